Source: an optimization exercise on an open RTL-to-GDS flow (aim: small area). Production flows keep margins and buffers that such runs may drop.
Where RTL was checked, it was by simulation tests only, not by an equivalence proof against the original.
The runs stand in the order in which they began. Some may have run side by side, so a run need not build on the results above it, and the first need not be the original design.
The series may have gaps, and a smaller design here may also do less where the tests do not look.
Function not checked in run 2: the RTL went through the layout flow alone.

`design/flow/run.sh`:
```
#!/bin/bash
# synth_recipe.tcl (not shown) runs the flow's synth.tcl, then flattens the netlist and writes it again
# the make line also repeats each setting of config.mk as NAME=value (left out here)
make -C /OpenROAD-flow-scripts/flow DESIGN_CONFIG=/design/flow/config.mk WORK_HOME=/design/flow/orfs CLKGATE_MAP_FILE= SYNTH_SCRIPT=/design/flow/synth_recipe.tcl finish
```
`design/flow/config.mk`:
```
export PLATFORM = sky130hd
export DESIGN_NAME = ALU
export DESIGN_NICKNAME = ALU
export VERILOG_FILES = /design/flow/design.v
export SDC_FILE = /design/flow/constraint.sdc
export NUM_CORES = 4
export LEC_CHECK = 0
export CAP_MARGIN = 20
export CORE_MARGIN = 2
export CORE_UTILIZATION = 40
export SLEW_MARGIN = 20
```
`design/flow/constraint.sdc`:
```
create_clock -name core_clock -period 20.0 [get_ports {CLK}]
set_input_delay 4.0000 -clock core_clock [delete_from_list [all_inputs] [get_ports {CLK}]]
set_output_delay 4.0000 -clock core_clock [all_outputs]
set_load 0.01 [all_outputs]
```
`design/flow/design.v`:
```
`timescale 1ns / 1ps
module ACT16bits(A,OP,R);
	input [15:0] A;
	input OP;
	output reg [15:0] R;
	always @(A or OP)
		case (OP)
			1'b0: R=16'b0;
			1'b1: R=A;
		endcase
endmodule
`timescale 1ns / 1ps
module ALU1module(opA,opB,Cin,op,R,CFA,AFA,OFA);
	input [15:0] opA,opB;
	input Cin;
	input [2:0] op;
	output wire [15:0] R;
	output wire CFA,AFA,OFA;
	wire [15:0] RAND,ROR,RXOR,RSUM;
	wire CinAdder,AF,CF,OF;
	assign CinAdder=(Cin&op[1]&~op[2]);
	ANDmodule AND(opA,opB,RAND);
	ORmodule OR(opA,opB,ROR);
	XORmodule XOR(opA,opB,RXOR);
	Adder16bits Adder(opA,opB,op[0],CinAdder,RSUM,AF,CF,OF);
	wire [1:0] opMux;
	wire FA,FS;
	DecoALU1module DecSal(op,opMux,FA,FS);
	Mux4a1de16bits MuxRDatos(RAND,ROR,RXOR,RSUM,opMux,R);
	assign CFA=(CF&FA)|(~CF&FS);
	assign AFA=(AF&FA)|(~AF&FS);
	assign OFA=OF&(FA|FS);
endmodule
`timescale 1ns / 1ps
module ALU2module(opA,opB,V,Cin,op,R,CF,OF);
	input [15:0] opA;
	input [3:0] opB;
	input V,Cin;
	input [2:0] op;
	output wire [15:0] R;
	output wire CF,OF;
	wire [15:0] RS,RR;
	wire CFS,CFR,OFS,OFR;
	ShiftBasicModule SHI(opA,opB,V,op[1:0],RS,CFS,OFS);
	RotateBasicModule ROT(opA,opB,Cin,V,op[1:0],RR,CFR,OFR);
	Mux2a1de16bits MuxRDatos(RR,RS,op[2],R);
	assign CF=(CFS&op[2])|(CFR&~op[2]);
	assign OF=(OFS&op[2])|(OFR&~op[2]);	
endmodule
`timescale 1ns / 1ps
module ANDmodule(A,B,R);
	input [15:0] A,B;
	output [15:0] R;
	assign R=A&B;
endmodule
`timescale 1ns / 1ps
module Adder16bits(A,B,OP,Cin,R,AF,CF,OF);
	input [15:0] A,B;
	input OP,Cin;
	output [15:0] R;
	output wire AF,CF,OF;
	wire C0,C1,C2,C4,C5,C6,C7,C8,C9,C10,C11,C12,C13,C14,C15,C16;
	wire [15:0] opB;
	assign AF=C4,
			 CF=C16,
			 OF=(C15^C16);
	assign opB[0]=B[0]^OP,opB[1]=B[1]^OP,
			 opB[2]=B[2]^OP,opB[3]=B[3]^OP, 
			 opB[4]=B[4]^OP,opB[5]=B[5]^OP,
			 opB[6]=B[6]^OP,opB[7]=B[7]^OP,
			 opB[8]=B[8]^OP,opB[9]=B[9]^OP, 
			 opB[10]=B[10]^OP,opB[11]=B[11]^OP, 
			 opB[12]=B[12]^OP,opB[13]=B[13]^OP,
			 opB[14]=B[14]^OP,opB[15]=B[15]^OP; 
	assign C0=(Cin^OP);
	FullAdder	AD0 (A[0],opB[0],C0,R[0],C1);
	FullAdder	AD1 (A[1],opB[1],C1,R[1],C2);
	FullAdder	AD2 (A[2],opB[2],C2,R[2],C3);
	FullAdder	AD3 (A[3],opB[3],C3,R[3],C4);
	FullAdder	AD4 (A[4],opB[4],C4,R[4],C5);
	FullAdder	AD5 (A[5],opB[5],C5,R[5],C6); 
	FullAdder	AD6 (A[6],opB[6],C6,R[6],C7);
	FullAdder	AD7 (A[7],opB[7],C7,R[7],C8);
	FullAdder	AD8 (A[8],opB[8],C8,R[8],C9);
	FullAdder	AD9 (A[9],opB[9],C9,R[9],C10);
	FullAdder	AD10 (A[10],opB[10],C10,R[10],C11);
	FullAdder	AD11 (A[11],opB[11],C11,R[11],C12);
	FullAdder	AD12 (A[12],opB[12],C12,R[12],C13);
	FullAdder	AD13 (A[13],opB[13],C13,R[13],C14);
	FullAdder	AD14 (A[14],opB[14],C14,R[14],C15);
	FullAdder	AD15 (A[15],opB[15],C15,R[15],C16);				
endmodule 
`timescale 1ns / 1ps
module AjustBasicModule(Ain,Bin,op,CFin,AFin,A,B,CF,AF);
	input [15:0] Ain,Bin;
	input [1:0] op;
	input AFin,CFin;
	output wire [15:0] A,B;
	output wire CF,AF;
	wire MA,MD;
	assign MA=(AFin|(Ain[3]&(Ain[2]|Ain[1])));
	assign MD=(CFin|(Ain[7]&(Ain[6]|Ain[5])));	
	wire [2:0] Dir;
	assign Dir={op[0],MD,MA};
   wire [15:0] Sal;
	RomDatosAjustBasic Rom(Dir,Sal);
	Mux2a1de16bits MuxB(Bin,Sal,op[1],B);
	assign A=Ain;
	assign AF=op[1]&MA;
	assign CF=op[1]&((~op[0]&AF)|(op[0]&MD));
endmodule
`timescale 1ns / 1ps
module Comple2d16bits(A,cmp,R);
	input [15:0] A;
	input cmp;
	output [15:0] R;
	wire C0,C1,C2,C3,C4,C5,C6,C7,C8,C9,C10,C11,C12,C13,C14;
	FullComple2 FC0(A[0],cmp,cmp,R[0],C0);
	FullComple2 FC1(A[1],C0,cmp,R[1],C1);
	FullComple2 FC2(A[2],C1,cmp,R[2],C2);
	FullComple2 FC3(A[3],C2,cmp,R[3],C3);
	FullComple2 FC4(A[4],C3,cmp,R[4],C4);
	FullComple2 FC5(A[5],C4,cmp,R[5],C5);
	FullComple2 FC6(A[6],C5,cmp,R[6],C6);
	FullComple2 FC7(A[7],C6,cmp,R[7],C7);
	FullComple2 FC8(A[8],C7,cmp,R[8],C8);
	FullComple2 FC9(A[9],C8,cmp,R[9],C9);
	FullComple2 FC10(A[10],C9,cmp,R[10],C10);
	FullComple2 FC11(A[11],C10,cmp,R[11],C11);
	FullComple2 FC12(A[12],C11,cmp,R[12],C12);
	FullComple2 FC13(A[13],C12,cmp,R[13],C13);
	FullComple2 FC14(A[14],C13,cmp,R[14],C14);
	FullComple2inc FC15(A[15],C14,cmp,R[15]);
endmodule
`timescale 1ns / 1ps
module Comple2d16bitsB(A,Cin,cmp,R,Co);
	input [15:0] A;
	input Cin,cmp;
	output wire [15:0] R;
	output wire Co;
	wire C0,C1,C2,C3,C4,C5,C6,C7,C8,C9,C10,C11,C12,C13,C14;
	FullComple2 FC0(A[0],Cin,cmp,R[0],C0);
	FullComple2 FC1(A[1],C0,cmp,R[1],C1);
	FullComple2 FC2(A[2],C1,cmp,R[2],C2);
	FullComple2 FC3(A[3],C2,cmp,R[3],C3);
	FullComple2 FC4(A[4],C3,cmp,R[4],C4);
	FullComple2 FC5(A[5],C4,cmp,R[5],C5);
	FullComple2 FC6(A[6],C5,cmp,R[6],C6);
	FullComple2 FC7(A[7],C6,cmp,R[7],C7);
	FullComple2 FC8(A[8],C7,cmp,R[8],C8);
	FullComple2 FC9(A[9],C8,cmp,R[9],C9);
	FullComple2 FC10(A[10],C9,cmp,R[10],C10);
	FullComple2 FC11(A[11],C10,cmp,R[11],C11);
	FullComple2 FC12(A[12],C11,cmp,R[12],C12);
	FullComple2 FC13(A[13],C12,cmp,R[13],C13);
	FullComple2 FC14(A[14],C13,cmp,R[14],C14);
	FullComple2 FC15(A[15],C14,cmp,R[15],Co);
endmodule
`timescale 1ns / 1ps
module Comple2d16bitsCin(A,Cin,cmp,R);
	input [15:0] A;
	input Cin,cmp;
	output [15:0] R;
	wire C0,C1,C2,C3,C4,C5,C6,C7,C8,C9,C10,C11,C12,C13,C14;
	FullComple2 FC0(A[0],Cin,cmp,R[0],C0);
	FullComple2 FC1(A[1],C0,cmp,R[1],C1);
	FullComple2 FC2(A[2],C1,cmp,R[2],C2);
	FullComple2 FC3(A[3],C2,cmp,R[3],C3);
	FullComple2 FC4(A[4],C3,cmp,R[4],C4);
	FullComple2 FC5(A[5],C4,cmp,R[5],C5);
	FullComple2 FC6(A[6],C5,cmp,R[6],C6);
	FullComple2 FC7(A[7],C6,cmp,R[7],C7);
	FullComple2 FC8(A[8],C7,cmp,R[8],C8);
	FullComple2 FC9(A[9],C8,cmp,R[9],C9);
	FullComple2 FC10(A[10],C9,cmp,R[10],C10);
	FullComple2 FC11(A[11],C10,cmp,R[11],C11);
	FullComple2 FC12(A[12],C11,cmp,R[12],C12);
	FullComple2 FC13(A[13],C12,cmp,R[13],C13);
	FullComple2 FC14(A[14],C13,cmp,R[14],C14);
	FullComple2inc FC15(A[15],C14,cmp,R[15]);
endmodule
`timescale 1ns / 1ps
module Comple2d32bits(A,Cin,cmp,R);
	input [31:0] A;
	input Cin,cmp;
	output [31:0] R;
	wire C0,C1,C2,C3,C4,C5,C6,C7,C8,C9,C10,C11,C12,C13,C14,C15,
		  C16,C17,C18,C19,C20,C21,C22,C23,C24,C25,C26,C27,C28,C29,C30;
	FullComple2 FC0(A[0],Cin,cmp,R[0],C0);
	FullComple2 FC1(A[1],C0,cmp,R[1],C1);
	FullComple2 FC2(A[2],C1,cmp,R[2],C2);
	FullComple2 FC3(A[3],C2,cmp,R[3],C3);
	FullComple2 FC4(A[4],C3,cmp,R[4],C4);
	FullComple2 FC5(A[5],C4,cmp,R[5],C5);
	FullComple2 FC6(A[6],C5,cmp,R[6],C6);
	FullComple2 FC7(A[7],C6,cmp,R[7],C7);
	FullComple2 FC8(A[8],C7,cmp,R[8],C8);
	FullComple2 FC9(A[9],C8,cmp,R[9],C9);
	FullComple2 FC10(A[10],C9,cmp,R[10],C10);
	FullComple2 FC11(A[11],C10,cmp,R[11],C11);
	FullComple2 FC12(A[12],C11,cmp,R[12],C12);
	FullComple2 FC13(A[13],C12,cmp,R[13],C13);
	FullComple2 FC14(A[14],C13,cmp,R[14],C14);
	FullComple2 FC15(A[15],C14,cmp,R[15],C15);
	FullComple2 FC16(A[16],C15,cmp,R[16],C16);
	FullComple2 FC17(A[17],C16,cmp,R[17],C17);
	FullComple2 FC18(A[18],C17,cmp,R[18],C18);
	FullComple2 FC19(A[19],C18,cmp,R[19],C19);
	FullComple2 FC20(A[20],C19,cmp,R[20],C20);
	FullComple2 FC21(A[21],C20,cmp,R[21],C21);
	FullComple2 FC22(A[22],C21,cmp,R[22],C22);
	FullComple2 FC23(A[23],C22,cmp,R[23],C23);
	FullComple2 FC24(A[24],C23,cmp,R[24],C24);
	FullComple2 FC25(A[25],C24,cmp,R[25],C25);
	FullComple2 FC26(A[26],C25,cmp,R[26],C26);
	FullComple2 FC27(A[27],C26,cmp,R[27],C27);
	FullComple2 FC28(A[28],C27,cmp,R[28],C28);
	FullComple2 FC29(A[29],C28,cmp,R[29],C29);
	FullComple2 FC30(A[30],C29,cmp,R[30],C30);
	FullComple2inc FC31(A[31],C30,cmp,R[31]);
endmodule
`timescale 1ns / 1ps
module DecoALU1module(op,opMux,FA,FS);
	input [2:0] op;
	output reg [1:0] opMux;
	output wire FA,FS;
	assign FA=(opMux[1]&opMux[0]&~op[0]);
	assign FS=(opMux[1]&opMux[0]&op[0]);
	always @(op)
		case (op)
			3'b000: opMux=2'b11;
			3'b001: opMux=2'b01;
			3'b010: opMux=2'b11;
			3'b011: opMux=2'b11;
			3'b100: opMux=2'b00;
			3'b101: opMux=2'b11;
			3'b110: opMux=2'b10;
			3'b111: opMux=2'b11;
		endcase
endmodule
`timescale 1ns / 1ps
module DetectorParidad(A,P);
	input [15:0] A;
	output wire P;
	assign P=~(^A[15:0]);
endmodule
`timescale 1ns / 1ps
module DetectorZero(A,Z);
	input [15:0] A;
	output wire Z;
	assign Z=~|A;
endmodule
`timescale 1ns / 1ps
module Divi16bits(A,B,Comp,R,Cout);
	input [16:0] A;
	input [15:0] B;
	input Comp;
	output wire [15:0] R;
	output wire Cout;
	wire C0,C1,C2,C3,C4,C5,C6,C7,C8,C9,C10,C11,C12,C13,C14,C15;
	FullDivi FD0(A[0],B[0],Comp,Comp,R[0],C0);
	FullDivi FD1(A[1],B[1],Comp,C0,R[1],C1);
	FullDivi FD2(A[2],B[2],Comp,C1,R[2],C2);
	FullDivi FD3(A[3],B[3],Comp,C2,R[3],C3);
	FullDivi FD4(A[4],B[4],Comp,C3,R[4],C4);
	FullDivi FD5(A[5],B[5],Comp,C4,R[5],C5);
	FullDivi FD6(A[6],B[6],Comp,C5,R[6],C6);
	FullDivi FD7(A[7],B[7],Comp,C6,R[7],C7);
	FullDivi FD8(A[8],B[8],Comp,C7,R[8],C8);
	FullDivi FD9(A[9],B[9],Comp,C8,R[9],C9);
	FullDivi FD10(A[10],B[10],Comp,C9,R[10],C10);
	FullDivi FD11(A[11],B[11],Comp,C10,R[11],C11);
	FullDivi FD12(A[12],B[12],Comp,C11,R[12],C12);
	FullDivi FD13(A[13],B[13],Comp,C12,R[13],C13);
	FullDivi FD14(A[14],B[14],Comp,C13,R[14],C14);
	FullDivi FD15(A[15],B[15],Comp,C14,R[15],C15);
	assign Cout=((~Comp&A[16]&C15)|(Comp&(A[16]|C15)));
endmodule 
`timescale 1ns / 1ps
module Divi16x16bits(CLK,RST,ENA,D,A,B,R,R2,FIN);
	input CLK,RST,ENA;
	input [15:0] D,A,B;
	output wire [15:0] R,R2;
	output wire FIN;
	wire [3:0] PRE;
	FSMDivi MaqEstDivi(CLK,RST,ENA,FIN,PRE);
	wire [15:0] R3,Ro,RE,opD;
	wire C,Co,A0,P0;
	assign P0=|PRE;
	Mux16a1de1bit MuxdeA0(A[15],A[14],A[13],A[12],A[11],A[10],A[9],A[8],
								 A[7],A[6],A[5],A[4],A[3],A[2],A[1],A[0],PRE,A0);
	Mux16a1de1bit MuxdeC(1'b1,R[15],R[14],R[13],R[12],R[11],R[10],R[9],
								R[8],R[7],R[6],R[5],R[4],R[3],R[2],R[1],PRE,C);
	Mux2a1de16bits MuxdeA(D,RE,P0,opD);
	Divi16bits D15({opD[15:0],A0},B,C,Ro,Co);
	Reg16bitsEnaDown RegDeRE(CLK,RST,ENA|P0,Ro,RE);
	RegRotate16bitsEnaDown RegDeC(CLK,RST,ENA|P0,PRE,Co,R);
	SemiAdder16bits Sum(RE,B,R3);
	Mux2a1de16bits MuxResiduo(R3,RE,R[0],R2);
endmodule
`timescale 1ns / 1ps
module FSMDivi(CLK,RST,ENA,FIN,PRE);
	input CLK,RST,ENA;
	output [3:0] PRE;
	output wire FIN;
	reg [3:0] PRE,FUT;
	parameter T0=4'b0000,T1=4'b0001,T2=4'b0010,T3=4'b0011,
				 T4=4'b0100,T5=4'b0101,T6=4'b0110,T7=4'b0111,
				 T8=4'b1000,T9=4'b1001,T10=4'b1010,T11=4'b1011,
				 T12=4'b1100,T13=4'b1101,T14=4'b1110,T15=4'b1111;
	always @(posedge CLK or posedge RST)
		if (RST)
			PRE<=T0;
		else 
			PRE<=FUT;
	always @(PRE or ENA)
		case (PRE)
			T0: if (ENA)
					FUT=T1;
				 else
					FUT=T0;
			T1: FUT=T2;
			T2: FUT=T3;
			T3: FUT=T4;
			T4: FUT=T5;
			T5: FUT=T6;
			T6: FUT=T7;
			T7: FUT=T8;
			T8: FUT=T9;
			T9: FUT=T10;
			T10: FUT=T11;
			T11: FUT=T12;
			T12: FUT=T13;
			T13: FUT=T14;
			T14: FUT=T15;
			T15: FUT=T0;
		endcase
	assign FIN=(~PRE[3]&~PRE[2]&~PRE[1]&~PRE[0]);
endmodule
`timescale 1ns / 1ps
module FullAdder(A,B,Cin,R,Cout);
	input A,B,Cin;
	output wire R,Cout;
	wire R1,O1,O2;
	assign R1=A^B;
	assign O1=A&B;
	assign R=R1^Cin;
	assign O2=R1&Cin;
	assign Cout=O1|O2;
endmodule 
`timescale 1ns / 1ps
module FullComple2(A,Cin,cmp,R,Cout);
	input A,Cin,cmp;
	output wire R,Cout;
	wire opA;
	assign opA=A^cmp;
	assign R=opA^Cin;
	assign Cout=opA&Cin;
endmodule
`timescale 1ns / 1ps
module FullComple2inc(A,Cin,cmp,R);
	input A,Cin,cmp;
	output wire R;
	wire opA;
	assign opA=A^cmp;
	assign R=opA^Cin;
endmodule
`timescale 1ns / 1ps
module FullDivi(A,B,Comp,Cin,R,Cout);
	input A,B,Comp,Cin;
	output wire R,Cout;
	wire opB;
	assign opB=B^Comp;
	FullAdder FA(A,opB,Cin,R,Cout);
endmodule
`timescale 1ns / 1ps
module Multi(A,B,R);
	input [15:0] A,B;
	output wire [31:0] R;
	assign R=A*B;
endmodule
`timescale 1ns / 1ps
module Mux16a1de1bit(A0,A1,A2,A3,A4,A5,A6,A7,A8,A9,A10,A11,A12,A13,A14,A15,op,R);
	input A0,A1,A2,A3,A4,A5,A6,A7,A8,A9,A10,A11,A12,A13,A14,A15;
	input [3:0] op;
	output reg R;
	always @ (A0 or A1 or A2 or A3 or A4 or A5 or A6 or A7 or A8
			or A9 or A10 or A11 or A12 or A13 or A14 or A15 or op)
		case (op)
			4'b0000: R=A0;
			4'b0001: R=A1;
			4'b0010: R=A2;
			4'b0011: R=A3;
			4'b0100: R=A4;
			4'b0101: R=A5;
			4'b0110: R=A6;
			4'b0111: R=A7;
			4'b1000: R=A8;
			4'b1001: R=A9;
			4'b1010: R=A10;
			4'b1011: R=A11;
			4'b1100: R=A12;
			4'b1101: R=A13;
			4'b1110: R=A14;
			4'b1111: R=A15;
		endcase
endmodule 
`timescale 1ns / 1ps
module Mux2a1de16bits(A0,A1,OP,R);
	input [15:0] A0,A1;
	input OP;
	output reg [15:0] R;
	always @(A0 or A1 or OP)
		case (OP)
			1'b0: R=A0;
			1'b1: R=A1;
		endcase
endmodule
`timescale 1ns / 1ps
module Mux2a1de8bits(A0,A1,OP,R);
	input [7:0] A0,A1;
	input OP;
	output reg [7:0] R;
	always @(A0 or A1 or OP)
		case (OP)
			1'b0: R=A0;
			1'b1: R=A1;
		endcase
endmodule
`timescale 1ns / 1ps
module Mux4a1de16bits(A0,A1,A2,A3,OP,R);
	input [15:0] A0,A1,A2,A3;
	input [1:0] OP;
	output reg [15:0] R;
	always @(A0 or A1 or A2 or A3 or OP)
		case (OP)
			2'b00: R=A0;
			2'b01: R=A1;
			2'b10: R=A2;
			2'b11: R=A3;
		endcase
endmodule
`timescale 1ns / 1ps
module Mux4a1de1bit(A0,A1,A2,A3,OP,R);
	input A0,A1,A2,A3;
	input [1:0] OP;
	output reg R;
	always @(A0 or A1 or A2 or A3 or OP)
		case (OP)
			2'b00: R=A0;
			2'b01: R=A1;
			2'b10: R=A2;
			2'b11: R=A3;
		endcase
endmodule
`timescale 1ns / 1ps
module Mux8a1de1bit(A0,A1,A2,A3,A4,A5,A6,A7,OP,R);
	input A0,A1,A2,A3,A4,A5,A6,A7;
	input [2:0] OP;
	output reg R;
	always @(A0 or A1 or A2 or A3 or A4 or A5 or A6 or A7 or OP)
		case (OP)
			3'b000: R=A0;
			3'b001: R=A1;
			3'b010: R=A2;
			3'b011: R=A3;
			3'b100: R=A4;
			3'b101: R=A5;
			3'b110: R=A6;
			3'b111: R=A7;
		endcase
endmodule
`timescale 1ns / 1ps
module MuxShiftLeftRota(A,OP,R);
	input [15:0] A;
	input [3:0] OP;
	output reg [15:0] R;
	always @ (A or OP)
		case (OP)
			4'b0000: R=A[15:0];
			4'b0001: R={A[14:0],A[15]};
			4'b0010: R={A[13:0],A[15:14]};
			4'b0011: R={A[12:0],A[15:13]};
			4'b0100: R={A[11:0],A[15:12]};
			4'b0101: R={A[10:0],A[15:11]};
			4'b0110: R={A[9:0],A[15:10]};
			4'b0111: R={A[8:0],A[15:9]};
			4'b1000: R={A[7:0],A[15:8]};
			4'b1001: R={A[6:0],A[15:7]};
			4'b1010: R={A[5:0],A[15:6]};
			4'b1011: R={A[4:0],A[15:5]};
			4'b1100: R={A[3:0],A[15:4]};
			4'b1101: R={A[2:0],A[15:3]};
			4'b1110: R={A[1:0],A[15:2]};
			4'b1111: R={A[0],A[15:1]};
		endcase
endmodule 
`timescale 1ns / 1ps
module MuxShiftLeftRotaWC(A,Cin,OP,R);
	input Cin;
	input [15:0] A;
	input [3:0] OP;
	output reg [16:0] R;
	always @ (A or Cin or OP)
		case (OP)
			4'b0000: R={Cin,A[15:0]};
			4'b0001: R={A[15:0],Cin};
			4'b0010: R={A[14:0],Cin,A[15]};
			4'b0011: R={A[13:0],Cin,A[15:14]};
			4'b0100: R={A[12:0],Cin,A[15:13]};
			4'b0101: R={A[11:0],Cin,A[15:12]};
			4'b0110: R={A[10:0],Cin,A[15:11]}; 
			4'b0111: R={A[9:0],Cin,A[15:10]};
			4'b1000: R={A[8:0],Cin,A[15:9]};
			4'b1001: R={A[7:0],Cin,A[15:8]};
			4'b1010: R={A[6:0],Cin,A[15:7]};
			4'b1011: R={A[5:0],Cin,A[15:6]};
			4'b1100: R={A[4:0],Cin,A[15:5]};
			4'b1101: R={A[3:0],Cin,A[15:4]};
			4'b1110: R={A[2:0],Cin,A[15:3]};
			4'b1111: R={A[1:0],Cin,A[15:2]};
		endcase
endmodule 
`timescale 1ns / 1ps
module MuxShiftLeftSimple(A,OP,R);
	input [15:0] A;
	input [3:0] OP;
	output reg [15:0] R;
	always @ (A or OP)
		case (OP)
			4'b0000: R=A[15:0];
			4'b0001: R={A[14:0],1'b0};
			4'b0010: R={A[13:0],2'b0};
			4'b0011: R={A[12:0],3'b0};
			4'b0100: R={A[11:0],4'b0};
			4'b0101: R={A[10:0],5'b0};
			4'b0110: R={A[9:0],6'b0};
			4'b0111: R={A[8:0],7'b0};
			4'b1000: R={A[7:0],8'b0};
			4'b1001: R={A[6:0],9'b0};
			4'b1010: R={A[5:0],10'b0};
			4'b1011: R={A[4:0],11'b0};
			4'b1100: R={A[3:0],12'b0};
			4'b1101: R={A[2:0],13'b0};
			4'b1110: R={A[1:0],14'b0};
			4'b1111: R={A[0],15'b0};
		endcase
endmodule 
`timescale 1ns / 1ps
module MuxShiftRightRota(A,OP,R);
	input [15:0] A;
	input [3:0] OP;
	output reg [15:0] R;
	always @ (A or OP)
		case (OP)
			4'b0000: R=A[15:0];
			4'b0001: R={A[0],A[15:1]};
			4'b0010: R={A[1:0],A[15:2]};
			4'b0011: R={A[2:0],A[15:3]};
			4'b0100: R={A[3:0],A[15:4]};
			4'b0101: R={A[4:0],A[15:5]};
			4'b0110: R={A[5:0],A[15:6]};
			4'b0111: R={A[6:0],A[15:7]};
			4'b1000: R={A[7:0],A[15:8]};
			4'b1001: R={A[8:0],A[15:9]};
			4'b1010: R={A[9:0],A[15:10]};
			4'b1011: R={A[10:0],A[15:11]};
			4'b1100: R={A[11:0],A[15:12]};
			4'b1101: R={A[12:0],A[15:13]};
			4'b1110: R={A[13:0],A[15:14]};
			4'b1111: R={A[14:0],A[15]};
		endcase
endmodule 
`timescale 1ns / 1ps
module MuxShiftRightRotaWC(A,Cin,OP,R);
	input Cin;
	input [15:0] A;
	input [3:0] OP;
	output reg [16:0] R;
	always @ (A or Cin or OP)
		case (OP)
			4'b0000: R={A[15:0],Cin};
			4'b0001: R={Cin,A[15:0]};
			4'b0010: R={A[0],Cin,A[15:1]};
			4'b0011: R={A[1:0],Cin,A[15:2]};
			4'b0100: R={A[2:0],Cin,A[15:3]};
			4'b0101: R={A[3:0],Cin,A[15:4]};
			4'b0110: R={A[4:0],Cin,A[15:5]};
			4'b0111: R={A[5:0],Cin,A[15:6]};
			4'b1000: R={A[6:0],Cin,A[15:7]};
			4'b1001: R={A[7:0],Cin,A[15:8]};
			4'b1010: R={A[8:0],Cin,A[15:9]};
			4'b1011: R={A[9:0],Cin,A[15:10]};
			4'b1100: R={A[10:0],Cin,A[15:11]};
			4'b1101: R={A[11:0],Cin,A[15:12]};
			4'b1110: R={A[12:0],Cin,A[15:13]};
			4'b1111: R={A[13:0],Cin,A[15:14]};
		endcase
endmodule 
`timescale 1ns / 1ps
module MuxShiftRightSimple(A,OP,R);
	input [15:0] A;
	input [3:0] OP;
	output reg [15:0] R;
	always @ (A or OP)
		case (OP)
			4'b0000: R=A[15:0];
			4'b0001: R={1'b0,A[15:1]};
			4'b0010: R={2'b0,A[15:2]};
			4'b0011: R={3'b0,A[15:3]};
			4'b0100: R={4'b0,A[15:4]};
			4'b0101: R={5'b0,A[15:5]};
			4'b0110: R={6'b0,A[15:6]};
			4'b0111: R={7'b0,A[15:7]};
			4'b1000: R={8'b0,A[15:8]};
			4'b1001: R={9'b0,A[15:9]};
			4'b1010: R={10'b0,A[15:10]};
			4'b1011: R={11'b0,A[15:11]};
			4'b1100: R={12'b0,A[15:12]};
			4'b1101: R={13'b0,A[15:13]};
			4'b1110: R={14'b0,A[15:14]};
			4'b1111: R={15'b0,A[15]};
		endcase
endmodule 
`timescale 1ns / 1ps
module MuxShiftRightSimpleArit(A,OP,R);
	input [15:0] A;
	input [3:0] OP;
	output reg [15:0] R;
	always @ (A or OP)
		case (OP)
			4'b0000: R=A[15:0];
			4'b0001: R={A[15],A[15:1]};
			4'b0010: R={A[15],A[15],A[15:2]};
			4'b0011: R={A[15],A[15],A[15],A[15:3]};
			4'b0100: R={A[15],A[15],A[15],A[15],A[15:4]};
			4'b0101: R={A[15],A[15],A[15],A[15],A[15],A[15:5]};
			4'b0110: R={A[15],A[15],A[15],A[15],A[15],A[15],A[15:6]};
			4'b0111: R={A[15],A[15],A[15],A[15],A[15],A[15],A[15],A[15:7]};
			4'b1000: R={A[15],A[15],A[15],A[15],A[15],A[15],A[15],A[15],A[15:8]};
			4'b1001: R={A[15],A[15],A[15],A[15],A[15],A[15],A[15],A[15],A[15],A[15:9]};
			4'b1010: R={A[15],A[15],A[15],A[15],A[15],A[15],A[15],A[15],A[15],A[15],A[15:10]};
			4'b1011: R={A[15],A[15],A[15],A[15],A[15],A[15],A[15],A[15],A[15],A[15],A[15],A[15:11]};
			4'b1100: R={A[15],A[15],A[15],A[15],A[15],A[15],A[15],A[15],A[15],A[15],A[15],A[15],A[15:12]};
			4'b1101: R={A[15],A[15],A[15],A[15],A[15],A[15],A[15],A[15],A[15],A[15],A[15],A[15],A[15],A[15:13]};
			4'b1110: R={A[15],A[15],A[15],A[15],A[15],A[15],A[15],A[15],A[15],A[15],A[15],A[15],A[15],A[15],A[15:14]};
			4'b1111: R={A[15],A[15],A[15],A[15],A[15],A[15],A[15],A[15],A[15],A[15],A[15],A[15],A[15],A[15],A[15],A[15]};
		endcase
endmodule 
`timescale 1ns / 1ps
module ORmodule(A,B,R);
	input [15:0] A,B;
	output [15:0] R;
	assign R=A|B;
endmodule
`timescale 1ns / 1ps
module Reg16bitsEnaDown(CLK,RST,ENA,D,Q);
	input CLK,RST,ENA;
	input [15:0] D;
	output reg [15:0] Q;
	always @(posedge CLK or posedge RST)
		if (RST)
			Q<=16'h0000;
		else if (ENA)
			Q<=D;
		else
			Q<=Q;
endmodule
`timescale 1ns / 1ps
module Reg1bitEnaDown(CLK,RST,ENA,D,Q);
	input CLK,RST,ENA;
	input D;
	output reg Q;
	always @(posedge CLK or posedge RST)
		if (RST)
			Q<=1'b0;
		else if (ENA)
			Q<=D;
		else
			Q<=Q;
endmodule
`timescale 1ns / 1ps
module Reg1bitEnaSetDown(CLK,RST,ENA,SET,D,Q);
	input CLK,RST,ENA,SET;
	input D;
	output reg Q;
	always @(posedge CLK or posedge RST)
		if (RST)
			Q<=1'b0;
		else if (SET)
			Q<=1'b1;
		else if (ENA)
			Q<=D;
		else
			Q<=Q;
endmodule
`timescale 1ns / 1ps
module Reg1bitEnaSetTogDown(CLK,RST,ENA,SET,TOG,D,Q);
	input CLK,RST,ENA,TOG,SET;
	input D;
	output reg Q;
	always @(posedge CLK or posedge RST)
		if (RST)
			Q<=1'b0;
		else if (SET)
			Q<=1'b1;
		else if (TOG)
			Q<=~Q;
		else if (ENA)
			Q<=D;
		else
			Q<=Q;
endmodule
`timescale 1ns / 1ps
module RegIfEnaSetDown(CLK,RST,RSET,ENA,SET,D,Q);
	input CLK,RST,RSET,ENA,SET;
	input D;
	output reg Q;
	always @(posedge CLK or posedge RST)
		if (RST)
			Q<=1'b1;
		else if (RSET)
			Q<=1'b0;
		else if (SET)
			Q<=1'b1;
		else if (ENA)
			Q<=D;
		else
			Q<=Q;
endmodule
`timescale 1ns / 1ps
module RegRotate16bitsEnaDown(CLK,RST,ENA,SEL,D,Q);
	input CLK,RST,ENA;
	input D;
	input [3:0] SEL;
	output wire [15:0] Q;
	wire [15:0] WR;
	RomRegRotate16bits RomSel(SEL,WR);
	Reg1bitEnaDown Q0(CLK,RST,ENA&WR[0],D,Q[15]);
	Reg1bitEnaDown Q1(CLK,RST,ENA&WR[1],D,Q[14]);
	Reg1bitEnaDown Q2(CLK,RST,ENA&WR[2],D,Q[13]);
	Reg1bitEnaDown Q3(CLK,RST,ENA&WR[3],D,Q[12]);
	Reg1bitEnaDown Q4(CLK,RST,ENA&WR[4],D,Q[11]);
	Reg1bitEnaDown Q5(CLK,RST,ENA&WR[5],D,Q[10]);
	Reg1bitEnaDown Q6(CLK,RST,ENA&WR[6],D,Q[9]);
	Reg1bitEnaDown Q7(CLK,RST,ENA&WR[7],D,Q[8]);
	Reg1bitEnaDown Q8(CLK,RST,ENA&WR[8],D,Q[7]);
	Reg1bitEnaDown Q9(CLK,RST,ENA&WR[9],D,Q[6]);
	Reg1bitEnaDown Q10(CLK,RST,ENA&WR[10],D,Q[5]);
	Reg1bitEnaDown Q11(CLK,RST,ENA&WR[11],D,Q[4]);
	Reg1bitEnaDown Q12(CLK,RST,ENA&WR[12],D,Q[3]);
	Reg1bitEnaDown Q13(CLK,RST,ENA&WR[13],D,Q[2]);
	Reg1bitEnaDown Q14(CLK,RST,ENA&WR[14],D,Q[1]);
	Reg1bitEnaDown Q15(CLK,RST,ENA&WR[15],D,Q[0]);
endmodule
`timescale 1ns / 1ps
module RomDatosAjustBasic(Dir,Sal);
	input [2:0] Dir;
	output reg [15:0] Sal;
	always @(Dir)
		case (Dir)
			3'b000: Sal=16'b0000;
			3'b001: Sal=16'h0106;
			3'b010: Sal=16'h0000;
			3'b011: Sal=16'h0106;
			3'b100: Sal=16'b0000;
			3'b101: Sal=16'h0006;
			3'b110: Sal=16'h0060;
			3'b111: Sal=16'h0066;
		endcase
endmodule
`timescale 1ns / 1ps
module RomDecComp(op,A15,A7,B15,B7,D15,CA,c2inA,c2inB,c2out);	
	input [3:0] op;
	input A15,A7,B15,B7,D15;
	output wire CA,c2inA,c2inB,c2out;
	wire I,Mu,Di,N8,N16,MD,NI;
	assign I=op[1];
	assign Mu=~op[3]&~op[2];
	assign Di=~op[3]&op[2];
	assign N8=~op[0];
	assign N16=op[0];
	assign MD=~op[3];
	assign NI=op[3]&~op[2];
	assign c2inA=(I&((Mu&((A15&N16)|(A7&N8)))|(Di&((D15&N16)|(A15&N8)))))|NI;
	assign c2inB=I&(MD)&
						((B15&N16)|(B7&N8));
	assign CA=(MD&(I&((Mu&((A15&N16)|(A7&N8)))|(Di&((D15&N16)|(A15&N8))))))|(NI&op[0]);
	assign c2out=MD&(c2inA^c2inB);
endmodule
`timescale 1ns / 1ps
module RomRegRotate16bits(SEL,WR);
	input [3:0] SEL;
	output reg [15:0] WR;
	always @(SEL)
		case (SEL)
			4'b0000: WR={4'b0000,4'b0000,4'b0000,4'b0001};
			4'b0001: WR={4'b0000,4'b0000,4'b0000,4'b0010};
			4'b0010: WR={4'b0000,4'b0000,4'b0000,4'b0100};
			4'b0011: WR={4'b0000,4'b0000,4'b0000,4'b1000};
			4'b0100: WR={4'b0000,4'b0000,4'b0001,4'b0000};
			4'b0101: WR={4'b0000,4'b0000,4'b0010,4'b0000};
			4'b0110: WR={4'b0000,4'b0000,4'b0100,4'b0000};
			4'b0111: WR={4'b0000,4'b0000,4'b1000,4'b0000};
			4'b1000: WR={4'b0000,4'b0001,4'b0000,4'b0000};
			4'b1001: WR={4'b0000,4'b0010,4'b0000,4'b0000};
			4'b1010: WR={4'b0000,4'b0100,4'b0000,4'b0000};
			4'b1011: WR={4'b0000,4'b1000,4'b0000,4'b0000};
			4'b1100: WR={4'b0001,4'b0000,4'b0000,4'b0000};
			4'b1101: WR={4'b0010,4'b0000,4'b0000,4'b0000};
			4'b1110: WR={4'b0100,4'b0000,4'b0000,4'b0000};
			4'b1111: WR={4'b1000,4'b0000,4'b0000,4'b0000};
	endcase
endmodule
`timescale 1ns / 1ps
module RomopFL(opFL,RSTCF,RSTDF,RSTIF,SETCF,SETDF,SETIF,TOGCF);
	input [2:0] opFL;
	output wire RSTCF,RSTDF,RSTIF,SETCF,SETDF,SETIF,TOGCF;
	reg [6:0] D;
	assign {RSTCF,RSTDF,RSTIF,SETCF,SETDF,SETIF,TOGCF}=D;
	always @(opFL)
		case (opFL)
			3'b000: D=7'b0000000;
			3'b001: D=7'b1000000;
			3'b010: D=7'b0000001;
			3'b011: D=7'b0001000;
			3'b100: D=7'b0100000;
			3'b101: D=7'b0000100;
			3'b110: D=7'b0010000;
			3'b111: D=7'b0000010;
		endcase
endmodule
`timescale 1ns / 1ps
module RotateBasicModule(A,B,Cin,Simp,op,R,CF,OF);
	input [15:0] A;
	input [3:0] B;
	input [1:0] op;
	input Cin,Simp;
	output wire [15:0] R;
	output wire CF,OF;
	wire [15:0] RRCL,RRCR,RROL,RROR;
	wire CRCR,CRCL;
	reg [3:0] Des;
	always @(B or Simp)
		if (Simp)
			Des=4'b0001;
		else
			Des=B;
	MuxShiftRightRotaWC RotacionRCR(A,Cin,Des,{RRCR[15:0],CRCR});
	MuxShiftLeftRotaWC RotacionRCL(A,Cin,Des,{CRCL,RRCL[15:0]});
	MuxShiftLeftRota RotacionROL(A,Des,RROL);
	MuxShiftRightRota RotacionROR(A,Des,RROR);	
	Mux4a1de16bits Mux(RROL,RROR,RRCL,RRCR,op,R);
	Mux4a1de1bit MuxC(R[15],R[0],CRCL,CRCR,op,CF);
	assign OF=(A[15]^R[15]);
endmodule
`timescale 1ns / 1ps
module SemiAdder16bits(A,B,R);
	input [15:0] A,B;
	output [15:0] R;
	wire C0,C1,C2,C4,C5,C6,C7,C8,C9,C10,C11,C12,C13,C14;
	SemiAdderIni	AD0 (A[0],B[0],R[0],C0);
	FullAdder	AD1 (A[1],B[1],C0,R[1],C1);
	FullAdder	AD2 (A[2],B[2],C1,R[2],C2);
	FullAdder	AD3 (A[3],B[3],C2,R[3],C3);
	FullAdder	AD4 (A[4],B[4],C3,R[4],C4);
	FullAdder	AD5 (A[5],B[5],C4,R[5],C5); 
	FullAdder	AD6 (A[6],B[6],C5,R[6],C6);
	FullAdder	AD7 (A[7],B[7],C6,R[7],C7);
	FullAdder	AD8 (A[8],B[8],C7,R[8],C8);
	FullAdder	AD9 (A[9],B[9],C8,R[9],C9);
	FullAdder	AD10 (A[10],B[10],C9,R[10],C10);
	FullAdder	AD11 (A[11],B[11],C10,R[11],C11);
	FullAdder	AD12 (A[12],B[12],C11,R[12],C12);
	FullAdder	AD13 (A[13],B[13],C12,R[13],C13);
	FullAdder	AD14 (A[14],B[14],C13,R[14],C14);
	SemiAdderFin	AD15 (A[15],B[15],C14,R[15]);
endmodule 
`timescale 1ns / 1ps
module SemiAdder8bits(A,B,R);
	input [7:0] A,B;
	output [7:0] R;
	wire C0,C1,C2,C4,C5,C6;
	SemiAdderIni	AD0 (A[0],B[0],R[0],C0);
	FullAdder	AD1 (A[1],B[1],C0,R[1],C1);
	FullAdder	AD2 (A[2],B[2],C1,R[2],C2);
	FullAdder	AD3 (A[3],B[3],C2,R[3],C3);
	FullAdder	AD4 (A[4],B[4],C3,R[4],C4);
	FullAdder	AD5 (A[5],B[5],C4,R[5],C5); 
	FullAdder	AD6 (A[6],B[6],C5,R[6],C6);
	SemiAdderFin	AD7 (A[7],B[7],C6,R[7]);
endmodule 
`timescale 1ns / 1ps
module SemiAdderFin(A,B,Cin,R);
	input A,B,Cin;
	output wire R;
	wire R1;
	assign R1=A^B;
	assign R=R1^Cin;
endmodule 
`timescale 1ns / 1ps
module SemiAdderIni(A,B,R,Cout);
	input A,B;
	output wire R,Cout;
	assign R=A^B;
	assign Cout=A&B;
endmodule 
`timescale 1ns / 1ps
module ShiftBasicModule(A,B,Simp,op,R,CF,OF);
	input [15:0] A;
	input [3:0] B;
	input [1:0] op;
	input Simp;
	output wire [15:0] R;
	output wire CF,OF;
	wire [15:0] RSHL,RSHR,RSAR;
	wire CFRight,CFLeft;
	reg [3:0] Des;
	always @(B or Simp)
		if (Simp)
			Des=4'b0001;
		else
			Des=B;
	MuxShiftRightSimple CorrimientoRS(A,Des,RSHR);
	MuxShiftLeftSimple CorrimientoLS(A,Des,RSHL);
	MuxShiftRightSimpleArit CorrimientoRSA(A,Des,RSAR);
	Mux16a1de1bit CarryRight(A[14],A[13],A[12],A[11],A[10],A[9],A[8],A[7],A[6],A[5],A[4],A[3],A[2],A[1],A[0],1'b0,Des,CFRight);
	Mux16a1de1bit CarryLeft(A[1],A[2],A[3],A[4],A[5],A[6],A[7],A[8],A[9],A[10],A[11],A[12],A[13],A[14],A[15],1'b0,Des,CFLeft);
	Mux4a1de16bits Mux(RSHL,RSHR,RSHL,RSAR,op,R);
	assign CF=(CFRight&op[0])|(CFLeft&~op[0]);
	assign OF=(A[15]^R[15]);
endmodule
`timescale 1ns / 1ps
module UnidadProducto(CLK,RST,ENA,A,B,D,op,R1,R2,OF,CF,FIN);
	input CLK,RST,ENA;
	input [15:0] A,B,D;
	input [3:0] op;
	output wire [15:0] R1,R2;
	output wire OF,CF,FIN;
	wire [15:0] AAMD,AA;
	Mux2a1de8bits MuxAMAD(A[7:0],A[15:8],op[0],AAMD[7:0]);
	assign AAMD[15:8]=8'b0;
	Mux2a1de16bits MuxdeEntrada(A,AAMD,op[3]&op[2],AA);
	wire CA,Co,c2inA,c2inB,c2out;
	wire [15:0] opA,opB,opD,DR;
	Comple2d32bits CompA2A({D,AA},CA,c2inA,{DR,opA});
	Comple2d16bits CompA2B(B,c2inB,opB);
	ACT16bits ActivadorD(DR,op[0],opD);
	RomDecComp DecoComple(op,AA[15],AA[7],B[15],B[7],D[15],CA,c2inA,c2inB,c2out);	
	wire [15:0] RMUL,RDIV,RMUL2,REDIV;
	Divi16x16bits Divisor(CLK,RST,ENA,opD,opA,opB,RDIV,REDIV,FIN);
	Multi Multiplicador(opA,opB,{RMUL2,RMUL});
	wire [15:0] opR1,opR2,C2R1,C2R2,opR;
	Mux2a1de16bits MuxR1(RMUL,RDIV,op[2],opR1);
	Mux2a1de16bits MuxR2(RMUL2,REDIV,op[2],opR2);
	Comple2d16bitsB CompA2R1(opR1,c2out,c2out,C2R1,Co);
	Comple2d16bitsCin CompA2R2(opR2,((Co&~op[2])|(c2out&op[2])),c2out,C2R2);
	Mux2a1de16bits AjustedeDIV(C2R1,{C2R2[7:0],C2R1[7:0]},(op[2]&~op[0]),opR);
	wire [15:0] opAAMDC;
	wire [7:0] opRAAD;
	SemiAdder8bits AdderdeAAM(RMUL[7:0],A[7:0],opRAAD);	
	Mux4a1de16bits MuxdeopAAMDC({A[7],A[7],A[7],A[7],A[7],A[7],A[7],A[7],A[7:0]},
										{A[15],A[15],A[15],A[15],A[15],A[15],A[15],A[15],A[15],A[15],A[15],A[15],A[15],A[15],A[15],A[15]},
										{RDIV[7:0],REDIV[7:0]},
										{8'b0,opRAAD},
										op[1:0],opAAMDC);
	Mux4a1de16bits MuxdeR1(opR,opR,opA,opAAMDC,op[3:2],R1);
	assign R2=C2R2;
	assign OF=CF;
	assign CF=|RMUL2;
endmodule
`timescale 1ns / 1ps
module XORmodule(A,B,R);
	input [15:0] A,B;
	output [15:0] R;
	assign R=A^B;
endmodule
`timescale 1ns / 1ps
module ALU(CLK,RST,A,V,op,WA,WB,WD,WR,ENADi,opFL,R1,R2,FLAGS,FL,FINP,IF);
	input CLK,RST;
	input [15:0] A;
	input V;
	input [5:0] op;
	input WA,WB,WD,ENADi;
	input [1:0] WR;
	input [2:0] opFL;
	output wire [15:0] R1,R2,FLAGS;
	output wire [5:0] FL;
	output wire FINP,IF;
	wire [15:0] opA,opB,opD,R;
	Reg16bitsEnaDown REGA(CLK,RST,WA,A,opA);
	Reg16bitsEnaDown REGB(CLK,RST,WB,A,opB);
	Reg16bitsEnaDown REGD(CLK,RST,WD,A,opD);
	wire [15:0] AA,BA;
	wire CFC,AFC;
	AjustBasicModule Ajuste(opA,opB,op[4:3],FLAGS[0],FLAGS[4],AA,BA,CFC,AFC);
	wire [15:0] RA;
	wire CFA,AFA,OFA;
	ALU1module ALU1(AA,BA,FLAGS[0],op[2:0],RA,CFA,AFA,OFA);
	wire [15:0] RB;
	wire CFB,OFB;
	ALU2module ALU2(opA,opB[3:0],V,FLAGS[0],op[2:0],RB,CFB,OFB);
	wire [15:0]opR1;
	wire OFD,CFD;
	UnidadProducto UnidPro(CLK,RST,ENADi,opA,opB,opD,op[3:0],opR1,R2,OFD,CFD,FINP);
	wire CF,OF,AF;
	Mux4a1de16bits MuxSal(RA,RB,{RA[15:8],4'b0,RA[3:0]},RA,op[4:3],R);
	Mux2a1de16bits MuxSalFinal(R,opR1,op[5],R1);
	Mux8a1de1bit MuxCF(CFA,CFB,CFC,CFC,CFD,CFD,1'b0,1'b0,op[5:3],CF);
	Mux8a1de1bit MuxOF(OFA,OFB,OFA,OFA,OFD,OFD,1'b0,1'b0,op[5:3],OF);
	Mux4a1de1bit MuxAF(AFA,AFA,AFC,AFC,op[4:3],AF);
	assign FLAGS[1]=1'b0,FLAGS[3]=1'b0,FLAGS[5]=1'b0,FLAGS[8]=1'b0,
			 FLAGS[12]=1'b0,FLAGS[13]=1'b0,FLAGS[14]=1'b0,FLAGS[15]=1'b0;
	wire P,Z,S;
	DetectorParidad Parid(R1,P);
	DetectorZero Zer(R1,Z);
	assign S=R1[15];
	wire CFR,PR,AFR,ZR,SR,OFR;
	assign CFR=(CF&~WR[1])|(A[0]&WR[1]);
	assign PR=(P&~WR[1])|(A[2]&WR[1]);
	assign AFR=(AF&~WR[1])|(A[4]&WR[1]);
	assign ZR=(Z&~WR[1])|(A[6]&WR[1]);
	assign SR=(S&~WR[1])|(A[7]&WR[1]);
	assign OFR=(OF&~WR[1])|(A[11]&WR[1]);
	wire RSTCF,RSTDF,RSTIF,SETCF,SETDF,SETIF,TOGCF;
	RomopFL RomdeopFL(opFL,RSTCF,RSTDF,RSTIF,SETCF,SETDF,SETIF,TOGCF);
	Reg1bitEnaSetTogDown REGF0(CLK,RST,(WR[1]|WR[0]|RSTCF),SETCF,TOGCF,CFR&~RSTCF,FLAGS[0]);	 
	Reg1bitEnaDown REGF2(CLK,RST,(WR[1]|WR[0]),PR,FLAGS[2]);										 
	Reg1bitEnaDown REGF4(CLK,RST,(WR[1]|WR[0]),AFR,FLAGS[4]);									 
	Reg1bitEnaDown REGF6(CLK,RST,(WR[1]|WR[0]),ZR,FLAGS[6]);										 
	Reg1bitEnaDown REGF7(CLK,RST,(WR[1]|WR[0]),SR,FLAGS[7]);										 
	RegIfEnaSetDown REGF9(CLK,RST,RSTIF,(WR[1]&~WR[0]),SETIF,A[9],FLAGS[9]);				 
	Reg1bitEnaSetDown REGF10(CLK,RST,((WR[1]&~WR[0])|RSTDF),SETDF,A[10]&~RSTDF,FLAGS[10]);			 
	Reg1bitEnaDown REGF11(CLK,RST,(WR[1]^WR[0]),OFR,FLAGS[11]);									 
	assign FL={FLAGS[10],FLAGS[0],FLAGS[6],FLAGS[7],FLAGS[11],FLAGS[2]};
	assign IF=FLAGS[9];			
endmodule
```
==> impl_metrics.json, run 1 <==
{
  "outcome": "timing/DRC/antenna clean",
  "dp_hpwl_um": 87000,
  "ys_ff_latch": 92,
  "num_vias": 24064,
  "yosysTopAreaCell": "fa_1",
  "slowest_delay_ns": 0.53,
  "criticalPathCategory": "primary input to output pin",
  "dieHeight_um": 250,
  "min_path_type": "flop to flop",
  "clk_path_buf_depth": 2,
  "die_w_um": 250,
  "dr.pass1.iters": 6,
  "row_count": 90,
  "clock_latency_ns": 0.37,
  "crit_required_ns": 16.00,
  "initial_core_util": 0.403,
  "r2r_setup_slack_ns": 6.92,
  "htreeDepth": 3,
  "syn_avg_cell_area_um2": 8.13,
  "worstPathArrival_ns": 15.56,
  "synth_ff_type": "dfrtp_1",
  "nets": 3553,
  "yosys_warnings": 29,
  "cts_tree": "done",
  "fillCellCount": 5993,
  "yosys.area_share.simple": 0.192,
  "muxShareOfSynthArea": 0.0733,
  "rr_endpoint": "REGF2.Q",
  "fmax_ghz": 0.0511,
  "end_kind": "output pin",
  "synth_compound_area_frac": 0.153,
  "ys_top_cells_by_area": "fa_1 20%, ha_1 12%, dfrtp_1 9.4%, nand2_1 5.8%, inv_1 5.2%",
  "first_iter_violations": 2499,
  "postCtsHoldBufs": 0,
  "worst_pin_slew_ns": 1.18,
  "via_per_inst": 6.27,
  "worstPathMaxFanout": 5,
  "pre_cts_ws_ns": -1.05,
  "wire_per_inst_um": 29.8,
  "cts_made_buffers": 9,
  "drt_wl_total_um": 114000,
  "slew_violations": 0,
  "ioPinCount": 90,
  "synth_cell_types": 98,
  "crit_end": "R1[14]",
  "fin_crit_ns": 19.56,
  "synth_enable_flop_cells": 0,
  "overflow": 0,
  "hold_violations": 0,
  "yosys.area_share.xor_xnor": 0.0610,
  "synthCells": 2974,
  "grtUsageTotal": 0.361,
  "drc": 0,
  "setup_slack_ns": 0.445,
  "synth_top_family_by_area": "adder cells",
  "cts_root_buffer": "clkbuf_16",
  "cp_slowest_cell": "fa_1",
  "min_period_over_period": 0.978,
  "die-area_mm2": 0.0625,
  "maxCapViolCount": 0,
  "cpMostUsedCell": "ha_1",
  "netlist_area_mm2": 0.0242,
  "portBuffers": 81,
  "worst_setup_hold_path_clk_slew_ns": 0.07,
  "reg2reg_from": "REGB.Q[1]",
  "ys_seq_area_frac": 0.0952,
  "drive_gt1_frac": 0.146,
  "antenna_found_initial": 3,
  "grt_max_degree": 65,
  "crit_path_start_kind": "primary input",
  "reg2reg_depth": 57,
  "place.gp.congestion": 1.00,
  "slew-limit-headroom": 0.205,
  "cp-startpoint": "op[0]",
  "clock_skew_ns": 0.0149,
  "grt_pass1_wl_um": 167000,
  "syn2layout_area_growth_pct": 13.2,
  "drtAntennaViolNets": 0,
  "coreArea_mm2": 0.0600,
  "setup_viol_count_final": 0,
  "clkSinkCount": 92,
  "async_flop_share": 1.00,
  "first_global_vias": 24402,
  "synth-adder-area-share": 0.320,
  "synth_top_area_share": 0.203
}
-- per-layer routing --
metal | vias to the layer above | GRT usage | routed length (um)
met2 | 1426 | 0.572 | 51300
met3 | 390 | 0.0525 | 9940
met5 | - | 0 | 0
met4 | 0 | 0.198 | 7530
met1 | 12022 | 0.476 | 45700
li1 | 10226 | - | -
-- area by class of cell --
class / count / area, um2 / area share
antenna: 2 / 5.00 / 0.000183
clock buffer: 10 / 239 / 0.00872
clock inverter: 6 / 92.6 / 0.00338
inverter: 341 / 1280 / 0.0468
multi-input combinational: 2288 / 19800 / 0.722
sequential: 92 / 2300 / 0.0841
tap: 782 / 978 / 0.0357
timing repair buffer: 317 / 2710 / 0.0991
-- layout by cell type, fill, tap and decap left out, drive strengths merged, types with 92 or more instances in the layout --
master    n
fa      245
nor2    144
ha      225
nand2   374
and2    128
a21oi    92
inv     340
o21ai   137
xnor2   110
buf     240
-- how the worst min path moves through the flow --
stage	start	end	slack [ns]	cells past startpoint
floorplan	REGF4.Q	REGF4.Q	0.48	2
global placement	REGF7.Q	REGF7.Q	0.50	2
detailed placement	REGF2.Q	REGF2.Q	0.51	2
CTS	REGF2.Q	REGF2.Q	0.53	2
global route	REGD.Q[9]	REGD.Q[9]	0.55	1
finish	REGF2.Q	REGF2.Q	0.52	2
-- metrics by stage --
step	instances	hold slack [ns]	area, um2	setup TNS [ns]	util
5_1_grt	3836	0.552	27400	-0.0142	0.456
3_5_place_dp	3809	0.509	26600	-3.69	0.442
3_3_place_gp	3809	0.498	26600	-2.72	0.442
4_1_cts	3830	0.527	27000	0	0.450
6_report	3838	0.520	27400	0	0.456
2_1_floorplan	2981	0.476	24300	0	-
-- cell usage after synthesis (all sizes together) (7+ instances only) --
cell type	n
nand2	374
inv	338
fa	245
ha	225
nor2	144
clkbuf	141
o21ai	137
and2	128
buf	119
xnor2	110
a21oi	92
dfrtp	91
nand3	77
mux2	70
o22ai	57
nor3	55
xor2	50
mux2i	49
nand2b	34
nor4	32
o211ai	32
a21o	25
a211oi	22
mux4	22
a31oi	21
nor2b	21
nand4	19
o32ai	14
or4	14
a22oi	13
o221ai	13
o31ai	12
a311oi	11
o2111ai	11
or3	9
a2111oi	8
a211o	8
a32oi	8
and3	8
a221oi	7
-- worst max-delay path, delay by kind of cell --
family / cells / cell delay [ns]
AO/OA/AOI/OAI: 10 / 1.83
XOR/XNOR: 4 / 0.72
adder cells (fa/ha/maj): 25 / 6.74
buffers and inverters: 11 / 1.57
multiplexers: 3 / 0.53
AND/OR/NAND/NOR: 2 / 0.15
-- kinds of logic after synthesis --
group,Yosys count
mux,141
other cells,1
buf+inv,601
xor+xnor,163
flops,92
fa+ha+maj,471
compound gates,552
simple gates,953
-- repair_timing --
action / 4_1_cts / 5_1_grt
endpoints found under the setup margin: 8 / 9
gates resized for setup: 25 / 73
buffers inserted: 5 / 5
pin swaps: 10 / 42
-- sequential cells by signal (all words and copies together) (netlist names), 4 cells and up --
register	flops
UnidPro.Divisor.RegDeRE.Q	16
REGB.Q	16
REGA.Q	16
REGD.Q	16
UnidPro.Divisor.MaqEstDivi.PRE	4
Power of run 1 is left out: the tool's default activity adds up to more than one toggle a clock period on the data nets, which glitch-free logic cannot reach.
==> run 2, diff against run 1 <==
==> design/flow/design.v (replaced) <==
`timescale 1ns / 1ps
module ALU1module(ra,rb,op,cf,af,RA,CFA,AFA,OFA,CFC,AFC);
	input [15:0] ra,rb;
	input [4:0] op;
	input cf,af;
	output reg [15:0] RA;
	output wire CFA,AFA,OFA,CFC,AFC;
	wire MA = af | (ra[3] & (ra[2] | ra[1]));
	wire MDj = cf | (ra[7] & (ra[6] | ra[5]));
	wire [15:0] Sal = op[3] ? {9'b0, MDj, MDj, 2'b0, MA, MA, 1'b0} : {7'b0, MA, 5'b0, MA, MA, 1'b0};
	wire [15:0] BA = op[4] ? Sal : rb;
	assign AFC = op[4] & MA;
	assign CFC = op[4] & (op[3] ? MDj : MA);
	wire sub = op[0];
	wire ci = (cf & op[1] & ~op[2]) ^ sub;
	wire [15:0] Bx = BA ^ {16{sub}};
	wire [16:0] ac;
	wire [15:0] RSUM;
	assign ac[0] = ci;
	genvar gi;
	generate for (gi = 0; gi < 16; gi = gi + 1) begin: gad
		FullAdder fa(ra[gi], Bx[gi], ac[gi], RSUM[gi], ac[gi+1]);
	end endgenerate
	always @(*)
		case (op[2:0])
			3'b001: RA = ra | BA;
			3'b100: RA = ra & BA;
			3'b110: RA = ra ^ BA;
			default: RA = RSUM;
		endcase
	wire arith = ~((op[2:0] == 3'b001) | (op[2:0] == 3'b100) | (op[2:0] == 3'b110));
	assign CFA = arith & (ac[16] ^ sub);
	assign AFA = arith & (ac[4] ^ sub);
	assign OFA = arith & (ac[15] ^ ac[16]);
endmodule
`timescale 1ns / 1ps
module ALU2module(ra,rb,V,cf,op,RB,CFB,OFB);
	input [15:0] ra;
	input [3:0] rb;
	input V,cf;
	input [2:0] op;
	output wire [15:0] RB;
	output wire CFB,OFB;
	wire [3:0] k = V ? 4'd1 : rb;
	wire k0 = ~|k;
	wire left = ~op[0];
	wire [3:0] s = (k ^ {4{left}}) + {3'b0, left};
	wire useRa = ~left | ~op[1] & ~op[2] | k0;
	wire useRa1 = left & op[1] & ~op[2] & ~k0;
	wire [15:0] ra1 = {cf, ra[15:1]};
	wire [15:0] Wl = ({16{useRa}} & ra) | ({16{useRa1}} & ra1);
	wire selA = left | ~op[1] & ~op[2];
	wire selS = ~left & op[1] & op[2];
	wire selC = ~left & op[1] & ~op[2];
	wire [14:0] rc = {ra[13:0], cf};
	wire [14:0] Wh = ({15{selA}} & ra[14:0]) | ({15{selS}} & {15{ra[15]}}) | ({15{selC}} & rc);
	wire [30:0] W = {Wh, Wl};
	wire [22:0] T1 = s[3] ? W[30:8] : W[22:0];
	wire [18:0] T2 = s[2] ? T1[22:4] : T1[18:0];
	wire [16:0] T3 = s[1] ? T2[18:2] : T2[16:0];
	assign RB = s[0] ? T3[16:1] : T3[15:0];
	wire nm = (op == 3'b010) | (op[2] & op[0]);
	wire plus = (op == 3'b010) | (op[2] & ~op[0]);
	wire [3:0] idx = (k ^ {4{nm}}) + (plus ? 4'd1 : 4'd15);
	wire cfm = ra[idx];
	reg c;
	always @(*)
		casez (op)
			3'b000: c = RB[15];
			3'b001: c = RB[0];
			3'b01?: c = k0 ? cf : cfm;
			default: c = (k == 4'd15) ? 1'b0 : cfm;
		endcase
	assign CFB = c;
	assign OFB = ra[15] ^ RB[15];
endmodule
`timescale 1ns / 1ps
module Divi16bits(D,A0,B,Comp,R,Cout);
	input [15:0] D,B;
	input A0,Comp;
	output wire [15:0] R;
	output wire Cout;
	wire [16:0] c;
	wire [16:0] X = {D, A0};
	assign c[0] = Comp;
	genvar gi;
	generate for (gi = 0; gi < 16; gi = gi + 1) begin: gdv
		FullAdder fa(X[gi], B[gi] ^ Comp, c[gi], R[gi], c[gi+1]);
	end endgenerate
	assign Cout = Comp ? (X[16] | c[16]) : (X[16] & c[16]);
endmodule
`timescale 1ns / 1ps
module FullAdder(A,B,Cin,R,Cout);
	input A,B,Cin;
	output wire R,Cout;
	wire R1,O1,O2;
	assign R1=A^B;
	assign O1=A&B;
	assign R=R1^Cin;
	assign O2=R1&Cin;
	assign Cout=O1|O2;
endmodule 
module Multi(A,B,RN);
	input [15:0] A,B;
	output [31:0] RN;
	wire [255:0] pp;
	genvar i,j;
	generate for (i=0;i<16;i=i+1) begin: g
		for (j=0;j<16;j=j+1) begin: h
			assign pp[i*16+j] = ~(A[j] & B[i]);
		end
	end endgenerate
	wire t1;
	wire t2;
	wire t3;
	wire t4;
	wire t5;
	wire t6;
	wire t7;
	wire t8;
	wire t9;
	wire t10;
	wire t11;
	wire t12;
	wire t13;
	wire t14;
	wire t15;
	wire t16;
	wire t17;
	wire t18;
	wire t19;
	wire t20;
	wire t21;
	wire t22;
	wire t23;
	wire t24;
	wire t25;
	wire t26;
	wire t27;
	wire t28;
	wire t29;
	wire t30;
	wire t31;
	wire t32;
	wire t33;
	wire t34;
	wire t35;
	wire t36;
	wire t37;
	wire t38;
	wire t39;
	wire t40;
	wire t41;
	wire t42;
	wire t43;
	wire t44;
	wire t45;
	wire t46;
	wire t47;
	wire t48;
	wire t49;
	wire t50;
	wire t51;
	wire t52;
	wire t53;
	wire t54;
	wire t55;
	wire t56;
	wire t57;
	wire t58;
	wire t59;
	wire t60;
	wire t61;
	wire t62;
	wire t63;
	wire t64;
	wire t65;
	wire t66;
	wire t67;
	wire t68;
	wire t69;
	wire t70;
	wire t71;
	wire t72;
	wire t73;
	wire t74;
	wire t75;
	wire t76;
	wire t77;
	wire t78;
	wire t79;
	wire t80;
	wire t81;
	wire t82;
	wire t83;
	wire t84;
	wire t85;
	wire t86;
	wire t87;
	wire t88;
	wire t89;
	wire t90;
	wire t91;
	wire t92;
	wire t93;
	wire t94;
	wire t95;
	wire t96;
	wire t97;
	wire t98;
	wire t99;
	wire t100;
	wire t101;
	wire t102;
	wire t103;
	wire t104;
	wire t105;
	wire t106;
	wire t107;
	wire t108;
	wire t109;
	wire t110;
	wire t111;
	wire t112;
	wire t113;
	wire t114;
	wire t115;
	wire t116;
	wire t117;
	wire t118;
	wire t119;
	wire t120;
	wire t121;
	wire t122;
	wire t123;
	wire t124;
	wire t125;
	wire t126;
	wire t127;
	wire t128;
	wire t129;
	wire t130;
	wire t131;
	wire t132;
	wire t133;
	wire t134;
	wire t135;
	wire t136;
	wire t137;
	wire t138;
	wire t139;
	wire t140;
	wire t141;
	wire t142;
	wire t143;
	wire t144;
	wire t145;
	wire t146;
	wire t147;
	wire t148;
	wire t149;
	wire t150;
	wire t151;
	wire t152;
	wire t153;
	wire t154;
	wire t155;
	wire t156;
	wire t157;
	wire t158;
	wire t159;
	wire t160;
	wire t161;
	wire t162;
	wire t163;
	wire t164;
	wire t165;
	wire t166;
	wire t167;
	wire t168;
	wire t169;
	wire t170;
	wire t171;
	wire t172;
	wire t173;
	wire t174;
	wire t175;
	wire t176;
	wire t177;
	wire t178;
	wire t179;
	wire t180;
	wire t181;
	wire t182;
	wire t183;
	wire t184;
	wire t185;
	wire t186;
	wire t187;
	wire t188;
	wire t189;
	wire t190;
	wire t191;
	wire t192;
	wire t193;
	wire t194;
	wire t195;
	wire t196;
	wire t197;
	wire t198;
	wire t199;
	wire t200;
	wire t201;
	wire t202;
	wire t203;
	wire t204;
	wire t205;
	wire t206;
	wire t207;
	wire t208;
	wire t209;
	wire t210;
	wire t211;
	wire t212;
	wire t213;
	wire t214;
	wire t215;
	wire t216;
	wire t217;
	wire t218;
	wire t219;
	wire t220;
	wire t221;
	wire t222;
	wire t223;
	wire t224;
	wire t225;
	wire t226;
	wire t227;
	wire t228;
	wire t229;
	wire t230;
	wire t231;
	wire t232;
	wire t233;
	wire t234;
	wire t235;
	wire t236;
	wire t237;
	wire t238;
	wire t239;
	wire t240;
	wire t241;
	wire t242;
	wire t243;
	wire t244;
	wire t245;
	wire t246;
	wire t247;
	wire t248;
	wire t249;
	wire t250;
	wire t251;
	wire t252;
	wire t253;
	wire t254;
	wire t255;
	wire t256;
	wire t257;
	wire t258;
	wire t259;
	wire t260;
	wire t261;
	wire t262;
	wire t263;
	wire t264;
	wire t265;
	wire t266;
	wire t267;
	wire t268;
	wire t269;
	wire t270;
	wire t271;
	wire t272;
	wire t273;
	wire t274;
	wire t275;
	wire t276;
	wire t277;
	wire t278;
	wire t279;
	wire t280;
	wire t281;
	wire t282;
	wire t283;
	wire t284;
	wire t285;
	wire t286;
	wire t287;
	wire t288;
	wire t289;
	wire t290;
	wire t291;
	wire t292;
	wire t293;
	wire t294;
	wire t295;
	wire t296;
	wire t297;
	wire t298;
	wire t299;
	wire t300;
	wire t301;
	wire t302;
	wire t303;
	wire t304;
	wire t305;
	wire t306;
	wire t307;
	wire t308;
	wire t309;
	wire t310;
	wire t311;
	wire t312;
	wire t313;
	wire t314;
	wire t315;
	wire t316;
	wire t317;
	wire t318;
	wire t319;
	wire t320;
	wire t321;
	wire t322;
	wire t323;
	wire t324;
	wire t325;
	wire t326;
	wire t327;
	wire t328;
	wire t329;
	wire t330;
	wire t331;
	wire t332;
	wire t333;
	wire t334;
	wire t335;
	wire t336;
	wire t337;
	wire t338;
	wire t339;
	wire t340;
	wire t341;
	wire t342;
	wire t343;
	wire t344;
	wire t345;
	wire t346;
	wire t347;
	wire t348;
	wire t349;
	wire t350;
	wire t351;
	wire t352;
	wire t353;
	wire t354;
	wire t355;
	wire t356;
	wire t357;
	wire t358;
	wire t359;
	wire t360;
	wire t361;
	wire t362;
	wire t363;
	wire t364;
	wire t365;
	wire t366;
	wire t367;
	wire t368;
	wire t369;
	wire t370;
	wire t371;
	wire t372;
	wire t373;
	wire t374;
	wire t375;
	wire t376;
	wire t377;
	wire t378;
	wire t379;
	wire t380;
	wire t381;
	wire t382;
	wire t383;
	wire t384;
	wire t385;
	wire t386;
	wire t387;
	wire t388;
	wire t389;
	wire t390;
	wire t391;
	wire t392;
	wire t393;
	wire t394;
	wire t395;
	wire t396;
	wire t397;
	wire t398;
	wire t399;
	wire t400;
	wire t401;
	wire t402;
	wire t403;
	wire t404;
	wire t405;
	wire t406;
	wire t407;
	wire t408;
	wire t409;
	wire t410;
	wire t411;
	wire t412;
	wire t413;
	wire t414;
	wire t415;
	wire t416;
	wire t417;
	wire t418;
	wire t419;
	wire t420;
	wire t421;
	wire t422;
	wire t423;
	wire t424;
	wire t425;
	wire t426;
	wire t427;
	wire t428;
	wire t429;
	wire t430;
	wire t431;
	wire t432;
	wire t433;
	wire t434;
	wire t435;
	wire t436;
	wire t437;
	wire t438;
	wire t439;
	wire t440;
	wire t441;
	wire t442;
	wire t443;
	wire t444;
	wire t445;
	wire t446;
	wire t447;
	wire t448;
	wire t449;
	wire t450;
	wire t451;
	wire t452;
	wire t453;
	wire t454;
	wire t455;
	wire t456;
	wire t457;
	wire t458;
	wire t459;
	wire t460;
	wire t461;
	wire t462;
	wire t463;
	wire t464;
	wire t465;
	wire t466;
	wire t467;
	wire t468;
	wire t469;
	wire t470;
	wire t471;
	wire t472;
	wire t473;
	wire t474;
	wire t475;
	wire t476;
	wire t477;
	wire t478;
	wire t479;
	wire t480;
	wire t481;
	wire t482;
	wire t483;
	wire t484;
	wire t485;
	wire t486;
	wire t487;
	wire t488;
	wire t489;
	wire t490;
	wire t491;
	wire t492;
	wire t493;
	wire t494;
	wire t495;
	wire t496;
	wire t497;
	wire t498;
	wire t499;
	wire t500;
	wire t501;
	wire t502;
	wire t503;
	wire t504;
	wire t505;
	wire t506;
	wire t507;
	wire t508;
	wire t509;
	wire t510;
	wire t511;
	wire t512;
	wire t513;
	wire t514;
	wire t515;
	wire t516;
	wire t517;
	wire t518;
	wire t519;
	wire t520;
	wire t521;
	wire t522;
	wire t523;
	wire t524;
	wire t525;
	wire t526;
	wire t527;
	wire t528;
	wire t529;
	wire t530;
	wire t531;
	wire t532;
	HalfAdderN ht1(pp[13],pp[28],t1,t2);
	FullAdder ft3(pp[14],pp[29],pp[44],t3,t4);
	HalfAdderN ht5(pp[59],pp[74],t5,t6);
	FullAdder ft7(pp[15],pp[30],pp[45],t7,t8);
	FullAdder ft9(pp[60],pp[75],pp[90],t9,t10);
	HalfAdderN ht11(pp[105],pp[120],t11,t12);
	FullAdder ft13(pp[31],pp[46],pp[61],t13,t14);
	FullAdder ft15(pp[76],pp[91],pp[106],t15,t16);
	HalfAdderN ht17(pp[121],pp[136],t17,t18);
	FullAdder ft19(pp[47],pp[62],pp[77],t19,t20);
	FullAdder ft21(pp[92],pp[107],pp[122],t21,t22);
	FullAdder ft23(pp[63],pp[78],pp[93],t23,t24);
	HalfAdderN ht25(pp[9],pp[24],t25,t26);
	FullAdder ft27(pp[10],pp[25],pp[40],t27,t28);
	HalfAdderN ht29(pp[55],pp[70],t29,t30);
	FullAdder ft31(pp[11],pp[26],pp[41],t31,t32);
	FullAdder ft33(pp[56],pp[71],pp[86],t33,t34);
	HalfAdderN ht35(pp[101],pp[116],t35,t36);
	FullAdder ft37(pp[12],pp[27],pp[42],t37,t38);
	FullAdder ft39(pp[57],pp[72],pp[87],t39,t40);
	FullAdder ft41(pp[102],pp[117],pp[132],t41,t42);
	HalfAdderN ht43(pp[147],pp[162],t43,t44);
	FullAdder ft45(t1,pp[43],pp[58],t45,t46);
	FullAdder ft47(pp[73],pp[88],pp[103],t47,t48);
	FullAdder ft49(pp[118],pp[133],pp[148],t49,t50);
	FullAdder ft51(pp[163],pp[178],pp[193],t51,t52);
	FullAdder ft53(t2,t3,t5,t53,t54);
	FullAdder ft55(pp[89],pp[104],pp[119],t55,t56);
	FullAdder ft57(pp[134],pp[149],pp[164],t57,t58);
	FullAdder ft59(pp[179],pp[194],pp[209],t59,t60);
	FullAdder ft61(t4,t6,t7,t61,t62);
	FullAdder ft63(t9,t11,pp[135],t63,t64);
	FullAdder ft65(pp[150],pp[165],pp[180],t65,t66);
	FullAdder ft67(pp[195],pp[210],pp[225],t67,t68);
	FullAdder ft69(t8,t10,t12,t69,t70);
	FullAdder ft71(t13,t15,t17,t71,t72);
	FullAdder ft73(pp[151],pp[166],pp[181],t73,t74);
	FullAdder ft75(pp[196],pp[211],pp[226],t75,t76);
	FullAdder ft77(t14,t16,t18,t77,t78);
	FullAdder ft79(t19,t21,pp[137],t79,t80);
	FullAdder ft81(pp[152],pp[167],pp[182],t81,t82);
	FullAdder ft83(pp[197],pp[212],pp[227],t83,t84);
	FullAdder ft85(t20,t22,t23,t85,t86);
	FullAdder ft87(pp[108],pp[123],pp[138],t87,t88);
	FullAdder ft89(pp[153],pp[168],pp[183],t89,t90);
	FullAdder ft91(pp[198],pp[213],pp[228],t91,t92);
	FullAdder ft93(t24,pp[79],pp[94],t93,t94);
	FullAdder ft95(pp[109],pp[124],pp[139],t95,t96);
	FullAdder ft97(pp[154],pp[169],pp[184],t97,t98);
	FullAdder ft99(pp[199],pp[214],pp[229],t99,t100);
	FullAdder ft101(pp[95],pp[110],pp[125],t101,t102);
	FullAdder ft103(pp[140],pp[155],pp[170],t103,t104);
	FullAdder ft105(pp[185],pp[200],pp[215],t105,t106);
	FullAdder ft107(pp[111],pp[126],pp[141],t107,t108);
	FullAdder ft109(pp[156],pp[171],pp[186],t109,t110);
	FullAdder ft111(pp[127],pp[142],pp[157],t111,t112);
	HalfAdderN ht113(pp[6],pp[21],t113,t114);
	FullAdder ft115(pp[7],pp[22],pp[37],t115,t116);
	HalfAdderN ht117(pp[52],pp[67],t117,t118);
	FullAdder ft119(pp[8],pp[23],pp[38],t119,t120);
	FullAdder ft121(pp[53],pp[68],pp[83],t121,t122);
	HalfAdderN ht123(pp[98],pp[113],t123,t124);
	FullAdder ft125(t25,pp[39],pp[54],t125,t126);
	FullAdder ft127(pp[69],pp[84],pp[99],t127,t128);
	FullAdder ft129(pp[114],pp[129],pp[144],t129,t130);
	FullAdder ft131(t26,t27,t29,t131,t132);
	FullAdder ft133(pp[85],pp[100],pp[115],t133,t134);
	FullAdder ft135(pp[130],pp[145],pp[160],t135,t136);
	FullAdder ft137(t28,t30,t31,t137,t138);
	FullAdder ft139(t33,t35,pp[131],t139,t140);
	FullAdder ft141(pp[146],pp[161],pp[176],t141,t142);
	FullAdder ft143(t32,t34,t36,t143,t144);
	FullAdder ft145(t37,t39,t41,t145,t146);
	FullAdder ft147(t43,pp[177],pp[192],t147,t148);
	FullAdder ft149(t38,t40,t42,t149,t150);
	FullAdder ft151(t44,t45,t47,t151,t152);
	FullAdder ft153(t49,t51,pp[208],t153,t154);
	FullAdder ft155(t46,t48,t50,t155,t156);
	FullAdder ft157(t52,t53,t55,t157,t158);
	FullAdder ft159(t57,t59,pp[224],t159,t160);
	FullAdder ft161(t54,t56,t58,t161,t162);
	FullAdder ft163(t60,t61,t63,t163,t164);
	FullAdder ft165(t65,t67,pp[240],t165,t166);
	FullAdder ft167(t62,t64,t66,t167,t168);
	FullAdder ft169(t68,t69,t71,t169,t170);
	FullAdder ft171(t73,t75,pp[241],t171,t172);
	FullAdder ft173(t70,t72,t74,t173,t174);
	FullAdder ft175(t76,t77,t79,t175,t176);
	FullAdder ft177(t81,t83,pp[242],t177,t178);
	FullAdder ft179(t78,t80,t82,t179,t180);
	FullAdder ft181(t84,t85,t87,t181,t182);
	FullAdder ft183(t89,t91,pp[243],t183,t184);
	FullAdder ft185(t86,t88,t90,t185,t186);
	FullAdder ft187(t92,t93,t95,t187,t188);
	FullAdder ft189(t97,t99,pp[244],t189,t190);
	FullAdder ft191(t94,t96,t98,t191,t192);
	FullAdder ft193(t100,t101,t103,t193,t194);
	FullAdder ft195(t105,pp[230],pp[245],t195,t196);
	FullAdder ft197(t102,t104,t106,t197,t198);
	FullAdder ft199(t107,t109,pp[201],t199,t200);
	FullAdder ft201(pp[216],pp[231],pp[246],t201,t202);
	FullAdder ft203(t108,t110,t111,t203,t204);
	FullAdder ft205(pp[172],pp[187],pp[202],t205,t206);
	FullAdder ft207(pp[217],pp[232],pp[247],t207,t208);
	FullAdder ft209(t112,pp[143],pp[158],t209,t210);
	FullAdder ft211(pp[173],pp[188],pp[203],t211,t212);
	FullAdder ft213(pp[218],pp[233],pp[248],t213,t214);
	FullAdder ft215(pp[159],pp[174],pp[189],t215,t216);
	FullAdder ft217(pp[204],pp[219],pp[234],t217,t218);
	FullAdder ft219(pp[175],pp[190],pp[205],t219,t220);
	HalfAdderN ht221(pp[4],pp[19],t221,t222);
	FullAdder ft223(pp[5],pp[20],pp[35],t223,t224);
	HalfAdderN ht225(pp[50],pp[65],t225,t226);
	FullAdder ft227(t113,pp[36],pp[51],t227,t228);
	FullAdder ft229(pp[66],pp[81],pp[96],t229,t230);
	FullAdder ft231(t114,t115,t117,t231,t232);
	FullAdder ft233(pp[82],pp[97],pp[112],t233,t234);
	FullAdder ft235(t116,t118,t119,t235,t236);
	FullAdder ft237(t121,t123,pp[128],t237,t238);
	FullAdder ft239(t120,t122,t124,t239,t240);
	FullAdder ft241(t125,t127,t129,t241,t242);
	FullAdder ft243(t126,t128,t130,t243,t244);
	FullAdder ft245(t131,t133,t135,t245,t246);
	FullAdder ft247(t132,t134,t136,t247,t248);
	FullAdder ft249(t137,t139,t141,t249,t250);
	FullAdder ft251(t138,t140,t142,t251,t252);
	FullAdder ft253(t143,t145,t147,t253,t254);
	FullAdder ft255(t144,t146,t148,t255,t256);
	FullAdder ft257(t149,t151,t153,t257,t258);
	FullAdder ft259(t150,t152,t154,t259,t260);
	FullAdder ft261(t155,t157,t159,t261,t262);
	FullAdder ft263(t156,t158,t160,t263,t264);
	FullAdder ft265(t161,t163,t165,t265,t266);
	FullAdder ft267(t162,t164,t166,t267,t268);
	FullAdder ft269(t167,t169,t171,t269,t270);
	FullAdder ft271(t168,t170,t172,t271,t272);
	FullAdder ft273(t173,t175,t177,t273,t274);
	FullAdder ft275(t174,t176,t178,t275,t276);
	FullAdder ft277(t179,t181,t183,t277,t278);
	FullAdder ft279(t180,t182,t184,t279,t280);
	FullAdder ft281(t185,t187,t189,t281,t282);
	FullAdder ft283(t186,t188,t190,t283,t284);
	FullAdder ft285(t191,t193,t195,t285,t286);
	FullAdder ft287(t192,t194,t196,t287,t288);
	FullAdder ft289(t197,t199,t201,t289,t290);
	FullAdder ft291(t198,t200,t202,t291,t292);
	FullAdder ft293(t203,t205,t207,t293,t294);
	FullAdder ft295(t204,t206,t208,t295,t296);
	FullAdder ft297(t209,t211,t213,t297,t298);
	FullAdder ft299(t210,t212,t214,t299,t300);
	FullAdder ft301(t215,t217,pp[249],t301,t302);
	FullAdder ft303(t216,t218,t219,t303,t304);
	FullAdder ft305(pp[220],pp[235],pp[250],t305,t306);
	FullAdder ft307(t220,pp[191],pp[206],t307,t308);
	FullAdder ft309(pp[221],pp[236],pp[251],t309,t310);
	FullAdder ft311(pp[207],pp[222],pp[237],t311,t312);
	HalfAdderN ht313(pp[3],pp[18],t313,t314);
	FullAdder ft315(t221,pp[34],pp[49],t315,t316);
	FullAdder ft317(t222,t223,t225,t317,t318);
	FullAdder ft319(t224,t226,t227,t319,t320);
	FullAdder ft321(t228,t230,t231,t321,t322);
	FullAdder ft323(t232,t234,t235,t323,t324);
	FullAdder ft325(t236,t238,t239,t325,t326);
	FullAdder ft327(t240,t242,t243,t327,t328);
	FullAdder ft329(t244,t246,t247,t329,t330);
	FullAdder ft331(t248,t250,t251,t331,t332);
	FullAdder ft333(t252,t254,t255,t333,t334);
	FullAdder ft335(t256,t258,t259,t335,t336);
	FullAdder ft337(t260,t262,t263,t337,t338);
	FullAdder ft339(t264,t266,t267,t339,t340);
	FullAdder ft341(t268,t270,t271,t341,t342);
	FullAdder ft343(t272,t274,t275,t343,t344);
	FullAdder ft345(t276,t278,t279,t345,t346);
	FullAdder ft347(t280,t282,t283,t347,t348);
	FullAdder ft349(t284,t286,t287,t349,t350);
	FullAdder ft351(t288,t290,t291,t351,t352);
	FullAdder ft353(t292,t294,t295,t353,t354);
	FullAdder ft355(t296,t298,t299,t355,t356);
	FullAdder ft357(t300,t302,t303,t357,t358);
	FullAdder ft359(t304,t306,t307,t359,t360);
	FullAdder ft361(t308,t310,t311,t361,t362);
	FullAdder ft363(t312,pp[223],pp[238],t363,t364);
	HalfAdderN ht365(pp[2],pp[17],t365,t366);
	FullAdder ft367(t313,pp[33],pp[48],t367,t368);
	FullAdder ft369(t314,t315,pp[64],t369,t370);
	FullAdder ft371(t316,t317,pp[80],t371,t372);
	FullAdder ft373(t318,t319,t229,t373,t374);
	FullAdder ft375(t320,t321,t233,t375,t376);
	FullAdder ft377(t322,t323,t237,t377,t378);
	FullAdder ft379(t324,t325,t241,t379,t380);
	FullAdder ft381(t326,t327,t245,t381,t382);
	FullAdder ft383(t328,t329,t249,t383,t384);
	FullAdder ft385(t330,t331,t253,t385,t386);
	FullAdder ft387(t332,t333,t257,t387,t388);
	FullAdder ft389(t334,t335,t261,t389,t390);
	FullAdder ft391(t336,t337,t265,t391,t392);
	FullAdder ft393(t338,t339,t269,t393,t394);
	FullAdder ft395(t340,t341,t273,t395,t396);
	FullAdder ft397(t342,t343,t277,t397,t398);
	FullAdder ft399(t344,t345,t281,t399,t400);
	FullAdder ft401(t346,t347,t285,t401,t402);
	FullAdder ft403(t348,t349,t289,t403,t404);
	FullAdder ft405(t350,t351,t293,t405,t406);
	FullAdder ft407(t352,t353,t297,t407,t408);
	FullAdder ft409(t354,t355,t301,t409,t410);
	FullAdder ft411(t356,t357,t305,t411,t412);
	FullAdder ft413(t358,t359,t309,t413,t414);
	FullAdder ft415(t360,t361,pp[252],t415,t416);
	FullAdder ft417(t362,t363,pp[253],t417,t418);
	FullAdder ft419(t364,pp[239],pp[254],t419,t420);
	HalfAdderN ht421(pp[1],pp[16],t421,t422);
	FullAdder ft423(t365,pp[32],t422,t423,t424);
	FullAdder ft425(t366,t367,t424,t425,t426);
	FullAdder ft427(t368,t369,t426,t427,t428);
	FullAdder ft429(t370,t371,t428,t429,t430);
	FullAdder ft431(t372,t373,t430,t431,t432);
	FullAdder ft433(t374,t375,t432,t433,t434);
	FullAdder ft435(t376,t377,t434,t435,t436);
	FullAdder ft437(t378,t379,t436,t437,t438);
	FullAdder ft439(t380,t381,t438,t439,t440);
	FullAdder ft441(t382,t383,t440,t441,t442);
	FullAdder ft443(t384,t385,t442,t443,t444);
	FullAdder ft445(t386,t387,t444,t445,t446);
	FullAdder ft447(t388,t389,t446,t447,t448);
	FullAdder ft449(t390,t391,t448,t449,t450);
	HalfAdderN ht451(t392,t393,t451,t452);
	assign t453 = t392 ^ t393;
	assign t454 = t392 & t393;
	FullAdder ft455(t394,t395,t452,t455,t456);
	FullAdder ft457(t394,t395,t454,t457,t458);
	FullAdder ft459(t396,t397,t456,t459,t460);
	FullAdder ft461(t396,t397,t458,t461,t462);
	FullAdder ft463(t398,t399,t460,t463,t464);
	FullAdder ft465(t398,t399,t462,t465,t466);
	FullAdder ft467(t400,t401,t464,t467,t468);
	FullAdder ft469(t400,t401,t466,t469,t470);
	FullAdder ft471(t402,t403,t468,t471,t472);
	FullAdder ft473(t402,t403,t470,t473,t474);
	FullAdder ft475(t404,t405,t472,t475,t476);
	FullAdder ft477(t404,t405,t474,t477,t478);
	FullAdder ft479(t406,t407,t476,t479,t480);
	FullAdder ft481(t406,t407,t478,t481,t482);
	assign t483 = t450 ? t451 : t453;
	assign t484 = t450 ? t455 : t457;
	assign t485 = t450 ? t459 : t461;
	assign t486 = t450 ? t463 : t465;
	assign t487 = t450 ? t467 : t469;
	assign t488 = t450 ? t471 : t473;
	assign t489 = t450 ? t475 : t477;
	assign t490 = t450 ? t479 : t481;
	assign t491 = t450 ? t480 : t482;
	HalfAdderN ht492(t408,t409,t492,t493);
	assign t494 = t408 ^ t409;
	assign t495 = t408 & t409;
	FullAdder ft496(t410,t411,t493,t496,t497);
	FullAdder ft498(t410,t411,t495,t498,t499);
	FullAdder ft500(t412,t413,t497,t500,t501);
	FullAdder ft502(t412,t413,t499,t502,t503);
	FullAdder ft504(t414,t415,t501,t504,t505);
	FullAdder ft506(t414,t415,t503,t506,t507);
	FullAdder ft508(t416,t417,t505,t508,t509);
	FullAdder ft510(t416,t417,t507,t510,t511);
	FullAdder ft512(t418,t419,t509,t512,t513);
	FullAdder ft514(t418,t419,t511,t514,t515);
	FullAdder ft516(t420,pp[255],t513,t516,t517);
	FullAdder ft518(t420,pp[255],t515,t518,t519);
	FullAdder ft520(1'b1,1'b1,t517,t520,t521);
	FullAdder ft522(1'b1,1'b1,t519,t522,t523);
	assign t524 = t491 ? t492 : t494;
	assign t525 = t491 ? t496 : t498;
	assign t526 = t491 ? t500 : t502;
	assign t527 = t491 ? t504 : t506;
	assign t528 = t491 ? t508 : t510;
	assign t529 = t491 ? t512 : t514;
	assign t530 = t491 ? t516 : t518;
	assign t531 = t491 ? t520 : t522;
	assign t532 = t491 ? t521 : t523;
	assign RN = {t531, t530, t529, t528, t527, t526, t525, t524, t490, t489, t488, t487, t486, t485, t484, t483, t449, t447, t445, t443, t441, t439, t437, t435, t433, t431, t429, t427, t425, t423, t421, pp[0]};
endmodule
module HalfAdderN(A,B,R,Cout);
	input A,B;
	output wire R,Cout;
	XnorGate X(A,B,R);
	assign Cout=A|B;
endmodule
module XnorGate(A,B,R);
	input A,B;
	output wire R;
	assign R=~(A^B);
endmodule
`timescale 1ns / 1ps
module SemiAdderIni(A,B,R,Cout);
	input A,B;
	output wire R,Cout;
	assign R=A^B;
	assign Cout=A&B;
endmodule 
`timescale 1ns / 1ps
module UnidadProducto(ra,rb,rd,p,Q,RE,opA,opB,opD,R1,R2,CF);
	input [15:0] ra,rb,rd;
	input [3:0] p;
	input [15:0] Q,RE;
	output wire [15:0] opA,opB,opD;
	output reg [15:0] R1;
	output wire [15:0] R2;
	output wire CF;
	wire [15:0] AA = (p[3] & p[2]) ? {8'b0, p[0] ? ra[15:8] : ra[7:0]} : ra;
	wire sgnA = p[1] & ~p[3] & (p[2] ? (p[0] ? rd[15] : ra[15]) : (p[0] ? ra[15] : ra[7]));
	wire NI = p[3] & ~p[2];
	wire c2inA = sgnA | NI;
	wire CA = sgnA | (NI & p[0]);
	wire c2inB = p[1] & ~p[3] & (p[0] ? rb[15] : rb[7]);
	wire c2out = ~p[3] & (sgnA ^ c2inB);
	wire [16:0] pfA, pfB;
	wire [15:0] pfD;
	assign pfA[0] = 1'b0;
	assign pfB[0] = 1'b0;
	assign pfD[0] = pfA[16];
	genvar gi;
	generate for (gi = 0; gi < 16; gi = gi + 1) begin: gpf
		assign pfA[gi+1] = pfA[gi] | ra[gi];
		assign pfB[gi+1] = pfB[gi] | rb[gi];
		if (gi > 0) begin: gd
			assign pfD[gi] = pfD[gi-1] | rd[gi-1];
		end
	end endgenerate
	assign opA = AA ^ ({16{c2inA}} & ({16{~CA}} | pfA[15:0]));
	wire [15:0] DR = rd ^ ({16{c2inA}} & ({16{~CA}} | pfD));
	assign opB = rb ^ ({16{c2inB}} & pfB[15:0]);
	assign opD = p[0] ? DR : 16'h0000;
	wire [31:0] prodn;
	Multi Mult(opA, opB, prodn);
	wire [31:0] prod = ~prodn;
	wire [15:0] RMUL = prod[15:0];
	wire [15:0] RMUL2 = prod[31:16];
	wire [15:0] Bq = opB & {16{~Q[0]}};
	wire [15:0] rc;
	wire [15:0] REDIV;
	SemiAdderIni rc0(RE[0], Bq[0], REDIV[0], rc[1]);
	generate for (gi = 1; gi < 15; gi = gi + 1) begin: grv
		FullAdder fa(RE[gi], Bq[gi], rc[gi], REDIV[gi], rc[gi+1]);
	end endgenerate
	assign REDIV[15] = RE[15] ^ Bq[15] ^ rc[15];
	wire [15:0] opR1 = p[2] ? Q : RMUL;
	wire [15:0] opR2 = p[2] ? REDIV : RMUL2;
	wire [16:0] po1, po2;
	assign po1[0] = 1'b0;
	assign po2[0] = ~p[2] & po1[16];
	generate for (gi = 0; gi < 16; gi = gi + 1) begin: gng
		assign po1[gi+1] = po1[gi] | opR1[gi];
		assign po2[gi+1] = po2[gi] | opR2[gi];
	end endgenerate
	wire [15:0] C2R1 = opR1 ^ ({16{c2out}} & po1[15:0]);
	wire [15:0] C2R2 = opR2 ^ ({16{c2out}} & po2[15:0]);
	wire [15:0] opR = (p[2] & ~p[0]) ? {C2R2[7:0], C2R1[7:0]} : C2R1;
	wire [7:0] aad = RMUL[7:0] + ra[7:0];
	always @(*)
		casez (p)
			4'b0???: R1 = opR;
			4'b10??: R1 = opA;
			4'b1100: R1 = {{8{ra[7]}}, ra[7:0]};
			4'b1101: R1 = {16{ra[15]}};
			4'b1110: R1 = {Q[7:0], REDIV[7:0]};
			4'b1111: R1 = {8'b0, aad};
		endcase
	assign R2 = C2R2;
	assign CF = |RMUL2;
endmodule
`timescale 1ns / 1ps
module ALU(CLK,RST,A,V,op,WA,WB,WD,WR,ENADi,opFL,R1,R2,FLAGS,FL,FINP,IF);
	input CLK,RST;
	input [15:0] A;
	input V;
	input [5:0] op;
	input WA,WB,WD,ENADi;
	input [1:0] WR;
	input [2:0] opFL;
	output wire [15:0] R1,R2,FLAGS;
	output wire [5:0] FL;
	output wire FINP,IF;
	reg [15:0] ra, rb, rd;
	always @(posedge CLK or posedge RST)
		if (RST) ra <= 16'h0000; else if (WA) ra <= A;
	always @(posedge CLK or posedge RST)
		if (RST) rb <= 16'h0000; else if (WB) rb <= A;
	always @(posedge CLK or posedge RST)
		if (RST) rd <= 16'h0000; else if (WD) rd <= A;
	reg cf, pf, af, zf, sf, fi, df, of;
	wire [15:0] opA, opB, opD, PR1;
	wire CFD;
	reg [15:0] RE, Q;
	UnidadProducto UnidPro(ra, rb, rd, op[3:0], Q, RE, opA, opB, opD, PR1, R2, CFD);
	reg [3:0] PRE;
	wire P0 = |PRE;
	wire A0 = opA[~PRE];
	wire C = P0 ? Q[5'd16 - {1'b0, PRE}] : 1'b1;
	wire [15:0] Ro;
	wire Co;
	Divi16bits Step(P0 ? RE : opD, A0, opB, C, Ro, Co);
	wire dena = ENADi | P0;
	always @(posedge CLK or posedge RST)
		if (RST) PRE <= 4'd0;
		else if (dena) PRE <= PRE + 4'd1;
	always @(posedge CLK or posedge RST)
		if (RST) RE <= 16'h0000;
		else if (dena) RE <= Ro;
	integer i;
	always @(posedge CLK or posedge RST)
		if (RST) Q <= 16'h0000;
		else for (i = 0; i < 16; i = i + 1)
			if (dena && (PRE == 15 - i)) Q[i] <= Co;
	assign FINP = ~P0;
	wire [15:0] RA;
	wire CFA, AFA, OFA, CFC, AFC;
	ALU1module ALU1(ra, rb, op[4:0], cf, af, RA, CFA, AFA, OFA, CFC, AFC);
	wire [15:0] RB;
	wire CFB, OFB;
	ALU2module ALU2(ra, rb[3:0], V, cf, op[2:0], RB, CFB, OFB);
	reg [15:0] R;
	always @(*)
		case (op[4:3])
			2'b01: R = RB;
			2'b10: R = {RA[15:8], 4'b0, RA[3:0]};
			default: R = RA;
		endcase
	assign R1 = op[5] ? PR1 : R;
	reg CF, OF;
	always @(*)
		case (op[5:3])
			3'b000: begin CF = CFA; OF = OFA; end
			3'b001: begin CF = CFB; OF = OFB; end
			3'b010, 3'b011: begin CF = CFC; OF = OFA; end
			3'b100, 3'b101: begin CF = CFD; OF = CFD; end
			default: begin CF = 1'b0; OF = 1'b0; end
		endcase
	wire AF = op[4] ? AFC : AFA;
	wire P = ~^R1;
	wire Z = ~|R1;
	wire S = R1[15];
	wire we = WR[1] | WR[0];
	wire RSTCF = (opFL == 3'b001);
	wire TOGCF = (opFL == 3'b010);
	wire SETCF = (opFL == 3'b011);
	wire RSTDF = (opFL == 3'b100);
	wire SETDF = (opFL == 3'b101);
	wire RSTIF = (opFL == 3'b110);
	wire SETIF = (opFL == 3'b111);
	wire w10 = WR[1] & ~WR[0];
	always @(posedge CLK or posedge RST)
		if (RST) cf <= 1'b0;
		else if (SETCF) cf <= 1'b1;
		else if (TOGCF) cf <= ~cf;
		else if (we | RSTCF) cf <= (WR[1] ? A[0] : CF) & ~RSTCF;
	always @(posedge CLK or posedge RST)
		if (RST) begin pf <= 1'b0; af <= 1'b0; zf <= 1'b0; sf <= 1'b0; end
		else if (we) begin
			pf <= WR[1] ? A[2] : P;
			af <= WR[1] ? A[4] : AF;
			zf <= WR[1] ? A[6] : Z;
			sf <= WR[1] ? A[7] : S;
		end
	always @(posedge CLK or posedge RST)
		if (RST) fi <= 1'b1;
		else if (RSTIF) fi <= 1'b0;
		else if (SETIF) fi <= 1'b1;
		else if (w10) fi <= A[9];
	always @(posedge CLK or posedge RST)
		if (RST) df <= 1'b0;
		else if (SETDF) df <= 1'b1;
		else if (w10 | RSTDF) df <= A[10] & ~RSTDF;
	always @(posedge CLK or posedge RST)
		if (RST) of <= 1'b0;
		else if (WR[1] ^ WR[0]) of <= WR[1] ? A[11] : OF;
	assign FLAGS = {4'b0, of, df, fi, 1'b0, sf, zf, 1'b0, af, 1'b0, pf, 1'b0, cf};
	assign FL = {df, cf, zf, sf, of, pf};
	assign IF = fi;
endmodule
--- a/design/flow/config.mk
+++ b/design/flow/config.mk
@@ -9,3 +9,5 @@
 export CORE_MARGIN = 2
 export CORE_UTILIZATION = 40
 export SLEW_MARGIN = 20
+export SYNTH_HIERARCHICAL = 1
+export SYNTH_MINIMUM_KEEP_SIZE = 0
==> impl_metrics.json, run 2 <==
{
  "nets": 2591,
  "cts_made_buffers": 9,
  "crit_end": "R1[14]",
  "maxCapViolCount": 0,
  "first_iter_violations": 1815,
  "antenna_found_initial": 4,
  "worstPathMaxFanout": 24,
  "clock_skew_ns": 0.0126,
  "async_flop_share": 1.00,
  "min_path_type": "flop to flop",
  "cts_resized": 0,
  "ioPinCount": 90,
  "final_cells": 2885,
  "dieHeight_um": 229,
  "wire_per_inst_um": 24.4,
  "cp-startpoint": "op[3]",
  "ys_ff_latch": 92,
  "postCtsHoldBufs": 0,
  "yosys_warnings": 10,
  "syn2layout_area_growth_pct": 7.19,
  "grt_max_degree": 68,
  "dp_hpwl_um": 54300,
  "grt_pass1_wl_um": 108000,
  "reg2reg_depth": 39,
  "diodes": 0,
  "num_vias": 17078,
  "fmax_ghz": 0.0514,
  "worstPathArrival_ns": 15.45,
  "setup_viol_count_final": 0,
  "die-area_mm2": 0.0525,
  "drive_gt1_frac": 0.128,
  "first_global_vias": 17562,
  "synth.most_common_cell": "nand2_1",
  "multi_input_area_mm2": 0.0165,
  "ys_seq_area_frac": 0.114,
  "dr.pass1.iters": 6,
  "overflow": 0,
  "die_w_um": 229,
  "slowest_delay_ns": 0.60,
  "worst_setup_hold_path_clk_slew_ns": 0.07,
  "rr_endpoint": "pf",
  "drc": 0,
  "rsz0062_at_grt": "no",
  "end_kind": "output pin",
  "slew_violations": 0,
  "synth_cell_types": 102,
  "cts_tree": "done",
  "final_common_cell": "nand2_1",
  "regArea_mm2": 0.00230,
  "min_period_over_period": 0.973,
  "fin_crit_ns": 19.45,
  "cp_slowest_cell": "fa_1",
  "finish.utilization": 0.434,
  "place.gp.congestion": 0.995,
  "drt_wl_total_um": 70400,
  "synth_ff_type": "dfrtp_1",
  "crit_required_ns": 16.00,
  "synthCells": 2242,
  "synth_common_cells": "411 x nand2_1, 285 x fa_1, 127 x mux2_2",
  "ys_top_cells_by_area": "fa_1 28%, dfrtp_1 11%, nand2_1 7.6%, mux2_2 7.1%, xnor2_1 4.2%",
  "fillCellCount": 4980,
  "row_count": 82,
  "netlist_area_mm2": 0.0203,
  "outcome": "timing/DRC/antenna clean",
  "worst_pin_slew_ns": 1.22,
  "placed_cell_area_mm2": 0.0214,
  "cts_root_buffer": "clkbuf_16",
  "coreArea_mm2": 0.0501,
  "clk_path_buf_depth": 2,
  "cpMostUsedCell": "fa_1",
  "clock_latency_ns": 0.37,
  "syn_avg_cell_area_um2": 9.05,
  "criticalPathCategory": "primary input to output pin",
  "postCtsSetupRepairBufs": 0,
  "htreeDepth": 3,
  "portBuffers": 81,
  "clkSinkCount": 92,
  "hold_violations": 0,
  "final.setup.tns_ns": 0,
  "crit_path_start_kind": "primary input",
  "yosysTopAreaCell": "fa_1",
  "slew-limit-headroom": 0.185,
  "via_per_inst": 5.92,
  "reg2reg_from": "ra[15]",
  "layout_common_cells": "411 x nand2_1, 285 x fa_1, 127 x mux2_2",
  "place_inst": 2869,
  "initial_core_util": 0.405,
  "grtUsageTotal": 0.269,
  "synth_enable_flop_cells": 0,
  "drtAntennaViolNets": 0,
  "r2r_setup_slack_ns": 7.37,
  "synth_top_area_share": 0.281,
  "final_area_mm2": 0.0217
}
-- run 2: changes by cell type after synthesis, sizes merged, moves of 23 or more --
cell,delta
nand2,+37
and2,-106
buf,-23
o21ai,-57
nor2,-36
fa,+40
ha,-161
mux2i,+30
mux2,+58
inv,-242
o22ai,-51
nor3,-36
nand3,-54
-- run 2: logic make-up after synthesis --
family          after synthesis  share of synthesized area
simple gates                709                      0.159
buf+inv                     313                     0.0780
other cells                   2                   0.000370
mux                         220                      0.126
compound gates              389                      0.129
fa+ha+maj                   350                      0.321
xor+xnor                    167                     0.0734
flops                        92                      0.114
-- run 2: routing by layer --
| metal | vias to the layer above | track usage | share of wire |
|---|---|---|---|
| met4 | 4 | 0.0956 | 0.041 |
| met5 | - | 0 | 0.00038 |
| met1 | 8654 | 0.370 | 0.42 |
| met3 | 162 | 0.0491 | 0.085 |
| li1 | 7458 | - | - |
| met2 | 800 | 0.425 | 0.45 |
-- run 2: worst min path at each step --
| stage | endpoint | start | slack [ns] | cells past startpoint |
|---|---|---|---|---|
| global placement | zf | zf | 0.50 | 2 |
| global route | zf | zf | 0.56 | 2 |
| floorplan | zf | zf | 0.48 | 2 |
| finish | zf | zf | 0.51 | 2 |
| detailed placement | zf | zf | 0.50 | 2 |
| CTS | zf | zf | 0.52 | 2 |
-- run 2: metrics by stage --
step / setup slack (ns) / hold WS, ns
2_1_floorplan: 2.01 / 0.477
3_3_place_gp: 0.898 / 0.496
3_5_place_dp: 0.640 / 0.500
4_1_cts: 0.650 / 0.516
5_1_grt: 0.0782 / 0.556
6_report: 0.548 / 0.511
-- run 2: layout make-up --
type / instances / area share
multi-input combinational: 1847 / 0.759
sequential: 92 / 0.106
timing repair buffer: 161 / 0.0643
tap: 672 / 0.0387
inverter: 97 / 0.0169
clock buffer: 10 / 0.0110
clock inverter: 6 / 0.00397
-- run 2: worst max-delay path, delay by kind of cell --
kind                       cells  cell delay (ns)
and+or+nand+nor                7             1.69
AOI/OAI and AO/OA              4             0.91
buffers and inverters          6             1.87
adders and majority gates     13             5.47
muxes                          2             0.70
xor gates and xnor gates       2             0.80
-- run 2: per-module statistics from Yosys, one instance, submodules excluded, a selection --
| module | flip-flops and latches | area [um2] |
|---|---|---|
| ALU2module | 0 | 1900 |
| Multi | 0 | 1680 |
| ALU1module | 0 | 1590 |
| FullAdder | 0 | 20.0 |
| SemiAdderIni | 0 | 12.5 |
| HalfAdderN | 0 | 6.26 |
Power of run 2 is left out for the same reason.
==> run 3, diff against run 2 <==
--- a/design/flow/design.v
+++ b/design/flow/design.v
@@ -21,14 +21,12 @@
 	generate for (gi = 0; gi < 16; gi = gi + 1) begin: gad
 		FullAdder fa(ra[gi], Bx[gi], ac[gi], RSUM[gi], ac[gi+1]);
 	end endgenerate
-	always @(*)
-		case (op[2:0])
-			3'b001: RA = ra | BA;
-			3'b100: RA = ra & BA;
-			3'b110: RA = ra ^ BA;
-			default: RA = RSUM;
-		endcase
+	wire [3:0] tt = {~op[1], op[0] | op[1], op[0] | op[1], 1'b0};
 	wire arith = ~((op[2:0] == 3'b001) | (op[2:0] == 3'b100) | (op[2:0] == 3'b110));
+	integer j;
+	always @(*)
+		for (j = 0; j < 16; j = j + 1)
+			RA[j] = arith ? RSUM[j] : tt[{ra[j], BA[j]}];
 	assign CFA = arith & (ac[16] ^ sub);
 	assign AFA = arith & (ac[4] ^ sub);
 	assign OFA = arith & (ac[15] ^ ac[16]);
@@ -75,6 +73,18 @@
 	assign OFB = ra[15] ^ RB[15];
 endmodule
 `timescale 1ns / 1ps
+module DetectorParidad(A,P);
+	input [15:0] A;
+	output wire P;
+	assign P=~(^A[15:0]);
+endmodule
+`timescale 1ns / 1ps
+module DetectorZero(A,Z);
+	input [15:0] A;
+	output wire Z;
+	assign Z=~|A;
+endmodule
+`timescale 1ns / 1ps
 module Divi16bits(D,A0,B,Comp,R,Cout);
 	input [15:0] D,B;
 	input A0,Comp;
@@ -1078,8 +1088,9 @@
 			default: begin CF = 1'b0; OF = 1'b0; end
 		endcase
 	wire AF = op[4] ? AFC : AFA;
-	wire P = ~^R1;
-	wire Z = ~|R1;
+	wire P, Z;
+	DetectorParidad Parid(R1, P);
+	DetectorZero Zer(R1, Z);
 	wire S = R1[15];
 	wire we = WR[1] | WR[0];
 	wire RSTCF = (opFL == 3'b001);
==> impl_metrics.json, run 3 <==
{
  "initial_core_util": 0.404,
  "htreeDepth": 3,
  "synth_common_cells": "419 x nand2_1, 285 x fa_1, 123 x mux2_2",
  "reg2reg_from": "ra[15]",
  "syn2layout_area_growth_pct": 7.19,
  "crit_required_ns": 16.00,
  "slew_violations": 0,
  "cpMostUsedCell": "fa_1",
  "grt_pass1_wl_um": 104000,
  "first_iter_violations": 1738,
  "fin_crit_ns": 19.43,
  "syn_avg_cell_area_um2": 9.02,
  "crit_path_start_kind": "primary input",
  "first_global_vias": 17308,
  "drtAntennaViolNets": 0,
  "synth_enable_flop_cells": 0,
  "min_from": "pf",
  "cts_tree": "done",
  "antenna_found_initial": 0,
  "cts_root_buffer": "clkbuf_16",
  "final_area_mm2": 0.0212,
  "synthCells": 2194,
  "worst_pin_slew_ns": 1.11,
  "placed_cell_area_mm2": 0.0209,
  "num_vias": 16876,
  "worstPathMaxFanout": 14,
  "rsz0062_at_grt": "no",
  "dp_hpwl_um": 50500,
  "overflow": 0,
  "drt_wl_total_um": 66800,
  "dr.pass1.iters": 8,
  "worstPathArrival_ns": 15.43,
  "yosys_warnings": 10,
  "maxCapViolCount": 0,
  "drc": 0,
  "fmax_ghz": 0.0515,
  "cp_slowest_cell": "xnor2_1",
  "async_flop_share": 1.00,
  "criticalPathCategory": "primary input to output pin",
  "drive_gt1_frac": 0.129,
  "nets": 2496,
  "place.gp.congestion": 1.02,
  "coreArea_mm2": 0.0490,
  "via_per_inst": 5.98,
  "min_period_over_period": 0.971,
  "die_w_um": 226,
  "worst_setup_hold_path_clk_slew_ns": 0.09,
  "final.setup.tns_ns": 0,
  "yosysTopAreaCell": "fa_1",
  "clock_skew_ns": 0.0197,
  "setup_viol_count_final": 0,
  "min_path_type": "flop to flop",
  "clkSinkCount": 92,
  "postCtsHoldBufs": 0,
  "row_count": 81,
  "cts_made_buffers": 9,
  "cts_resized": 0,
  "clk_path_buf_depth": 2,
  "ys_top_cells_by_area": "fa_1 29%, dfrtp_1 12%, nand2_1 7.9%, mux2_2 7.0%, xnor2_1 4.7%",
  "portBuffers": 81,
  "outcome": "timing/DRC/antenna clean",
  "die-area_mm2": 0.0513,
  "hold_violations": 0,
  "postCtsSetupRepairBufs": 0,
  "synth_cell_types": 99,
  "wire_per_inst_um": 23.7,
  "layout_common_cells": "419 x nand2_1, 285 x fa_1, 123 x mux2_2",
  "final_common_cell": "nand2_1",
  "grt_max_degree": 84,
  "ioPinCount": 90,
  "synth_top_area_share": 0.288,
  "slew-limit-headroom": 0.254,
  "clock_latency_ns": 0.38,
  "cp-startpoint": "op[3]",
  "synth.most_common_cell": "nand2_1",
  "grtUsageTotal": 0.267,
  "ys_ff_latch": 92,
  "dieHeight_um": 226,
  "ys_seq_area_frac": 0.116,
  "synth_ff_type": "dfrtp_1",
  "netlist_area_mm2": 0.0198,
  "slowest_delay_ns": 0.72,
  "end_kind": "output pin",
  "fillCellCount": 4823
}
run 3: cell count changes after synthesis, sizes merged, moves of 12 or more:
| cell | before | now |
|---|---|---|
| xor2 | 67 | 80 |
| inv | 96 | 29 |
| o21ai | 80 | 115 |
| ha | 64 | 24 |
| a21oi | 105 | 92 |
| o32a | 1 | 13 |
| nor2b | 19 | 45 |
run 3: Yosys stat by module (local to each module, per instance), excerpt:
module | flip-flops and latches | times used
XnorGate | 0 | 18
UnidadProducto | 0 | 1
HalfAdderN | 0 | 18
ALU | 92 | 1
ALU2module | 0 | 1
Divi16bits | 0 | 1
DetectorParidad | 0 | 1
Multi | 0 | 1
ALU1module | 0 | 1
run 3: per-layer routing:
metal,routed length [um],part of all wire,track usage
met3,6140,0.092,0.0561
met2,31000,0.46,0.429
met4,1300,0.019,0.0586
met5,0,0,0
met1,28400,0.42,0.370
run 3: logic make-up after synthesis:
group | count (synthesis) | share of synthesized area
xor+xnor | 187 | 0.0831
flops | 92 | 0.116
simple gates | 747 | 0.174
compound gates | 391 | 0.130
buf+inv | 250 | 0.0655
fa+ha+maj | 310 | 0.304
other cells | 2 | 0.000379
mux | 215 | 0.127
run 3: final timing paths:
path | slack (ns) | cells after the start | end
max in group asynchronous | 14.82 | 3 | PRE[1]
worst max register to register | 7.46 | 38 | pf
worst min-delay path | 0.52 | 2 | pf
worst min register to register | 0.52 | 2 | pf
min in group asynchronous | 4.03 | 2 | rd[8]
worst max-delay path | 0.57 | 30 | R2[15]
run 3: cell type report:
type	count	area (um2)	share of cell area
Clock buffer	9	225	0.0106
Antenna cell	1	2.50	0.000118
Clock inverter	7	80.1	0.00377
Sequential cell	92	2300	0.109
Timing Repair Buffer	156	1380	0.0649
Inverter	32	123	0.00578
Tap cell	664	831	0.0391
Multi-Input combinational cell	1862	16300	0.767
run 3: through the flow:
| step | setup WS, ns | util | cells | hold WS, ns |
|---|---|---|---|---|
| after global placement | 0.945 | 0.427 | 2806 | 0.494 |
| after detailed placement | 0.812 | 0.427 | 2806 | 0.503 |
| final | 0.574 | 0.434 | 2823 | 0.519 |
| after CTS | 0.750 | 0.433 | 2822 | 0.525 |
| after global routing | 0.0745 | 0.433 | 2822 | 0.534 |
| after floorplan | 1.98 | - | 2204 | 0.477 |
run 3: critical path: cells and delay by family:
kind	cells	cell delay, ns
AOI/OAI and AO/OA	4	1.01
xor gates and xnor gates	2	0.94
adders and majority gates	13	5.80
buffers and inverters	3	1.63
muxes	2	0.58
and+or+nand+nor	6	1.45
Power of run 3 is left out for the same reason.
==> run 4, diff against run 3 <==
==> design/flow/flow/run.sh (new file) <==
#!/bin/bash
# The standard layout, with plain buf_1 cells as the port buffers
set -euo pipefail
export BUFFER_PORTS_ARGS="-buffer_cell sky130_fd_sc_hd__buf_1"
bash standard.sh > standard.log 2>&1
==> design/flow/standard.sh (new file) <==
#!/bin/bash
# synth_recipe.tcl (not shown) runs the flow's synth.tcl, then flattens the netlist and writes it again
# the make line also repeats each setting of config.mk as NAME=value (left out here)
make -C /OpenROAD-flow-scripts/flow DESIGN_CONFIG=/design/flow/config.mk WORK_HOME=/design/flow/orfs CLKGATE_MAP_FILE= SYNTH_SCRIPT=/design/flow/synth_recipe.tcl "${@:-finish}"
--- a/design/flow/config.mk
+++ b/design/flow/config.mk
@@ -7,7 +7,8 @@
 export LEC_CHECK = 0
 export CAP_MARGIN = 20
 export CORE_MARGIN = 2
-export CORE_UTILIZATION = 40
+export CORE_UTILIZATION = 65
+export CTS_BUF_LIST = sky130_fd_sc_hd__clkbuf_8
 export SLEW_MARGIN = 20
 export SYNTH_HIERARCHICAL = 1
 export SYNTH_MINIMUM_KEEP_SIZE = 0
removed: design/flow/run.sh
==> impl_metrics.json, run 4 <==
{
  "slew-limit-headroom": 0.320,
  "dp_hpwl_um": 45800,
  "yosysTopAreaCell": "fa_1",
  "rsz0062_at_grt": "no",
  "crit_required_ns": 16.00,
  "synth_ff_type": "dfrtp_1",
  "dr.pass1.iters": 6,
  "grt_max_degree": 60,
  "cp_slowest_cell": "fa_1",
  "synth.most_common_cell": "nand2_1",
  "portBuffers": 81,
  "final_common_cell": "nand2_1",
  "overflow": 0,
  "die-area_mm2": 0.0319,
  "worstPathArrival_ns": 14.75,
  "slowest_delay_ns": 0.59,
  "cts_tree": "done",
  "synth_top_area_share": 0.288,
  "worst_setup_hold_path_clk_slew_ns": 0.11,
  "hold_slack_ns": 0.523,
  "clkSinkCount": 92,
  "synthCells": 2194,
  "htreeDepth": 3,
  "ys_top_cells_by_area": "fa_1 29%, dfrtp_1 12%, nand2_1 7.9%, mux2_2 7.0%, xnor2_1 4.7%",
  "via_per_inst": 6.58,
  "slew_violations": 0,
  "num_vias": 16710,
  "worstPathMaxFanout": 43,
  "die_w_um": 179,
  "initial_core_util": 0.664,
  "maxCapViolCount": 0,
  "drive_gt1_frac": 0.125,
  "grtUsageTotal": 0.393,
  "crit_path_start_kind": "primary input",
  "pre_cts_ws_ns": 1.24,
  "synth_common_cells": "419 x nand2_1, 285 x fa_1, 123 x mux2_2",
  "fmax_ghz": 0.0533,
  "final.setup.tns_ns": 0,
  "postCtsHoldBufs": 0,
  "yosys_warnings": 10,
  "clock_latency_ns": 0.40,
  "grt_pass1_wl_um": 94600,
  "hold_violations": 0,
  "final_area_mm2": 0.0202,
  "setup_viol_count_final": 0,
  "cts_resized": 0,
  "synth_cell_types": 99,
  "syn_avg_cell_area_um2": 9.02,
  "clk_path_buf_depth": 2,
  "row_count": 63,
  "syn2layout_area_growth_pct": 2.02,
  "diodes": 0,
  "first_iter_violations": 1827,
  "place.gp.congestion": 0.944,
  "ioPinCount": 90,
  "placed_cell_area_mm2": 0.0200,
  "synth_enable_flop_cells": 0,
  "setup_slack_ns": 1.25,
  "nets": 2489,
  "cpMostUsedCell": "fa_1",
  "antenna_found_initial": 0,
  "fillCellCount": 2526,
  "cp_num_buf_inv": 5,
  "wire_per_inst_um": 23.7,
  "fin_crit_ns": 18.75,
  "end_kind": "output pin",
  "outcome": "timing/DRC/antenna clean",
  "clock_skew_ns": 0.0162,
  "layout_common_cells": "419 x nand2_1, 285 x fa_1, 123 x mux2_2",
  "ys_seq_area_frac": 0.116,
  "worst_pin_slew_ns": 1.01,
  "min_path_type": "flop to flop",
  "coreArea_mm2": 0.0298,
  "dieHeight_um": 179,
  "criticalPathCategory": "primary input to output pin",
  "drc": 0,
  "netlist_area_mm2": 0.0198,
  "drt_wl_total_um": 60300,
  "postCtsSetupRepairBufs": 0,
  "cts_root_buffer": "clkbuf_8",
  "min_period_over_period": 0.937,
  "cp_top_family": "adder cells",
  "ys_ff_latch": 92,
  "first_global_vias": 16773,
  "cts_made_buffers": 9,
  "drtAntennaViolNets": 0,
  "async_flop_share": 1.00
}
## run 4: cell counts after synthesis
No cell type changed its count.
## run 4: final cells by class
class | count | area, um2 | area share
Clock buffer | 9 | 124 | 0.00613
Clock inverter | 7 | 80.1 | 0.00396
Inverter | 32 | 123 | 0.00607
Multi-Input combinational cell | 1862 | 16300 | 0.805
Sequential cell | 92 | 2300 | 0.114
Tap cell | 390 | 488 | 0.0242
Timing Repair Buffer | 149 | 823 | 0.0408
## run 4: cells by family (layout without fill, tap and decap cells)
logic type / Yosys count / in the layout / share of synthesized area
buffers and inverters: 250 / 197 / 0.0655
AND/OR/NAND/NOR: 747 / 747 / 0.174
adder cells (fa/ha/maj): 310 / 310 / 0.304
other: 2 / 12 / 0.000379
AO/OA/AOI/OAI: 391 / 391 / 0.130
XOR/XNOR: 187 / 187 / 0.0831
flip-flops: 92 / 92 / 0.116
multiplexers: 215 / 215 / 0.127
## run 4: per-layer routing
metal	track usage	up-vias	share of wire
met2	0.597	942	0.45
met1	0.544	8280	0.41
met5	0	-	0
met3	0.0993	180	0.10
li1	-	7308	-
met4	0.146	0	0.042
## run 4: stage by stage
step / instances / util
floorplan: 2204 / -
global placement: 2525 / 0.671
detailed placement: 2525 / 0.671
CTS: 2541 / 0.678
global route: 2541 / 0.678
finish: 2541 / 0.678
## run 4: worst register-to-register path: cells and delay by family, from the launching register on
kind                     cells  cell delay [ns]
multiplexers                 3             0.78
adder cells (fa/ha/maj)     13             5.76
buffers and inverters        1             0.34
flip-flops                   1             0.95
AND/OR/NAND/NOR              7             1.37
AO/OA/AOI/OAI                6             1.52
XOR/XNOR                     6             1.32
## run 4: Yosys stat by module, one instance, submodules excluded, excerpt
module	cells inside	flops+latches	copies in the design	area [um2]
XnorGate	1	0	18	8.76
SemiAdderIni	1	0	1	12.5
ALU	424	92	1	4970
DetectorZero	5	0	1	33.8
ALU2module	266	0	1	1900
Multi	373	0	1	1680
HalfAdderN	1	0	18	6.26
ALU1module	192	0	1	1240
## run 4: worst paths after layout
check / from / endpoint / slack, ns / cells past startpoint
worst max-delay path: op[2] / R1[11] / 1.25 / 35
worst min-delay path: zf / zf / 0.52 / 2
worst max register to register: ra[7] / pf / 7.85 / 36
worst min register to register: zf / zf / 0.52 / 2
max in group asynchronous: RST / Q[6] / 15.23 / 3
min in group asynchronous: RST / of / 3.58 / 2
Power of run 4 is left out for the same reason.
==> run 5, diff against run 4 <==
--- a/design/flow/design.v
+++ b/design/flow/design.v
@@ -638,20 +638,6 @@
 	wire t516;
 	wire t517;
 	wire t518;
-	wire t519;
-	wire t520;
-	wire t521;
-	wire t522;
-	wire t523;
-	wire t524;
-	wire t525;
-	wire t526;
-	wire t527;
-	wire t528;
-	wire t529;
-	wire t530;
-	wire t531;
-	wire t532;
 	HalfAdderN ht1(pp[13],pp[28],t1,t2);
 	FullAdder ft3(pp[14],pp[29],pp[44],t3,t4);
 	HalfAdderN ht5(pp[59],pp[74],t5,t6);
@@ -878,58 +864,58 @@
 	FullAdder ft447(t388,t389,t446,t447,t448);
 	FullAdder ft449(t390,t391,t448,t449,t450);
 	HalfAdderN ht451(t392,t393,t451,t452);
-	assign t453 = t392 ^ t393;
-	assign t454 = t392 & t393;
-	FullAdder ft455(t394,t395,t452,t455,t456);
-	FullAdder ft457(t394,t395,t454,t457,t458);
-	FullAdder ft459(t396,t397,t456,t459,t460);
-	FullAdder ft461(t396,t397,t458,t461,t462);
-	FullAdder ft463(t398,t399,t460,t463,t464);
-	FullAdder ft465(t398,t399,t462,t465,t466);
-	FullAdder ft467(t400,t401,t464,t467,t468);
-	FullAdder ft469(t400,t401,t466,t469,t470);
-	FullAdder ft471(t402,t403,t468,t471,t472);
-	FullAdder ft473(t402,t403,t470,t473,t474);
-	FullAdder ft475(t404,t405,t472,t475,t476);
-	FullAdder ft477(t404,t405,t474,t477,t478);
-	FullAdder ft479(t406,t407,t476,t479,t480);
-	FullAdder ft481(t406,t407,t478,t481,t482);
-	assign t483 = t450 ? t451 : t453;
-	assign t484 = t450 ? t455 : t457;
-	assign t485 = t450 ? t459 : t461;
-	assign t486 = t450 ? t463 : t465;
-	assign t487 = t450 ? t467 : t469;
-	assign t488 = t450 ? t471 : t473;
-	assign t489 = t450 ? t475 : t477;
-	assign t490 = t450 ? t479 : t481;
-	assign t491 = t450 ? t480 : t482;
-	HalfAdderN ht492(t408,t409,t492,t493);
-	assign t494 = t408 ^ t409;
-	assign t495 = t408 & t409;
-	FullAdder ft496(t410,t411,t493,t496,t497);
-	FullAdder ft498(t410,t411,t495,t498,t499);
-	FullAdder ft500(t412,t413,t497,t500,t501);
-	FullAdder ft502(t412,t413,t499,t502,t503);
-	FullAdder ft504(t414,t415,t501,t504,t505);
-	FullAdder ft506(t414,t415,t503,t506,t507);
-	FullAdder ft508(t416,t417,t505,t508,t509);
-	FullAdder ft510(t416,t417,t507,t510,t511);
-	FullAdder ft512(t418,t419,t509,t512,t513);
-	FullAdder ft514(t418,t419,t511,t514,t515);
-	FullAdder ft516(t420,pp[255],t513,t516,t517);
-	FullAdder ft518(t420,pp[255],t515,t518,t519);
-	FullAdder ft520(1'b1,1'b1,t517,t520,t521);
-	FullAdder ft522(1'b1,1'b1,t519,t522,t523);
-	assign t524 = t491 ? t492 : t494;
-	assign t525 = t491 ? t496 : t498;
-	assign t526 = t491 ? t500 : t502;
-	assign t527 = t491 ? t504 : t506;
-	assign t528 = t491 ? t508 : t510;
-	assign t529 = t491 ? t512 : t514;
-	assign t530 = t491 ? t516 : t518;
-	assign t531 = t491 ? t520 : t522;
-	assign t532 = t491 ? t521 : t523;
-	assign RN = {t531, t530, t529, t528, t527, t526, t525, t524, t490, t489, t488, t487, t486, t485, t484, t483, t449, t447, t445, t443, t441, t439, t437, t435, t433, t431, t429, t427, t425, t423, t421, pp[0]};
+	FullAdder ft453(t394,t395,t452,t453,t454);
+	FullAdder ft455(t396,t397,t454,t455,t456);
+	FullAdder ft457(t398,t399,t456,t457,t458);
+	FullAdder ft459(t400,t401,t458,t459,t460);
+	FullAdder ft461(t402,t403,t460,t461,t462);
+	FullAdder ft463(t404,t405,t462,t463,t464);
+	FullAdder ft465(t406,t407,t464,t465,t466);
+	assign t467 = ~t450;
+	assign t468 = t451 ^ t467;
+	assign t469 = t467 & ~t451;
+	assign t470 = t453 ^ t469;
+	assign t471 = t469 & ~t453;
+	assign t472 = t455 ^ t471;
+	assign t473 = t471 & ~t455;
+	assign t474 = t457 ^ t473;
+	assign t475 = t473 & ~t457;
+	assign t476 = t459 ^ t475;
+	assign t477 = t475 & ~t459;
+	assign t478 = t461 ^ t477;
+	assign t479 = t477 & ~t461;
+	assign t480 = t463 ^ t479;
+	assign t481 = t479 & ~t463;
+	assign t482 = t465 ^ t481;
+	assign t483 = t481 & ~t465;
+	assign t484 = t466 & ~t483;
+	HalfAdderN ht485(t408,t409,t485,t486);
+	FullAdder ft487(t410,t411,t486,t487,t488);
+	FullAdder ft489(t412,t413,t488,t489,t490);
+	FullAdder ft491(t414,t415,t490,t491,t492);
+	FullAdder ft493(t416,t417,t492,t493,t494);
+	FullAdder ft495(t418,t419,t494,t495,t496);
+	FullAdder ft497(t420,pp[255],t496,t497,t498);
+	FullAdder ft499(1'b1,1'b1,t498,t499,t500);
+	assign t501 = ~t484;
+	assign t502 = t485 ^ t501;
+	assign t503 = t501 & ~t485;
+	assign t504 = t487 ^ t503;
+	assign t505 = t503 & ~t487;
+	assign t506 = t489 ^ t505;
+	assign t507 = t505 & ~t489;
+	assign t508 = t491 ^ t507;
+	assign t509 = t507 & ~t491;
+	assign t510 = t493 ^ t509;
+	assign t511 = t509 & ~t493;
+	assign t512 = t495 ^ t511;
+	assign t513 = t511 & ~t495;
+	assign t514 = t497 ^ t513;
+	assign t515 = t513 & ~t497;
+	assign t516 = t499 ^ t515;
+	assign t517 = t515 & ~t499;
+	assign t518 = t500 & ~t517;
+	assign RN = {t516, t514, t512, t510, t508, t506, t504, t502, t482, t480, t478, t476, t474, t472, t470, t468, t449, t447, t445, t443, t441, t439, t437, t435, t433, t431, t429, t427, t425, t423, t421, pp[0]};
 endmodule
 module HalfAdderN(A,B,R,Cout);
 	input A,B;
@@ -1047,7 +1033,9 @@
 	reg [3:0] PRE;
 	wire P0 = |PRE;
 	wire A0 = opA[~PRE];
-	wire C = P0 ? Q[5'd16 - {1'b0, PRE}] : 1'b1;
+	reg qlast;
+	always @(posedge CLK) qlast <= Co;
+	wire C = P0 ? qlast : 1'b1;
 	wire [15:0] Ro;
 	wire Co;
 	Divi16bits Step(P0 ? RE : opD, A0, opB, C, Ro, Co);
==> impl_metrics.json, run 5 <==
{
  "outcome": "timing/DRC/antenna clean",
  "syn2layout_area_growth_pct": -0.0565,
  "rsz0062_at_grt": "no",
  "setup_viol_count_final": 0,
  "cts_resized": 0,
  "hold_violations": 0,
  "ys_ff_latch": 93,
  "dieHeight_um": 179,
  "fillCellCount": 2547,
  "cts_root_buffer": "clkbuf_8",
  "min_period_over_period": 0.958,
  "first_iter_violations": 1654,
  "worstPathArrival_ns": 15.17,
  "cp_slowest_cell": "fa_1",
  "final.setup.tns_ns": 0,
  "layout_common_cells": "408 x nand2_1, 271 x fa_1, 107 x o21ai_0",
  "grt_use_met3": 0.0704,
  "min_path_type": "flop to flop",
  "clk_path_buf_depth": 2,
  "postCtsHoldBufs": 0,
  "portBuffers": 81,
  "initial_core_util": 0.656,
  "netlist_area_mm2": 0.0199,
  "rr_endpoint": "cf",
  "worst_pin_slew_ns": 1.09,
  "wire_per_inst_um": 24.7,
  "drive_gt1_frac": 0.124,
  "final_common_cell": "nand2_1",
  "drc": 0,
  "grtUsageTotal": 0.399,
  "criticalPathCategory": "primary input to output pin",
  "coreArea_mm2": 0.0303,
  "ioPinCount": 90,
  "cpMostUsedCell": "fa_1",
  "synth_cell_types": 98,
  "reg2reg_from": "ra[3]",
  "r2r_setup_slack_ns": 7.20,
  "grt.busiest_layer": "met2",
  "clock_skew_ns": 0.0225,
  "yosys_warnings": 10,
  "cts_tree": "done",
  "htreeDepth": 3,
  "dr.pass1.iters": 6,
  "num_vias": 16596,
  "slew_violations": 0,
  "via_per_inst": 6.54,
  "use_met1": 0.521,
  "synth.most_common_cell": "nand2_1",
  "synth_enable_flop_cells": 0,
  "clkSinkCount": 93,
  "first_global_vias": 16374,
  "grt_max_degree": 83,
  "cts_made_buffers": 9,
  "cp-startpoint": "op[2]",
  "diodes": 0,
  "die_w_um": 179,
  "fin_crit_ns": 19.17,
  "ys_top_cells_by_area": "fa_1 27%, dfrtp_1 11%, nand2_1 7.7%, mux2_2 5.1%, xnor2_1 4.6%",
  "crit_path_start_kind": "primary input",
  "grt_pass1_wl_um": 95600,
  "met2_usage": 0.641,
  "clock_latency_ns": 0.39,
  "synth_common_cells": "408 x nand2_1, 271 x fa_1, 107 x o21ai_0",
  "worstPathMaxFanout": 17,
  "dp_hpwl_um": 48000,
  "synth_ff_type": "dfrtp_1",
  "end_kind": "output pin",
  "row_count": 64,
  "crit_required_ns": 16.00,
  "place.gp.congestion": 0.996,
  "synth_top_area_share": 0.272,
  "drtAntennaViolNets": 0,
  "yosysTopAreaCell": "fa_1",
  "drt_wl_total_um": 62700,
  "nets": 2477,
  "maxCapViolCount": 0,
  "fmax_ghz": 0.0522,
  "postCtsSetupRepairBufs": 0,
  "antenna_found_initial": 0,
  "overflow": 0,
  "ys_seq_area_frac": 0.117,
  "synthCells": 2172,
  "die-area_mm2": 0.0321,
  "async_flop_share": 0.989,
  "slew-limit-headroom": 0.269,
  "worst_setup_hold_path_clk_slew_ns": 0.11,
  "slowest_delay_ns": 0.50,
  "reg2reg_depth": 38,
  "crit_end": "R2[15]",
  "syn_avg_cell_area_um2": 9.17
}
run 5: changes by cell type after synthesis, moves of 13 or more:
cell      change
clkbuf_1     -72
buf_6        +63
inv_1        +32
mux2_2       -32
mux2_4       +16
fa_1         -14
ha_1         +13
run 5: final cells by class:
type | instances | area [um2] | area share
Clock buffer | 9 | 124 | 0.00622
Tap cell | 396 | 495 | 0.0249
Clock inverter | 7 | 80.1 | 0.00402
Sequential cell | 93 | 2320 | 0.117
Multi-Input combinational cell | 1812 | 15800 | 0.792
Inverter | 64 | 243 | 0.0122
Timing Repair Buffer | 155 | 868 | 0.0436
run 5: how the worst min path moves through the flow:
stage / startpoint / endpoint / cells past startpoint
after floorplan: pf / pf / 2
after global placement: pf / pf / 2
after detailed placement: pf / pf / 2
after CTS: pf / pf / 2
after global routing: pf / pf / 2
final: pf / pf / 2
run 5: cells by family (layout without fill, tap and decap cells):
family                   Yosys count  count (layout)  synth area share
AO/OA/AOI/OAI                    385             385             0.128
other                              2              10          0.000377
adder cells (fa/ha/maj)          309             309             0.296
buffers and inverters            275             235            0.0945
AND/OR/NAND/NOR                  731             731             0.170
flip-flops                        93              93             0.117
multiplexers                     190             190             0.112
XOR/XNOR                         187             187            0.0826
run 5: through the flow:
| step | hold WS (ns) | utilization | std cells | setup slack, ns | area, um2 |
|---|---|---|---|---|---|
| finish | 0.533 | 0.656 | 2536 | 0.834 | 19900 |
| global route | 0.553 | 0.656 | 2536 | 0.204 | 19900 |
| CTS | 0.530 | 0.656 | 2536 | 0.909 | 19900 |
| detailed placement | 0.502 | 0.649 | 2520 | 0.922 | 19700 |
| global placement | 0.494 | 0.649 | 2520 | 0.958 | 19700 |
| floorplan | 0.477 | - | 2180 | 1.51 | 20000 |
run 5: Yosys stat by module, one instance, submodules excluded:
module	copies in the design	cell area (um2)	flip-flops and latches
HalfAdderN	18	6.26	0
UnidadProducto	1	3710	0
SemiAdderIni	1	12.5	0
DetectorParidad	1	131	0
FullAdder	269	20.0	0
Multi	1	2270	0
DetectorZero	1	33.8	0
ALU	1	4790	93
ALU1module	1	1240	0
ALU2module	1	1900	0
XnorGate	18	8.76	0
Divi16bits	1	183	0
run 5: per-layer routing:
| metal | up-vias | share of wire |
|---|---|---|
| met3 | 216 | 0.094 |
| met2 | 976 | 0.46 |
| met4 | 0 | 0.056 |
| met5 | - | 0 |
| li1 | 7184 | - |
| met1 | 8220 | 0.39 |
run 5: critical path, delay by kind of cell:
kind	cells	cell delay (ns)
multiplexers	1	0.35
XOR/XNOR	3	0.59
adder cells (fa/ha/maj)	24	7.18
AND/OR/NAND/NOR	7	1.52
buffers and inverters	5	0.80
AO/OA/AOI/OAI	3	0.70
Power of run 5 is left out for the same reason.
==> run 6, diff against run 5 <==
--- a/design/flow/design.v
+++ b/design/flow/design.v
@@ -53,10 +53,24 @@
 	wire [14:0] rc = {ra[13:0], cf};
 	wire [14:0] Wh = ({15{selA}} & ra[14:0]) | ({15{selS}} & {15{ra[15]}}) | ({15{selC}} & rc);
 	wire [30:0] W = {Wh, Wl};
-	wire [22:0] T1 = s[3] ? W[30:8] : W[22:0];
-	wire [18:0] T2 = s[2] ? T1[22:4] : T1[18:0];
-	wire [16:0] T3 = s[1] ? T2[18:2] : T2[16:0];
-	assign RB = s[0] ? T3[16:1] : T3[15:0];
+	wire [22:0] T1;
+	wire [18:0] T2;
+	wire [16:0] T3;
+	genvar gi;
+	generate
+		for (gi = 0; gi < 23; gi = gi + 1) begin: g1
+			MuxInv2 m(W[gi], W[gi+8], s[3], T1[gi]);
+		end
+		for (gi = 0; gi < 19; gi = gi + 1) begin: g2
+			MuxInv2 m(T1[gi], T1[gi+4], s[2], T2[gi]);
+		end
+		for (gi = 0; gi < 17; gi = gi + 1) begin: g3
+			MuxInv2 m(T2[gi], T2[gi+2], s[1], T3[gi]);
+		end
+		for (gi = 0; gi < 16; gi = gi + 1) begin: g4
+			MuxInv2 m(T3[gi], T3[gi+1], s[0], RB[gi]);
+		end
+	endgenerate
 	wire nm = (op == 3'b010) | (op[2] & op[0]);
 	wire plus = (op == 3'b010) | (op[2] & ~op[0]);
 	wire [3:0] idx = (k ^ {4{nm}}) + (plus ? 4'd1 : 4'd15);
@@ -873,22 +887,22 @@
 	FullAdder ft465(t406,t407,t464,t465,t466);
 	assign t467 = ~t450;
 	assign t468 = t451 ^ t467;
-	assign t469 = t467 & ~t451;
-	assign t470 = t453 ^ t469;
+	assign t469 = ~t451;
+	assign t470 = t453 ^ (t467 & t469);
 	assign t471 = t469 & ~t453;
-	assign t472 = t455 ^ t471;
+	assign t472 = t455 ^ (t467 & t471);
 	assign t473 = t471 & ~t455;
-	assign t474 = t457 ^ t473;
+	assign t474 = t457 ^ (t467 & t473);
 	assign t475 = t473 & ~t457;
-	assign t476 = t459 ^ t475;
+	assign t476 = t459 ^ (t467 & t475);
 	assign t477 = t475 & ~t459;
-	assign t478 = t461 ^ t477;
+	assign t478 = t461 ^ (t467 & t477);
 	assign t479 = t477 & ~t461;
-	assign t480 = t463 ^ t479;
+	assign t480 = t463 ^ (t467 & t479);
 	assign t481 = t479 & ~t463;
-	assign t482 = t465 ^ t481;
+	assign t482 = t465 ^ (t467 & t481);
 	assign t483 = t481 & ~t465;
-	assign t484 = t466 & ~t483;
+	assign t484 = t466 & ~(t467 & t483);
 	HalfAdderN ht485(t408,t409,t485,t486);
 	FullAdder ft487(t410,t411,t486,t487,t488);
 	FullAdder ft489(t412,t413,t488,t489,t490);
@@ -899,24 +913,30 @@
 	FullAdder ft499(1'b1,1'b1,t498,t499,t500);
 	assign t501 = ~t484;
 	assign t502 = t485 ^ t501;
-	assign t503 = t501 & ~t485;
-	assign t504 = t487 ^ t503;
+	assign t503 = ~t485;
+	assign t504 = t487 ^ (t501 & t503);
 	assign t505 = t503 & ~t487;
-	assign t506 = t489 ^ t505;
+	assign t506 = t489 ^ (t501 & t505);
 	assign t507 = t505 & ~t489;
-	assign t508 = t491 ^ t507;
+	assign t508 = t491 ^ (t501 & t507);
 	assign t509 = t507 & ~t491;
-	assign t510 = t493 ^ t509;
+	assign t510 = t493 ^ (t501 & t509);
 	assign t511 = t509 & ~t493;
-	assign t512 = t495 ^ t511;
+	assign t512 = t495 ^ (t501 & t511);
 	assign t513 = t511 & ~t495;
-	assign t514 = t497 ^ t513;
+	assign t514 = t497 ^ (t501 & t513);
 	assign t515 = t513 & ~t497;
-	assign t516 = t499 ^ t515;
+	assign t516 = t499 ^ (t501 & t515);
 	assign t517 = t515 & ~t499;
-	assign t518 = t500 & ~t517;
+	assign t518 = t500 & ~(t501 & t517);
 	assign RN = {t516, t514, t512, t510, t508, t506, t504, t502, t482, t480, t478, t476, t474, t472, t470, t468, t449, t447, t445, t443, t441, t439, t437, t435, t433, t431, t429, t427, t425, t423, t421, pp[0]};
 endmodule
+`timescale 1ns / 1ps
+module MuxInv2(A,B,S,R);
+	input A,B,S;
+	output wire R;
+	assign R = ~(S ? B : A);
+endmodule
 module HalfAdderN(A,B,R,Cout);
 	input A,B;
 	output wire R,Cout;
==> design/flow/flow/run.sh (replaced) <==
#!/bin/bash
# Layout flow: the standard flow with two changes.
#  1. Synthesis is the standard synthesis script, except that each ABC
#     mapping call runs Yosys's default ABC script (with a 20 ns delay target)
#     instead of ORFS's speed script. Everything else, registers included,
#     is the same as in standard.sh synth.
#  2. The port buffers that global placement inserts are buf_1 cells.
set -euo pipefail
here=$(pwd)
export BUFFER_PORTS_ARGS="-buffer_cell sky130_fd_sc_hd__buf_1"
{
  head -n 1 synth_recipe.tcl
  cat flow/abc_default.tcl
  tail -n +2 synth_recipe.tcl
} > my_synth.tcl
sed "s#SYNTH_SCRIPT=[^ ]*#SYNTH_SCRIPT=$here/my_synth.tcl#" standard.sh > my_standard.sh
bash my_standard.sh synth > synth.log 2>&1
bash standard.sh > standard.log 2>&1
==> design/flow/flow/abc_default.tcl (new file) <==
# Replaces the abc command: drops ORFS's -script and -D arguments, so that ABC
# runs Yosys's default mapping script with a 20 ns delay target.
proc abc {args} {
  set out {}
  set skip 0
  foreach a $args {
    if {$skip} { set skip 0; continue }
    if {$a eq "-script" || $a eq "-D"} { set skip 1; continue }
    lappend out $a
  }
  yosys abc {*}$out -D 20000
}
--- a/design/flow/config.mk
+++ b/design/flow/config.mk
@@ -8,7 +8,6 @@
 export CAP_MARGIN = 20
 export CORE_MARGIN = 2
 export CORE_UTILIZATION = 65
-export CTS_BUF_LIST = sky130_fd_sc_hd__clkbuf_8
 export SLEW_MARGIN = 20
 export SYNTH_HIERARCHICAL = 1
 export SYNTH_MINIMUM_KEEP_SIZE = 0
==> impl_metrics.json, run 6 <==
{
  "outcome": "timing/DRC/antenna clean",
  "synth_enable_flop_cells": 0,
  "slowest_delay_ns": 0.63,
  "wire_per_inst_um": 25.3,
  "cpMostUsedCell": "fa_1",
  "cts_tree": "done",
  "ys_seq_area_frac": 0.133,
  "drt_wl_total_um": 56900,
  "diodes": 0,
  "postCtsSetupRepairBufs": 0,
  "first_iter_violations": 1494,
  "slew-limit-headroom": 0.294,
  "synthCells": 1893,
  "drtAntennaViolNets": 0,
  "min_path_type": "flop to flop",
  "first_global_vias": 15009,
  "crit_path_start_kind": "primary input",
  "cts_root_buffer": "clkbuf_16",
  "drc": 0,
  "via_per_inst": 6.62,
  "yosys_warnings": 10,
  "synth_cell_types": 68,
  "r2r_setup_slack_ns": 6.98,
  "worstPathMaxFanout": 24,
  "worst_pin_slew_ns": 1.05,
  "min_path_cells": 1,
  "netlist_area_mm2": 0.0175,
  "clkSinkCount": 93,
  "ioPinCount": 90,
  "clock_skew_ns": 0.0239,
  "hold_violations": 0,
  "yosysTopAreaCell": "fa_1",
  "synth_common_cells": "375 x nand2_1, 271 x fa_1, 99 x mux2_2",
  "portBuffers": 81,
  "setup_viol_count_final": 0,
  "dr.pass1.iters": 6,
  "rsz0062_at_grt": "no",
  "postCtsHoldBufs": 0,
  "cp_top_family": "adder cells",
  "synth.most_common_cell": "nand2_1",
  "cp_slowest_cell": "or4_1",
  "antenna_found_initial": 2,
  "die-area_mm2": 0.0282,
  "synth_top_area_share": 0.311,
  "grt_max_degree": 83,
  "coreArea_mm2": 0.0267,
  "syn_avg_cell_area_um2": 9.23,
  "die_w_um": 168,
  "fin_crit_ns": 19.25,
  "cp_num_buf_inv": 4,
  "criticalPathCategory": "primary input to output pin",
  "crit_cells": 33,
  "crit_required_ns": 16.00,
  "min_period_over_period": 0.963,
  "grt_pass1_wl_um": 87800,
  "async_flop_share": 0.989,
  "overflow": 0,
  "cts_made_buffers": 9,
  "initial_core_util": 0.655,
  "dieHeight_um": 168,
  "worst_setup_hold_path_clk_slew_ns": 0.08,
  "synth_ff_type": "dfrtp_1",
  "syn2layout_area_growth_pct": 4.84,
  "ys_top_cells_by_area": "fa_1 31%, dfrtp_1 13%, nand2_1 8.1%, mux2_2 6.4%, mux2i_1 5.5%",
  "nets": 2235,
  "place.gp.congestion": 0.953,
  "fillCellCount": 2154,
  "worstPathArrival_ns": 15.25,
  "fmax_ghz": 0.0519,
  "reg2reg_depth": 36,
  "drive_gt1_frac": 0.120,
  "clk_path_buf_depth": 2,
  "slew_violations": 0,
  "end_kind": "output pin",
  "grtUsageTotal": 0.412,
  "cts_resized": 0,
  "dp_hpwl_um": 42500,
  "final.setup.tns_ns": 0,
  "clock_latency_ns": 0.37,
  "num_vias": 14911,
  "ys_ff_latch": 93,
  "htreeDepth": 3,
  "row_count": 60,
  "maxCapViolCount": 0,
  "final_common_cell": "nand2_1",
  "layout_common_cells": "375 x nand2_1, 271 x fa_1, 99 x mux2_2"
}
## run 6: area by class of cell
type	count	area [um2]	area share
Inverter	39	149	0.00813
Clock buffer	9	225	0.0123
Multi-Input combinational cell	1620	14300	0.783
Tap cell	341	427	0.0233
Clock inverter	7	78.8	0.00430
Sequential cell	93	2320	0.127
Timing Repair Buffer	143	772	0.0422
## run 6: modules after synthesis (local to each module, per instance), excerpt
| module | area [um2] | times used | cells inside |
|---|---|---|---|
| DetectorParidad | 131 | 1 | 15 |
| MuxInv2 | 10.0 | 75 | 1 |
| Divi16bits | 158 | 1 | 19 |
| UnidadProducto | 2880 | 1 | 490 |
| SemiAdderIni | 12.5 | 1 | 1 |
| ALU2module | 805 | 1 | 97 |
| DetectorZero | 33.8 | 1 | 6 |
| Multi | 1560 | 1 | 357 |
| HalfAdderN | 6.26 | 18 | 1 |
| ALU | 4620 | 1 | 385 |
## run 6: logic make-up after synthesis
logic type,count (synthesis),share of synthesized area
compound gates,318,0.115
xor+xnor,162,0.0812
fa+ha+maj,297,0.329
buf+inv,188,0.0524
flops,93,0.133
mux,202,0.128
other cells,2,0.000430
simple gates,631,0.161
## run 6: path summary, 6_finish.rpt
| kind | endpoint | from |
|---|---|---|
| min in group asynchronous | ra[5] | RST |
| hold reg to reg | Q[12] | Q[12] |
| max in group asynchronous | PRE[1] | RST |
| hold / removal | Q[12] | Q[12] |
| setup / recovery | R2[15] | op[3] |
| setup reg to reg | pf | ra[1] |
## run 6: metal layers
| layer | part of all wire | GRT usage | vias to the layer above |
|---|---|---|---|
| li1 | - | - | 6367 |
| met1 | 0.39 | 0.567 | 7455 |
| met2 | 0.44 | 0.627 | 924 |
| met3 | 0.13 | 0.126 | 161 |
| met4 | 0.036 | 0.140 | 4 |
| met5 | 0.00047 | 0 | - |
## run 6: per-stage QoR
stage / setup slack (ns) / hold WS, ns / instance area [um2] / std cells / util
after floorplan: 0.0300 / 0.470 / 17500 / 1901 / -
after global placement: 1.12 / 0.492 / 18000 / 2236 / 0.675
after detailed placement: 0.866 / 0.495 / 18000 / 2236 / 0.675
after CTS: 0.850 / 0.514 / 18300 / 2252 / 0.687
after global routing: 0.246 / 0.532 / 18300 / 2252 / 0.687
final: 0.749 / 0.512 / 18300 / 2252 / 0.687
Power of run 6 is left out for the same reason.
==> run 7, diff against run 6 <==
--- a/design/flow/design.v
+++ b/design/flow/design.v
@@ -652,6 +652,16 @@
 	wire t516;
 	wire t517;
 	wire t518;
+	wire t519;
+	wire t520;
+	wire t521;
+	wire t522;
+	wire t523;
+	wire t524;
+	wire t525;
+	wire t526;
+	wire t527;
+	wire t528;
 	HalfAdderN ht1(pp[13],pp[28],t1,t2);
 	FullAdder ft3(pp[14],pp[29],pp[44],t3,t4);
 	HalfAdderN ht5(pp[59],pp[74],t5,t6);
@@ -873,63 +883,73 @@
 	FullAdder ft437(t378,t379,t436,t437,t438);
 	FullAdder ft439(t380,t381,t438,t439,t440);
 	FullAdder ft441(t382,t383,t440,t441,t442);
-	FullAdder ft443(t384,t385,t442,t443,t444);
+	HalfAdderN ht443(t384,t385,t443,t444);
 	FullAdder ft445(t386,t387,t444,t445,t446);
 	FullAdder ft447(t388,t389,t446,t447,t448);
 	FullAdder ft449(t390,t391,t448,t449,t450);
-	HalfAdderN ht451(t392,t393,t451,t452);
+	FullAdder ft451(t392,t393,t450,t451,t452);
 	FullAdder ft453(t394,t395,t452,t453,t454);
 	FullAdder ft455(t396,t397,t454,t455,t456);
 	FullAdder ft457(t398,t399,t456,t457,t458);
-	FullAdder ft459(t400,t401,t458,t459,t460);
-	FullAdder ft461(t402,t403,t460,t461,t462);
-	FullAdder ft463(t404,t405,t462,t463,t464);
-	FullAdder ft465(t406,t407,t464,t465,t466);
-	assign t467 = ~t450;
-	assign t468 = t451 ^ t467;
-	assign t469 = ~t451;
-	assign t470 = t453 ^ (t467 & t469);
+	assign t459 = ~t442;
+	assign t460 = t443 ^ t459;
+	assign t461 = ~t443;
+	assign t462 = t445 ^ (t459 & t461);
+	assign t463 = t461 & ~t445;
+	assign t464 = t447 ^ (t459 & t463);
+	assign t465 = t463 & ~t447;
+	assign t466 = t449 ^ (t459 & t465);
+	assign t467 = t465 & ~t449;
+	assign t468 = t451 ^ (t459 & t467);
+	assign t469 = t467 & ~t451;
+	assign t470 = t453 ^ (t459 & t469);
 	assign t471 = t469 & ~t453;
-	assign t472 = t455 ^ (t467 & t471);
+	assign t472 = t455 ^ (t459 & t471);
 	assign t473 = t471 & ~t455;
-	assign t474 = t457 ^ (t467 & t473);
+	assign t474 = t457 ^ (t459 & t473);
 	assign t475 = t473 & ~t457;
-	assign t476 = t459 ^ (t467 & t475);
-	assign t477 = t475 & ~t459;
-	assign t478 = t461 ^ (t467 & t477);
-	assign t479 = t477 & ~t461;
-	assign t480 = t463 ^ (t467 & t479);
-	assign t481 = t479 & ~t463;
-	assign t482 = t465 ^ (t467 & t481);
-	assign t483 = t481 & ~t465;
-	assign t484 = t466 & ~(t467 & t483);
-	HalfAdderN ht485(t408,t409,t485,t486);
+	assign t476 = t458 & ~(t459 & t475);
+	HalfAdderN ht477(t400,t401,t477,t478);
+	FullAdder ft479(t402,t403,t478,t479,t480);
+	FullAdder ft481(t404,t405,t480,t481,t482);
+	FullAdder ft483(t406,t407,t482,t483,t484);
+	FullAdder ft485(t408,t409,t484,t485,t486);
 	FullAdder ft487(t410,t411,t486,t487,t488);
-	FullAdder ft489(t412,t413,t488,t489,t490);
-	FullAdder ft491(t414,t415,t490,t491,t492);
-	FullAdder ft493(t416,t417,t492,t493,t494);
-	FullAdder ft495(t418,t419,t494,t495,t496);
-	FullAdder ft497(t420,pp[255],t496,t497,t498);
-	FullAdder ft499(1'b1,1'b1,t498,t499,t500);
-	assign t501 = ~t484;
-	assign t502 = t485 ^ t501;
-	assign t503 = ~t485;
-	assign t504 = t487 ^ (t501 & t503);
-	assign t505 = t503 & ~t487;
-	assign t506 = t489 ^ (t501 & t505);
-	assign t507 = t505 & ~t489;
-	assign t508 = t491 ^ (t501 & t507);
-	assign t509 = t507 & ~t491;
-	assign t510 = t493 ^ (t501 & t509);
-	assign t511 = t509 & ~t493;
-	assign t512 = t495 ^ (t501 & t511);
-	assign t513 = t511 & ~t495;
-	assign t514 = t497 ^ (t501 & t513);
-	assign t515 = t513 & ~t497;
-	assign t516 = t499 ^ (t501 & t515);
-	assign t517 = t515 & ~t499;
-	assign t518 = t500 & ~(t501 & t517);
-	assign RN = {t516, t514, t512, t510, t508, t506, t504, t502, t482, t480, t478, t476, t474, t472, t470, t468, t449, t447, t445, t443, t441, t439, t437, t435, t433, t431, t429, t427, t425, t423, t421, pp[0]};
+	assign t489 = ~t476;
+	assign t490 = t477 ^ t489;
+	assign t491 = ~t477;
+	assign t492 = t479 ^ (t489 & t491);
+	assign t493 = t491 & ~t479;
+	assign t494 = t481 ^ (t489 & t493);
+	assign t495 = t493 & ~t481;
+	assign t496 = t483 ^ (t489 & t495);
+	assign t497 = t495 & ~t483;
+	assign t498 = t485 ^ (t489 & t497);
+	assign t499 = t497 & ~t485;
+	assign t500 = t487 ^ (t489 & t499);
+	assign t501 = t499 & ~t487;
+	assign t502 = t488 & ~(t489 & t501);
+	HalfAdderN ht503(t412,t413,t503,t504);
+	FullAdder ft505(t414,t415,t504,t505,t506);
+	FullAdder ft507(t416,t417,t506,t507,t508);
+	FullAdder ft509(t418,t419,t508,t509,t510);
+	FullAdder ft511(t420,pp[255],t510,t511,t512);
+	FullAdder ft513(1'b1,1'b1,t512,t513,t514);
+	assign t515 = ~t502;
+	assign t516 = t503 ^ t515;
+	assign t517 = ~t503;
+	assign t518 = t505 ^ (t515 & t517);
+	assign t519 = t517 & ~t505;
+	assign t520 = t507 ^ (t515 & t519);
+	assign t521 = t519 & ~t507;
+	assign t522 = t509 ^ (t515 & t521);
+	assign t523 = t521 & ~t509;
+	assign t524 = t511 ^ (t515 & t523);
+	assign t525 = t523 & ~t511;
+	assign t526 = t513 ^ (t515 & t525);
+	assign t527 = t525 & ~t513;
+	assign t528 = t514 & ~(t515 & t527);
+	assign RN = {t526, t524, t522, t520, t518, t516, t500, t498, t496, t494, t492, t490, t474, t472, t470, t468, t466, t464, t462, t460, t441, t439, t437, t435, t433, t431, t429, t427, t425, t423, t421, pp[0]};
 endmodule
 `timescale 1ns / 1ps
 module MuxInv2(A,B,S,R);
@@ -956,14 +976,30 @@
 	assign Cout=A&B;
 endmodule 
 `timescale 1ns / 1ps
-module UnidadProducto(ra,rb,rd,p,Q,RE,opA,opB,opD,R1,R2,CF);
-	input [15:0] ra,rb,rd;
-	input [3:0] p;
-	input [15:0] Q,RE;
-	output wire [15:0] opA,opB,opD;
-	output reg [15:0] R1;
-	output wire [15:0] R2;
-	output wire CF;
+module ALU(CLK,RST,A,V,op,WA,WB,WD,WR,ENADi,opFL,R1,R2,FLAGS,FL,FINP,IF);
+	input CLK,RST;
+	input [15:0] A;
+	input V;
+	input [5:0] op;
+	input WA,WB,WD,ENADi;
+	input [1:0] WR;
+	input [2:0] opFL;
+	output wire [15:0] R1,R2,FLAGS;
+	output wire [5:0] FL;
+	output wire FINP,IF;
+	reg [15:0] ra, rb, rd;
+	always @(posedge CLK or posedge RST)
+		if (RST) ra <= 16'h0000; else if (WA) ra <= A;
+	always @(posedge CLK or posedge RST)
+		if (RST) rb <= 16'h0000; else if (WB) rb <= A;
+	always @(posedge CLK or posedge RST)
+		if (RST) rd <= 16'h0000; else if (WD) rd <= A;
+	reg cf, pf, af, zf, sf, fi, df, of;
+	wire [15:0] opA, opB, DR;
+	reg [15:0] PR1;
+	wire [3:0] p = op[3:0];
+	wire CFD;
+	reg [15:0] RE, Q;
 	wire [15:0] AA = (p[3] & p[2]) ? {8'b0, p[0] ? ra[15:8] : ra[7:0]} : ra;
 	wire sgnA = p[1] & ~p[3] & (p[2] ? (p[0] ? rd[15] : ra[15]) : (p[0] ? ra[15] : ra[7]));
 	wire NI = p[3] & ~p[2];
@@ -976,18 +1012,17 @@
 	assign pfA[0] = 1'b0;
 	assign pfB[0] = 1'b0;
 	assign pfD[0] = pfA[16];
-	genvar gi;
-	generate for (gi = 0; gi < 16; gi = gi + 1) begin: gpf
-		assign pfA[gi+1] = pfA[gi] | ra[gi];
-		assign pfB[gi+1] = pfB[gi] | rb[gi];
-		if (gi > 0) begin: gd
-			assign pfD[gi] = pfD[gi-1] | rd[gi-1];
+	genvar gj;
+	generate for (gj = 0; gj < 16; gj = gj + 1) begin: gpf
+		assign pfA[gj+1] = pfA[gj] | ra[gj];
+		assign pfB[gj+1] = pfB[gj] | rb[gj];
+		if (gj > 0) begin: gd
+			assign pfD[gj] = pfD[gj-1] | rd[gj-1];
 		end
 	end endgenerate
-	assign opA = AA ^ ({16{c2inA}} & ({16{~CA}} | pfA[15:0]));
-	wire [15:0] DR = rd ^ ({16{c2inA}} & ({16{~CA}} | pfD));
+	wire [15:0] opA_; assign opA = AA ^ ({16{c2inA}} & ({16{~CA}} | pfA[15:0]));
+	assign DR = rd ^ ({16{c2inA}} & ({16{~CA}} | pfD));
 	assign opB = rb ^ ({16{c2inB}} & pfB[15:0]);
-	assign opD = p[0] ? DR : 16'h0000;
 	wire [31:0] prodn;
 	Multi Mult(opA, opB, prodn);
 	wire [31:0] prod = ~prodn;
@@ -997,8 +1032,8 @@
 	wire [15:0] rc;
 	wire [15:0] REDIV;
 	SemiAdderIni rc0(RE[0], Bq[0], REDIV[0], rc[1]);
-	generate for (gi = 1; gi < 15; gi = gi + 1) begin: grv
-		FullAdder fa(RE[gi], Bq[gi], rc[gi], REDIV[gi], rc[gi+1]);
+	generate for (gj = 1; gj < 15; gj = gj + 1) begin: grv
+		FullAdder fa(RE[gj], Bq[gj], rc[gj], REDIV[gj], rc[gj+1]);
 	end endgenerate
 	assign REDIV[15] = RE[15] ^ Bq[15] ^ rc[15];
 	wire [15:0] opR1 = p[2] ? Q : RMUL;
@@ -1006,50 +1041,31 @@
 	wire [16:0] po1, po2;
 	assign po1[0] = 1'b0;
 	assign po2[0] = ~p[2] & po1[16];
-	generate for (gi = 0; gi < 16; gi = gi + 1) begin: gng
-		assign po1[gi+1] = po1[gi] | opR1[gi];
-		assign po2[gi+1] = po2[gi] | opR2[gi];
+	generate for (gj = 0; gj < 16; gj = gj + 1) begin: gng
+		assign po1[gj+1] = po1[gj] | opR1[gj];
+		assign po2[gj+1] = po2[gj] | opR2[gj];
 	end endgenerate
 	wire [15:0] C2R1 = opR1 ^ ({16{c2out}} & po1[15:0]);
 	wire [15:0] C2R2 = opR2 ^ ({16{c2out}} & po2[15:0]);
 	wire [15:0] opR = (p[2] & ~p[0]) ? {C2R2[7:0], C2R1[7:0]} : C2R1;
-	wire [7:0] aad = RMUL[7:0] + ra[7:0];
+	wire [7:0] aad;
+	wire [7:0] ac;
+	SemiAdderIni aa0(RMUL[0], ra[0], aad[0], ac[1]);
+	generate for (gj = 1; gj < 7; gj = gj + 1) begin: gaa
+		FullAdder fa(RMUL[gj], ra[gj], ac[gj], aad[gj], ac[gj+1]);
+	end endgenerate
+	assign aad[7] = RMUL[7] ^ ra[7] ^ ac[7];
 	always @(*)
 		casez (p)
-			4'b0???: R1 = opR;
-			4'b10??: R1 = opA;
-			4'b1100: R1 = {{8{ra[7]}}, ra[7:0]};
-			4'b1101: R1 = {16{ra[15]}};
-			4'b1110: R1 = {Q[7:0], REDIV[7:0]};
-			4'b1111: R1 = {8'b0, aad};
+			4'b0???: PR1 = opR;
+			4'b10??: PR1 = opA;
+			4'b1100: PR1 = {{8{ra[7]}}, ra[7:0]};
+			4'b1101: PR1 = {16{ra[15]}};
+			4'b1110: PR1 = {Q[7:0], REDIV[7:0]};
+			4'b1111: PR1 = {8'b0, aad};
 		endcase
 	assign R2 = C2R2;
-	assign CF = |RMUL2;
-endmodule
-`timescale 1ns / 1ps
-module ALU(CLK,RST,A,V,op,WA,WB,WD,WR,ENADi,opFL,R1,R2,FLAGS,FL,FINP,IF);
-	input CLK,RST;
-	input [15:0] A;
-	input V;
-	input [5:0] op;
-	input WA,WB,WD,ENADi;
-	input [1:0] WR;
-	input [2:0] opFL;
-	output wire [15:0] R1,R2,FLAGS;
-	output wire [5:0] FL;
-	output wire FINP,IF;
-	reg [15:0] ra, rb, rd;
-	always @(posedge CLK or posedge RST)
-		if (RST) ra <= 16'h0000; else if (WA) ra <= A;
-	always @(posedge CLK or posedge RST)
-		if (RST) rb <= 16'h0000; else if (WB) rb <= A;
-	always @(posedge CLK or posedge RST)
-		if (RST) rd <= 16'h0000; else if (WD) rd <= A;
-	reg cf, pf, af, zf, sf, fi, df, of;
-	wire [15:0] opA, opB, opD, PR1;
-	wire CFD;
-	reg [15:0] RE, Q;
-	UnidadProducto UnidPro(ra, rb, rd, op[3:0], Q, RE, opA, opB, opD, PR1, R2, CFD);
+	assign CFD = |RMUL2;
 	reg [3:0] PRE;
 	wire P0 = |PRE;
 	wire A0 = opA[~PRE];
@@ -1058,7 +1074,8 @@
 	wire C = P0 ? qlast : 1'b1;
 	wire [15:0] Ro;
 	wire Co;
-	Divi16bits Step(P0 ? RE : opD, A0, opB, C, Ro, Co);
+	wire [15:0] X = P0 ? RE : (op[0] ? DR : 16'h0000);
+	Divi16bits Step(X, A0, opB, C, Ro, Co);
 	wire dena = ENADi | P0;
 	always @(posedge CLK or posedge RST)
 		if (RST) PRE <= 4'd0;
==> impl_metrics.json, run 7 <==
{
  "row_count": 59,
  "slew-limit-headroom": 0.251,
  "syn2layout_area_growth_pct": 5.10,
  "first_iter_violations": 1578,
  "synth_cell_types": 64,
  "min_period_over_period": 0.966,
  "setup_viol_count_final": 0,
  "hold_violations": 0,
  "netlist_area_mm2": 0.0172,
  "yosysTopAreaCell": "fa_1",
  "ys_top_cells_by_area": "fa_1 32%, dfrtp_1 13%, nand2_1 8.4%, mux2i_1 5.6%, mux2_2 5.2%",
  "cp_slowest_cell": "xnor2_1",
  "ys_seq_area_frac": 0.135,
  "ys_ff_latch": 93,
  "cpMostUsedCell": "fa_1",
  "worst_setup_hold_path_clk_slew_ns": 0.07,
  "dieHeight_um": 167,
  "criticalPathCategory": "primary input to output pin",
  "overflow": 0,
  "slew_violations": 0,
  "ioPinCount": 90,
  "crit_required_ns": 16.00,
  "wire_per_inst_um": 24.1,
  "initial_core_util": 0.662,
  "synth_enable_flop_cells": 0,
  "grt_pass1_wl_um": 84500,
  "final.setup.tns_ns": 0,
  "first_global_vias": 15085,
  "worstPathArrival_ns": 15.31,
  "worst_pin_slew_ns": 1.12,
  "end_kind": "output pin",
  "crit_end": "R2[15]",
  "reg2reg_depth": 40,
  "crit_path_start_kind": "primary input",
  "fillCellCount": 2146,
  "cp-startpoint": "op[0]",
  "die-area_mm2": 0.0278,
  "slowest_delay_ns": 0.73,
  "r2r_setup_slack_ns": 7.21,
  "cts_root_buffer": "clkbuf_16",
  "met1_length_um": 20700,
  "yosys_warnings": 9,
  "clkSinkCount": 93,
  "met3_length_um": 6170,
  "cts_tree": "done",
  "clock_skew_ns": 0.00684,
  "nets": 2209,
  "drt_wl_total_um": 53400,
  "rsz0062_at_grt": "no",
  "worstPathMaxFanout": 13,
  "synthCells": 1863,
  "reg2reg_from": "ra[15]",
  "synth_common_cells": "385 x nand2_1, 275 x fa_1, 97 x mux2i_1",
  "regArea_mm2": 0.00232,
  "drc": 0,
  "postCtsHoldBufs": 0,
  "top_layer_used": "met4",
  "die_w_um": 167,
  "place.gp.congestion": 0.996,
  "met2_length_um": 24500,
  "synth.most_common_cell": "nand2_1",
  "clock_latency_ns": 0.36,
  "fmax_ghz": 0.0518,
  "clk_path_buf_depth": 2,
  "synth_top_area_share": 0.319,
  "async_flop_share": 0.989,
  "grt_max_degree": 86,
  "dp_hpwl_um": 41000,
  "grtUsageTotal": 0.393,
  "layout_common_cells": "385 x nand2_1, 275 x fa_1, 97 x mux2i_1",
  "antenna_found_initial": 0,
  "via_per_inst": 6.59,
  "cts_made_buffers": 9,
  "multi_input_area_mm2": 0.0141,
  "portBuffers": 81,
  "dr.pass1.iters": 8,
  "syn_avg_cell_area_um2": 9.25,
  "fin_crit_ns": 19.31,
  "outcome": "timing/DRC/antenna clean",
  "synth_ff_type": "dfrtp_1",
  "coreArea_mm2": 0.0261,
  "min_path_type": "flop to flop",
  "drive_gt1_frac": 0.110,
  "num_vias": 14643,
  "diodes": 0,
  "rr_endpoint": "pf",
  "final_common_cell": "nand2_1",
  "htreeDepth": 3,
  "drtAntennaViolNets": 0,
  "maxCapViolCount": 0
}
==> run 7: cell types whose count changed after synthesis, moves of 6 or more <==
| cell | before | now |
|---|---|---|
| a21oi_1 | 90 | 75 |
| a221oi_1 | 5 | 21 |
| a22o_1 | 17 | 23 |
| a22oi_1 | 15 | 3 |
| a31oi_1 | 14 | 20 |
| mux2_2 | 99 | 80 |
| nand2_1 | 375 | 385 |
| nand4_1 | 17 | 9 |
| nor2b_1 | 40 | 33 |
| o21ai_0 | 98 | 77 |
| xnor2_1 | 89 | 95 |
| xor2_1 | 73 | 67 |
==> run 7: worst min path at each step <==
stage | start | to | depth (start not counted)
floorplan | sf | sf | 2
global placement | sf | sf | 2
detailed placement | sf | sf | 2
CTS | sf | sf | 2
global route | Q[11] | Q[11] | 1
finish | sf | sf | 2
==> run 7: logic make-up (layout without fill, tap and decap cells) <==
family	Yosys count	after routing	share of synthesized area
buf+inv	188	203	0.0529
other cells	2	10	0.000436
xor+xnor	162	162	0.0823
flops	93	93	0.135
compound gates	316	316	0.123
fa+ha+maj	296	296	0.334
mux	180	180	0.112
simple gates	626	626	0.160
==> run 7: layout make-up <==
| class | count | share of cell area |
|---|---|---|
| flip-flops and latches | 93 | 0.128 |
| clock buffers | 10 | 0.0126 |
| inverters | 40 | 0.00836 |
| well taps | 335 | 0.0231 |
| clock inverters | 6 | 0.00435 |
| repair buffers | 147 | 0.0443 |
| multi-input cells | 1590 | 0.779 |
==> run 7: critical path: cells and delay by family <==
family,cells,cell delay [ns]
mux,2,0.37
fa+ha+maj,13,5.55
xor+xnor,3,1.10
simple gates,7,1.14
buf+inv,3,0.81
compound gates,8,2.32
==> run 7: Yosys stat by module, one instance, submodules excluded, excerpt <==
module           cells  times used  cell area [um2]  flops+latches
HalfAdderN           1          19             6.26              0
DetectorParidad     15           1              131              0
DetectorZero         6           1             33.8              0
Multi              368           1             1630              0
FullAdder            1         274             20.0              0
ALU1module         143           1              861              0
Divi16bits          19           1              158              0
ALU                827           1             7080             93
MuxInv2              1          75             10.0              0
SemiAdderIni         1           2             12.5              0
ALU2module          96           1              805              0
==> run 7: through the flow <==
stage	setup WS [ns]	instance area (um2)	hold WS, ns	instances	utilization
3_5_place_dp	0.664	17800	0.478	2204	0.682
6_report	0.689	18100	0.499	2221	0.695
4_1_cts	0.636	18100	0.495	2220	0.694
3_3_place_gp	0.982	17800	0.473	2204	0.681
5_1_grt	0.00944	18100	0.527	2221	0.695
2_1_floorplan	0.940	17300	0.466	1871	-
==> run 7: what timing repair did <==
item                                    CTS  global route
buffers inserted                          0             0
endpoints found under the setup margin    0             6
resized for setup                         0             5
==> run 7: routing by layer <==
layer | global-route usage | vias to the layer above
met5 | 0 | -
met4 | 0.144 | 0
met3 | 0.0920 | 155
met2 | 0.607 | 894
met1 | 0.547 | 7290
li1 | - | 6304
Power of run 7 is left out for the same reason.
==> run 8, diff against run 7 <==
--- a/design/flow/design.v
+++ b/design/flow/design.v
@@ -1,92 +1,4 @@
 `timescale 1ns / 1ps
-module ALU1module(ra,rb,op,cf,af,RA,CFA,AFA,OFA,CFC,AFC);
-	input [15:0] ra,rb;
-	input [4:0] op;
-	input cf,af;
-	output reg [15:0] RA;
-	output wire CFA,AFA,OFA,CFC,AFC;
-	wire MA = af | (ra[3] & (ra[2] | ra[1]));
-	wire MDj = cf | (ra[7] & (ra[6] | ra[5]));
-	wire [15:0] Sal = op[3] ? {9'b0, MDj, MDj, 2'b0, MA, MA, 1'b0} : {7'b0, MA, 5'b0, MA, MA, 1'b0};
-	wire [15:0] BA = op[4] ? Sal : rb;
-	assign AFC = op[4] & MA;
-	assign CFC = op[4] & (op[3] ? MDj : MA);
-	wire sub = op[0];
-	wire ci = (cf & op[1] & ~op[2]) ^ sub;
-	wire [15:0] Bx = BA ^ {16{sub}};
-	wire [16:0] ac;
-	wire [15:0] RSUM;
-	assign ac[0] = ci;
-	genvar gi;
-	generate for (gi = 0; gi < 16; gi = gi + 1) begin: gad
-		FullAdder fa(ra[gi], Bx[gi], ac[gi], RSUM[gi], ac[gi+1]);
-	end endgenerate
-	wire [3:0] tt = {~op[1], op[0] | op[1], op[0] | op[1], 1'b0};
-	wire arith = ~((op[2:0] == 3'b001) | (op[2:0] == 3'b100) | (op[2:0] == 3'b110));
-	integer j;
-	always @(*)
-		for (j = 0; j < 16; j = j + 1)
-			RA[j] = arith ? RSUM[j] : tt[{ra[j], BA[j]}];
-	assign CFA = arith & (ac[16] ^ sub);
-	assign AFA = arith & (ac[4] ^ sub);
-	assign OFA = arith & (ac[15] ^ ac[16]);
-endmodule
-`timescale 1ns / 1ps
-module ALU2module(ra,rb,V,cf,op,RB,CFB,OFB);
-	input [15:0] ra;
-	input [3:0] rb;
-	input V,cf;
-	input [2:0] op;
-	output wire [15:0] RB;
-	output wire CFB,OFB;
-	wire [3:0] k = V ? 4'd1 : rb;
-	wire k0 = ~|k;
-	wire left = ~op[0];
-	wire [3:0] s = (k ^ {4{left}}) + {3'b0, left};
-	wire useRa = ~left | ~op[1] & ~op[2] | k0;
-	wire useRa1 = left & op[1] & ~op[2] & ~k0;
-	wire [15:0] ra1 = {cf, ra[15:1]};
-	wire [15:0] Wl = ({16{useRa}} & ra) | ({16{useRa1}} & ra1);
-	wire selA = left | ~op[1] & ~op[2];
-	wire selS = ~left & op[1] & op[2];
-	wire selC = ~left & op[1] & ~op[2];
-	wire [14:0] rc = {ra[13:0], cf};
-	wire [14:0] Wh = ({15{selA}} & ra[14:0]) | ({15{selS}} & {15{ra[15]}}) | ({15{selC}} & rc);
-	wire [30:0] W = {Wh, Wl};
-	wire [22:0] T1;
-	wire [18:0] T2;
-	wire [16:0] T3;
-	genvar gi;
-	generate
-		for (gi = 0; gi < 23; gi = gi + 1) begin: g1
-			MuxInv2 m(W[gi], W[gi+8], s[3], T1[gi]);
-		end
-		for (gi = 0; gi < 19; gi = gi + 1) begin: g2
-			MuxInv2 m(T1[gi], T1[gi+4], s[2], T2[gi]);
-		end
-		for (gi = 0; gi < 17; gi = gi + 1) begin: g3
-			MuxInv2 m(T2[gi], T2[gi+2], s[1], T3[gi]);
-		end
-		for (gi = 0; gi < 16; gi = gi + 1) begin: g4
-			MuxInv2 m(T3[gi], T3[gi+1], s[0], RB[gi]);
-		end
-	endgenerate
-	wire nm = (op == 3'b010) | (op[2] & op[0]);
-	wire plus = (op == 3'b010) | (op[2] & ~op[0]);
-	wire [3:0] idx = (k ^ {4{nm}}) + (plus ? 4'd1 : 4'd15);
-	wire cfm = ra[idx];
-	reg c;
-	always @(*)
-		casez (op)
-			3'b000: c = RB[15];
-			3'b001: c = RB[0];
-			3'b01?: c = k0 ? cf : cfm;
-			default: c = (k == 4'd15) ? 1'b0 : cfm;
-		endcase
-	assign CFB = c;
-	assign OFB = ra[15] ^ RB[15];
-endmodule
-`timescale 1ns / 1ps
 module DetectorParidad(A,P);
 	input [15:0] A;
 	output wire P;
@@ -1089,12 +1001,81 @@
 		else for (i = 0; i < 16; i = i + 1)
 			if (dena && (PRE == 15 - i)) Q[i] <= Co;
 	assign FINP = ~P0;
-	wire [15:0] RA;
+	reg [15:0] RA;
 	wire CFA, AFA, OFA, CFC, AFC;
-	ALU1module ALU1(ra, rb, op[4:0], cf, af, RA, CFA, AFA, OFA, CFC, AFC);
+	genvar g1;
+	wire MA = af | (ra[3] & (ra[2] | ra[1]));
+	wire MDj = cf | (ra[7] & (ra[6] | ra[5]));
+	wire [15:0] Sal = op[3] ? {9'b0, MDj, MDj, 2'b0, MA, MA, 1'b0} : {7'b0, MA, 5'b0, MA, MA, 1'b0};
+	wire [15:0] BA = op[4] ? Sal : rb;
+	assign AFC = op[4] & MA;
+	assign CFC = op[4] & (op[3] ? MDj : MA);
+	wire sub = op[0];
+	wire ci = (cf & op[1] & ~op[2]) ^ sub;
+	wire [15:0] Bx = BA ^ {16{sub}};
+	wire [16:0] aca;
+	wire [15:0] RSUM;
+	assign aca[0] = ci;
+	generate for (g1 = 0; g1 < 16; g1 = g1 + 1) begin: gad
+		FullAdder fa(ra[g1], Bx[g1], aca[g1], RSUM[g1], aca[g1+1]);
+	end endgenerate
+	wire [3:0] tt = {~op[1], op[0] | op[1], op[0] | op[1], 1'b0};
+	wire arith = ~((op[2:0] == 3'b001) | (op[2:0] == 3'b100) | (op[2:0] == 3'b110));
+	integer j1;
+	always @(*)
+		for (j1 = 0; j1 < 16; j1 = j1 + 1)
+			RA[j1] = arith ? RSUM[j1] : tt[{ra[j1], BA[j1]}];
+	assign CFA = arith & (aca[16] ^ sub);
+	assign AFA = arith & (aca[4] ^ sub);
+	assign OFA = arith & (aca[15] ^ aca[16]);
 	wire [15:0] RB;
 	wire CFB, OFB;
-	ALU2module ALU2(ra, rb[3:0], V, cf, op[2:0], RB, CFB, OFB);
+	wire [3:0] sk = V ? 4'd1 : rb[3:0];
+	wire sk0 = ~|sk;
+	wire sleft = ~op[0];
+	wire [3:0] ss = (sk ^ {4{sleft}}) + {3'b0, sleft};
+	wire suseRa = ~sleft | ~op[1] & ~op[2] | sk0;
+	wire suseRa1 = sleft & op[1] & ~op[2] & ~sk0;
+	wire [15:0] sra1 = {cf, ra[15:1]};
+	wire [15:0] sWl = ({16{suseRa}} & ra) | ({16{suseRa1}} & sra1);
+	wire sselA = sleft | ~op[1] & ~op[2];
+	wire sselS = ~sleft & op[1] & op[2];
+	wire sselC = ~sleft & op[1] & ~op[2];
+	wire [14:0] src = {ra[13:0], cf};
+	wire [14:0] sWh = ({15{sselA}} & ra[14:0]) | ({15{sselS}} & {15{ra[15]}}) | ({15{sselC}} & src);
+	wire [30:0] sW = {sWh, sWl};
+	wire [22:0] sT1;
+	wire [18:0] sT2;
+	wire [16:0] sT3;
+	genvar gs;
+	generate
+		for (gs = 0; gs < 23; gs = gs + 1) begin: gs1
+			MuxInv2 m(sW[gs], sW[gs+8], ss[3], sT1[gs]);
+		end
+		for (gs = 0; gs < 19; gs = gs + 1) begin: gs2
+			MuxInv2 m(sT1[gs], sT1[gs+4], ss[2], sT2[gs]);
+		end
+		for (gs = 0; gs < 17; gs = gs + 1) begin: gs3
+			MuxInv2 m(sT2[gs], sT2[gs+2], ss[1], sT3[gs]);
+		end
+		for (gs = 0; gs < 16; gs = gs + 1) begin: gs4
+			MuxInv2 m(sT3[gs], sT3[gs+1], ss[0], RB[gs]);
+		end
+	endgenerate
+	wire snm = (op[2:0] == 3'b010) | (op[2] & op[0]);
+	wire splus = (op[2:0] == 3'b010) | (op[2] & ~op[0]);
+	wire [3:0] sidx = (sk ^ {4{snm}}) + (splus ? 4'd1 : 4'd15);
+	wire scfm = ra[sidx];
+	reg sc;
+	always @(*)
+		casez (op[2:0])
+			3'b000: sc = RB[15];
+			3'b001: sc = RB[0];
+			3'b01?: sc = sk0 ? cf : scfm;
+			default: sc = (sk == 4'd15) ? 1'b0 : scfm;
+		endcase
+	assign CFB = sc;
+	assign OFB = ra[15] ^ RB[15];
 	reg [15:0] R;
 	always @(*)
 		case (op[4:3])
--- a/design/flow/config.mk
+++ b/design/flow/config.mk
@@ -7,7 +7,8 @@
 export LEC_CHECK = 0
 export CAP_MARGIN = 20
 export CORE_MARGIN = 2
-export CORE_UTILIZATION = 65
+export CORE_UTILIZATION = 75
+export GPL_TIMING_DRIVEN = 0
 export SLEW_MARGIN = 20
 export SYNTH_HIERARCHICAL = 1
 export SYNTH_MINIMUM_KEEP_SIZE = 0
==> impl_metrics.json, run 8 <==
{
  "netlist_area_mm2": 0.0172,
  "synth_top_area_share": 0.320,
  "worstPathMaxFanout": 10,
  "layout_common_cells": "393 x nand2_1, 275 x fa_1, 91 x dfrtp_1",
  "clk_path_buf_depth": 2,
  "slew-limit-headroom": 0.149,
  "nets": 2308,
  "yosys_warnings": 7,
  "crit_required_ns": 16.00,
  "synth_ff_type": "dfrtp_1",
  "clkSinkCount": 93,
  "min_path_type": "flop to flop",
  "cts_root_buffer": "clkbuf_16",
  "hold_violations": 0,
  "clock_latency_ns": 0.37,
  "setup_viol_count_final": 2,
  "wire_per_inst_um": 29.7,
  "grt_use_met3": 0.201,
  "drive_gt1_frac": 0.133,
  "ys_seq_area_frac": 0.135,
  "drc": 0,
  "synth_common_cells": "393 x nand2_1, 275 x fa_1, 109 x clkbuf_1",
  "drt_wl_total_um": 67600,
  "dieHeight_um": 156,
  "final_common_cell": "nand2_1",
  "final_cells": 2274,
  "place.gp.congestion": 1.05,
  "dp_hpwl_um": 46700,
  "overflow": 0,
  "min_period_over_period": 1.01,
  "synthCells": 1871,
  "first_iter_violations": 3233,
  "htreeDepth": 3,
  "fin_crit_ns": 20.13,
  "reg2reg_from": "ra[15]",
  "so.violations": "setup timing",
  "async_flop_share": 0.989,
  "die_w_um": 156,
  "worstPathArrival_ns": 16.13,
  "worst_pin_slew_ns": 1.27,
  "criticalPathCategory": "primary input to output pin",
  "r2r_setup_slack_ns": 6.34,
  "synth.most_common_cell": "nand2_1",
  "ys_top_cells_by_area": "fa_1 32%, dfrtp_1 13%, nand2_1 8.6%, mux2i_1 5.2%, xnor2_1 5.0%",
  "postCtsHoldBufs": 0,
  "syn_avg_cell_area_um2": 9.21,
  "placed_cell_area_mm2": 0.0181,
  "clock_skew_ns": 0.0196,
  "final_area_mm2": 0.0189,
  "reg2reg_depth": 32,
  "first_global_vias": 17487,
  "synth_enable_flop_cells": 0,
  "dr.pass1.iters": 15,
  "grt_pass1_wl_um": 96900,
  "cpMostUsedCell": "fa_1",
  "die-area_mm2": 0.0242,
  "slew_violations": 0,
  "initial_core_util": 0.763,
  "cts_tree": "done",
  "grt.busiest_layer": "met2",
  "antenna_found_initial": 6,
  "crit_end": "R2[15]",
  "yosysTopAreaCell": "fa_1",
  "coreArea_mm2": 0.0226,
  "worst_setup_hold_path_clk_slew_ns": 0.08,
  "via_per_inst": 7.62,
  "crit_path_start_kind": "primary input",
  "outcome": "failed layout checks",
  "ys_ff_latch": 93,
  "end_kind": "output pin",
  "ioPinCount": 90,
  "syn2layout_area_growth_pct": 9.67,
  "final.setup.tns_ns": -0.173,
  "portBuffers": 77,
  "cp_slowest_cell": "xnor2_4",
  "cp-startpoint": "op[1]",
  "place_inst": 2246,
  "cts_made_buffers": 9,
  "maxCapViolCount": 0,
  "slowest_delay_ns": 0.58,
  "rr_endpoint": "cf",
  "num_vias": 17338,
  "grt_max_degree": 48,
  "synth_cell_types": 61,
  "row_count": 55,
  "setup_slack_ns": -0.127,
  "use_met1": 0.660,
  "grtUsageTotal": 0.536,
  "hold_slack_ns": 0.517,
  "met2_usage": 0.784,
  "min_from": "Q[8]",
  "drtAntennaViolNets": 0,
  "fmax_ghz": 0.0497
}
## run 8: cell count changes after synthesis, moves of 8 or more
cell | before | now
a21oi_1 | 75 | 87
a31oi_1 | 20 | 6
clkbuf_1 | 88 | 109
inv_1 | 40 | 31
nand2_1 | 385 | 393
nand3b_1 | 14 | 4
nor2_1 | 80 | 70
o211ai_1 | 5 | 20
o21ai_0 | 77 | 87
## run 8: routing by layer
metal  share of wire  routed length (um)  up-vias
met5         0.00090                  61        -
met4            0.12                7870        4
met3            0.17               11400      783
met2            0.41               27500     1964
met1            0.31               20900     8102
li1                -                   -     6485
## run 8: modules after synthesis (local to each module, per instance)
module,flip-flops and latches,times used,cell area [um2]
ALU,93,1,8730
DetectorParidad,0,1,131
XnorGate,0,19,8.76
SemiAdderIni,0,2,12.5
FullAdder,0,274,20.0
DetectorZero,0,1,33.8
HalfAdderN,0,19,6.26
Divi16bits,0,1,158
MuxInv2,0,75,10.0
Multi,0,1,1630
## run 8: what timing repair did
item                                   CTS  global route
pin swaps                                5             8
gates resized for setup                 37            51
setup buffers                            6             6
endpoints found under the hold margin    0             0
setup endpoints to repair               18            13
## run 8: how the worst min path moves through the flow
| stage | end | slack (ns) | cells after the start |
|---|---|---|---|
| 2_1_floorplan | sf | 0.47 | 2 |
| 3_3_place_gp | Q[12] | 0.49 | 1 |
| 3_5_place_dp | Q[15] | 0.50 | 1 |
| 4_1_cts | Q[8] | 0.51 | 1 |
| 5_1_grt | Q[8] | 0.53 | 1 |
| 6_report | Q[8] | 0.52 | 1 |
## run 8: logic make-up after synthesis
logic type,share of synthesized area
AND/OR/NAND/NOR,0.153
AO/OA/AOI/OAI,0.129
adder cells (fa/ha/maj),0.334
buffers and inverters,0.0551
multiplexers,0.110
XOR/XNOR,0.0839
flip-flops,0.135
other,0.000436
## run 8: final cells by class
type / count / area [um2]
multi-input cells: 1588 / 14500
fillers: 1221 / 3680
flip-flops and latches: 93 / 2320
plain buffers: 163 / 852
repair buffers: 94 / 453
well taps: 285 / 357
clock buffers: 10 / 229
inverters: 31 / 119
clock inverters: 6 / 77.6
diodes: 4 / 10.0
## run 8: through the flow
| step | setup WS, ns | util |
|---|---|---|
| after floorplan | 0.968 | - |
| after global placement | -1.55 | 0.793 |
| after detailed placement | -1.73 | 0.800 |
| after CTS | 0.00884 | 0.824 |
| after global routing | -0.264 | 0.837 |
| final | -0.127 | 0.837 |
## run 8: worst max-delay path, delay by kind of cell
family                   cells  cell delay (ns)
AO/OA/AOI/OAI                7             2.91
XOR/XNOR                     3             1.00
adder cells (fa/ha/maj)     12             5.37
AND/OR/NAND/NOR              7             1.71
buffers and inverters        4             1.10
Power of run 8 is left out for the same reason.
==> run 9, diff against run 8 <==
==> design/flow/config.mk (replaced) <==
export PLATFORM = sky130hd
export DESIGN_NAME = ALU
export DESIGN_NICKNAME = ALU
export VERILOG_FILES = /design/flow/design.v
export SDC_FILE = /design/flow/constraint.sdc
export NUM_CORES = 4
export LEC_CHECK = 0
export CAP_MARGIN = 5
export CORE_MARGIN = 2
export CORE_UTILIZATION = 65
export SLEW_MARGIN = 5
export SYNTH_HIERARCHICAL = 1
export SYNTH_MINIMUM_KEEP_SIZE = 0
==> impl_metrics.json, run 9 <==
{
  "fin_crit_ns": 19.16,
  "cpMostUsedCell": "fa_1",
  "placed_cell_area_mm2": 0.0177,
  "grtUsageTotal": 0.401,
  "final_common_cell": "nand2_1",
  "grt_use_met3": 0.0934,
  "first_global_vias": 15043,
  "synth_common_cells": "393 x nand2_1, 275 x fa_1, 109 x clkbuf_1",
  "postCtsHoldBufs": 0,
  "htreeDepth": 3,
  "via_per_inst": 6.63,
  "synthCells": 1871,
  "wire_per_inst_um": 24.5,
  "worstPathMaxFanout": 18,
  "clk_path_buf_depth": 2,
  "async_flop_share": 0.989,
  "setup_viol_count_final": 0,
  "ys_top_cells_by_area": "fa_1 32%, dfrtp_1 13%, nand2_1 8.6%, mux2i_1 5.2%, xnor2_1 5.0%",
  "slew-limit-headroom": 0.178,
  "dieHeight_um": 167,
  "syn2layout_area_growth_pct": 4.39,
  "synth_top_area_share": 0.320,
  "cts_made_buffers": 9,
  "end_kind": "output pin",
  "min_period_over_period": 0.958,
  "worstPathArrival_ns": 15.16,
  "maxCapViolCount": 0,
  "ioPinCount": 90,
  "rr_endpoint": "pf",
  "die_w_um": 167,
  "synth_cell_types": 61,
  "grt_pass1_wl_um": 85300,
  "grt_max_degree": 48,
  "first_iter_violations": 1705,
  "criticalPathCategory": "primary input to output pin",
  "die-area_mm2": 0.0278,
  "cts_tree": "done",
  "reg2reg_depth": 36,
  "ys_ff_latch": 93,
  "row_count": 59,
  "met2_usage": 0.620,
  "worst_pin_slew_ns": 1.22,
  "postCtsSetupRepairBufs": 0,
  "use_met1": 0.554,
  "ys_seq_area_frac": 0.135,
  "yosysTopAreaCell": "fa_1",
  "min_path_type": "flop to flop",
  "min_from": "sf",
  "cp_slowest_cell": "a2111oi_0",
  "worst_setup_hold_path_clk_slew_ns": 0.08,
  "antenna_found_initial": 2,
  "initial_core_util": 0.661,
  "cts_root_buffer": "clkbuf_16",
  "overflow": 0,
  "outcome": "timing/DRC/antenna clean",
  "netlist_area_mm2": 0.0172,
  "dr.pass1.iters": 9,
  "nets": 2196,
  "hold_violations": 0,
  "drtAntennaViolNets": 0,
  "holdPathEnd": "sf",
  "min_path_cells": 2,
  "slowest_delay_ns": 0.79,
  "crit_required_ns": 16.00,
  "drt_wl_total_um": 54100,
  "reg2reg_from": "ra[15]",
  "syn_avg_cell_area_um2": 9.21,
  "crit_path_start_kind": "primary input",
  "drive_gt1_frac": 0.106,
  "clock_skew_ns": 0.0173,
  "portBuffers": 81,
  "place.gp.congestion": 1.01,
  "synth_ff_type": "dfrtp_1",
  "clock_latency_ns": 0.37,
  "synth_enable_flop_cells": 0,
  "fmax_ghz": 0.0522,
  "clkSinkCount": 93,
  "layout_common_cells": "393 x nand2_1, 275 x fa_1, 96 x xnor2_1",
  "yosys_warnings": 7,
  "cts_resized": 0,
  "grt.busiest_layer": "met2",
  "r2r_setup_slack_ns": 7.13,
  "drc": 0,
  "dp_hpwl_um": 41500,
  "final_area_mm2": 0.0180,
  "final.setup.tns_ns": 0,
  "rsz0062_at_grt": "no",
  "coreArea_mm2": 0.0261,
  "synth.most_common_cell": "nand2_1",
  "slew_violations": 0,
  "num_vias": 14643
}
run 9: modules after synthesis, one instance, submodules excluded:
module	copies in the design	cells	area, um2
FullAdder	274	1	20.0
ALU	1	1074	8730
Multi	1	368	1630
HalfAdderN	19	1	6.26
DetectorZero	1	6	33.8
Divi16bits	1	19	158
XnorGate	19	1	8.76
DetectorParidad	1	15	131
SemiAdderIni	2	1	12.5
MuxInv2	75	1	10.0
run 9: layout make-up:
cell class              count  area, um2
multi-input cells        1588      14000
fillers                  2105       8070
flip-flops and latches     93       2320
repair buffers            145        786
well taps                 335        419
clock buffers               9        225
inverters                  31        118
clock inverters             7       81.3
diodes                      1       2.50
run 9: worst max-delay path, delay by kind of cell:
family,cells,cell delay (ns)
compound gates,8,3.13
xor+xnor,2,0.28
fa+ha+maj,13,5.62
buf+inv,5,0.90
mux,1,0.22
simple gates,6,0.99
run 9: cells by family (layout without fill, tap and decap cells):
logic type                 count (synthesis)  in the layout  share of synthesized area
muxes                                    172            172                      0.110
other                                      2             11                   0.000436
AOI/OAI and AO/OA                        339            339                      0.129
buffers and inverters                    198            192                     0.0551
xor gates and xnor gates                 165            165                     0.0839
adders and majority gates                295            295                      0.334
DFF                                       93             93                      0.135
and+or+nand+nor                          607            607                      0.153
run 9: stage by stage:
step	setup slack [ns]	hold WS, ns	std cells	utilization
after CTS	0.873	0.507	2208	0.690
final	0.837	0.505	2209	0.690
after detailed placement	0.906	0.487	2192	0.678
after floorplan	0.968	0.466	1879	-
after global placement	1.17	0.476	2192	0.678
after global routing	0.0235	0.526	2209	0.690
run 9: how the worst max path moves through the flow:
stage / from / end / slack (ns) / depth (start not counted)
after global routing: op[0] / R2[15] / 0.02 / 33
after global placement: op[0] / R2[15] / 1.17 / 35
after detailed placement: op[0] / R2[15] / 0.91 / 32
after CTS: op[0] / R2[15] / 0.87 / 32
final: op[0] / R2[15] / 0.84 / 35
after floorplan: op[2] / R2[13] / 0.97 / 38
run 9: metal layers:
layer | part of all wire | vias to the layer above | wire length, um
li1 | - | 6278 | -
met1 | 0.39 | 7310 | 20900
met2 | 0.45 | 871 | 24600
met3 | 0.11 | 184 | 6160
met4 | 0.045 | 0 | 2450
met5 | 0 | - | 0
Power of run 9 is left out for the same reason.
==> run 10, diff against run 9 <==
==> design/flow/config.mk (replaced) <==
export PLATFORM = sky130hd
export DESIGN_NAME = ALU
export DESIGN_NICKNAME = ALU
export VERILOG_FILES = /design/flow/design.v
export SDC_FILE = /design/flow/constraint.sdc
export NUM_CORES = 4
export LEC_CHECK = 0
export CAP_MARGIN = 0
export CORE_MARGIN = 2
export CORE_UTILIZATION = 65
export SLEW_MARGIN = 0
export SYNTH_HIERARCHICAL = 1
export SYNTH_MINIMUM_KEEP_SIZE = 0
==> impl_metrics.json, run 10 <==
{
  "synth_cell_types": 61,
  "async_flop_share": 0.989,
  "ioPinCount": 90,
  "min_period_over_period": 0.958,
  "antenna_found_initial": 2,
  "die-area_mm2": 0.0278,
  "synth_common_cells": "393 x nand2_1, 275 x fa_1, 109 x clkbuf_1",
  "slew-limit-headroom": 0.178,
  "final_common_cell": "nand2_1",
  "postCtsHoldBufs": 0,
  "via_per_inst": 6.63,
  "synth_ff_type": "dfrtp_1",
  "crit_required_ns": 16.00,
  "drtAntennaViolNets": 0,
  "place.gp.congestion": 1.01,
  "yosys.area_share.xor_xnor": 0.0839,
  "worstPathMaxFanout": 18,
  "slowest_delay_ns": 0.79,
  "dieHeight_um": 167,
  "end_kind": "output pin",
  "synthCells": 1871,
  "fmax_ghz": 0.0522,
  "r2r_setup_slack_ns": 7.13,
  "wire_per_inst_um": 24.5,
  "portBuffers": 81,
  "cts_root_buffer": "clkbuf_16",
  "synth-adder-area-share": 0.334,
  "hold_violations": 0,
  "worst_setup_hold_path_clk_slew_ns": 0.08,
  "holdPathEnd": "sf",
  "synth.most_common_cell": "nand2_1",
  "yosys.area_share.simple": 0.153,
  "first_iter_violations": 1705,
  "min_path_type": "flop to flop",
  "num_vias": 14643,
  "finish.utilization": 0.690,
  "syn2layout_area_growth_pct": 4.39,
  "clkSinkCount": 93,
  "clock_skew_ns": 0.0173,
  "syn_avg_cell_area_um2": 9.21,
  "grt_max_degree": 48,
  "ys_ff_latch": 93,
  "dp_hpwl_um": 41500,
  "clock_latency_ns": 0.37,
  "dr.pass1.iters": 9,
  "ys_seq_area_frac": 0.135,
  "rr_endpoint": "pf",
  "outcome": "timing/DRC/antenna clean",
  "overflow": 0,
  "yosys_warnings": 7,
  "final.setup.tns_ns": 0,
  "nets": 2196,
  "reg2reg_from": "ra[15]",
  "muxShareOfSynthArea": 0.110,
  "die_w_um": 167,
  "slew_violations": 0,
  "min_path_cells": 2,
  "min_from": "sf",
  "fin_crit_ns": 19.16,
  "yosysTopAreaCell": "fa_1",
  "crit_path_start_kind": "primary input",
  "grt_pass1_wl_um": 85300,
  "grtUsageTotal": 0.401,
  "worst_pin_slew_ns": 1.22,
  "clk_path_buf_depth": 2,
  "row_count": 59,
  "synth_top_family_by_area": "adder cells",
  "setup_viol_count_final": 0,
  "reg2reg_depth": 36,
  "drt_wl_total_um": 54100,
  "drive_gt1_frac": 0.106,
  "layout_common_cells": "393 x nand2_1, 275 x fa_1, 96 x xnor2_1",
  "maxCapViolCount": 0,
  "synth_top_area_share": 0.320,
  "first_global_vias": 15043,
  "cts_made_buffers": 9,
  "synth_compound_area_frac": 0.129,
  "cpMostUsedCell": "fa_1",
  "drc": 0,
  "ys_top_cells_by_area": "fa_1 32%, dfrtp_1 13%, nand2_1 8.6%, mux2i_1 5.2%, xnor2_1 5.0%",
  "htreeDepth": 3,
  "worstPathArrival_ns": 15.16,
  "fillCellCount": 2105,
  "coreArea_mm2": 0.0261,
  "cts_tree": "done",
  "rsz0062_at_grt": "no",
  "criticalPathCategory": "primary input to output pin",
  "synth_enable_flop_cells": 0,
  "initial_core_util": 0.661,
  "cp_slowest_cell": "a2111oi_0",
  "netlist_area_mm2": 0.0172
}
## run 10: cell counts in the layout (fill, tap and decap cells not counted)
No cell type changed its count.
## run 10: how the worst max path moves through the flow
stage / start / endpoint / slack [ns]
after global routing: op[0] / R2[15] / 0.02
final: op[0] / R2[15] / 0.84
after floorplan: op[2] / R2[13] / 0.97
after global placement: op[0] / R2[15] / 1.17
after detailed placement: op[0] / R2[15] / 0.91
after CTS: op[0] / R2[15] / 0.87
## run 10: worst max-delay path, delay by kind of cell
kind / cells / cell delay [ns]
buffers and inverters: 5 / 0.90
adders and majority gates: 13 / 5.62
AOI/OAI and AO/OA: 8 / 3.13
muxes: 1 / 0.22
and+or+nand+nor: 6 / 0.99
xor gates and xnor gates: 2 / 0.28
## run 10: stage by stage
| step | instance area (um2) | hold WS [ns] | setup slack (ns) | instances |
|---|---|---|---|---|
| detailed placement | 17700 | 0.487 | 0.906 | 2192 |
| finish | 18000 | 0.505 | 0.837 | 2209 |
| floorplan | 17300 | 0.466 | 0.968 | 1879 |
| CTS | 18000 | 0.507 | 0.873 | 2208 |
| global placement | 17700 | 0.476 | 1.17 | 2192 |
| global route | 18000 | 0.526 | 0.0235 | 2209 |
## run 10: modules after synthesis, one instance, submodules excluded, a selection
| module | cells inside | flops+latches | cell area (um2) |
|---|---|---|---|
| Multi | 368 | 0 | 1630 |
| FullAdder | 1 | 0 | 20.0 |
| DetectorZero | 6 | 0 | 33.8 |
| SemiAdderIni | 1 | 0 | 12.5 |
| XnorGate | 1 | 0 | 8.76 |
| DetectorParidad | 15 | 0 | 131 |
| Divi16bits | 19 | 0 | 158 |
| MuxInv2 | 1 | 0 | 10.0 |
| HalfAdderN | 1 | 0 | 6.26 |
## run 10: logic make-up after synthesis
logic type,Yosys count
compound gates,339
xor+xnor,165
fa+ha+maj,295
buf+inv,198
flops,93
mux,172
other cells,2
simple gates,607
## run 10: timing repair
action / CTS / global route
setup buffers: 0 / 0
gates resized for setup: 0 / 1
setup endpoints to repair: 0 / 1
hold endpoints to repair: 0 / 0
## run 10: cell type report
cell class | instances | area (um2) | share of cell area
diodes | 1 | 2.50 | 0.000139
clock buffers | 9 | 225 | 0.0125
clock inverters | 7 | 81.3 | 0.00452
inverters | 31 | 118 | 0.00654
multi-input cells | 1588 | 14000 | 0.780
flip-flops and latches | 93 | 2320 | 0.129
well taps | 335 | 419 | 0.0233
repair buffers | 145 | 786 | 0.0437
## run 10: metal layers
metal,GRT usage,vias to the layer above,wire (um)
li1,-,6278,-
met1,0.554,7310,20900
met2,0.620,871,24600
met3,0.0934,184,6160
met4,0.159,0,2450
met5,0,-,0
Power of run 10 is left out for the same reason.
==> run 11, diff against run 10 <==
==> design/flow/config.mk (replaced) <==
export PLATFORM = sky130hd
export DESIGN_NAME = ALU
export DESIGN_NICKNAME = ALU
export VERILOG_FILES = /design/flow/design.v
export SDC_FILE = /design/flow/constraint.sdc
export NUM_CORES = 4
export LEC_CHECK = 0
export CAP_MARGIN = 5
export CORE_MARGIN = 2
export CORE_UTILIZATION = 65
export CTS_BUF_LIST = sky130_fd_sc_hd__clkbuf_8 sky130_fd_sc_hd__clkbuf_16
export SLEW_MARGIN = 5
export SYNTH_HIERARCHICAL = 1
export SYNTH_MINIMUM_KEEP_SIZE = 0
==> impl_metrics.json, run 11 <==
{
  "min_period_over_period": 0.958,
  "clock_skew_ns": 0.0173,
  "clock_latency_ns": 0.37,
  "slew_violations": 0,
  "end_kind": "output pin",
  "first_iter_violations": 1705,
  "synthCells": 1871,
  "row_count": 59,
  "portBuffers": 81,
  "final_area_mm2": 0.0180,
  "slew-limit-headroom": 0.178,
  "dp_hpwl_um": 41500,
  "clkSinkCount": 93,
  "outcome": "timing/DRC/antenna clean",
  "setup_viol_count_final": 0,
  "coreArea_mm2": 0.0261,
  "synth_ff_type": "dfrtp_1",
  "crit_required_ns": 16.00,
  "dieHeight_um": 167,
  "fin_crit_ns": 19.16,
  "place.gp.congestion": 1.01,
  "num_vias": 14643,
  "rsz0062_at_grt": "no",
  "synth_top_area_share": 0.320,
  "hold_violations": 0,
  "synth_common_cells": "393 x nand2_1, 275 x fa_1, 109 x clkbuf_1",
  "cts_root_buffer": "clkbuf_16",
  "cts_tree": "done",
  "cp_slowest_cell": "a2111oi_0",
  "drc": 0,
  "worst_setup_hold_path_clk_slew_ns": 0.08,
  "grt_pass1_wl_um": 85300,
  "htreeDepth": 3,
  "final.setup.tns_ns": 0,
  "placed_cell_area_mm2": 0.0177,
  "ys_seq_area_frac": 0.135,
  "maxCapViolCount": 0,
  "worstPathMaxFanout": 18,
  "die-area_mm2": 0.0278,
  "crit_path_start_kind": "primary input",
  "syn_avg_cell_area_um2": 9.21,
  "hold_slack_ns": 0.505,
  "die_w_um": 167,
  "fmax_ghz": 0.0522,
  "syn2layout_area_growth_pct": 4.39,
  "cts_made_buffers": 9,
  "criticalPathCategory": "primary input to output pin",
  "initial_core_util": 0.661,
  "yosys_warnings": 7,
  "wire_per_inst_um": 24.5,
  "overflow": 0,
  "synth_cell_types": 61,
  "drt_wl_total_um": 54100,
  "first_global_vias": 15043,
  "async_flop_share": 0.989,
  "yosysTopAreaCell": "fa_1",
  "ys_top_cells_by_area": "fa_1 32%, dfrtp_1 13%, nand2_1 8.6%, mux2i_1 5.2%, xnor2_1 5.0%",
  "drtAntennaViolNets": 0,
  "grt_max_degree": 48,
  "clk_path_buf_depth": 2,
  "dr.pass1.iters": 9,
  "nets": 2196,
  "antenna_found_initial": 2,
  "ioPinCount": 90,
  "slowest_delay_ns": 0.79,
  "final_common_cell": "nand2_1",
  "layout_common_cells": "393 x nand2_1, 275 x fa_1, 96 x xnor2_1",
  "netlist_area_mm2": 0.0172,
  "ys_ff_latch": 93,
  "finish.utilization": 0.690,
  "drive_gt1_frac": 0.106,
  "via_per_inst": 6.63,
  "worst_pin_slew_ns": 1.22,
  "worstPathArrival_ns": 15.16,
  "synth.most_common_cell": "nand2_1",
  "min_path_type": "flop to flop",
  "synth_enable_flop_cells": 0,
  "cpMostUsedCell": "fa_1",
  "postCtsSetupRepairBufs": 0,
  "grtUsageTotal": 0.401
}
## run 11: cell counts in the layout (fill, tap and decap cells not counted)
No cell type changed its count.
## run 11: routing by layer
metal	wire length, um	track usage
met4	2450	0.159
met1	20900	0.554
met3	6160	0.0934
met2	24600	0.620
met5	0	0
## run 11: path summary, 6_finish.rpt
kind / start / end / slack [ns] / cells past startpoint
setup / recovery: op[0] / R2[15] / 0.84 / 35
hold / removal: sf / sf / 0.51 / 2
setup reg to reg: ra[15] / pf / 7.13 / 36
hold reg to reg: sf / sf / 0.51 / 2
max in group asynchronous: RST / ra[3] / 15.13 / 3
min in group asynchronous: RST / pf / 3.75 / 2
## run 11: cell families (layout without fill, tap and decap cells)
kind of cell	count (synthesis)	after routing	share of synthesized area
and+or+nand+nor	607	607	0.153
DFF	93	93	0.135
adders and majority gates	295	295	0.334
xor gates and xnor gates	165	165	0.0839
buffers and inverters	198	192	0.0551
other	2	11	0.000436
AOI/OAI and AO/OA	339	339	0.129
muxes	172	172	0.110
## run 11: worst max-delay path: cells and delay by family
kind | cells | cell delay, ns
adders and majority gates | 13 | 5.62
AOI/OAI and AO/OA | 8 | 3.13
and+or+nand+nor | 6 | 0.99
buffers and inverters | 5 | 0.90
xor gates and xnor gates | 2 | 0.28
muxes | 1 | 0.22
## run 11: what timing repair did
action	4_1_cts	5_1_grt
setup endpoints to repair	0	1
resized for setup	0	1
hold buffers	0	0
## run 11: modules after synthesis, one instance, submodules excluded
| module | times used | area, um2 | cells |
|---|---|---|---|
| DetectorZero | 1 | 33.8 | 6 |
| MuxInv2 | 75 | 10.0 | 1 |
| Divi16bits | 1 | 158 | 19 |
| ALU | 1 | 8730 | 1074 |
| FullAdder | 274 | 20.0 | 1 |
| XnorGate | 19 | 8.76 | 1 |
| SemiAdderIni | 2 | 12.5 | 1 |
| Multi | 1 | 1630 | 368 |
| HalfAdderN | 19 | 6.26 | 1 |
| DetectorParidad | 1 | 131 | 15 |
## run 11: layout make-up
class | count | area, um2
multi-input cells | 1588 | 14000
fillers | 2105 | 8070
flip-flops and latches | 93 | 2320
repair buffers | 145 | 786
well taps | 335 | 419
clock buffers | 9 | 225
inverters | 31 | 118
clock inverters | 7 | 81.3
diodes | 1 | 2.50
## run 11: stage by stage
step                      worst slack [ns]  std cells
after floorplan                      0.968       1879
after global placement                1.17       2192
after detailed placement             0.906       2192
after CTS                            0.873       2208
after global routing                0.0235       2209
final                                0.837       2209
Power of run 11 is left out for the same reason.
==> run 12, diff against run 11 <==
--- a/design/flow/design.v
+++ b/design/flow/design.v
@@ -568,12 +568,6 @@
 	wire t520;
 	wire t521;
 	wire t522;
-	wire t523;
-	wire t524;
-	wire t525;
-	wire t526;
-	wire t527;
-	wire t528;
 	HalfAdderN ht1(pp[13],pp[28],t1,t2);
 	FullAdder ft3(pp[14],pp[29],pp[44],t3,t4);
 	HalfAdderN ht5(pp[59],pp[74],t5,t6);
@@ -795,73 +789,67 @@
 	FullAdder ft437(t378,t379,t436,t437,t438);
 	FullAdder ft439(t380,t381,t438,t439,t440);
 	FullAdder ft441(t382,t383,t440,t441,t442);
-	HalfAdderN ht443(t384,t385,t443,t444);
+	FullAdder ft443(t384,t385,t442,t443,t444);
 	FullAdder ft445(t386,t387,t444,t445,t446);
-	FullAdder ft447(t388,t389,t446,t447,t448);
+	HalfAdderN ht447(t388,t389,t447,t448);
 	FullAdder ft449(t390,t391,t448,t449,t450);
 	FullAdder ft451(t392,t393,t450,t451,t452);
 	FullAdder ft453(t394,t395,t452,t453,t454);
 	FullAdder ft455(t396,t397,t454,t455,t456);
 	FullAdder ft457(t398,t399,t456,t457,t458);
-	assign t459 = ~t442;
-	assign t460 = t443 ^ t459;
-	assign t461 = ~t443;
-	assign t462 = t445 ^ (t459 & t461);
-	assign t463 = t461 & ~t445;
-	assign t464 = t447 ^ (t459 & t463);
-	assign t465 = t463 & ~t447;
-	assign t466 = t449 ^ (t459 & t465);
+	FullAdder ft459(t400,t401,t458,t459,t460);
+	FullAdder ft461(t402,t403,t460,t461,t462);
+	assign t463 = ~t446;
+	assign t464 = t447 ^ t463;
+	assign t465 = ~t447;
+	assign t466 = t449 ^ (t463 & t465);
 	assign t467 = t465 & ~t449;
-	assign t468 = t451 ^ (t459 & t467);
+	assign t468 = t451 ^ (t463 & t467);
 	assign t469 = t467 & ~t451;
-	assign t470 = t453 ^ (t459 & t469);
+	assign t470 = t453 ^ (t463 & t469);
 	assign t471 = t469 & ~t453;
-	assign t472 = t455 ^ (t459 & t471);
+	assign t472 = t455 ^ (t463 & t471);
 	assign t473 = t471 & ~t455;
-	assign t474 = t457 ^ (t459 & t473);
+	assign t474 = t457 ^ (t463 & t473);
 	assign t475 = t473 & ~t457;
-	assign t476 = t458 & ~(t459 & t475);
-	HalfAdderN ht477(t400,t401,t477,t478);
-	FullAdder ft479(t402,t403,t478,t479,t480);
-	FullAdder ft481(t404,t405,t480,t481,t482);
+	assign t476 = t459 ^ (t463 & t475);
+	assign t477 = t475 & ~t459;
+	assign t478 = t461 ^ (t463 & t477);
+	assign t479 = t477 & ~t461;
+	assign t480 = t462 & ~(t463 & t479);
+	HalfAdderN ht481(t404,t405,t481,t482);
 	FullAdder ft483(t406,t407,t482,t483,t484);
 	FullAdder ft485(t408,t409,t484,t485,t486);
 	FullAdder ft487(t410,t411,t486,t487,t488);
-	assign t489 = ~t476;
-	assign t490 = t477 ^ t489;
-	assign t491 = ~t477;
-	assign t492 = t479 ^ (t489 & t491);
-	assign t493 = t491 & ~t479;
-	assign t494 = t481 ^ (t489 & t493);
-	assign t495 = t493 & ~t481;
-	assign t496 = t483 ^ (t489 & t495);
-	assign t497 = t495 & ~t483;
-	assign t498 = t485 ^ (t489 & t497);
-	assign t499 = t497 & ~t485;
-	assign t500 = t487 ^ (t489 & t499);
-	assign t501 = t499 & ~t487;
-	assign t502 = t488 & ~(t489 & t501);
-	HalfAdderN ht503(t412,t413,t503,t504);
-	FullAdder ft505(t414,t415,t504,t505,t506);
-	FullAdder ft507(t416,t417,t506,t507,t508);
-	FullAdder ft509(t418,t419,t508,t509,t510);
-	FullAdder ft511(t420,pp[255],t510,t511,t512);
-	FullAdder ft513(1'b1,1'b1,t512,t513,t514);
-	assign t515 = ~t502;
-	assign t516 = t503 ^ t515;
-	assign t517 = ~t503;
-	assign t518 = t505 ^ (t515 & t517);
-	assign t519 = t517 & ~t505;
-	assign t520 = t507 ^ (t515 & t519);
-	assign t521 = t519 & ~t507;
-	assign t522 = t509 ^ (t515 & t521);
-	assign t523 = t521 & ~t509;
-	assign t524 = t511 ^ (t515 & t523);
-	assign t525 = t523 & ~t511;
-	assign t526 = t513 ^ (t515 & t525);
-	assign t527 = t525 & ~t513;
-	assign t528 = t514 & ~(t515 & t527);
-	assign RN = {t526, t524, t522, t520, t518, t516, t500, t498, t496, t494, t492, t490, t474, t472, t470, t468, t466, t464, t462, t460, t441, t439, t437, t435, t433, t431, t429, t427, t425, t423, t421, pp[0]};
+	FullAdder ft489(t412,t413,t488,t489,t490);
+	FullAdder ft491(t414,t415,t490,t491,t492);
+	FullAdder ft493(t416,t417,t492,t493,t494);
+	FullAdder ft495(t418,t419,t494,t495,t496);
+	FullAdder ft497(t420,pp[255],t496,t497,t498);
+	FullAdder ft499(1'b1,1'b1,t498,t499,t500);
+	assign t501 = ~t480;
+	assign t502 = t481 ^ t501;
+	assign t503 = ~t481;
+	assign t504 = t483 ^ (t501 & t503);
+	assign t505 = t503 & ~t483;
+	assign t506 = t485 ^ (t501 & t505);
+	assign t507 = t505 & ~t485;
+	assign t508 = t487 ^ (t501 & t507);
+	assign t509 = t507 & ~t487;
+	assign t510 = t489 ^ (t501 & t509);
+	assign t511 = t509 & ~t489;
+	assign t512 = t491 ^ (t501 & t511);
+	assign t513 = t511 & ~t491;
+	assign t514 = t493 ^ (t501 & t513);
+	assign t515 = t513 & ~t493;
+	assign t516 = t495 ^ (t501 & t515);
+	assign t517 = t515 & ~t495;
+	assign t518 = t497 ^ (t501 & t517);
+	assign t519 = t517 & ~t497;
+	assign t520 = t499 ^ (t501 & t519);
+	assign t521 = t519 & ~t499;
+	assign t522 = t500 & ~(t501 & t521);
+	assign RN = {t520, t518, t516, t514, t512, t510, t508, t506, t504, t502, t478, t476, t474, t472, t470, t468, t466, t464, t445, t443, t441, t439, t437, t435, t433, t431, t429, t427, t425, t423, t421, pp[0]};
 endmodule
 `timescale 1ns / 1ps
 module MuxInv2(A,B,S,R);
--- a/design/flow/config.mk
+++ b/design/flow/config.mk
@@ -8,7 +8,6 @@
 export CAP_MARGIN = 5
 export CORE_MARGIN = 2
 export CORE_UTILIZATION = 65
-export CTS_BUF_LIST = sky130_fd_sc_hd__clkbuf_8 sky130_fd_sc_hd__clkbuf_16
 export SLEW_MARGIN = 5
 export SYNTH_HIERARCHICAL = 1
 export SYNTH_MINIMUM_KEEP_SIZE = 0
==> impl_metrics.json, run 12 <==
{
  "outcome": "timing/DRC/antenna clean",
  "crit_path_start_kind": "primary input",
  "synth_enable_flop_cells": 0,
  "synth.most_common_cell": "nand2_1",
  "drc": 0,
  "hold_violations": 0,
  "slowest_delay_ns": 0.68,
  "fin_crit_ns": 19.46,
  "die-area_mm2": 0.0278,
  "drt_wl_total_um": 54900,
  "worst_setup_hold_path_clk_slew_ns": 0.08,
  "slew-limit-headroom": 0.133,
  "min_period_over_period": 0.973,
  "dieHeight_um": 167,
  "fmax_ghz": 0.0514,
  "min_path_cells": 2,
  "syn2layout_area_growth_pct": 4.23,
  "portBuffers": 81,
  "setup_viol_count_final": 0,
  "min_path_type": "flop to flop",
  "cts_root_buffer": "clkbuf_16",
  "clkSinkCount": 93,
  "synthCells": 1864,
  "nets": 2185,
  "grt_max_degree": 67,
  "postCtsSetupRepairBufs": 0,
  "grtUsageTotal": 0.406,
  "clk_path_buf_depth": 2,
  "end_kind": "output pin",
  "pre_cts_ws_ns": 0.736,
  "syn_avg_cell_area_um2": 9.23,
  "ys_top_cells_by_area": "fa_1 32%, dfrtp_1 13%, nand2_1 8.5%, mux2i_1 5.2%, xnor2_1 5.0%",
  "overflow": 0,
  "first_global_vias": 14966,
  "fillCellCount": 2096,
  "maxCapViolCount": 0,
  "dr.pass1.iters": 8,
  "synth_cell_types": 61,
  "hold_slack_ns": 0.515,
  "ys_ff_latch": 93,
  "setup_slack_ns": 0.536,
  "clock_latency_ns": 0.37,
  "via_per_inst": 6.66,
  "htreeDepth": 3,
  "worstPathArrival_ns": 15.46,
  "cts_resized": 0,
  "synth_top_area_share": 0.321,
  "worst_pin_slew_ns": 1.29,
  "die_w_um": 167,
  "clock_skew_ns": 0.0149,
  "yosysTopAreaCell": "fa_1",
  "synth_ff_type": "dfrtp_1",
  "wire_per_inst_um": 25.0,
  "antenna_found_initial": 2,
  "row_count": 59,
  "coreArea_mm2": 0.0260,
  "cp_slowest_cell": "or4_1",
  "num_vias": 14629,
  "drtAntennaViolNets": 0,
  "async_flop_share": 0.989,
  "crit_required_ns": 16.00,
  "layout_common_cells": "391 x nand2_1, 276 x fa_1, 96 x xnor2_1",
  "cts_made_buffers": 9,
  "worstPathMaxFanout": 16,
  "slew_violations": 0,
  "netlist_area_mm2": 0.0172,
  "reg2reg_depth": 38,
  "initial_core_util": 0.662,
  "yosys_warnings": 7,
  "drive_gt1_frac": 0.104,
  "postCtsHoldBufs": 0,
  "criticalPathCategory": "primary input to output pin",
  "final_common_cell": "nand2_1",
  "dp_hpwl_um": 41800,
  "grt_pass1_wl_um": 85600,
  "place.gp.congestion": 0.985,
  "first_iter_violations": 1640,
  "cts_tree": "done",
  "ioPinCount": 90,
  "synth_common_cells": "391 x nand2_1, 276 x fa_1, 110 x clkbuf_1",
  "ys_seq_area_frac": 0.135,
  "cpMostUsedCell": "fa_1"
}
## run 12: layout make-up
type / instances / area [um2] / area share
inverter: 29 / 110 / 0.00614
multi-input combinational: 1582 / 14000 / 0.781
antenna: 1 / 2.50 / 0.000140
sequential: 93 / 2320 / 0.130
tap: 335 / 419 / 0.0234
clock inverter: 7 / 80.1 / 0.00447
clock buffer: 9 / 225 / 0.0126
timing repair buffer: 142 / 763 / 0.0426
## run 12: Yosys stat by module (local to each module, per instance), a selection
module / area [um2] / flops+latches
DetectorParidad: 131 / 0
MuxInv2: 10.0 / 0
Multi: 1590 / 0
ALU: 8730 / 93
FullAdder: 20.0 / 0
DetectorZero: 33.8 / 0
Divi16bits: 158 / 0
## run 12: path summary, 6_finish.rpt
path	startpoint	endpoint	slack [ns]
min in group asynchronous	RST	df	3.60
max	op[0]	R2[13]	0.54
min	sf	sf	0.51
min reg2reg	sf	sf	0.51
max in group asynchronous	RST	Q[9]	15.11
max reg2reg	ra[7]	pf	6.24
## run 12: routing by layer
layer	vias up	track usage	wire, um
li1	6267	-	-
met1	7344	0.549	21000
met2	848	0.606	24600
met3	168	0.139	7000
met4	2	0.162	2260
met5	-	0	12
## run 12: kinds of logic after synthesis
logic type	Yosys count	synth area share
AOI/OAI and AO/OA	339	0.129
DFF	93	0.135
other	2	0.000437
adders and majority gates	295	0.335
buffers and inverters	197	0.0550
xor gates and xnor gates	163	0.0830
and+or+nand+nor	603	0.153
muxes	172	0.110
## run 12: critical path: cells and delay by family
family	cells	cell delay [ns]
buf+inv	4	0.85
compound gates	7	2.40
xor+xnor	3	0.79
fa+ha+maj	13	5.28
mux	1	0.38
simple gates	6	1.76
## run 12: through the flow
step | cells | setup TNS (ns) | cell area [um2] | utilization
6_report | 2198 | 0 | 17900 | 0.690
5_1_grt | 2198 | -0.00708 | 17900 | 0.690
4_1_cts | 2197 | 0 | 17900 | 0.689
3_5_place_dp | 2181 | 0 | 17600 | 0.678
3_3_place_gp | 2181 | 0 | 17600 | 0.678
2_1_floorplan | 1872 | 0 | 17200 | -
Power of run 12 is left out for the same reason.

## afterwards: timing with drivers on the ports
How much do the figures lean on ideal ports? The routed layouts below were timed once more, with nothing changed but the port constraints. Step 1: set_driving_cell puts a clkbuf_16 on CLK and a buf_2 on each other input, an assumption about the parent block. Step 2 moves the port delays by t, midway between the first and last clock arrival at a register: inputs arrive t later, outputs are due t later. That takes back most of the time a late clock gives input paths. Three values: ideal, step 1, step 2; two values: the first two.
run | t, ns | slack for setup (ns) | latest minus earliest clock arrival (ns) | worst register clock-pin slew, ns
run 1 | 0.403 | 0.445 / 0.406 / 0.406 | 0.015 / 0.015 | 0.08 / 0.08
run 2 | 0.400 | 0.548 / 0.458 / 0.458 | 0.013 / 0.012 | 0.07 / 0.07
run 3 | 0.413 | 0.574 / 0.531 / 0.531 | 0.020 / 0.020 | 0.09 / 0.09
run 4 | 0.431 | 1.251 / 1.219 / 1.219 | 0.017 / 0.017 | 0.11 / 0.11
run 5 | 0.416 | 0.834 / 0.802 / 0.802 | 0.023 / 0.023 | 0.12 / 0.12
run 6 | 0.410 | 0.749 / 0.725 / 0.725 | 0.025 / 0.025 | 0.10 / 0.10
run 7 | 0.403 | 0.689 / 0.664 / 0.664 | 0.007 / 0.007 | 0.08 / 0.08
run 8 | 0.410 | -0.127 / -0.150 / -0.150 | 0.020 / 0.019 | 0.09 / 0.09
run 9 | 0.408 | 0.837 / 0.750 / 0.750 | 0.018 / 0.017 | 0.09 / 0.09
run 10 | 0.408 | 0.837 / 0.750 / 0.750 | 0.018 / 0.017 | 0.09 / 0.09
run 11 | 0.408 | 0.837 / 0.750 / 0.750 | 0.018 / 0.017 | 0.09 / 0.09
run 12 | 0.414 | 0.536 / 0.456 / 0.456 | 0.015 / 0.015 | 0.09 / 0.09
The setup slack of run 2, which loses most, moves by -0.090 ns with the drivers and by -0.090 ns with both steps.
